From an optimization exercise on the open Yosys and OpenROAD flow, aimed at small area, a short achievable clock period and few clock cycles; shortcuts taken in it are not production practice. Where RTL was checked, it was by simulation tests only, not by an equivalence proof against the original. Order is by start time. A run may have started before the one above it ended, and the first run may already hold edits. The series may have gaps, and a smaller design here may also do less where the tests do not look. Only the layout flow was run in runs 5 and 6; the RTL was not checked for function there. Power is estimated from default activity; no workload was simulated.

--- flow/config.mk ---
export PLATFORM = sky130hd
export DESIGN_NAME = cpu_v
export DESIGN_NICKNAME = cpu_v
export VERILOG_FILES = /design/flow/design.v
export SDC_FILE = /design/flow/constraint.sdc
export NUM_CORES = 4
export LEC_CHECK = 0
export CAP_MARGIN = 20
export CORE_MARGIN = 2
export CORE_UTILIZATION = 40
export SLEW_MARGIN = 20
--- flow/constraint.sdc ---
create_clock -name core_clock -period 32.0 [get_ports {wire_clock}]
set_input_delay 6.4000 -clock core_clock [delete_from_list [all_inputs] [get_ports {wire_clock}]]
set_output_delay 6.4000 -clock core_clock [all_outputs]
set_load 0.01 [all_outputs]
--- flow/design.v ---
module alu_v(wire_clock, wire_reset, enable_alu, m2, m3, m4, opCode, FR_in, FR_out, useCarry, flagToShifthAndRot, dec);
   input  wire         wire_clock;
   input  wire         wire_reset;
   input  wire         enable_alu;
   output reg  [15:0]  m2;
   input  wire [15:0]  m3;
   input  wire [15:0]  m4;
   input  wire [5:0]   opCode;
   input  wire [15:0]  FR_in;
   output reg  [15:0]  FR_out;
   input  wire         useCarry;
   input  wire [2:0]   flagToShifthAndRot;
   input  wire         dec;
   reg [15:0]  m2_next;
   reg [15:0]  FR_next;
   reg         m2_we;
   reg [31:0]  temp;
   reg [15:0]  m3c;
   wire        cin = useCarry & FR_out[11];
   always @* begin
      m2_next = m2;
      FR_next = FR_out;
      m2_we   = 1'b0;
      temp    = 32'h00000000;
      m3c     = 16'h0000;
      casez(opCode)
        6'b000110: begin
           FR_next = FR_in;
        end
        6'b100000: begin
           temp = {16'h0000, m3} + {16'h0000, m4} + {31'h0, cin};
           FR_next[11] = (temp > 32'h0000ffff);
           m2_next = temp[15:0];
           m2_we = 1'b1;
           FR_next[12] = (temp[15:0] == 16'h0000);
        end
        6'b100001: begin
           temp = {16'h0000, m3} - {16'h0000, m4} + {31'h0, cin};
           m3c = m3 + {15'h0000, cin};
           m2_we = 1'b1;
           if(m4 > m3c) begin
              FR_next[6] = 1'b1;
              m2_next = 16'h0000;
           end
           else begin
              FR_next[6] = 1'b0;
              m2_next = temp[15:0];
           end
           FR_next[12] = (temp[15:0] == 16'h0000);
        end
        6'b100010: begin
           temp = m3 * m4;
           m2_next = temp[15:0];
           m2_we = 1'b1;
           FR_next[10] = (temp > 32'h0000ffff);
           FR_next[12] = (temp[15:0] == 16'h0000);
        end
        6'b100011: begin
           m2_we = 1'b1;
           if(m4 == 16'h0000) begin
              FR_next[9] = 1'b1;
              m2_next = 16'h0000;
           end
           else begin
              FR_next[9] = 1'b0;
              m2_next = m3 / m4;
           end
           FR_next[12] = (m2_next == 16'h0000);
        end
        6'b100101: begin
           m2_we = 1'b1;
           if(m4 == 16'h0000) begin
              FR_next[9] = 1'b1;
              m2_next = 16'h0000;
           end
           else begin
              FR_next[9] = 1'b0;
              m2_next = m3 % m4;
           end
           FR_next[12] = (m2_next == 16'h0000);
        end
        6'b100100: begin
           m2_we = 1'b1;
           if(dec == 1'b0) begin
              m2_next = m3 + 16'h0001;
              FR_next[12] = 1'b0;
           end
           else begin
              m2_next = m3 - 16'h0001;
              FR_next[12] = (m2_next == 16'h0000);
           end
        end
        6'b010110: begin
           if(m3 == m4) FR_next[15:13] = 3'b001;
           if(m3 <  m4) FR_next[15:13] = 3'b010;
           if(m3 >  m4) FR_next[15:13] = 3'b100;
        end
        6'b010010: begin
           m2_next = m3 & m4;
           m2_we = 1'b1;
           if(m2_next == 16'h0000) FR_next[12] = 1'b1;
        end
        6'b010011: begin
           m2_next = m3 | m4;
           m2_we = 1'b1;
           if(m2_next == 16'h0000) FR_next[12] = 1'b1;
        end
        6'b010100: begin
           m2_next = m3 ^ m4;
           m2_we = 1'b1;
           if(m2_next == 16'h0000) FR_next[12] = 1'b1;
        end
        6'b010101: begin
           m2_next = ~m3;
           m2_we = 1'b1;
           if(m2_next == 16'h0000) FR_next[12] = 1'b1;
        end
        6'b010000: begin
           m2_we = 1'b1;
           casez(flagToShifthAndRot)
             3'b10?: m2_next = ((m3 << m4) & 16'hffff) | (m3 >> (16'h000f - m4));
             3'b11?: m2_next = ((m3 >> (16'h0010 - m4)) | (m3 << m4)) & 16'hffff;
             3'b00?: m2_next = m3 << m4;
             default: m2_next = m3 >> m4;
           endcase
        end
        default: begin
        end
      endcase
   end
   always @(posedge wire_clock) begin
      if(wire_reset) begin
         FR_out <= 16'h0000;
      end
      else if(enable_alu) begin
         FR_out <= FR_next;
         if(m2_we) m2 <= m2_next;
      end
   end
endmodule
module control_unit_v(wire_clock, wire_reset, bus_RAM_DATA_IN, bus_RAM_DATA_OUT, bus_RAM_ADDRESS, wire_RW, bus_keyboard, videoflag, bus_vga_pos, bus_vga_char, enable_alu, FR_in_at_control, FR_out_at_control, opcode, useCarry, flagToShifthAndRot, useDec, m2, m3, m4, data_debug, led);
   input  wire        wire_clock;
   input  wire        wire_reset;
   input  wire [15:0] bus_RAM_DATA_IN;
   output reg  [15:0] bus_RAM_DATA_OUT;
   output reg  [15:0] bus_RAM_ADDRESS;
   output reg         wire_RW;
   input  wire [7:0]  bus_keyboard;
   output reg         videoflag;
   output reg  [15:0] bus_vga_pos;
   output reg  [15:0] bus_vga_char;
   output reg         enable_alu;
   input  wire [15:0] FR_in_at_control;
   output reg  [15:0] FR_out_at_control;
   output reg  [5:0]  opcode;
   output reg         useCarry;
   output reg  [2:0]  flagToShifthAndRot;
   output reg         useDec;
   input  wire [15:0] m2;
   output reg  [15:0] m3;
   output reg  [15:0] m4;
   output wire [15:0] data_debug;
   output wire [15:0] led;
   reg [2:0]   stage;
   reg         processing_instruction;
   reg [15:0]  IR;
   reg [15:0]  PC;
   reg [15:0]  Rn [0:7];
   reg [15:0]  END;
   reg [15:0]  SP;
   assign led = 16'h0000;
   assign data_debug = 16'h0000;
   wire [2:0]  ra = IR[9:7];
   wire [2:0]  rb = IR[6:4];
   wire [2:0]  rc = IR[3:1];
   wire [15:0] FR = FR_in_at_control;
   reg cond;
   always @* begin
      case(IR[9:6])
        4'b0000: cond = 1'b1;
        4'b0001: cond = FR[13];
        4'b0010: cond = ~FR[13];
        4'b0011: cond = FR[12];
        4'b0100: cond = ~FR[12];
        4'b0101: cond = FR[11];
        4'b0110: cond = ~FR[11];
        4'b0111: cond = FR[15];
        4'b1000: cond = FR[14];
        4'b1001: cond = FR[15] | FR[13];
        4'b1010: cond = FR[14] | FR[13];
        4'b1011: cond = FR[10];
        4'b1100: cond = ~FR[10];
        4'b1101: cond = FR[6];
        4'b1110: cond = FR[9];
        default: cond = 1'b0;
      endcase
   end
   always @(posedge wire_clock) begin
      if(wire_reset) begin
         wire_RW <= 1'b0;
         PC <= 16'h0000;
         SP <= 16'h7ffc;
         videoflag <= 1'b0;
         enable_alu <= 1'b0;
         Rn[1] <= 16'h0121;
         Rn[3] <= 16'h0241;
         stage <= 3'd1;
         processing_instruction <= 1'b0;
      end
      else begin
         stage <= stage + 3'd1;
         enable_alu <= 1'b0;
         if(processing_instruction == 1'b0) begin
            case(stage)
              3'd1: begin
                 bus_RAM_ADDRESS <= PC;
              end
              3'd2: begin
                 processing_instruction <= 1'b1;
                 IR <= bus_RAM_DATA_IN;
                 PC <= PC + 16'h0001;
                 stage <= 3'd1;
              end
              default: ;
            endcase
         end
         else begin
            casez(IR)
              16'b110000??????????: begin
                 case(stage)
                   3'd1: bus_RAM_ADDRESS <= PC;
                   3'd2: END <= bus_RAM_DATA_IN;
                   3'd3: bus_RAM_ADDRESS <= END;
                   3'd4: begin
                      PC <= PC + 16'h0001;
                      Rn[ra] <= bus_RAM_DATA_IN;
                      processing_instruction <= 1'b0;
                      stage <= 3'd1;
                   end
                   default: ;
                 endcase
              end
              16'b110001??????????: begin
                 case(stage)
                   3'd1: bus_RAM_ADDRESS <= PC;
                   3'd2: END <= bus_RAM_DATA_IN;
                   3'd3: bus_RAM_ADDRESS <= END;
                   3'd4: begin
                      wire_RW <= 1'b1;
                      bus_RAM_DATA_OUT <= Rn[ra];
                   end
                   3'd5: begin
                      PC <= PC + 16'h0001;
                      wire_RW <= 1'b0;
                      processing_instruction <= 1'b0;
                      stage <= 3'd1;
                   end
                   default: ;
                 endcase
              end
              16'b111101??????????: begin
                 case(stage)
                   3'd1: bus_RAM_ADDRESS <= Rn[ra];
                   3'd2: begin
                      wire_RW <= 1'b1;
                      bus_RAM_DATA_OUT <= Rn[rb];
                   end
                   3'd3: begin
                      wire_RW <= 1'b0;
                      processing_instruction <= 1'b0;
                      stage <= 3'd1;
                   end
                   default: ;
                 endcase
              end
              16'b111100??????????: begin
                 case(stage)
                   3'd1: bus_RAM_ADDRESS <= Rn[rb];
                   3'd2: begin
                      Rn[ra] <= bus_RAM_DATA_IN;
                      processing_instruction <= 1'b0;
                      stage <= 3'd1;
                   end
                   default: ;
                 endcase
              end
              16'b111000??????????: begin
                 case(stage)
                   3'd1: bus_RAM_ADDRESS <= PC;
                   3'd2: begin
                      Rn[ra] <= bus_RAM_DATA_IN;
                      PC <= PC + 16'h0001;
                      processing_instruction <= 1'b0;
                      stage <= 3'd1;
                   end
                   default: ;
                 endcase
              end
              16'b110011??????????: begin
                 case(stage)
                   3'd1: begin
                      casez(IR[1:0])
                        2'b?0: Rn[ra] <= Rn[rb];
                        2'b01: Rn[ra] <= SP;
                        2'b11: SP <= Rn[ra];
                      endcase
                   end
                   3'd2: begin
                      processing_instruction <= 1'b0;
                      stage <= 3'd1;
                   end
                   default: ;
                 endcase
              end
              16'b110010??????????: begin
                 case(stage)
                   3'd1: begin
                      bus_vga_pos <= Rn[rb];
                      bus_vga_char <= Rn[ra];
                   end
                   3'd2: begin
                      if(bus_vga_char[11:8] == 4'h0)
                        bus_vga_char <= Rn[ra] + 16'h0f00;
                      else if(bus_vga_char[11:8] == 4'hf)
                        bus_vga_char <= Rn[ra] - 16'h0f00;
                   end
                   3'd3: videoflag <= 1'b1;
                   3'd4: videoflag <= 1'b0;
                   3'd5: begin
                      processing_instruction <= 1'b0;
                      stage <= 3'd1;
                   end
                   default: ;
                 endcase
              end
              16'b110101??????????: begin
                 case(stage)
                   3'd1: Rn[ra] <= {8'h00, bus_keyboard};
                   3'd2: begin
                      processing_instruction <= 1'b0;
                      stage <= 3'd1;
                   end
                   default: ;
                 endcase
              end
              16'b000101??????????: begin
                 case(stage)
                   3'd1: bus_RAM_ADDRESS <= SP;
                   3'd2: begin
                      wire_RW <= 1'b1;
                      if(IR[6] == 1'b0)
                        bus_RAM_DATA_OUT <= Rn[ra];
                      else
                        bus_RAM_DATA_OUT <= FR;
                   end
                   3'd3: begin
                      wire_RW <= 1'b0;
                      processing_instruction <= 1'b0;
                      stage <= 3'd1;
                      SP <= SP - 16'h0001;
                   end
                   default: ;
                 endcase
              end
              16'b000110??????????: begin
                 case(stage)
                   3'd1: SP <= SP + 16'h0001;
                   3'd2: bus_RAM_ADDRESS <= SP;
                   3'd3: begin
                      if(IR[6] == 1'b0) begin
                         Rn[ra] <= bus_RAM_DATA_IN;
                      end
                      else begin
                         FR_out_at_control <= bus_RAM_DATA_IN;
                         opcode <= IR[15:10];
                         enable_alu <= 1'b1;
                      end
                   end
                   3'd6: begin
                      processing_instruction <= 1'b0;
                      stage <= 3'd1;
                   end
                   default: ;
                 endcase
              end
              16'b000100??????????: begin
                 case(stage)
                   3'd1: SP <= SP + 16'h0001;
                   3'd2: bus_RAM_ADDRESS <= SP;
                   3'd3: PC <= bus_RAM_DATA_IN;
                   3'd4: begin
                      PC <= PC + 16'h0001;
                      processing_instruction <= 1'b0;
                      stage <= 3'd1;
                   end
                   default: ;
                 endcase
              end
              16'b100000??????????, 16'b100001??????????, 16'b100010??????????,
              16'b100011??????????, 16'b100101??????????, 16'b010010??????????,
              16'b010011??????????, 16'b010100??????????, 16'b010101??????????,
              16'b100100??????????, 16'b010110??????????, 16'b010000??????????: begin
                 case(stage)
                   3'd1: begin
                      opcode <= IR[15:10];
                      enable_alu <= 1'b1;
                      casez(IR[15:10])
                        6'b100100: begin
                           m3 <= Rn[ra];
                           useDec <= IR[6];
                        end
                        6'b010110: begin
                           m3 <= Rn[ra];
                           m4 <= Rn[rb];
                        end
                        6'b010101: begin
                           m3 <= Rn[rb];
                        end
                        6'b010000: begin
                           m3 <= Rn[ra];
                           m4 <= {12'h000, IR[3:0]};
                           flagToShifthAndRot <= IR[6:4];
                        end
                        6'b10000?: begin
                           m3 <= Rn[rb];
                           m4 <= Rn[rc];
                           useCarry <= IR[0];
                        end
                        default: begin
                           m3 <= Rn[rb];
                           m4 <= Rn[rc];
                        end
                      endcase
                   end
                   3'd6: begin
                      if(IR[15:10] == 6'b010110)
                        bus_vga_char <= FR;
                      else
                        Rn[ra] <= m2;
                      if(IR[15:10] == 6'b010100)
                        bus_vga_char <= m2;
                      processing_instruction <= 1'b0;
                      stage <= 3'd1;
                   end
                   default: ;
                 endcase
              end
              16'b000010??????????: begin
                 case(stage)
                   3'd1: bus_RAM_ADDRESS <= PC;
                   3'd2: if(cond) PC <= bus_RAM_DATA_IN - 16'h0001;
                   3'd3: PC <= PC + 16'h0001;
                   3'd4: begin
                      processing_instruction <= 1'b0;
                      stage <= 3'd1;
                   end
                   default: ;
                 endcase
              end
              16'b000011??????????: begin
                 case(stage)
                   3'd1: bus_RAM_ADDRESS <= SP;
                   3'd2: begin
                      wire_RW <= 1'b1;
                      bus_RAM_DATA_OUT <= PC;
                   end
                   3'd3: wire_RW <= 1'b0;
                   3'd4: bus_RAM_ADDRESS <= PC;
                   3'd5: begin
                      if(cond) begin
                         PC <= bus_RAM_DATA_IN - 16'h0001;
                         SP <= SP - 16'h0001;
                      end
                   end
                   3'd6: PC <= PC + 16'h0001;
                   3'd7: begin
                      processing_instruction <= 1'b0;
                      stage <= 3'd1;
                   end
                   default: ;
                 endcase
              end
              default: begin
                 wire_RW <= 1'b0;
                 processing_instruction <= 1'b0;
                 stage <= 3'd1;
              end
            endcase
         end
      end
   end
endmodule
module  cpu_v(wire_clock, wire_reset, bus_RAM_DATA_IN,bus_RAM_DATA_OUT,bus_RAM_ADDRESS,wire_RW, bus_keyboard, videoflag, bus_vga_pos, bus_vga_char,data_debug, led);
   input wire         wire_clock;
   input wire         wire_reset;
   input wire [15:0]  bus_RAM_DATA_IN;
   output wire [15:0]  bus_RAM_DATA_OUT;
   output wire [15:0]  bus_RAM_ADDRESS;
   output wire         wire_RW;
   input  wire [7:0]  bus_keyboard;
   output wire         videoflag;
   output wire [15:0]  bus_vga_pos;
   output wire [15:0]  bus_vga_char;
   output wire [15:0]  data_debug;
   output wire [15:0]  led;
   wire [15:0]         m2;
   wire [15:0]         m3;
   wire [15:0]         m4;
   wire                enable_alu;
   wire [5:0]          opCode;
   wire                useCarry;
   wire                useDec;
   wire [15:0]         FR_in_at_control;
   wire [15:0]         FR_out_at_control;
   wire [2:0]          flagToShifthAndRot;
   alu_v alu_v_dut(wire_clock,wire_reset,enable_alu,m2,m3,m4,opCode,FR_out_at_control,FR_in_at_control,useCarry,flagToShifthAndRot,useDec);
   control_unit_v control_v_dut(wire_clock, wire_reset, bus_RAM_DATA_IN,bus_RAM_DATA_OUT,bus_RAM_ADDRESS,wire_RW, bus_keyboard, videoflag, bus_vga_pos, bus_vga_char,enable_alu,FR_in_at_control,FR_out_at_control,opCode,useCarry,flagToShifthAndRot,useDec,m2,m3,m4,data_debug, led);
endmodule
--- flow/run.sh ---
#!/bin/bash
# synth_recipe.tcl (not shown) runs the flow's synth.tcl, then flattens the netlist and writes it again
# the make line also repeats each setting of config.mk as NAME=value (left out here)
make -C /OpenROAD-flow-scripts/flow DESIGN_CONFIG=/design/flow/config.mk WORK_HOME=/design/flow/orfs CLKGATE_MAP_FILE= SYNTH_SCRIPT=/design/flow/synth_recipe.tcl finish
==> flow_summary.html, run 1 <==
<table>
<tr><th>Metric</th><th>Value</th></tr>
<tr><th colspan="2">Outcome</th></tr>
<tr><td>Result of the run</td><td>timing/DRC/antenna clean</td></tr>
<tr><th colspan="2">CTS</th></tr>
<tr><td>Clock Tree Buf Depth</td><td>3</td></tr>
<tr><td>Clock insertion delay at the later pin of the skew report</td><td>0.61 ns</td></tr>
<tr><td>H-tree lvl count</td><td>2</td></tr>
<tr><td>Number of buffers inserted during clock tree synthesis</td><td>41</td></tr>
<tr><td>CTS root buffer</td><td>sky130_fd_sc_hd__clkbuf_16</td></tr>
<tr><td>Register clock-pin slew on the reported worst setup and hold paths</td><td>0.07 ns</td></tr>
<tr><td>Clock tree from TritonCTS</td><td>yes</td></tr>
<tr><td>Clock tree sinks</td><td>362</td></tr>
<tr><th colspan="2">Synth</th></tr>
<tr><td>Gate count after technology mapping</td><td>5,132</td></tr>
<tr><td>Biggest area consumer among synthesized cells</td><td>sky130_fd_sc_hd__edfxtp_1</td></tr>
<tr><td>Share of synthesized registers carrying an async set or reset</td><td>0</td></tr>
<tr><td>Post-synth EDFFs</td><td>282</td></tr>
<tr><td>Most used flip-flop cell after synthesis</td><td>sky130_fd_sc_hd__edfxtp_1</td></tr>
<tr><td>Cell variety after synth</td><td>96</td></tr>
<tr><td>Netlist area before placement</td><td>43,970 um2</td></tr>
<tr><td>Top post-synthesis cells by area</td><td>sky130_fd_sc_hd__edfxtp_1 (19%), sky130_fd_sc_hd__ha_1 (10%), sky130_fd_sc_hd__fa_1 (9.4%)</td></tr>
<tr><td>Fraction of the yosys area taken by sequential cells</td><td>0.2290</td></tr>
<tr><td>Yosys warnings</td><td>2</td></tr>
<tr><td>Mean instance size in the synthesized netlist</td><td>8.568 um2</td></tr>
<tr><td>Top-area cell type share of the netlist area</td><td>0.1926</td></tr>
<tr><td>Post-synthesis sequential element count</td><td>362</td></tr>
<tr><th colspan="2">Floorplanning</th></tr>
<tr><td>Std-Cell Rows</td><td>121</td></tr>
<tr><td>IO Count</td><td>124</td></tr>
<tr><td>Die outline height</td><td>335.5 um</td></tr>
<tr><td>Core footprint</td><td>109,000 um2</td></tr>
<tr><td>Width of the chip</td><td>335.5 um</td></tr>
<tr><td>Area of the die</td><td>112,600 um2</td></tr>
<tr><td>Initial cell density of the core</td><td>0.4034</td></tr>
<tr><th colspan="2">Timing</th></tr>
<tr><td>Max-Slew Margin vs Limit</td><td>0.1773</td></tr>
<tr><td>Final period util</td><td>0.9398</td></tr>
<tr><td>Post-Route Hold Slack</td><td>0.4552 ns</td></tr>
<tr><td>Min Tclk post-route</td><td>30.07 ns</td></tr>
<tr><td>Clk_skew</td><td>0.04284 ns</td></tr>
<tr><td>Final-report setup violation count</td><td>0</td></tr>
<tr><td>Fmax achieved</td><td>33.25 MHz</td></tr>
<tr><td>Number of hold-slack violations in the final timing report</td><td>0</td></tr>
<tr><td>Least-Margin Pin Slew</td><td>1.221 ns</td></tr>
<tr><td>Count of final max-slew check failures</td><td>0</td></tr>
<tr><th colspan="2">Detailed routing</th></tr>
<tr><td>Number of iterations in the first detailed-routing pass</td><td>7</td></tr>
<tr><td>Detailed-route vias per instance</td><td>6.473</td></tr>
<tr><td>Total routed wirelength</td><td>186,400 um</td></tr>
<tr><td>Number of violations reported at the end of detailed-routing iteration 0</td><td>5,367</td></tr>
<tr><td>Remaining DRCs</td><td>0</td></tr>
<tr><td>Final routed wire length divided by cell count</td><td>28.39 um</td></tr>
<tr><td>Count of vias placed by the detailed router</td><td>42.49k</td></tr>
<tr><td>Remaining antenna violation count</td><td>0</td></tr>
<tr><th colspan="2">Cells and area</th></tr>
<tr><td>Post-layout instance count excluding filler cells</td><td>6,564</td></tr>
<tr><td>Nets</td><td>5,709</td></tr>
<tr><td>Util after Layout</td><td>0.4424</td></tr>
<tr><td>Area of all placed cells without fillers</td><td>48,230 um2</td></tr>
<tr><td>Signed area change from the synthesized netlist to the final layout</td><td>9.681%</td></tr>
<tr><td>Total of fill cells in the finished design</td><td>10.79k</td></tr>
<tr><td>Share of post-route cells with drive strength above 1</td><td>0.09169</td></tr>
<tr><th colspan="2">Pwr</th></tr>
<tr><td>Switching power share of the total</td><td>0.3662</td></tr>
<tr><td>Combinational Power Share</td><td>0.342</td></tr>
<tr><td>Relative contribution of the clock network to total power</td><td>0.316</td></tr>
<tr><td>Sum of internal, switching and leakage power</td><td>0.001611 W</td></tr>
<tr><td>Leakage power</td><td>19.79 nW</td></tr>
<tr><td>Total net switching power</td><td>0.0005900 W</td></tr>
<tr><td>Total internal power</td><td>0.001021 W</td></tr>
<tr><td>Power density relative to cell area</td><td>33.41 nW/um2</td></tr>
<tr><td>Reg power frac</td><td>0.343</td></tr>
<tr><td>Worst ir drop on vdd</td><td>0.03881 mV</td></tr>
<tr><th colspan="2">GRT</th></tr>
<tr><td>Overall global routing resource usage</td><td>0.3226</td></tr>
<tr><td>Met1 capacity usage during global routing</td><td>0.4167</td></tr>
<tr><td>Top Usage Layer GRT</td><td>met2</td></tr>
<tr><td>Wire length of the first global-routing pass</td><td>270,600 um</td></tr>
<tr><td>Global Route met2 Usage</td><td>0.5033</td></tr>
<tr><td>Initial antenna violation count</td><td>6</td></tr>
<tr><td>Final global-route overflow total</td><td>0</td></tr>
<tr><td>Met3 demand-to-capacity share in global routing</td><td>0.06122</td></tr>
<tr><td>Number of global-route vias before repair</td><td>40.05k</td></tr>
<tr><td>Maximum number of pins on one net before global-route repair</td><td>46</td></tr>
<tr><th colspan="2">Critical path</th></tr>
<tr><td>Critical-path maximum fanout</td><td>30</td></tr>
<tr><td>Critical-path cell with the highest stage delay</td><td>sky130_fd_sc_hd__nor4_2</td></tr>
<tr><td>CP peak stage delay</td><td>0.68 ns</td></tr>
<tr><td>Worst path most repeated cell</td><td>sky130_fd_sc_hd__ha_1</td></tr>
<tr><td>Setup crit start kind</td><td>flip-flop</td></tr>
<tr><td>Path type of the worst setup path</td><td>reg2reg</td></tr>
<tr><td>Critical path data arrival time</td><td>30.41 ns</td></tr>
<tr><td>Crit path capture type</td><td>flip-flop</td></tr>
<tr><td>Worst path required time</td><td>32.34 ns</td></tr>
<tr><th colspan="2">Placement</th></tr>
<tr><td>Routability congestion estimate</td><td>1.066</td></tr>
<tr><td>Placed Instances</td><td>6,480</td></tr>
<tr><td>DPL Wire Length</td><td>138,000 um</td></tr>
<tr><td>Count of input and output buffers</td><td>91</td></tr>
<tr><td>Placement-stage cell area</td><td>46,660 um2</td></tr>
<tr><th colspan="2">Worst hold path</th></tr>
<tr><td>Hold/Removal Path Class</td><td>reg2reg</td></tr>
<tr><th colspan="2">Run</th></tr>
<tr><td>Total of max-cap violations</td><td>0</td></tr>
</table>
synth_stat cells (39+ instances only):
cell,count
sky130_fd_sc_hd__a31oi_1,53
sky130_fd_sc_hd__fa_1,207
sky130_fd_sc_hd__nand2_1,479
sky130_fd_sc_hd__nor2_1,561
sky130_fd_sc_hd__xor2_1,69
sky130_fd_sc_hd__and3_1,44
sky130_fd_sc_hd__mux2i_1,125
sky130_fd_sc_hd__o211ai_1,58
sky130_fd_sc_hd__a211oi_1,74
sky130_fd_sc_hd__a21oi_1,355
sky130_fd_sc_hd__buf_1,50
sky130_fd_sc_hd__mux4_2,104
sky130_fd_sc_hd__nor3_1,115
sky130_fd_sc_hd__nand3_1,111
sky130_fd_sc_hd__clkbuf_1,262
sky130_fd_sc_hd__o221ai_1,46
sky130_fd_sc_hd__nand2b_1,42
sky130_fd_sc_hd__a21o_1,67
sky130_fd_sc_hd__ha_1,361
sky130_fd_sc_hd__xnor2_1,158
sky130_fd_sc_hd__o21a_1,56
sky130_fd_sc_hd__nor2b_1,40
sky130_fd_sc_hd__inv_1,371
sky130_fd_sc_hd__nor4_1,40
sky130_fd_sc_hd__o21ai_0,264
sky130_fd_sc_hd__dfxtp_1,80
sky130_fd_sc_hd__edfxtp_1,282
sky130_fd_sc_hd__nand4_1,39
sky130_fd_sc_hd__o22ai_1,50
path summary, 6_finish.rpt:
check / startpoint / endpoint / slack [ns] / cells past startpoint
worst max-delay path: control_v_dut.m4[12] / alu_v_dut.m2[15] / 1.93 / 117
worst min-delay path: control_v_dut.stage[0] / control_v_dut.stage[0] / 0.46 / 1
worst max register to register: control_v_dut.m4[12] / alu_v_dut.m2[15] / 1.93 / 117
worst min register to register: control_v_dut.stage[0] / control_v_dut.stage[0] / 0.46 / 1
registers in the layout, indices dropped and copies added, names as in the netlist, 6 cells and up, named ones only:
register and count:
control_v_dut.IR 16, control_v_dut.PC 16, control_v_dut.FR_out_at_control 16, control_v_dut.bus_vga_pos 16, control_v_dut.END 16, control_v_dut.bus_RAM_DATA_OUT 16
alu_v_dut.m2 16, control_v_dut.Rn 128, control_v_dut.opcode 6, control_v_dut.bus_RAM_ADDRESS 16, control_v_dut.m4 16, control_v_dut.m3 16
control_v_dut.bus_vga_char 16, alu_v_dut.FR_out 16, control_v_dut.SP 16
through the flow:
stage / setup WS [ns] / TNS [ns]
detailed placement: 0.8269 / 0
global route: -0.01036 / -0.01036
CTS: 0.6844 / 0
finish: 1.926 / 0
floorplan: 3.647 / 0
global placement: 1.132 / 0
critical path: cells and delay by family, from the launching register on:
kind	cells	cell delay (ns)
buffers and inverters	10	1.38
DFF	1	0.59
AOI/OAI and AO/OA	62	15.20
muxes	5	1.93
adders and majority gates	15	4.69
and+or+nand+nor	25	5.95
power by group through the flow:
stage	Sequential (W)	Clock [W]	Combinational [W]
global route	0.000553	0.000528	0.000596
global placement	0.000560	0	0.000536
detailed placement	0.000560	0	0.000537
floorplan	0.000549	0	0.000367
finish	0.000552	0.000509	0.000550
CTS	0.000550	0.000512	0.000541
metal layers:
layer | share of wire | vias up
met4 | 0.072 | 8
li1 | - | 18585
met1 | 0.39 | 20704
met3 | 0.10 | 613
met2 | 0.44 | 2576
met5 | 0.00029 | -
layout make-up:
| type | count | area, um2 | area share |
|---|---|---|---|
| multi-input combinational | 4072 | 31350 | 0.6501 |
| sequential | 362 | 10070 | 0.2089 |
| timing repair buffer | 260 | 2175 | 0.04509 |
| tap | 1414 | 1769 | 0.03669 |
| inverter | 378 | 1419 | 0.02942 |
| clock buffer | 50 | 1070 | 0.02218 |
| clock inverter | 26 | 362.8 | 0.007524 |
| antenna | 2 | 5.005 | 0.0001038 |
layout by cell type, fill, tap and decap left out, types with 34 or more instances in the layout:
| master | netlist | routed |
|---|---|---|
| sky130_fd_sc_hd__or3_1 | 35 | 35 |
| sky130_fd_sc_hd__clkbuf_16 | 0 | 41 |
| sky130_fd_sc_hd__edfxtp_1 | 282 | 282 |
| sky130_fd_sc_hd__a21oi_1 | 355 | 352 |
| sky130_fd_sc_hd__o22ai_1 | 50 | 50 |
| sky130_fd_sc_hd__fa_1 | 207 | 207 |
| sky130_fd_sc_hd__a21o_1 | 67 | 66 |
| sky130_fd_sc_hd__a211oi_1 | 74 | 74 |
| sky130_fd_sc_hd__nand4_1 | 39 | 39 |
| sky130_fd_sc_hd__nand3_1 | 111 | 109 |
| sky130_fd_sc_hd__nor2b_1 | 40 | 39 |
| sky130_fd_sc_hd__a31oi_1 | 53 | 51 |
| sky130_fd_sc_hd__nor2_1 | 561 | 557 |
| sky130_fd_sc_hd__o21a_1 | 56 | 55 |
| sky130_fd_sc_hd__clkdlybuf4s50_1 | 0 | 90 |
| sky130_fd_sc_hd__buf_4 | 32 | 169 |
| sky130_fd_sc_hd__o21ai_0 | 264 | 262 |
| sky130_fd_sc_hd__o211ai_1 | 58 | 58 |
| sky130_fd_sc_hd__mux2i_1 | 125 | 124 |
| sky130_fd_sc_hd__dfxtp_1 | 80 | 77 |
| sky130_fd_sc_hd__inv_1 | 371 | 370 |
| sky130_fd_sc_hd__nand2_1 | 479 | 477 |
| sky130_fd_sc_hd__mux4_2 | 104 | 104 |
| sky130_fd_sc_hd__nor3_1 | 115 | 112 |
| sky130_fd_sc_hd__a22oi_1 | 37 | 37 |
| sky130_fd_sc_hd__ha_1 | 361 | 361 |
| sky130_fd_sc_hd__nor4_1 | 40 | 34 |
| sky130_fd_sc_hd__and3_1 | 44 | 44 |
| sky130_fd_sc_hd__nand2b_1 | 42 | 42 |
| sky130_fd_sc_hd__xor2_1 | 69 | 69 |
| sky130_fd_sc_hd__o221ai_1 | 46 | 46 |
| sky130_fd_sc_hd__xnor2_1 | 158 | 157 |
cells by family after synthesis:
logic type      Yosys count  share of synthesized area
other cells               1                 0.00008529
buf+inv                 729                    0.06531
xor+xnor                227                    0.04522
simple gates           1630                     0.1701
mux                     262                    0.09027
flops                   362                     0.2290
compound gates         1353                     0.2030
fa+ha+maj               568                     0.1970
repair_timing:
item	in CTS	in global routing
resized for setup	0	16
setup endpoints to repair	0	17
hold buffers	0	0
setup buffers	0	4
Testbench counts, summed over its fixed seeds: cycles 417,741.
==> run 2: changes to the inputs <==
==> flow/design.v (replaced) <==
module alu_v(x, n, mode, y);
   input  wire [15:0] x;
   input  wire [4:0]  n;
   input  wire [1:0]  mode;
   output reg  [15:0] y;
   wire       rmode = (mode == 2'b01);
   wire [3:0] amt = rmode ? (4'd0 - n[3:0]) : n[3:0];
   wire [15:0] s0 = amt[0] ? {x[14:0],  x[15]}    : x;
   wire [15:0] s1 = amt[1] ? {s0[13:0], s0[15:14]} : s0;
   wire [15:0] s2 = amt[2] ? {s1[11:0], s1[15:12]} : s1;
   wire [15:0] rot = amt[3] ? {s2[7:0],  s2[15:8]}  : s2;
   reg [15:0] mhi, mle, mr;
   integer j;
   always @* begin
      for (j = 0; j < 16; j = j + 1) begin
         mhi[j] = (j >= n);
         mle[j] = (j <= n);
         mr[j]  = (j + n <= 15);
      end
      case (mode)
        2'b00: y = rot & mhi;
        2'b01: y = rot & mr;
        2'b10: y = (rot & mhi) | ({rot[14:0], rot[15]} & mle);
        default: y = rot;
      endcase
   end
endmodule
module control_unit_v(clk, rst, din, dout, addr, rw, kb, vf, vpos, vchar);
   input  wire        clk;
   input  wire        rst;
   input  wire [15:0] din;
   output reg  [15:0] dout;
   output reg  [15:0] addr;
   output wire        rw;
   input  wire [7:0]  kb;
   output wire        vf;
   output wire [15:0] vpos;
   output wire [15:0] vchar;
   reg [15:0] R0, R1, R2, R3, R4, R5, R6, R7;
   reg [15:0] PC, SP, FR, IR;
   reg [15:0] T;         
   reg [15:0] Q;         
   reg        ex;        
   reg        ph;        
   reg        it;        
   reg        ov;        
   reg [3:0]  cnt;       
   wire [5:0] op = IR[15:10];
   wire [2:0] ra = IR[9:7];
   wire [2:0] rb = IR[6:4];
   wire [2:0] rc = IR[3:1];
   wire isLOADN  = op == 6'b111000;
   wire isLOAD   = op == 6'b110000;
   wire isSTORE  = op == 6'b110001;
   wire isLOADI  = op == 6'b111100;
   wire isSTOREI = op == 6'b111101;
   wire isMOV    = op == 6'b110011;
   wire isOUT    = op == 6'b110010;
   wire isIN     = op == 6'b110101;
   wire isPUSH   = op == 6'b000101;
   wire isPOP    = op == 6'b000110;
   wire isRTS    = op == 6'b000100;
   wire isJMP    = op == 6'b000010;
   wire isCALL   = op == 6'b000011;
   wire isADD    = op == 6'b100000;
   wire isSUB    = op == 6'b100001;
   wire isMUL    = op == 6'b100010;
   wire isDIV    = op == 6'b100011;
   wire isMOD    = op == 6'b100101;
   wire isINC    = op == 6'b100100;
   wire isCMP    = op == 6'b010110;
   wire isAND    = op == 6'b010010;
   wire isOR     = op == 6'b010011;
   wire isXOR    = op == 6'b010100;
   wire isNOT    = op == 6'b010101;
   wire isSH     = op == 6'b010000;
   wire isDM   = isDIV | isMOD;
   wire isMD   = isMUL | isDM;
   wire isLOG  = isAND | isOR | isXOR | isNOT;
   wire isMEM  = isLOADN | isLOAD | isSTORE | isLOADI | isSTOREI | isPUSH | isPOP | isRTS | isJMP | isCALL;
   wire use_bc = isADD | isSUB | isMD | isLOG;
   wire [2:0] xs = use_bc ? rb : ra;
   wire [2:0] ys = use_bc ? rc : rb;
   reg [15:0] X, Y;
   always @* begin
      case (xs)
        3'd0: X = R0; 3'd1: X = R1; 3'd2: X = R2; 3'd3: X = R3;
        3'd4: X = R4; 3'd5: X = R5; 3'd6: X = R6; default: X = R7;
      endcase
      case (ys)
        3'd0: Y = R0; 3'd1: Y = R1; 3'd2: Y = R2; 3'd3: Y = R3;
        3'd4: Y = R4; 3'd5: Y = R5; 3'd6: Y = R6; default: Y = R7;
      endcase
   end
   reg cond;
   always @* begin
      case (IR[9:6])
        4'b0000: cond = 1'b1;
        4'b0001: cond = FR[13];
        4'b0010: cond = ~FR[13];
        4'b0011: cond = FR[12];
        4'b0100: cond = ~FR[12];
        4'b0101: cond = FR[11];
        4'b0110: cond = ~FR[11];
        4'b0111: cond = FR[15];
        4'b1000: cond = FR[14];
        4'b1001: cond = FR[15] | FR[13];
        4'b1010: cond = FR[14] | FR[13];
        4'b1011: cond = FR[10];
        4'b1100: cond = ~FR[10];
        4'b1101: cond = FR[6];
        4'b1110: cond = FR[9];
        default: cond = 1'b0;
      endcase
   end
   wire        subm = isSUB | isDM | isCMP;
   wire        kk   = isSUB & IR[0] & FR[11];
   wire [15:0] A    = X + {15'h0000, kk};
   wire [15:0] B    = subm ? ~Y : (isINC ? {{15{IR[6]}}, 1'b1} : Y);
   wire        ci   = subm | (isADD & IR[0] & FR[11]);
   wire [16:0] S    = {1'b0, A} + {1'b0, B} + {16'h0000, ci};
   wire        zS   = (S[15:0] == 16'h0000);
   wire        lt   = ~S[16];           
   reg  [4:0]  L;                       
   integer     j;
   always @* begin
      L = 5'd0;
      for (j = 0; j < 16; j = j + 1)
        if (Y[j]) L = j + 1;
   end
   wire [15:0] shres;
   alu_v shifter(.x(X), .n(isDM ? (5'd17 - L) : {1'b0, IR[3:0]}),
                 .mode(isDM ? 2'b01 : IR[6:5]), .y(shres));
   wire [16:0] mstep = {1'b0, T[14:0], 1'b0} + (Y[cnt] ? {1'b0, X} : 17'h00000);
   wire        movf  = ov | T[15] | mstep[16];
   wire [16:0] dsub  = {T, X[cnt]} - {1'b0, Y};
   wire        dge   = ~dsub[16];
   wire [15:0] drem  = dge ? dsub[15:0] : {T[14:0], X[cnt]};
   wire [15:0] dquo  = {Q[14:0], dge};
   wire yzero   = (Y == 16'h0000);
   wire md_init_done = isMUL ? (L <= 5'd1) : (yzero | lt);
   wire md_done = it ? (cnt == 4'd0) : md_init_done;
   reg [15:0] mdres;
   always @* begin
      if (!it) begin
         if (isMUL) mdres = Y[0] ? X : 16'h0000;
         else if (isDIV | yzero) mdres = 16'h0000;
         else mdres = X;
      end
      else if (isMUL) mdres = mstep[15:0];
      else if (isDIV) mdres = dquo;
      else mdres = drem;
   end
   reg [15:0] res;
   always @* begin
      if (isADD | isINC) res = S[15:0];
      else if (isSUB) res = lt ? 16'h0000 : S[15:0];
      else if (isAND) res = X & Y;
      else if (isOR)  res = X | Y;
      else if (isXOR) res = X ^ Y;
      else if (isNOT) res = ~X;
      else if (isSH)  res = shres;
      else if (isMD)  res = mdres;
      else if (isIN)  res = {8'h00, kb};
      else if (isMOV & (IR[1:0] == 2'b01)) res = SP;
      else if (isMOV) res = Y;
      else res = din;
   end
   wire zres = (res == 16'h0000);
   wire simple  = ~isMEM & ~isMD;
   wire fetch   = ~ex | simple | (isMD & md_done);
   wire memlast = isLOADN | isLOADI | isSTOREI | isPUSH | isPOP | isRTS | isJMP |
                  ((isLOAD | isSTORE | isCALL) & ph);
   wire we = ex & ((isADD | isSUB | isINC | isLOG | isSH | isIN) |
                   (isMOV & (IR[1:0] != 2'b11)) |
                   isLOADN | (isLOAD & ph) | isLOADI | (isPOP & ~IR[6]) |
                   (isMD & md_done));
   assign rw = ex & ((isSTORE & ph) | isSTOREI | isPUSH | (isCALL & ~ph));
   wire [15:0] SPp = SP + 16'h0001;
   always @* begin
      if (!ex) addr = PC;
      else if ((isLOAD | isSTORE) & ph) addr = T;
      else if (isLOADI) addr = Y;
      else if (isSTOREI) addr = X;
      else if (isPUSH | (isCALL & ~ph)) addr = SP;
      else if (isPOP | isRTS) addr = SPp;
      else addr = PC;
      if (isCALL) dout = PC;
      else if (isSTOREI) dout = Y;
      else if (isPUSH & IR[6]) dout = FR;
      else dout = X;
   end
   assign vf = ex & isOUT;
   assign vpos = Y;
   assign vchar = {X[15:12], (X[11:8] == 4'h0) ? 4'hf : ((X[11:8] == 4'hf) ? 4'h0 : X[11:8]), X[7:0]};
   wire [15:0] PCp = PC + 16'h0001;
   always @(posedge clk) begin
      if (rst) begin
         ex <= 1'b0;
         ph <= 1'b0;
         it <= 1'b0;
         PC <= 16'h0000;
         SP <= 16'h7ffc;
         FR <= 16'h0000;
         R1 <= 16'h0121;
         R3 <= 16'h0241;
      end
      else begin
         if (fetch) begin
            IR <= din;
            ex <= 1'b1;
            PC <= PCp;
         end
         else begin
            if (memlast) ex <= 1'b0;
            if (isLOADN | ((isLOAD | isSTORE) & ~ph)) PC <= PCp;
            if (isJMP | (isCALL & ph)) PC <= cond ? din : PCp;
            if (isRTS) PC <= din + 16'h0001;
         end
         ph <= ex & (isLOAD | isSTORE | isCALL) & ~ph;
         if (ex & (isLOAD | isSTORE) & ~ph) T <= din;
         if (ex) begin
            if (isPUSH) SP <= SP - 16'h0001;
            if (isPOP | isRTS) SP <= SPp;
            if (isCALL & ph & cond) SP <= SP - 16'h0001;
            if (isMOV & (IR[1:0] == 2'b11)) SP <= X;
            if (isPOP & IR[6]) FR <= din;
            if (isADD) begin FR[11] <= S[16]; FR[12] <= zS; end
            if (isSUB) begin FR[6] <= lt; FR[12] <= zS; end
            if (isINC) FR[12] <= IR[6] & zS;
            if (isCMP) FR[15:13] <= zS ? 3'b001 : (lt ? 3'b010 : 3'b100);
            if (isLOG & zres) FR[12] <= 1'b1;
            if (isMD & md_done) begin
               FR[12] <= zres;
               if (isMUL) FR[10] <= it & movf;
               else FR[9] <= yzero;
            end
            if (isMD & ~md_done) begin
               it <= 1'b1;
               if (!it) begin
                  ov <= 1'b0;
                  Q <= 16'h0000;
                  if (isMUL) begin
                     T <= X;
                     cnt <= L[3:0] - 4'd2;
                  end
                  else begin
                     T <= shres;
                     cnt <= 4'd0 - L[3:0];
                  end
               end
               else begin
                  cnt <= cnt - 4'd1;
                  T <= isMUL ? mstep[15:0] : drem;
                  Q <= dquo;
                  ov <= movf;
               end
            end
            else it <= 1'b0;
         end
         if (we) begin
            case (ra)
              3'd0: R0 <= res; 3'd1: R1 <= res; 3'd2: R2 <= res; 3'd3: R3 <= res;
              3'd4: R4 <= res; 3'd5: R5 <= res; 3'd6: R6 <= res; default: R7 <= res;
            endcase
         end
      end
   end
endmodule
module  cpu_v(wire_clock, wire_reset, bus_RAM_DATA_IN,bus_RAM_DATA_OUT,bus_RAM_ADDRESS,wire_RW, bus_keyboard, videoflag, bus_vga_pos, bus_vga_char,data_debug, led);
   input wire         wire_clock;
   input wire         wire_reset;
   input wire [15:0]  bus_RAM_DATA_IN;
   output wire [15:0]  bus_RAM_DATA_OUT;
   output wire [15:0]  bus_RAM_ADDRESS;
   output wire         wire_RW;
   input  wire [7:0]  bus_keyboard;
   output wire         videoflag;
   output wire [15:0]  bus_vga_pos;
   output wire [15:0]  bus_vga_char;
   output wire [15:0]  data_debug;
   output wire [15:0]  led;
   assign data_debug = 16'h0000;
   assign led = 16'h0000;
   control_unit_v cu(.clk(wire_clock), .rst(wire_reset), .din(bus_RAM_DATA_IN),
                     .dout(bus_RAM_DATA_OUT), .addr(bus_RAM_ADDRESS), .rw(wire_RW),
                     .kb(bus_keyboard), .vf(videoflag), .vpos(bus_vga_pos), .vchar(bus_vga_char));
endmodule
==> flow_summary.html, run 2 <==
<table>
<tr><th>Metric</th><th>Value</th></tr>
<tr><th colspan="2">Outcome</th></tr>
<tr><td>Result of the run</td><td>timing/DRC/antenna clean</td></tr>
<tr><th colspan="2">Pwr</th></tr>
<tr><td>Worst ir drop on vdd</td><td>0.05039 mV</td></tr>
<tr><td>Power density relative to cell area</td><td>51.58 nW/um2</td></tr>
<tr><td>Leakage power</td><td>10.01 nW</td></tr>
<tr><td>Sum of internal, switching and leakage power</td><td>0.001372 W</td></tr>
<tr><th colspan="2">Critical path</th></tr>
<tr><td>Series of cell instances along the critical path</td><td>nor2_2 &gt; o21a_2 &gt; buf_4 &gt; o21ai_0 &gt; nand2_1 &gt; mux2i_1 &gt; o22ai_1 &gt; o22a_1 &gt; inv_1 &gt; a211oi_1 &gt; a21oi_1 &gt; nor2_1 &gt; a21oi_1 &gt; a21oi_1 &gt; clkdlybuf4s50_1</td></tr>
<tr><td>Critical-path cell with the highest stage delay</td><td>sky130_fd_sc_hd__nand2_1</td></tr>
<tr><td>Critical path data arrival time</td><td>6.47 ns</td></tr>
<tr><td>Path type of the worst setup path</td><td>reg2out</td></tr>
<tr><td>CP peak stage delay</td><td>0.76 ns</td></tr>
<tr><td>Worst path most repeated cell</td><td>sky130_fd_sc_hd__a21oi_1</td></tr>
<tr><td>Critical-path maximum fanout</td><td>41</td></tr>
<tr><td>Crit path capture type</td><td>output pin</td></tr>
<tr><td>Setup crit start kind</td><td>flip-flop</td></tr>
<tr><td>Worst path required time</td><td>25.60 ns</td></tr>
<tr><th colspan="2">CTS</th></tr>
<tr><td>CTS root buffer</td><td>sky130_fd_sc_hd__clkbuf_16</td></tr>
<tr><td>H-tree lvl count</td><td>1</td></tr>
<tr><td># resized after CTS</td><td>0</td></tr>
<tr><td>Clock Tree Buf Depth</td><td>3</td></tr>
<tr><td>Post-CTS setup repair buffer count</td><td>0</td></tr>
<tr><td>Clock tree sinks</td><td>231</td></tr>
<tr><td>Register clock-pin slew on the reported worst setup and hold paths</td><td>0.07 ns</td></tr>
<tr><td>Clock insertion delay at the later pin of the skew report</td><td>0.64 ns</td></tr>
<tr><td>Number of buffers inserted by hold repair at cts</td><td>0</td></tr>
<tr><td>Clock tree from TritonCTS</td><td>yes</td></tr>
<tr><td>Number of buffers inserted during clock tree synthesis</td><td>31</td></tr>
<tr><th colspan="2">Cells and area</th></tr>
<tr><td>Share of post-route cells with drive strength above 1</td><td>0.09670</td></tr>
<tr><td>Nets</td><td>3,351</td></tr>
<tr><td>Signed area change from the synthesized netlist to the final layout</td><td>11.79%</td></tr>
<tr><td>Most common cell after layout, fill and taps aside</td><td>sky130_fd_sc_hd__nand2_1</td></tr>
<tr><td>Top library cells by usage in the layout, fill and taps aside</td><td>sky130_fd_sc_hd__nand2_1 (385), sky130_fd_sc_hd__nor2_1 (365), sky130_fd_sc_hd__a21oi_1 (315)</td></tr>
<tr><th colspan="2">Synth</th></tr>
<tr><td>Yosys warnings</td><td>2</td></tr>
<tr><td>Post-synth EDFFs</td><td>148</td></tr>
<tr><td>Fraction of the yosys area taken by sequential cells</td><td>0.2565</td></tr>
<tr><td>Share of synthesized registers carrying an async set or reset</td><td>0</td></tr>
<tr><td>Gate count after technology mapping</td><td>3,222</td></tr>
<tr><td>Top cells by instance count after synthesis</td><td>sky130_fd_sc_hd__nand2_1 (385), sky130_fd_sc_hd__nor2_1 (371), sky130_fd_sc_hd__a21oi_1 (315)</td></tr>
<tr><td>Most frequent cell after synthesis</td><td>sky130_fd_sc_hd__nand2_1</td></tr>
<tr><td>Biggest area consumer among synthesized cells</td><td>sky130_fd_sc_hd__edfxtp_1</td></tr>
<tr><td>Post-synthesis sequential element count</td><td>231</td></tr>
<tr><td>Netlist area before placement</td><td>23,800 um2</td></tr>
<tr><td>Top post-synthesis cells by area</td><td>sky130_fd_sc_hd__edfxtp_1 (19%), sky130_fd_sc_hd__dfxtp_1 (7.0%), sky130_fd_sc_hd__a21oi_1 (6.6%)</td></tr>
<tr><td>Top-area cell type share of the netlist area</td><td>0.1867</td></tr>
<tr><td>Mean instance size in the synthesized netlist</td><td>7.387 um2</td></tr>
<tr><td>Most used flip-flop cell after synthesis</td><td>sky130_fd_sc_hd__edfxtp_1</td></tr>
<tr><td>Cell variety after synth</td><td>109</td></tr>
<tr><th colspan="2">GRT</th></tr>
<tr><td>Number of global-route vias before repair</td><td>25.60k</td></tr>
<tr><td>Initial antenna violation count</td><td>12</td></tr>
<tr><td>Final global-route overflow total</td><td>0</td></tr>
<tr><td>Maximum number of pins on one net before global-route repair</td><td>65</td></tr>
<tr><td>Wire length of the first global-routing pass</td><td>199,400 um</td></tr>
<tr><td>Overall global routing resource usage</td><td>0.4593</td></tr>
<tr><th colspan="2">Timing</th></tr>
<tr><td>Count of final max-slew check failures</td><td>0</td></tr>
<tr><td>Final-report setup violation count</td><td>0</td></tr>
<tr><td>Final period util</td><td>0.4023</td></tr>
<tr><td>Least-Margin Pin Slew</td><td>1.272 ns</td></tr>
<tr><td>Fmax achieved</td><td>77.68 MHz</td></tr>
<tr><td>Unrepaired setup endpoints after global routing</td><td>false</td></tr>
<tr><td>Worst-case setup margin in the final layout</td><td>19.13 ns</td></tr>
<tr><td>Min Tclk post-route</td><td>12.87 ns</td></tr>
<tr><td>Clk_skew</td><td>0.01544 ns</td></tr>
<tr><td>Max-Slew Margin vs Limit</td><td>0.1398</td></tr>
<tr><td>Aggregate negative setup slack</td><td>0 ns</td></tr>
<tr><td>Number of hold-slack violations in the final timing report</td><td>0</td></tr>
<tr><th colspan="2">Detailed routing</th></tr>
<tr><td>Total routed wirelength</td><td>144,900 um</td></tr>
<tr><td>Detailed-route vias per instance</td><td>7.088</td></tr>
<tr><td>Count of vias placed by the detailed router</td><td>28.55k</td></tr>
<tr><td>Remaining DRCs</td><td>0</td></tr>
<tr><td>Number of iterations in the first detailed-routing pass</td><td>7</td></tr>
<tr><td>Remaining antenna violation count</td><td>0</td></tr>
<tr><td>Number of violations reported at the end of detailed-routing iteration 0</td><td>4,139</td></tr>
<tr><td>Final routed wire length divided by cell count</td><td>35.97 um</td></tr>
<tr><th colspan="2">Worst hold path</th></tr>
<tr><td>Hold/Removal Path Class</td><td>reg2reg</td></tr>
<tr><th colspan="2">Placement</th></tr>
<tr><td>DP Worst Slack</td><td>20.11 ns</td></tr>
<tr><td>Count of input and output buffers</td><td>91</td></tr>
<tr><td>DPL Wire Length</td><td>108,000 um</td></tr>
<tr><td>Routability congestion estimate</td><td>1.076</td></tr>
<tr><th colspan="2">Run</th></tr>
<tr><td>Total of max-cap violations</td><td>0</td></tr>
<tr><th colspan="2">Floorplanning</th></tr>
<tr><td>Core footprint</td><td>58,910 um2</td></tr>
<tr><td>Initial cell density of the core</td><td>0.4040</td></tr>
<tr><td>Area of the die</td><td>61,470 um2</td></tr>
<tr><td>Width of the chip</td><td>247.9 um</td></tr>
<tr><td>Die outline height</td><td>247.9 um</td></tr>
<tr><td>Std-Cell Rows</td><td>89</td></tr>
<tr><td>IO Count</td><td>124</td></tr>
</table>
run 2: cell types whose count changed after synthesis, moves of 107 or more:
cell and delta:
sky130_fd_sc_hd__edfxtp_1 -134, sky130_fd_sc_hd__fa_1 -203, sky130_fd_sc_hd__ha_1 -262, sky130_fd_sc_hd__inv_1 -289
sky130_fd_sc_hd__nor2_1 -190, sky130_fd_sc_hd__xnor2_1 -107
run 2: final cells by class:
type / instances / area, um2
diodes: 8 / 20.02
clock buffers: 38 / 802.0
clock inverters: 20 / 166.4
fillers: 6009 / 32300
inverters: 95 / 356.6
multi-input cells: 2644 / 16320
flip-flops and latches: 231 / 6108
well taps: 773 / 967.2
repair buffers: 219 / 1867
run 2: per-stage QoR:
| stage | util | instances | hold WS (ns) | instance area [um2] |
|---|---|---|---|---|
| 2_1_floorplan | - | 3253 | 0.4360 | 23920 |
| 3_3_place_gp | 0.4343 | 3960 | 0.4456 | 25580 |
| 3_5_place_dp | 0.4348 | 3962 | 0.4546 | 25610 |
| 4_1_cts | 0.4512 | 4020 | 0.4625 | 26580 |
| 5_1_grt | 0.4514 | 4021 | 0.4854 | 26590 |
| 6_report | 0.4517 | 4028 | 0.4650 | 26610 |
run 2: logic make-up (layout without fill, tap and decap cells):
group | after synthesis | after routing | synth area share
AO/OA/AOI/OAI | 1160 | 1160 | 0.3133
adder cells (fa/ha/maj) | 103 | 103 | 0.05541
buffers and inverters | 378 | 372 | 0.06771
AND/OR/NAND/NOR | 1161 | 1161 | 0.2222
XOR/XNOR | 69 | 69 | 0.02539
multiplexers | 119 | 119 | 0.05935
other | 1 | 40 | 0.0001576
flip-flops | 231 | 231 | 0.2565
run 2: power breakdown:
part / switching, W / internal (W) / total [W]
Clock: 0.000157 / 0.000188 / 0.000345
Combinational: 0.000472 / 0.000213 / 0.000686
Sequential: 0.0000130 / 0.000328 / 0.000341
Total: 0.000643 / 0.000730 / 0.00137
run 2: worst paths after layout:
kind              slack [ns]      start  depth (start not counted)                  to
hold reg to reg         0.46   cu.FR[5]                          2            cu.FR[5]
hold / removal          0.46   cu.FR[5]                          2            cu.FR[5]
setup / recovery       19.13  cu.IR[13]                         15  bus_RAM_ADDRESS[9]
setup reg to reg       20.72  cu.IR[13]                         27           cu.FR[12]
run 2: worst max-delay path, delay by kind of cell (launching register included):
kind | cells | cell delay, ns
flops | 1 | 0.63
simple gates | 3 | 1.37
compound gates | 8 | 1.98
mux | 1 | 0.18
buf+inv | 3 | 1.60
run 2: metal layers:
metal / routed length [um] / vias to the layer above / share of wire / track usage
met4: 12420 / 14 / 0.086 / 0.3110
met3: 19650 / 647 / 0.14 / 0.1600
met2: 58540 / 2294 / 0.40 / 0.6569
li1: - / 11912 / - / -
met5: 99 / - / 0.00068 / 0
met1: 54160 / 13683 / 0.37 / 0.5783
Testbench counts for the RTL of run 2, summed over its fixed seeds: cycles 119,277.
==> run 3: changes to the inputs <==
--- a/flow/config.mk
+++ b/flow/config.mk
@@ -6,4 +6,5 @@
 export NUM_CORES = 4
 export LEC_CHECK = 0
+export ABC_CLOCK_PERIOD_IN_PS = 6000
 export CAP_MARGIN = 20
 export CORE_MARGIN = 2
==> flow_summary.html, run 3 <==
<table>
<tr><th>Metric</th><th>Value</th></tr>
<tr><th colspan="2">Critical path</th></tr>
<tr><td>CP peak stage delay</td><td>0.76 ns</td></tr>
<tr><td>Series of cell instances along the critical path</td><td>nor2_2 &gt; o21a_2 &gt; buf_4 &gt; o21ai_0 &gt; nand2_1 &gt; mux2i_1 &gt; o22ai_1 &gt; o22a_1 &gt; inv_1 &gt; a211oi_1 &gt; a21oi_1 &gt; nor2_1 &gt; a21oi_1 &gt; a21oi_1 &gt; clkdlybuf4s50_1</td></tr>
<tr><td>Setup crit start kind</td><td>flip-flop</td></tr>
<tr><td>Worst path most repeated cell</td><td>sky130_fd_sc_hd__a21oi_1</td></tr>
<tr><td>Crit path capture type</td><td>output pin</td></tr>
<tr><td>Critical-path maximum fanout</td><td>41</td></tr>
<tr><td>Path type of the worst setup path</td><td>reg2out</td></tr>
<tr><td>Critical-path cell with the highest stage delay</td><td>sky130_fd_sc_hd__nand2_1</td></tr>
<tr><td>Worst path required time</td><td>25.60 ns</td></tr>
<tr><td>Critical path data arrival time</td><td>6.47 ns</td></tr>
<tr><th colspan="2">Cells and area</th></tr>
<tr><td>Share of post-route cells with drive strength above 1</td><td>0.09670</td></tr>
<tr><td>Multi-input logic area</td><td>16,320 um2</td></tr>
<tr><td>Register area</td><td>6108 um2</td></tr>
<tr><td>Signed area change from the synthesized netlist to the final layout</td><td>11.79%</td></tr>
<tr><td>Nets</td><td>3,351</td></tr>
<tr><td>Post-layout instance count excluding filler cells</td><td>4,028</td></tr>
<tr><td>Top library cells by usage in the layout, fill and taps aside</td><td>sky130_fd_sc_hd__nand2_1 (385), sky130_fd_sc_hd__nor2_1 (365), sky130_fd_sc_hd__a21oi_1 (315)</td></tr>
<tr><td>Total of fill cells in the finished design</td><td>6,009</td></tr>
<tr><td>Most common cell after layout, fill and taps aside</td><td>sky130_fd_sc_hd__nand2_1</td></tr>
<tr><th colspan="2">Pwr</th></tr>
<tr><td>Power density relative to cell area</td><td>51.58 nW/um2</td></tr>
<tr><td>Worst ir drop on vdd</td><td>0.05039 mV</td></tr>
<tr><td>Sum of internal, switching and leakage power</td><td>0.001372 W</td></tr>
<tr><td>Leakage power</td><td>10.01 nW</td></tr>
<tr><th colspan="2">Synth</th></tr>
<tr><td>Share of synthesized registers carrying an async set or reset</td><td>0</td></tr>
<tr><td>Cell variety after synth</td><td>109</td></tr>
<tr><td>Yosys warnings</td><td>2</td></tr>
<tr><td>Top-area cell type share of the netlist area</td><td>0.1867</td></tr>
<tr><td>Post-synthesis sequential element count</td><td>231</td></tr>
<tr><td>Mean instance size in the synthesized netlist</td><td>7.387 um2</td></tr>
<tr><td>Biggest area consumer among synthesized cells</td><td>sky130_fd_sc_hd__edfxtp_1</td></tr>
<tr><td>Top post-synthesis cells by area</td><td>sky130_fd_sc_hd__edfxtp_1 (19%), sky130_fd_sc_hd__dfxtp_1 (7.0%), sky130_fd_sc_hd__a21oi_1 (6.6%)</td></tr>
<tr><td>Most used flip-flop cell after synthesis</td><td>sky130_fd_sc_hd__edfxtp_1</td></tr>
<tr><td>Most frequent cell after synthesis</td><td>sky130_fd_sc_hd__nand2_1</td></tr>
<tr><td>Fraction of the yosys area taken by sequential cells</td><td>0.2565</td></tr>
<tr><td>Top cells by instance count after synthesis</td><td>sky130_fd_sc_hd__nand2_1 (385), sky130_fd_sc_hd__nor2_1 (371), sky130_fd_sc_hd__a21oi_1 (315)</td></tr>
<tr><td>Gate count after technology mapping</td><td>3,222</td></tr>
<tr><td>Post-synth EDFFs</td><td>148</td></tr>
<tr><td>Netlist area before placement</td><td>23,800 um2</td></tr>
<tr><th colspan="2">Timing</th></tr>
<tr><td>Max-Slew Margin vs Limit</td><td>0.1398</td></tr>
<tr><td>Min Tclk post-route</td><td>12.87 ns</td></tr>
<tr><td>Final period util</td><td>0.4023</td></tr>
<tr><td>Count of final max-slew check failures</td><td>0</td></tr>
<tr><td>Final-report setup violation count</td><td>0</td></tr>
<tr><td>Fmax achieved</td><td>77.68 MHz</td></tr>
<tr><td>Number of hold-slack violations in the final timing report</td><td>0</td></tr>
<tr><td>Aggregate negative setup slack</td><td>0 ns</td></tr>
<tr><td>Post-Route Hold Slack</td><td>0.4650 ns</td></tr>
<tr><td>Least-Margin Pin Slew</td><td>1.272 ns</td></tr>
<tr><td>Worst-case setup margin in the final layout</td><td>19.13 ns</td></tr>
<tr><td>Unrepaired setup endpoints after global routing</td><td>false</td></tr>
<tr><td>Clk_skew</td><td>0.01544 ns</td></tr>
<tr><th colspan="2">Outcome</th></tr>
<tr><td>Result of the run</td><td>timing/DRC/antenna clean</td></tr>
<tr><th colspan="2">Detailed routing</th></tr>
<tr><td>Remaining DRCs</td><td>0</td></tr>
<tr><td>Number of violations reported at the end of detailed-routing iteration 0</td><td>4,139</td></tr>
<tr><td>Remaining antenna violation count</td><td>0</td></tr>
<tr><td>Count of vias placed by the detailed router</td><td>28.55k</td></tr>
<tr><td>Detailed-route vias per instance</td><td>7.088</td></tr>
<tr><td>Final routed wire length divided by cell count</td><td>35.97 um</td></tr>
<tr><td>Number of iterations in the first detailed-routing pass</td><td>7</td></tr>
<tr><td>Total routed wirelength</td><td>144,900 um</td></tr>
<tr><th colspan="2">CTS</th></tr>
<tr><td># resized after CTS</td><td>0</td></tr>
<tr><td>CTS root buffer</td><td>sky130_fd_sc_hd__clkbuf_16</td></tr>
<tr><td>Post-CTS setup repair buffer count</td><td>0</td></tr>
<tr><td>Register clock-pin slew on the reported worst setup and hold paths</td><td>0.07 ns</td></tr>
<tr><td>Clock tree from TritonCTS</td><td>yes</td></tr>
<tr><td>Number of buffers inserted during clock tree synthesis</td><td>31</td></tr>
<tr><td>Clock insertion delay at the later pin of the skew report</td><td>0.64 ns</td></tr>
<tr><td>Clock Tree Buf Depth</td><td>3</td></tr>
<tr><td>Clock tree sinks</td><td>231</td></tr>
<tr><td>H-tree lvl count</td><td>1</td></tr>
<tr><td>Number of buffers inserted by hold repair at cts</td><td>0</td></tr>
<tr><th colspan="2">Floorplanning</th></tr>
<tr><td>Width of the chip</td><td>247.9 um</td></tr>
<tr><td>Initial cell density of the core</td><td>0.4040</td></tr>
<tr><td>Core footprint</td><td>58,910 um2</td></tr>
<tr><td>Area of the die</td><td>61,470 um2</td></tr>
<tr><td>Std-Cell Rows</td><td>89</td></tr>
<tr><td>Die outline height</td><td>247.9 um</td></tr>
<tr><td>IO Count</td><td>124</td></tr>
<tr><th colspan="2">Worst hold path</th></tr>
<tr><td>Hold/Removal Path Class</td><td>reg2reg</td></tr>
<tr><th colspan="2">Run</th></tr>
<tr><td>Total of max-cap violations</td><td>0</td></tr>
<tr><th colspan="2">Placement</th></tr>
<tr><td>Count of input and output buffers</td><td>91</td></tr>
<tr><td>DP Worst Slack</td><td>20.11 ns</td></tr>
<tr><td>DPL Wire Length</td><td>108,000 um</td></tr>
<tr><td>Placed Instances</td><td>3,962</td></tr>
<tr><td>Routability congestion estimate</td><td>1.076</td></tr>
<tr><th colspan="2">GRT</th></tr>
<tr><td>Initial antenna violation count</td><td>12</td></tr>
<tr><td>Number of global-route vias before repair</td><td>25.60k</td></tr>
<tr><td>Maximum number of pins on one net before global-route repair</td><td>65</td></tr>
<tr><td>Final global-route overflow total</td><td>0</td></tr>
<tr><td>Overall global routing resource usage</td><td>0.4593</td></tr>
<tr><td>Wire length of the first global-routing pass</td><td>199,400 um</td></tr>
</table>
[run 3: cell counts in the layout (fill, tap and decap cells not counted)]
No cell type changed its count.
[run 3: worst max-delay path: cells and delay by family, from the launching register on]
kind / cells / cell delay, ns
simple gates: 3 / 1.37
flops: 1 / 0.63
mux: 1 / 0.18
buf+inv: 3 / 1.60
compound gates: 8 / 1.98
[run 3: routing by layer]
layer,part of all wire,vias to the layer above,track usage
li1,-,11912,-
met1,0.37,13683,0.5783
met2,0.40,2294,0.6569
met3,0.14,647,0.1600
met4,0.086,14,0.3110
met5,0.00068,-,0
[run 3: stage by stage]
step                      instance area (um2)    util
after floorplan                         23920       -
after global placement                  25580  0.4343
after detailed placement                25610  0.4348
after CTS                               26580  0.4512
after global routing                    26590  0.4514
final                                   26610  0.4517
[run 3: cell type report]
cell class	instances	area share
Multi-Input combinational cell	2644	0.6134
Sequential cell	231	0.2296
Timing Repair Buffer	219	0.07016
Tap cell	773	0.03635
Clock buffer	38	0.03014
Inverter	95	0.01340
Clock inverter	20	0.006254
Antenna cell	8	0.0007524
[run 3: power breakdown]
group / switching (W) / leakage (nW) / internal [W]
Clock: 0.000157 / 0.469 / 0.000188
Combinational: 0.000472 / 7.50 / 0.000213
Sequential: 0.0000130 / 2.03 / 0.000328
Total: 0.000643 / 10.0 / 0.000730
[run 3: worst paths after layout]
kind | slack [ns] | startpoint | depth (start not counted) | to
hold / removal | 0.46 | cu.FR[5] | 2 | cu.FR[5]
hold reg to reg | 0.46 | cu.FR[5] | 2 | cu.FR[5]
setup reg to reg | 20.72 | cu.IR[13] | 27 | cu.FR[12]
setup / recovery | 19.13 | cu.IR[13] | 15 | bus_RAM_ADDRESS[9]
[run 3: cell families (layout without fill, tap and decap cells)]
kind of cell / count (synthesis) / count (layout) / share of synthesized area
AND/OR/NAND/NOR: 1161 / 1161 / 0.2222
multiplexers: 119 / 119 / 0.05935
other: 1 / 40 / 0.0001576
AO/OA/AOI/OAI: 1160 / 1160 / 0.3133
adder cells (fa/ha/maj): 103 / 103 / 0.05541
flip-flops: 231 / 231 / 0.2565
XOR/XNOR: 69 / 69 / 0.02539
buffers and inverters: 378 / 372 / 0.06771
==> run 4: changes to the inputs <==
==> flow/flow/run.sh (new file) <==
#!/bin/bash
set -e
cat >> config.mk <<EOC
export SETUP_SLACK_MARGIN = 22
EOC
bash standard.sh > standard.log 2>&1
==> flow/standard.sh (new file) <==
#!/bin/bash
# synth_recipe.tcl (not shown) runs the flow's synth.tcl, then flattens the netlist and writes it again
# the make line also repeats each setting of config.mk as NAME=value (left out here)
make -C /OpenROAD-flow-scripts/flow DESIGN_CONFIG=/design/flow/config.mk WORK_HOME=/design/flow/orfs CLKGATE_MAP_FILE= SYNTH_SCRIPT=/design/flow/synth_recipe.tcl "${@:-finish}"
--- a/flow/config.mk
+++ b/flow/config.mk
@@ -6,7 +6,7 @@
 export NUM_CORES = 4
 export LEC_CHECK = 0
-export ABC_CLOCK_PERIOD_IN_PS = 6000
 export CAP_MARGIN = 20
 export CORE_MARGIN = 2
 export CORE_UTILIZATION = 40
 export SLEW_MARGIN = 20
+export SETUP_SLACK_MARGIN = 22
removed: flow/run.sh
==> flow_summary.html, run 4 <==
<table>
<tr><th>Metric</th><th>Value</th></tr>
<tr><th colspan="2">Timing</th></tr>
<tr><td>Min Tclk post-route</td><td>10.65 ns</td></tr>
<tr><td>Fmax achieved</td><td>93.92 MHz</td></tr>
<tr><td>Final-report setup violation count</td><td>0</td></tr>
<tr><td>Aggregate negative setup slack</td><td>0 ns</td></tr>
<tr><td>Final period util</td><td>0.3327</td></tr>
<tr><td>Post-Route Hold Slack</td><td>0.4580 ns</td></tr>
<tr><td>Count of final max-slew check failures</td><td>0</td></tr>
<tr><td>Unrepaired setup endpoints after global routing</td><td>true</td></tr>
<tr><td>Number of hold-slack violations in the final timing report</td><td>0</td></tr>
<tr><td>Least-Margin Pin Slew</td><td>1.387 ns</td></tr>
<tr><td>Max-Slew Margin vs Limit</td><td>0.07530</td></tr>
<tr><td>Clk_skew</td><td>0.03335 ns</td></tr>
<tr><th colspan="2">Cells and area</th></tr>
<tr><td>Multi-input logic area</td><td>17,690 um2</td></tr>
<tr><td>Most common cell after layout, fill and taps aside</td><td>sky130_fd_sc_hd__nand2_1</td></tr>
<tr><td>Top library cells by usage in the layout, fill and taps aside</td><td>sky130_fd_sc_hd__nand2_1 (373), sky130_fd_sc_hd__nor2_1 (351), sky130_fd_sc_hd__buf_4 (283)</td></tr>
<tr><td>Share of post-route cells with drive strength above 1</td><td>0.2481</td></tr>
<tr><td>Signed area change from the synthesized netlist to the final layout</td><td>33.21%</td></tr>
<tr><td>Nets</td><td>3,660</td></tr>
<tr><td>Register area</td><td>6108 um2</td></tr>
<tr><td>Total of fill cells in the finished design</td><td>5,576</td></tr>
<tr><td>Area of all placed cells without fillers</td><td>31,710 um2</td></tr>
<tr><th colspan="2">Synth</th></tr>
<tr><td>Yosys warnings</td><td>2</td></tr>
<tr><td>Biggest area consumer among synthesized cells</td><td>sky130_fd_sc_hd__edfxtp_1</td></tr>
<tr><td>Gate count after technology mapping</td><td>3,222</td></tr>
<tr><td>Cell variety after synth</td><td>109</td></tr>
<tr><td>Mean instance size in the synthesized netlist</td><td>7.387 um2</td></tr>
<tr><td>Fraction of the yosys area taken by sequential cells</td><td>0.2565</td></tr>
<tr><td>Most used flip-flop cell after synthesis</td><td>sky130_fd_sc_hd__edfxtp_1</td></tr>
<tr><td>Post-synthesis sequential element count</td><td>231</td></tr>
<tr><td>Top-area cell type share of the netlist area</td><td>0.1867</td></tr>
<tr><td>Post-synth EDFFs</td><td>148</td></tr>
<tr><td>Share of synthesized registers carrying an async set or reset</td><td>0</td></tr>
<tr><td>Most frequent cell after synthesis</td><td>sky130_fd_sc_hd__nand2_1</td></tr>
<tr><td>Top cells by instance count after synthesis</td><td>sky130_fd_sc_hd__nand2_1 (385), sky130_fd_sc_hd__nor2_1 (371), sky130_fd_sc_hd__a21oi_1 (315)</td></tr>
<tr><td>Top post-synthesis cells by area</td><td>sky130_fd_sc_hd__edfxtp_1 (19%), sky130_fd_sc_hd__dfxtp_1 (7.0%), sky130_fd_sc_hd__a21oi_1 (6.6%)</td></tr>
<tr><td>Netlist area before placement</td><td>23,800 um2</td></tr>
<tr><th colspan="2">Detailed routing</th></tr>
<tr><td>Count of vias placed by the detailed router</td><td>30.75k</td></tr>
<tr><td>Remaining antenna violation count</td><td>0</td></tr>
<tr><td>Number of violations reported at the end of detailed-routing iteration 0</td><td>4,585</td></tr>
<tr><td>Total routed wirelength</td><td>158,200 um</td></tr>
<tr><td>Detailed-route vias per instance</td><td>7.078</td></tr>
<tr><td>Remaining DRCs</td><td>0</td></tr>
<tr><td>Number of iterations in the first detailed-routing pass</td><td>9</td></tr>
<tr><td>Final routed wire length divided by cell count</td><td>36.41 um</td></tr>
<tr><th colspan="2">Pwr</th></tr>
<tr><td>Total internal power</td><td>0.0008479 W</td></tr>
<tr><td>Combinational Power Share</td><td>0.561</td></tr>
<tr><td>Leakage power</td><td>12.32 nW</td></tr>
<tr><td>Worst ir drop on vdd</td><td>0.04610 mV</td></tr>
<tr><td>Reg power frac</td><td>0.216</td></tr>
<tr><td>Switching power share of the total</td><td>0.4598</td></tr>
<tr><td>Power density relative to cell area</td><td>49.51 nW/um2</td></tr>
<tr><td>Total net switching power</td><td>0.0007218 W</td></tr>
<tr><td>Relative contribution of the clock network to total power</td><td>0.223</td></tr>
<tr><th colspan="2">Floorplanning</th></tr>
<tr><td>Die outline height</td><td>247.9 um</td></tr>
<tr><td>IO Count</td><td>124</td></tr>
<tr><td>Initial cell density of the core</td><td>0.4040</td></tr>
<tr><td>Core footprint</td><td>58,910 um2</td></tr>
<tr><td>Area of the die</td><td>61,470 um2</td></tr>
<tr><td>Width of the chip</td><td>247.9 um</td></tr>
<tr><td>Std-Cell Rows</td><td>89</td></tr>
<tr><th colspan="2">CTS</th></tr>
<tr><td>H-tree lvl count</td><td>1</td></tr>
<tr><td>Clock tree sinks</td><td>231</td></tr>
<tr><td>Clock Tree Buf Depth</td><td>3</td></tr>
<tr><td>Clock insertion delay at the later pin of the skew report</td><td>0.63 ns</td></tr>
<tr><td>Register clock-pin slew on the reported worst setup and hold paths</td><td>0.06 ns</td></tr>
<tr><td>Number of buffers inserted by hold repair at cts</td><td>0</td></tr>
<tr><td>Number of buffers inserted during clock tree synthesis</td><td>30</td></tr>
<tr><td>CTS root buffer</td><td>sky130_fd_sc_hd__clkbuf_16</td></tr>
<tr><td>Clock tree from TritonCTS</td><td>yes</td></tr>
<tr><th colspan="2">Placement</th></tr>
<tr><td>Count of input and output buffers</td><td>91</td></tr>
<tr><td>DPL Wire Length</td><td>105,600 um</td></tr>
<tr><td>Placement-stage cell area</td><td>25,560 um2</td></tr>
<tr><td>Routability congestion estimate</td><td>1.106</td></tr>
<tr><th colspan="2">GRT</th></tr>
<tr><td>Overall global routing resource usage</td><td>0.4983</td></tr>
<tr><td>Initial antenna violation count</td><td>15</td></tr>
<tr><td>Wire length of the first global-routing pass</td><td>215,100 um</td></tr>
<tr><td>Number of global-route vias before repair</td><td>27.95k</td></tr>
<tr><td>Final global-route overflow total</td><td>0</td></tr>
<tr><td>Maximum number of pins on one net before global-route repair</td><td>65</td></tr>
<tr><th colspan="2">Worst hold path</th></tr>
<tr><td>Hold/Removal Path Class</td><td>reg2reg</td></tr>
<tr><td>Hold Crit Start</td><td>cu.FR[1]</td></tr>
<tr><th colspan="2">Critical path</th></tr>
<tr><td>Crit. Startpoint</td><td>cu.IR[14]</td></tr>
<tr><td>RR Startpoint</td><td>cu.IR[14]</td></tr>
<tr><td>Setup crit start kind</td><td>flip-flop</td></tr>
<tr><td>Critical-path maximum fanout</td><td>6</td></tr>
<tr><td>Path type of the worst setup path</td><td>reg2out</td></tr>
<tr><td>Critical path data arrival time</td><td>4.25 ns</td></tr>
<tr><td>Crit path capture type</td><td>output pin</td></tr>
<tr><td>Worst path required time</td><td>25.60 ns</td></tr>
<tr><th colspan="2">Outcome</th></tr>
<tr><td>Result of the run</td><td>timing/DRC/antenna clean</td></tr>
<tr><th colspan="2">Run</th></tr>
<tr><td>Total of max-cap violations</td><td>0</td></tr>
</table>
==> run 4: cells by family (layout without fill, tap and decap cells) <==
family                     after synthesis  in the layout  share of synthesized area
buffers and inverters                  378            679                    0.06771
adders and majority gates              103            103                    0.05541
and+or+nand+nor                       1161           1162                     0.2222
AOI/OAI and AO/OA                     1160           1160                     0.3133
xor gates and xnor gates                69             69                    0.02539
other                                    1             48                  0.0001576
DFF                                    231            231                     0.2565
muxes                                  119            119                    0.05935
==> run 4: repair_timing <==
action | in CTS | in global routing
pin swaps | 102 | 89
setup buffers | 236 | 63
resized for setup | 640 | 169
endpoints found under the setup margin | 207 | 89
gates cloned | 17 | 2
==> run 4: final timing paths <==
kind / endpoint / slack, ns / depth (start not counted)
worst max-delay path: bus_RAM_ADDRESS[1] / 21.35 / 16
worst min-delay path: cu.FR[1] / 0.46 / 2
worst max register to register: cu.FR[12] / 22.20 / 35
worst min register to register: cu.FR[1] / 0.46 / 2
==> run 4: layout make-up <==
cell class	instances	share of cell area
diodes	16	0.001263
clock buffers	38	0.02463
clock inverters	18	0.006117
inverters	95	0.01555
multi-input cells	2645	0.5578
flip-flops and latches	231	0.1927
well taps	773	0.03051
repair buffers	528	0.1715
==> run 4: power by group through the flow <==
| stage | clock [W] | sequential (W) | combinational (W) |
|---|---|---|---|
| after floorplan | 0 | 0.000338 | 0.000368 |
| after global placement | 0 | 0.000346 | 0.000637 |
| after detailed placement | 0 | 0.000346 | 0.000642 |
| after CTS | 0.000350 | 0.000339 | 0.000787 |
| after global routing | 0.000360 | 0.000339 | 0.000889 |
| final | 0.000350 | 0.000340 | 0.000880 |
==> run 4: metrics by stage <==
stage                 util  setup slack (ns)  total power, W  std cells
global route        0.5375             21.30        0.001587       4328
floorplan                -             21.93       0.0007062       3253
finish              0.5382             21.35        0.001570       4344
CTS                 0.5190             21.44        0.001476       4262
global placement    0.4334             20.01       0.0009829       3951
detailed placement  0.4339             19.79       0.0009888       3953
==> run 4: critical path, cell delays in order, from the launching register on <==
cell and delay [ns]:
sky130_fd_sc_hd__edfxtp_1 0.52, sky130_fd_sc_hd__nand3b_4 0.24, sky130_fd_sc_hd__a211o_4 0.40, sky130_fd_sc_hd__buf_12 0.18, sky130_fd_sc_hd__and3_4 0.19, sky130_fd_sc_hd__nor2_4 0.18
sky130_fd_sc_hd__buf_6 0.14, sky130_fd_sc_hd__buf_8 0.13, sky130_fd_sc_hd__nor3_4 0.05, sky130_fd_sc_hd__a32o_1 0.21, sky130_fd_sc_hd__o32a_1 0.36, sky130_fd_sc_hd__buf_12 0.16
sky130_fd_sc_hd__a211oi_2 0.26, sky130_fd_sc_hd__a211oi_2 0.09, sky130_fd_sc_hd__a21oi_2 0.16, sky130_fd_sc_hd__a21oi_2 0.11, sky130_fd_sc_hd__buf_2 0.20
==> run 4: routing by layer <==
| layer | up-vias | routed length [um] | GRT usage |
|---|---|---|---|
| met3 | 885 | 22370 | 0.1803 |
| met5 | - | 173 | 0.01431 |
| met4 | 10 | 17170 | 0.4079 |
| li1 | 12537 | - | - |
| met1 | 14586 | 55450 | 0.5982 |
| met2 | 2731 | 63010 | 0.7090 |
==> run 5: changes to the inputs <==
--- a/flow/design.v
+++ b/flow/design.v
@@ -30,9 +30,9 @@
    input  wire        rst;
    input  wire [15:0] din;
-   output reg  [15:0] dout;
-   output reg  [15:0] addr;
-   output wire        rw;
+   output wire [15:0] dout;
+   output wire [15:0] addr;
+   output reg         rw;
    input  wire [7:0]  kb;
-   output wire        vf;
+   output reg         vf;
    output wire [15:0] vpos;
    output wire [15:0] vchar;
@@ -46,8 +46,9 @@
    reg        ov;        
    reg [3:0]  cnt;       
+   reg [7:0]  xoh, yoh;  
+   reg [5:0]  asel;      
+   reg [3:0]  dsel;      
    wire [5:0] op = IR[15:10];
    wire [2:0] ra = IR[9:7];
-   wire [2:0] rb = IR[6:4];
-   wire [2:0] rc = IR[3:1];
    wire isLOADN  = op == 6'b111000;
    wire isLOAD   = op == 6'b110000;
@@ -79,17 +80,15 @@
    wire isLOG  = isAND | isOR | isXOR | isNOT;
    wire isMEM  = isLOADN | isLOAD | isSTORE | isLOADI | isSTOREI | isPUSH | isPOP | isRTS | isJMP | isCALL;
-   wire use_bc = isADD | isSUB | isMD | isLOG;
-   wire [2:0] xs = use_bc ? rb : ra;
-   wire [2:0] ys = use_bc ? rc : rb;
    reg [15:0] X, Y;
+   integer    k;
    always @* begin
-      case (xs)
-        3'd0: X = R0; 3'd1: X = R1; 3'd2: X = R2; 3'd3: X = R3;
-        3'd4: X = R4; 3'd5: X = R5; 3'd6: X = R6; default: X = R7;
-      endcase
-      case (ys)
-        3'd0: Y = R0; 3'd1: Y = R1; 3'd2: Y = R2; 3'd3: Y = R3;
-        3'd4: Y = R4; 3'd5: Y = R5; 3'd6: Y = R6; default: Y = R7;
-      endcase
+      X = 16'h0000;
+      Y = 16'h0000;
+      for (k = 0; k < 16; k = k + 1) begin
+         X[k] = (xoh[0] & R0[k]) | (xoh[1] & R1[k]) | (xoh[2] & R2[k]) | (xoh[3] & R3[k]) |
+                (xoh[4] & R4[k]) | (xoh[5] & R5[k]) | (xoh[6] & R6[k]) | (xoh[7] & R7[k]);
+         Y[k] = (yoh[0] & R0[k]) | (yoh[1] & R1[k]) | (yoh[2] & R2[k]) | (yoh[3] & R3[k]) |
+                (yoh[4] & R4[k]) | (yoh[5] & R5[k]) | (yoh[6] & R6[k]) | (yoh[7] & R7[k]);
+      end
    end
    reg cond;
@@ -114,13 +113,7 @@
       endcase
    end
-   wire        subm = isSUB | isDM | isCMP;
-   wire        kk   = isSUB & IR[0] & FR[11];
-   wire [15:0] A    = X + {15'h0000, kk};
-   wire [15:0] B    = subm ? ~Y : (isINC ? {{15{IR[6]}}, 1'b1} : Y);
-   wire        ci   = subm | (isADD & IR[0] & FR[11]);
-   wire [16:0] S    = {1'b0, A} + {1'b0, B} + {16'h0000, ci};
-   wire        zS   = (S[15:0] == 16'h0000);
-   wire        lt   = ~S[16];           
-   reg  [4:0]  L;                       
+   wire        subm  = isSUB | isDM | isCMP;
+   wire        kk    = isSUB & IR[0] & FR[11];
+   reg  [4:0]  L;                                 
    integer     j;
    always @* begin
@@ -129,26 +122,52 @@
         if (Y[j]) L = j + 1;
    end
+   wire [3:0]  mcnt  = it ? cnt : ((L == 5'd0) ? 4'd0 : (L[3:0] - 4'd1));
+   wire        mbit  = Y[mcnt];
+   wire        xb    = X[cnt];
+   wire        diter = isDM & it;
+   reg  [15:0] A, B;
+   reg         ci;
+   always @* begin
+      A  = X;
+      B  = Y;
+      ci = 1'b0;
+      if (isMUL) begin
+         A  = mbit ? X : 16'h0000;
+         B  = it ? {T[14:0], 1'b0} : 16'h0000;
+      end
+      else if (diter) begin
+         A  = T;
+         B  = {1'b1, ~Y[15:1]};
+         ci = xb | ~Y[0];
+      end
+      else if (subm) begin
+         A  = X + {15'h0000, kk};
+         B  = ~Y;
+         ci = 1'b1;
+      end
+      else if (isINC) begin
+         B  = {16{IR[6]}};
+         ci = ~IR[6];
+      end
+      else ci = IR[0] & FR[11];
+   end
+   wire [16:0] S    = {1'b0, A} + {1'b0, B} + {16'h0000, ci};
+   wire        zS   = (S[15:0] == 16'h0000);
+   wire        lt   = ~S[16];
    wire [15:0] shres;
    alu_v shifter(.x(X), .n(isDM ? (5'd17 - L) : {1'b0, IR[3:0]}),
                  .mode(isDM ? 2'b01 : IR[6:5]), .y(shres));
-   wire [16:0] mstep = {1'b0, T[14:0], 1'b0} + (Y[cnt] ? {1'b0, X} : 17'h00000);
-   wire        movf  = ov | T[15] | mstep[16];
-   wire [16:0] dsub  = {T, X[cnt]} - {1'b0, Y};
-   wire        dge   = ~dsub[16];
-   wire [15:0] drem  = dge ? dsub[15:0] : {T[14:0], X[cnt]};
+   wire        movf  = (it & (ov | T[15])) | S[16];
+   wire        dge   = S[16];
+   wire [15:0] drem  = dge ? {S[14:0], xb ^ Y[0]} : {T[14:0], xb};
    wire [15:0] dquo  = {Q[14:0], dge};
    wire yzero   = (Y == 16'h0000);
-   wire md_init_done = isMUL ? (L <= 5'd1) : (yzero | lt);
-   wire md_done = it ? (cnt == 4'd0) : md_init_done;
+   wire md_done = isMUL ? (mcnt == 4'd0) : (it ? (cnt == 4'd0) : (yzero | lt));
    reg [15:0] mdres;
    always @* begin
-      if (!it) begin
-         if (isMUL) mdres = Y[0] ? X : 16'h0000;
-         else if (isDIV | yzero) mdres = 16'h0000;
-         else mdres = X;
-      end
-      else if (isMUL) mdres = mstep[15:0];
-      else if (isDIV) mdres = dquo;
-      else mdres = drem;
+      if (isMUL) mdres = S[15:0];
+      else if (it) mdres = isDIV ? dquo : drem;
+      else if (isDIV | yzero) mdres = 16'h0000;
+      else mdres = X;
    end
    reg [15:0] res;
@@ -164,8 +183,9 @@
       else if (isIN)  res = {8'h00, kb};
       else if (isMOV & (IR[1:0] == 2'b01)) res = SP;
-      else if (isMOV) res = Y;
-      else res = din;
+      else res = Y;
    end
    wire zres = (res == 16'h0000);
+   wire ldw  = isLOADN | isLOAD | isLOADI | isPOP;    
+   wire [15:0] wd = ldw ? din : res;
    wire simple  = ~isMEM & ~isMD;
    wire fetch   = ~ex | simple | (isMD & md_done);
@@ -176,20 +196,40 @@
                    isLOADN | (isLOAD & ph) | isLOADI | (isPOP & ~IR[6]) |
                    (isMD & md_done));
-   assign rw = ex & ((isSTORE & ph) | isSTOREI | isPUSH | (isCALL & ~ph));
-   wire [15:0] SPp = SP + 16'h0001;
+   wire        ex_n = fetch | ~memlast;
+   wire        ph_n = ex & (isLOAD | isSTORE | isCALL) & ~ph;
+   wire [15:0] IR_n = fetch ? din : IR;
+   wire [5:0]  op_n = IR_n[15:10];
+   wire        bc_n = (op_n == 6'b100000) | (op_n == 6'b100001) | (op_n == 6'b100010) |
+                      (op_n == 6'b100011) | (op_n == 6'b100101) | (op_n == 6'b010010) |
+                      (op_n == 6'b010011) | (op_n == 6'b010100) | (op_n == 6'b010101);
+   wire [2:0]  xs_n = bc_n ? IR_n[6:4] : IR_n[9:7];
+   wire [2:0]  ys_n = bc_n ? IR_n[3:1] : IR_n[6:4];
+   reg  [5:0]  asel_n;
+   reg  [3:0]  dsel_n;
+   reg         rw_n;
    always @* begin
-      if (!ex) addr = PC;
-      else if ((isLOAD | isSTORE) & ph) addr = T;
-      else if (isLOADI) addr = Y;
-      else if (isSTOREI) addr = X;
-      else if (isPUSH | (isCALL & ~ph)) addr = SP;
-      else if (isPOP | isRTS) addr = SPp;
-      else addr = PC;
-      if (isCALL) dout = PC;
-      else if (isSTOREI) dout = Y;
-      else if (isPUSH & IR[6]) dout = FR;
-      else dout = X;
+      asel_n = 6'b000001;
+      dsel_n = 4'b1000;
+      rw_n   = 1'b0;
+      if (ex_n) begin
+         case (op_n)
+           6'b110000: if (ph_n) asel_n = 6'b000010;                       
+           6'b110001: if (ph_n) begin asel_n = 6'b000010; rw_n = 1'b1; end  
+           6'b111100: asel_n = 6'b000100;                                 
+           6'b111101: begin asel_n = 6'b001000; rw_n = 1'b1; dsel_n = 4'b0010; end  
+           6'b000101: begin asel_n = 6'b010000; rw_n = 1'b1;              
+                            if (IR_n[6]) dsel_n = 4'b0100; end
+           6'b000110, 6'b000100: asel_n = 6'b100000;                      
+           6'b000011: begin dsel_n = 4'b0001;                             
+                            if (!ph_n) begin asel_n = 6'b010000; rw_n = 1'b1; end end
+           default: ;
+         endcase
+      end
    end
-   assign vf = ex & isOUT;
+   wire [15:0] SPp = SP + 16'h0001;
+   assign addr = ({16{asel[0]}} & PC) | ({16{asel[1]}} & T) | ({16{asel[2]}} & Y) |
+                 ({16{asel[3]}} & X)  | ({16{asel[4]}} & SP) | ({16{asel[5]}} & SPp);
+   assign dout = ({16{dsel[0]}} & PC) | ({16{dsel[1]}} & Y) | ({16{dsel[2]}} & FR) |
+                 ({16{dsel[3]}} & X);
    assign vpos = Y;
    assign vchar = {X[15:12], (X[11:8] == 4'h0) ? 4'hf : ((X[11:8] == 4'hf) ? 4'h0 : X[11:8]), X[7:0]};
@@ -200,4 +240,7 @@
          ph <= 1'b0;
          it <= 1'b0;
+         rw <= 1'b0;
+         vf <= 1'b0;
+         asel <= 6'b000001;
          PC <= 16'h0000;
          SP <= 16'h7ffc;
@@ -207,16 +250,21 @@
       end
       else begin
+         ex <= ex_n;
+         ph <= ph_n;
+         rw <= rw_n;
+         vf <= ex_n & (op_n == 6'b110010);
+         asel <= asel_n;
+         dsel <= dsel_n;
+         xoh <= 8'h01 << xs_n;
+         yoh <= 8'h01 << ys_n;
          if (fetch) begin
             IR <= din;
-            ex <= 1'b1;
             PC <= PCp;
          end
          else begin
-            if (memlast) ex <= 1'b0;
             if (isLOADN | ((isLOAD | isSTORE) & ~ph)) PC <= PCp;
             if (isJMP | (isCALL & ph)) PC <= cond ? din : PCp;
             if (isRTS) PC <= din + 16'h0001;
          end
-         ph <= ex & (isLOAD | isSTORE | isCALL) & ~ph;
          if (ex & (isLOAD | isSTORE) & ~ph) T <= din;
          if (ex) begin
@@ -233,26 +281,23 @@
             if (isMD & md_done) begin
                FR[12] <= zres;
-               if (isMUL) FR[10] <= it & movf;
+               if (isMUL) FR[10] <= movf;
                else FR[9] <= yzero;
             end
             if (isMD & ~md_done) begin
                it <= 1'b1;
-               if (!it) begin
-                  ov <= 1'b0;
+               if (isMUL) begin
+                  T <= S[15:0];
+                  ov <= movf;
+                  cnt <= mcnt - 4'd1;
+               end
+               else if (!it) begin
                   Q <= 16'h0000;
-                  if (isMUL) begin
-                     T <= X;
-                     cnt <= L[3:0] - 4'd2;
-                  end
-                  else begin
-                     T <= shres;
-                     cnt <= 4'd0 - L[3:0];
-                  end
+                  T <= shres;
+                  cnt <= 4'd0 - L[3:0];
                end
                else begin
                   cnt <= cnt - 4'd1;
-                  T <= isMUL ? mstep[15:0] : drem;
+                  T <= drem;
                   Q <= dquo;
-                  ov <= movf;
                end
             end
@@ -261,6 +306,6 @@
          if (we) begin
             case (ra)
-              3'd0: R0 <= res; 3'd1: R1 <= res; 3'd2: R2 <= res; 3'd3: R3 <= res;
-              3'd4: R4 <= res; 3'd5: R5 <= res; 3'd6: R6 <= res; default: R7 <= res;
+              3'd0: R0 <= wd; 3'd1: R1 <= wd; 3'd2: R2 <= wd; 3'd3: R3 <= wd;
+              3'd4: R4 <= wd; 3'd5: R5 <= wd; 3'd6: R6 <= wd; default: R7 <= wd;
             endcase
          end
==> flow/flow/run.sh (replaced) <==
#!/bin/bash
set -e
cat >> config.mk <<EOC
export SETUP_SLACK_MARGIN = 21
EOC
bash standard.sh > standard.log 2>&1
--- a/flow/config.mk
+++ b/flow/config.mk
@@ -10,3 +10,3 @@
 export CORE_UTILIZATION = 40
 export SLEW_MARGIN = 20
-export SETUP_SLACK_MARGIN = 22
+export SETUP_SLACK_MARGIN = 21
==> flow_summary.html, run 5 <==
<table>
<tr><th>Metric</th><th>Value</th></tr>
<tr><th colspan="2">Cells and area</th></tr>
<tr><td>Nets</td><td>2,763</td></tr>
<tr><td>Area of all placed cells without fillers</td><td>24,890 um2</td></tr>
<tr><td>Most common cell after layout, fill and taps aside</td><td>sky130_fd_sc_hd__nand2_1</td></tr>
<tr><td>Signed area change from the synthesized netlist to the final layout</td><td>10.68%</td></tr>
<tr><td>Share of post-route cells with drive strength above 1</td><td>0.09219</td></tr>
<tr><td>Multi-input logic area</td><td>14,250 um2</td></tr>
<tr><td>Top library cells by usage in the layout, fill and taps aside</td><td>sky130_fd_sc_hd__nand2_1 (238), sky130_fd_sc_hd__nor2_1 (217), sky130_fd_sc_hd__a21oi_1 (183)</td></tr>
<tr><td>Total of fill cells in the finished design</td><td>5,484</td></tr>
<tr><td>Register area</td><td>6868 um2</td></tr>
<tr><th colspan="2">Timing</th></tr>
<tr><td>Min Tclk post-route</td><td>10.70 ns</td></tr>
<tr><td>Final period util</td><td>0.3344</td></tr>
<tr><td>Aggregate negative setup slack</td><td>0 ns</td></tr>
<tr><td>Number of hold-slack violations in the final timing report</td><td>0</td></tr>
<tr><td>Final-report setup violation count</td><td>0</td></tr>
<tr><td>Max-Slew Margin vs Limit</td><td>0.2273</td></tr>
<tr><td>Fmax achieved</td><td>93.46 MHz</td></tr>
<tr><td>Least-Margin Pin Slew</td><td>1.159 ns</td></tr>
<tr><td>Clk_skew</td><td>0.02175 ns</td></tr>
<tr><td>Count of final max-slew check failures</td><td>0</td></tr>
<tr><td>Unrepaired setup endpoints after global routing</td><td>false</td></tr>
<tr><th colspan="2">Worst hold path</th></tr>
<tr><td>Hold Crit Start</td><td>cu.FR[0]</td></tr>
<tr><td>Worst hold path depth</td><td>2</td></tr>
<tr><td>Endpoint, Worst Hold</td><td>cu.FR[0]</td></tr>
<tr><td>Hold/Removal Path Class</td><td>reg2reg</td></tr>
<tr><th colspan="2">Synth</th></tr>
<tr><td>Most frequent cell after synthesis</td><td>sky130_fd_sc_hd__nand2_1</td></tr>
<tr><td>Netlist area before placement</td><td>22,480 um2</td></tr>
<tr><td>Top-area cell type share of the netlist area</td><td>0.2244</td></tr>
<tr><td>Most used flip-flop cell after synthesis</td><td>sky130_fd_sc_hd__edfxtp_1</td></tr>
<tr><td>Share of synthesized registers carrying an async set or reset</td><td>0</td></tr>
<tr><td>Yosys warnings</td><td>2</td></tr>
<tr><td>Mean instance size in the synthesized netlist</td><td>8.358 um2</td></tr>
<tr><td>Fraction of the yosys area taken by sequential cells</td><td>0.3054</td></tr>
<tr><td>Cell variety after synth</td><td>110</td></tr>
<tr><td>Top cells by instance count after synthesis</td><td>sky130_fd_sc_hd__nand2_1 (238), sky130_fd_sc_hd__nor2_1 (219), sky130_fd_sc_hd__a21oi_1 (184)</td></tr>
<tr><td>Post-synth EDFFs</td><td>168</td></tr>
<tr><td>Gate count after technology mapping</td><td>2,690</td></tr>
<tr><td>Top post-synthesis cells by area</td><td>sky130_fd_sc_hd__edfxtp_1 (22%), sky130_fd_sc_hd__dfxtp_1 (8.1%), sky130_fd_sc_hd__mux2i_1 (5.9%)</td></tr>
<tr><td>Post-synthesis sequential element count</td><td>259</td></tr>
<tr><td>Biggest area consumer among synthesized cells</td><td>sky130_fd_sc_hd__edfxtp_1</td></tr>
<tr><th colspan="2">Critical path</th></tr>
<tr><td>Critical path data arrival time</td><td>11.04 ns</td></tr>
<tr><td>Endpoint of the worst register-to-register path</td><td>cu.xoh[7]</td></tr>
<tr><td>Worst path required time</td><td>32.35 ns</td></tr>
<tr><td>Setup crit start kind</td><td>flip-flop</td></tr>
<tr><td>Critical path buffers and inverters</td><td>4</td></tr>
<tr><td>Critical-path cell with the highest stage delay</td><td>sky130_fd_sc_hd__edfxtp_1</td></tr>
<tr><td>Number of cells traversed by the worst register-to-register path</td><td>27</td></tr>
<tr><td>Path type of the worst setup path</td><td>reg2reg</td></tr>
<tr><td>Crit path capture type</td><td>flip-flop</td></tr>
<tr><td>RR Startpoint</td><td>cu.yoh[1]</td></tr>
<tr><td>Critical-path maximum fanout</td><td>34</td></tr>
<tr><td>Worst path most repeated cell</td><td>sky130_fd_sc_hd__o21a_1</td></tr>
<tr><td>Worst reg-to-reg setup slack</td><td>21.30 ns</td></tr>
<tr><td>CP delay by family, top</td><td>compound AO/OA/AOI/OAI gates</td></tr>
<tr><td>CP peak stage delay</td><td>0.73 ns</td></tr>
<tr><th colspan="2">Pwr</th></tr>
<tr><td>Power density relative to cell area</td><td>47.09 nW/um2</td></tr>
<tr><td>Combinational Power Share</td><td>0.364</td></tr>
<tr><td>Total net switching power</td><td>0.0004736 W</td></tr>
<tr><td>Leakage power</td><td>9.045 nW</td></tr>
<tr><td>Switching power share of the total</td><td>0.4042</td></tr>
<tr><td>Relative contribution of the clock network to total power</td><td>0.295</td></tr>
<tr><td>Reg power frac</td><td>0.342</td></tr>
<tr><td>Total internal power</td><td>0.0006982 W</td></tr>
<tr><td>Worst ir drop on vdd</td><td>0.03329 mV</td></tr>
<tr><th colspan="2">Outcome</th></tr>
<tr><td>Result of the run</td><td>timing/DRC/antenna clean</td></tr>
<tr><th colspan="2">Detailed routing</th></tr>
<tr><td>Remaining DRCs</td><td>0</td></tr>
<tr><td>Total routed wirelength</td><td>121,300 um</td></tr>
<tr><td>Number of iterations in the first detailed-routing pass</td><td>14</td></tr>
<tr><td>Final routed wire length divided by cell count</td><td>35.23 um</td></tr>
<tr><td>Remaining antenna violation count</td><td>0</td></tr>
<tr><td>Count of vias placed by the detailed router</td><td>24.93k</td></tr>
<tr><td>Number of violations reported at the end of detailed-routing iteration 0</td><td>4,273</td></tr>
<tr><td>Detailed-route vias per instance</td><td>7.240</td></tr>
<tr><th colspan="2">CTS</th></tr>
<tr><td>Clock insertion delay at the later pin of the skew report</td><td>0.61 ns</td></tr>
<tr><td>H-tree lvl count</td><td>1</td></tr>
<tr><td>Clock tree from TritonCTS</td><td>yes</td></tr>
<tr><td>Register clock-pin slew on the reported worst setup and hold paths</td><td>0.07 ns</td></tr>
<tr><td>Clock tree sinks</td><td>259</td></tr>
<tr><td>Clock Tree Buf Depth</td><td>3</td></tr>
<tr><td>CTS root buffer</td><td>sky130_fd_sc_hd__clkbuf_16</td></tr>
<tr><td>Number of buffers inserted by hold repair at cts</td><td>0</td></tr>
<tr><td>Number of buffers inserted during clock tree synthesis</td><td>29</td></tr>
<tr><td>Post-CTS setup repair buffer count</td><td>0</td></tr>
<tr><th colspan="2">GRT</th></tr>
<tr><td>Initial antenna violation count</td><td>12</td></tr>
<tr><td>Wire length of the first global-routing pass</td><td>168,900 um</td></tr>
<tr><td>Overall global routing resource usage</td><td>0.4058</td></tr>
<tr><td>Number of global-route vias before repair</td><td>22.71k</td></tr>
<tr><td>Final global-route overflow total</td><td>0</td></tr>
<tr><td>Maximum number of pins on one net before global-route repair</td><td>57</td></tr>
<tr><th colspan="2">Floorplanning</th></tr>
<tr><td>Area of the die</td><td>58,120 um2</td></tr>
<tr><td>Width of the chip</td><td>241.1 um</td></tr>
<tr><td>IO Count</td><td>124</td></tr>
<tr><td>Die outline height</td><td>241.1 um</td></tr>
<tr><td>Core footprint</td><td>55,310 um2</td></tr>
<tr><td>Initial cell density of the core</td><td>0.4065</td></tr>
<tr><td>Std-Cell Rows</td><td>86</td></tr>
<tr><th colspan="2">Placement</th></tr>
<tr><td>DPL Wire Length</td><td>85,300 um</td></tr>
<tr><td>Placement-stage cell area</td><td>23,850 um2</td></tr>
<tr><td>Routability congestion estimate</td><td>1.082</td></tr>
<tr><td>Count of input and output buffers</td><td>91</td></tr>
<tr><th colspan="2">Run</th></tr>
<tr><td>Total of max-cap violations</td><td>0</td></tr>
</table>
[run 5: routing by layer]
| layer | global-route usage | wire length, um | up-vias |
|---|---|---|---|
| met3 | 0.1230 | 17180 | 533 |
| met1 | 0.5268 | 44960 | 11927 |
| met5 | 0 | 78 | - |
| met4 | 0.2681 | 9769 | 12 |
| met2 | 0.5799 | 49350 | 2182 |
| li1 | - | - | 10279 |
[run 5: power by group through the flow]
stage | clock network (W) | registers, W | logic, W
3_3_place_gp | 0 | 0.000405 | 0.000399
4_1_cts | 0.000345 | 0.000398 | 0.000402
2_1_floorplan | 0 | 0.000384 | 0.000255
3_5_place_dp | 0 | 0.000405 | 0.000400
6_report | 0.000346 | 0.000400 | 0.000426
5_1_grt | 0.000357 | 0.000400 | 0.000436
[run 5: worst min-delay path, delay by kind of cell (launching register included)]
family           cells  cell delay (ns)
AND/OR/NAND/NOR      1             0.05
flip-flops           1             0.31
AO/OA/AOI/OAI        1             0.05
[run 5: cell type report]
cell class,instances,share of cell area
Inverter,79,0.01212
Clock inverter,18,0.007542
Sequential cell,259,0.2760
Tap cell,748,0.03761
Antenna cell,6,0.0006033
Clock buffer,36,0.03062
Multi-Input combinational cell,2121,0.5726
Timing Repair Buffer,177,0.06295
[run 5: worst max-delay path by stage]
| stage | endpoint | slack, ns | cells past startpoint | startpoint |
|---|---|---|---|---|
| 2_1_floorplan | cu.IR[10] | 23.03 | 4 | wire_reset |
| 3_3_place_gp | cu.xoh[7] | 21.74 | 28 | cu.yoh[1] |
| 3_5_place_dp | cu.xoh[7] | 21.46 | 28 | cu.yoh[1] |
| 4_1_cts | cu.xoh[7] | 21.41 | 28 | cu.yoh[1] |
| 5_1_grt | cu.xoh[7] | 21.16 | 28 | cu.yoh[3] |
| 6_report | cu.xoh[7] | 21.30 | 27 | cu.yoh[1] |
[run 5: what timing repair did]
action | CTS | global route
endpoints found under the hold margin | 0 | 0
resized for setup | 0 | 4
setup endpoints to repair | 0 | 16
[run 5: cells by family after synthesis]
family                     share of synthesized area
AOI/OAI and AO/OA                             0.3031
and+or+nand+nor                               0.1762
buffers and inverters                        0.07234
DFF                                           0.3054
muxes                                        0.08203
adders and majority gates                    0.03962
xor gates and xnor gates                     0.02109
other                                      0.0001668
[run 5: through the flow]
| stage | power (W) | hold WS, ns | worst slack (ns) | std cells | util |
|---|---|---|---|---|---|
| 2_1_floorplan | 0.0006390 | 0.4357 | 23.03 | 2721 | - |
| 3_3_place_gp | 0.0008036 | 0.4440 | 21.74 | 3381 | 0.4310 |
| 3_5_place_dp | 0.0008046 | 0.4464 | 21.46 | 3382 | 0.4313 |
| 4_1_cts | 0.001145 | 0.4549 | 21.41 | 3436 | 0.4485 |
| 5_1_grt | 0.001192 | 0.4768 | 21.16 | 3438 | 0.4497 |
| 6_report | 0.001172 | 0.4576 | 21.30 | 3444 | 0.4499 |
==> run 6: changes to the inputs <==
==> flow/run.sh (new file) <==
#!/bin/bash
# synth_recipe.tcl (not shown) runs the flow's synth.tcl, then flattens the netlist and writes it again
# the make line also repeats each setting of config.mk as NAME=value (left out here)
make -C /OpenROAD-flow-scripts/flow DESIGN_CONFIG=/design/flow/config.mk WORK_HOME=/design/flow/orfs CLKGATE_MAP_FILE= SYNTH_SCRIPT=/design/flow/synth_recipe.tcl finish
--- a/flow/config.mk
+++ b/flow/config.mk
@@ -10,3 +10,2 @@
 export CORE_UTILIZATION = 40
 export SLEW_MARGIN = 20
-export SETUP_SLACK_MARGIN = 21
removed: flow/flow/run.sh
removed: flow/standard.sh
==> flow_summary.html, run 6 <==
<table>
<tr><th>Metric</th><th>Value</th></tr>
<tr><th colspan="2">Timing</th></tr>
<tr><td>Count of final max-slew check failures</td><td>0</td></tr>
<tr><td>Min Tclk post-route</td><td>11.12 ns</td></tr>
<tr><td>Max-Slew Margin vs Limit</td><td>0.2402</td></tr>
<tr><td>Fmax achieved</td><td>89.94 MHz</td></tr>
<tr><td>Least-Margin Pin Slew</td><td>1.111 ns</td></tr>
<tr><td>Final period util</td><td>0.3475</td></tr>
<tr><td>Unrepaired setup endpoints after global routing</td><td>false</td></tr>
<tr><td>Final-report setup violation count</td><td>0</td></tr>
<tr><td>Number of hold-slack violations in the final timing report</td><td>0</td></tr>
<tr><td>Clk_skew</td><td>0.02606 ns</td></tr>
<tr><td>Post-Route Hold Slack</td><td>0.4553 ns</td></tr>
<tr><td>Aggregate negative setup slack</td><td>0 ns</td></tr>
<tr><th colspan="2">Detailed routing</th></tr>
<tr><td>Final routed wire length divided by cell count</td><td>35.17 um</td></tr>
<tr><td>Total routed wirelength</td><td>121,100 um</td></tr>
<tr><td>Detailed-route vias per instance</td><td>7.292</td></tr>
<tr><td>Remaining antenna violation count</td><td>0</td></tr>
<tr><td>Count of vias placed by the detailed router</td><td>25.11k</td></tr>
<tr><td>Remaining DRCs</td><td>0</td></tr>
<tr><td>Number of iterations in the first detailed-routing pass</td><td>10</td></tr>
<tr><td>Number of violations reported at the end of detailed-routing iteration 0</td><td>4,115</td></tr>
<tr><th colspan="2">Placement</th></tr>
<tr><td>DPL Wire Length</td><td>85,300 um</td></tr>
<tr><td>Count of input and output buffers</td><td>91</td></tr>
<tr><td>Routability congestion estimate</td><td>1.082</td></tr>
<tr><th colspan="2">Synth</th></tr>
<tr><td>Top post-synthesis cells by area</td><td>sky130_fd_sc_hd__edfxtp_1 (22%), sky130_fd_sc_hd__dfxtp_1 (8.1%), sky130_fd_sc_hd__mux2i_1 (5.9%)</td></tr>
<tr><td>Mean instance size in the synthesized netlist</td><td>8.358 um2</td></tr>
<tr><td>Fraction of the yosys area taken by sequential cells</td><td>0.3054</td></tr>
<tr><td>Post-synth EDFFs</td><td>168</td></tr>
<tr><td>Share of synthesized registers carrying an async set or reset</td><td>0</td></tr>
<tr><td>Biggest area consumer among synthesized cells</td><td>sky130_fd_sc_hd__edfxtp_1</td></tr>
<tr><td>Gate count after technology mapping</td><td>2,690</td></tr>
<tr><td>Yosys warnings</td><td>2</td></tr>
<tr><td>Post-synthesis sequential element count</td><td>259</td></tr>
<tr><td>Top cells by instance count after synthesis</td><td>sky130_fd_sc_hd__nand2_1 (238), sky130_fd_sc_hd__nor2_1 (219), sky130_fd_sc_hd__a21oi_1 (184)</td></tr>
<tr><td>Netlist area before placement</td><td>22,480 um2</td></tr>
<tr><td>Most used flip-flop cell after synthesis</td><td>sky130_fd_sc_hd__edfxtp_1</td></tr>
<tr><td>Top-area cell type share of the netlist area</td><td>0.2244</td></tr>
<tr><td>Cell variety after synth</td><td>110</td></tr>
<tr><td>Most frequent cell after synthesis</td><td>sky130_fd_sc_hd__nand2_1</td></tr>
<tr><th colspan="2">Floorplanning</th></tr>
<tr><td>Core footprint</td><td>55,310 um2</td></tr>
<tr><td>Width of the chip</td><td>241.1 um</td></tr>
<tr><td>IO Count</td><td>124</td></tr>
<tr><td>Initial cell density of the core</td><td>0.4065</td></tr>
<tr><td>Die outline height</td><td>241.1 um</td></tr>
<tr><td>Area of the die</td><td>58,120 um2</td></tr>
<tr><td>Std-Cell Rows</td><td>86</td></tr>
<tr><th colspan="2">Cells and area</th></tr>
<tr><td>Total of fill cells in the finished design</td><td>5,482</td></tr>
<tr><td>Signed area change from the synthesized netlist to the final layout</td><td>10.57%</td></tr>
<tr><td>Most common cell after layout, fill and taps aside</td><td>sky130_fd_sc_hd__nand2_1</td></tr>
<tr><td>Util after Layout</td><td>0.4495</td></tr>
<tr><td>Share of post-route cells with drive strength above 1</td><td>0.09037</td></tr>
<tr><td>Top library cells by usage in the layout, fill and taps aside</td><td>sky130_fd_sc_hd__nand2_1 (238), sky130_fd_sc_hd__nor2_1 (217), sky130_fd_sc_hd__a21oi_1 (184)</td></tr>
<tr><td>Nets</td><td>2,762</td></tr>
<tr><td>Multi-input logic area</td><td>14,220 um2</td></tr>
<tr><td>Register area</td><td>6868 um2</td></tr>
<tr><th colspan="2">CTS</th></tr>
<tr><td>Register clock-pin slew on the reported worst setup and hold paths</td><td>0.06 ns</td></tr>
<tr><td>Clock tree sinks</td><td>259</td></tr>
<tr><td>Number of buffers inserted during clock tree synthesis</td><td>29</td></tr>
<tr><td>Clock tree from TritonCTS</td><td>yes</td></tr>
<tr><td>H-tree lvl count</td><td>1</td></tr>
<tr><td># resized after CTS</td><td>0</td></tr>
<tr><td>Clock Tree Buf Depth</td><td>3</td></tr>
<tr><td>Number of buffers inserted by hold repair at cts</td><td>0</td></tr>
<tr><td>Post-CTS setup repair buffer count</td><td>0</td></tr>
<tr><td>CTS root buffer</td><td>sky130_fd_sc_hd__clkbuf_16</td></tr>
<tr><td>Clock insertion delay at the later pin of the skew report</td><td>0.62 ns</td></tr>
<tr><th colspan="2">Worst hold path</th></tr>
<tr><td>Hold/Removal Path Class</td><td>reg2reg</td></tr>
<tr><td>Endpoint, Worst Hold</td><td>cu.FR[0]</td></tr>
<tr><td>Hold Crit Start</td><td>cu.FR[0]</td></tr>
<tr><td>Worst hold path depth</td><td>2</td></tr>
<tr><th colspan="2">GRT</th></tr>
<tr><td>Met1 capacity usage during global routing</td><td>0.5268</td></tr>
<tr><td>Overall global routing resource usage</td><td>0.4058</td></tr>
<tr><td>Met3 demand-to-capacity share in global routing</td><td>0.1230</td></tr>
<tr><td>Number of global-route vias before repair</td><td>22.71k</td></tr>
<tr><td>Global Route met2 Usage</td><td>0.5799</td></tr>
<tr><td>Top Usage Layer GRT</td><td>met2</td></tr>
<tr><td>Final global-route overflow total</td><td>0</td></tr>
<tr><td>Wire length of the first global-routing pass</td><td>168,900 um</td></tr>
<tr><td>Initial antenna violation count</td><td>12</td></tr>
<tr><td>Maximum number of pins on one net before global-route repair</td><td>57</td></tr>
<tr><th colspan="2">Pwr</th></tr>
<tr><td>Leakage power</td><td>9.046 nW</td></tr>
<tr><td>Worst ir drop on vdd</td><td>0.03379 mV</td></tr>
<tr><td>Power density relative to cell area</td><td>47.10 nW/um2</td></tr>
<tr><th colspan="2">Critical path</th></tr>
<tr><td>Endpoint of the worst register-to-register path</td><td>cu.xoh[7]</td></tr>
<tr><td>Crit path capture type</td><td>flip-flop</td></tr>
<tr><td>Worst path most repeated cell</td><td>sky130_fd_sc_hd__o21a_1</td></tr>
<tr><td>Critical-path cell with the highest stage delay</td><td>sky130_fd_sc_hd__edfxtp_1</td></tr>
<tr><td>CP peak stage delay</td><td>0.73 ns</td></tr>
<tr><td>Setup crit start kind</td><td>flip-flop</td></tr>
<tr><td>Worst reg-to-reg setup slack</td><td>20.88 ns</td></tr>
<tr><td>RR Startpoint</td><td>cu.yoh[2]</td></tr>
<tr><td>Crit. Startpoint</td><td>cu.yoh[2]</td></tr>
<tr><td>Path type of the worst setup path</td><td>reg2reg</td></tr>
<tr><td>Number of cells traversed by the worst register-to-register path</td><td>28</td></tr>
<tr><td>Critical-path maximum fanout</td><td>34</td></tr>
<tr><td>Critical path data arrival time</td><td>11.47 ns</td></tr>
<tr><td>Worst path required time</td><td>32.35 ns</td></tr>
<tr><th colspan="2">Outcome</th></tr>
<tr><td>Result of the run</td><td>timing/DRC/antenna clean</td></tr>
<tr><th colspan="2">Run</th></tr>
<tr><td>Total of max-cap violations</td><td>0</td></tr>
</table>
-- run 6: cell counts after synthesis --
Identical to the previous run, type by type.
-- run 6: worst max-delay path, delay by kind of cell, from the launching register on --
kind / cells / cell delay, ns
DFF: 1 / 0.73
muxes: 3 / 1.43
buffers and inverters: 4 / 1.64
AOI/OAI and AO/OA: 17 / 5.21
and+or+nand+nor: 2 / 0.93
adders and majority gates: 2 / 0.84
-- run 6: worst max-delay path by stage --
| stage | endpoint | slack (ns) |
|---|---|---|
| 3_5_place_dp | cu.xoh[7] | 21.46 |
| 2_1_floorplan | cu.IR[10] | 23.03 |
| 3_3_place_gp | cu.xoh[7] | 21.74 |
| 4_1_cts | cu.xoh[7] | 21.41 |
| 6_report | cu.xoh[7] | 20.88 |
| 5_1_grt | cu.xoh[7] | 20.70 |
-- run 6: routing by layer --
| metal | vias up | share of wire |
|---|---|---|
| met2 | 2196 | 0.41 |
| met4 | 8 | 0.077 |
| met3 | 526 | 0.14 |
| met5 | - | 0.00064 |
| li1 | 10290 | - |
| met1 | 12092 | 0.37 |
-- run 6: logic make-up after synthesis --
group           synth area share
simple gates              0.1762
mux                      0.08203
compound gates            0.3031
other cells            0.0001668
buf+inv                  0.07234
xor+xnor                 0.02109
fa+ha+maj                0.03962
flops                     0.3054
-- run 6: cell type report --
class / count / share of cell area
Multi-Input combinational cell: 2120 / 0.5722
Clock buffer: 36 / 0.03065
Inverter: 79 / 0.01198
Antenna cell: 7 / 0.0007046
Tap cell: 748 / 0.03765
Timing Repair Buffer: 177 / 0.06301
Clock inverter: 18 / 0.007549
Sequential cell: 259 / 0.2763
-- run 6: through the flow --
step | std cells | instance area, um2 | setup slack, ns | power, W
2_1_floorplan | 2721 | 22600 | 23.03 | 0.0006390
3_3_place_gp | 3381 | 23840 | 21.74 | 0.0008036
3_5_place_dp | 3382 | 23850 | 21.46 | 0.0008046
4_1_cts | 3436 | 24800 | 21.41 | 0.001145
5_1_grt | 3437 | 24840 | 20.70 | 0.001191
6_report | 3444 | 24860 | 20.88 | 0.001171
-- run 6: power breakdown --
part           internal [W]  switching, W
Sequential         0.000372     0.0000279
Clock              0.000194      0.000153
Combinational      0.000131      0.000293
Total              0.000698      0.000473
==> run 7: changes to the inputs <==
--- a/flow/design.v
+++ b/flow/design.v
@@ -80,4 +80,39 @@
    wire isLOG  = isAND | isOR | isXOR | isNOT;
    wire isMEM  = isLOADN | isLOAD | isSTORE | isLOADI | isSTOREI | isPUSH | isPOP | isRTS | isJMP | isCALL;
+   function [16:0] addpp;
+      input [15:0] a, b;
+      input        c;
+      reg   [16:0] g, p, g2, p2;
+      integer      i, d;
+      begin
+         g = {a & b, c};
+         p = {a ^ b, 1'b0};
+         for (d = 1; d < 17; d = d * 2) begin
+            g2 = g; p2 = p;
+            for (i = d; i < 17; i = i + 1) begin
+               g2[i] = g[i] | (p[i] & g[i-d]);
+               p2[i] = p[i] & p[i-d];
+            end
+            g = g2; p = p2;
+         end
+         addpp = {g[16], (a ^ b) ^ g[15:0]};
+      end
+   endfunction
+   function [15:0] incpp;
+      input [15:0] a;
+      integer i;
+      begin
+         for (i = 0; i < 16; i = i + 1)
+           incpp[i] = a[i] ^ ((i == 0) ? 1'b1 : &(a | ~((16'h0001 << i) - 16'h0001)));
+      end
+   endfunction
+   function [15:0] decpp;
+      input [15:0] a;
+      integer i;
+      begin
+         for (i = 0; i < 16; i = i + 1)
+           decpp[i] = a[i] ^ ((i == 0) ? 1'b1 : ~|(a & ((16'h0001 << i) - 16'h0001)));
+      end
+   endfunction
    reg [15:0] X, Y;
    integer    k;
@@ -114,5 +149,6 @@
    end
    wire        subm  = isSUB | isDM | isCMP;
-   wire        kk    = isSUB & IR[0] & FR[11];
+   wire        kk    = isSUB & IR[0] & FR[11];    
+   wire        sub1  = kk & ~it;
    reg  [4:0]  L;                                 
    integer     j;
@@ -122,6 +158,7 @@
         if (Y[j]) L = j + 1;
    end
+   wire        yzero = (Y == 16'h0000);
    wire [3:0]  mcnt  = it ? cnt : ((L == 5'd0) ? 4'd0 : (L[3:0] - 4'd1));
-   wire        mbit  = Y[mcnt];
+   wire        mbit  = it ? Y[cnt] : ~yzero;    
    wire        xb    = X[cnt];
    wire        diter = isDM & it;
@@ -141,6 +178,10 @@
          ci = xb | ~Y[0];
       end
+      else if (sub1) begin
+         B  = 16'h0000;
+         ci = 1'b1;
+      end
       else if (subm) begin
-         A  = X + {15'h0000, kk};
+         if (kk) A = T;
          B  = ~Y;
          ci = 1'b1;
@@ -152,5 +193,5 @@
       else ci = IR[0] & FR[11];
    end
-   wire [16:0] S    = {1'b0, A} + {1'b0, B} + {16'h0000, ci};
+   wire [16:0] S    = addpp(A, B, ci);
    wire        zS   = (S[15:0] == 16'h0000);
    wire        lt   = ~S[16];
@@ -162,6 +203,27 @@
    wire [15:0] drem  = dge ? {S[14:0], xb ^ Y[0]} : {T[14:0], xb};
    wire [15:0] dquo  = {Q[14:0], dge};
-   wire yzero   = (Y == 16'h0000);
-   wire md_done = isMUL ? (mcnt == 4'd0) : (it ? (cnt == 4'd0) : (yzero | lt));
+   reg [15:0] cg, ce;
+   reg [7:0]  cg1, ce1;
+   reg [3:0]  cg2, ce2;
+   reg [1:0]  cg3, ce3;
+   integer    m;
+   always @* begin
+      cg = X & ~Y;
+      ce = ~(X ^ Y);
+      for (m = 0; m < 8; m = m + 1) begin
+         cg1[m] = cg[2*m+1] | (ce[2*m+1] & cg[2*m]);
+         ce1[m] = ce[2*m+1] & ce[2*m];
+      end
+      for (m = 0; m < 4; m = m + 1) begin
+         cg2[m] = cg1[2*m+1] | (ce1[2*m+1] & cg1[2*m]);
+         ce2[m] = ce1[2*m+1] & ce1[2*m];
+      end
+      for (m = 0; m < 2; m = m + 1) begin
+         cg3[m] = cg2[2*m+1] | (ce2[2*m+1] & cg2[2*m]);
+         ce3[m] = ce2[2*m+1] & ce2[2*m];
+      end
+   end
+   wire xlty = ~(cg3[1] | (ce3[1] & cg3[0])) & ~(ce3[1] & ce3[0]);
+   wire md_done = isMUL ? (it ? (cnt == 4'd0) : ~|Y[15:1]) : (it ? (cnt == 4'd0) : (yzero | xlty));
    reg [15:0] mdres;
    always @* begin
@@ -188,44 +250,42 @@
    wire ldw  = isLOADN | isLOAD | isLOADI | isPOP;    
    wire [15:0] wd = ldw ? din : res;
-   wire simple  = ~isMEM & ~isMD;
+   wire simple  = ~isMEM & ~isMD & ~sub1;
    wire fetch   = ~ex | simple | (isMD & md_done);
    wire memlast = isLOADN | isLOADI | isSTOREI | isPUSH | isPOP | isRTS | isJMP |
                   ((isLOAD | isSTORE | isCALL) & ph);
-   wire we = ex & ((isADD | isSUB | isINC | isLOG | isSH | isIN) |
+   wire we = ex & ((isADD | (isSUB & ~sub1) | isINC | isLOG | isSH | isIN) |
                    (isMOV & (IR[1:0] != 2'b11)) |
                    isLOADN | (isLOAD & ph) | isLOADI | (isPOP & ~IR[6]) |
                    (isMD & md_done));
-   wire        ex_n = fetch | ~memlast;
-   wire        ph_n = ex & (isLOAD | isSTORE | isCALL) & ~ph;
-   wire [15:0] IR_n = fetch ? din : IR;
-   wire [5:0]  op_n = IR_n[15:10];
-   wire        bc_n = (op_n == 6'b100000) | (op_n == 6'b100001) | (op_n == 6'b100010) |
-                      (op_n == 6'b100011) | (op_n == 6'b100101) | (op_n == 6'b010010) |
-                      (op_n == 6'b010011) | (op_n == 6'b010100) | (op_n == 6'b010101);
-   wire [2:0]  xs_n = bc_n ? IR_n[6:4] : IR_n[9:7];
-   wire [2:0]  ys_n = bc_n ? IR_n[3:1] : IR_n[6:4];
-   reg  [5:0]  asel_n;
-   reg  [3:0]  dsel_n;
-   reg         rw_n;
-   always @* begin
-      asel_n = 6'b000001;
-      dsel_n = 4'b1000;
-      rw_n   = 1'b0;
-      if (ex_n) begin
-         case (op_n)
-           6'b110000: if (ph_n) asel_n = 6'b000010;                       
-           6'b110001: if (ph_n) begin asel_n = 6'b000010; rw_n = 1'b1; end  
-           6'b111100: asel_n = 6'b000100;                                 
-           6'b111101: begin asel_n = 6'b001000; rw_n = 1'b1; dsel_n = 4'b0010; end  
-           6'b000101: begin asel_n = 6'b010000; rw_n = 1'b1;              
-                            if (IR_n[6]) dsel_n = 4'b0100; end
-           6'b000110, 6'b000100: asel_n = 6'b100000;                      
-           6'b000011: begin dsel_n = 4'b0001;                             
-                            if (!ph_n) begin asel_n = 6'b010000; rw_n = 1'b1; end end
-           default: ;
-         endcase
-      end
+   wire [5:0]  fop  = din[15:10];
+   wire        fbc  = (fop == 6'b100000) | (fop == 6'b100001) | (fop == 6'b100010) |
+                      (fop == 6'b100011) | (fop == 6'b100101) | (fop == 6'b010010) |
+                      (fop == 6'b010011) | (fop == 6'b010100) | (fop == 6'b010101);
+   wire [2:0]  fxs  = fbc ? din[6:4] : din[9:7];
+   wire [2:0]  fys  = fbc ? din[3:1] : din[6:4];
+   reg  [5:0]  fasel;
+   reg  [3:0]  fdsel;
+   reg         frw;
+   always @* begin
+      fasel = 6'b000001;
+      fdsel = 4'b1000;
+      frw   = 1'b0;
+      case (fop)
+        6'b111100: fasel = 6'b000100;                                       
+        6'b111101: begin fasel = 6'b001000; frw = 1'b1; fdsel = 4'b0010; end  
+        6'b000101: begin fasel = 6'b010000; frw = 1'b1;                     
+                         if (din[6]) fdsel = 4'b0100; end
+        6'b000110, 6'b000100: fasel = 6'b100000;                            
+        6'b000011: begin fdsel = 4'b0001; fasel = 6'b010000; frw = 1'b1; end  
+        default: ;
+      endcase
    end
-   wire [15:0] SPp = SP + 16'h0001;
+   wire        p2   = ex & (isLOAD | isSTORE) & ~ph;
+   wire [5:0]  iasel = p2 ? 6'b000010 : 6'b000001;
+   wire [3:0]  idsel = isCALL ? 4'b0001 : 4'b1000;
+   wire        irw   = p2 & isSTORE;
+   wire        ph_n  = ex & (isLOAD | isSTORE | isCALL) & ~ph;
+   wire        ex_n  = fetch | ~memlast;
+   wire [15:0] SPp = incpp(SP);
    assign addr = ({16{asel[0]}} & PC) | ({16{asel[1]}} & T) | ({16{asel[2]}} & Y) |
                  ({16{asel[3]}} & X)  | ({16{asel[4]}} & SP) | ({16{asel[5]}} & SPp);
@@ -234,5 +294,5 @@
    assign vpos = Y;
    assign vchar = {X[15:12], (X[11:8] == 4'h0) ? 4'hf : ((X[11:8] == 4'hf) ? 4'h0 : X[11:8]), X[7:0]};
-   wire [15:0] PCp = PC + 16'h0001;
+   wire [15:0] PCp = incpp(PC);
    always @(posedge clk) begin
       if (rst) begin
@@ -252,10 +312,18 @@
          ex <= ex_n;
          ph <= ph_n;
-         rw <= rw_n;
-         vf <= ex_n & (op_n == 6'b110010);
-         asel <= asel_n;
-         dsel <= dsel_n;
-         xoh <= 8'h01 << xs_n;
-         yoh <= 8'h01 << ys_n;
+         if (fetch) begin
+            rw <= frw;
+            vf <= (fop == 6'b110010);
+            asel <= fasel;
+            dsel <= fdsel;
+            xoh <= 8'h01 << fxs;
+            yoh <= 8'h01 << fys;
+         end
+         else begin
+            rw <= irw;
+            vf <= 1'b0;
+            asel <= iasel;
+            dsel <= idsel;
+         end
          if (fetch) begin
             IR <= din;
@@ -265,15 +333,15 @@
             if (isLOADN | ((isLOAD | isSTORE) & ~ph)) PC <= PCp;
             if (isJMP | (isCALL & ph)) PC <= cond ? din : PCp;
-            if (isRTS) PC <= din + 16'h0001;
+            if (isRTS) PC <= incpp(din);
          end
          if (ex & (isLOAD | isSTORE) & ~ph) T <= din;
          if (ex) begin
-            if (isPUSH) SP <= SP - 16'h0001;
+            if (isPUSH) SP <= decpp(SP);
             if (isPOP | isRTS) SP <= SPp;
-            if (isCALL & ph & cond) SP <= SP - 16'h0001;
+            if (isCALL & ph & cond) SP <= decpp(SP);
             if (isMOV & (IR[1:0] == 2'b11)) SP <= X;
             if (isPOP & IR[6]) FR <= din;
             if (isADD) begin FR[11] <= S[16]; FR[12] <= zS; end
-            if (isSUB) begin FR[6] <= lt; FR[12] <= zS; end
+            if (isSUB & ~sub1) begin FR[6] <= lt; FR[12] <= zS; end
             if (isINC) FR[12] <= IR[6] & zS;
             if (isCMP) FR[15:13] <= zS ? 3'b001 : (lt ? 3'b010 : 3'b100);
@@ -284,7 +352,8 @@
                else FR[9] <= yzero;
             end
-            if (isMD & ~md_done) begin
+            if ((isMD & ~md_done) | sub1) begin
                it <= 1'b1;
-               if (isMUL) begin
+               if (sub1) T <= S[15:0];
+               else if (isMUL) begin
                   T <= S[15:0];
                   ov <= movf;
==> flow/flow/run.sh (new file) <==
#!/bin/bash
# The standard layout, with two changes to how it is made:
#  - the port buffers are sky130_fd_sc_hd__buf_4 (buffer_ports picks a slow
#    delay cell by default);
#  - repair_timing aims for extra setup slack, to get a shorter achieved period.
# The constraints (constraint.sdc, the clock period) are the standard flow's, unchanged.
set -e
cat >> config.mk <<EOC
export BUFFER_PORTS_ARGS = -buffer_cell sky130_fd_sc_hd__buf_4
export SETUP_SLACK_MARGIN = 22.5
EOC
bash standard.sh > standard.log 2>&1
==> flow/standard.sh (new file) <==
#!/bin/bash
# synth_recipe.tcl (not shown) runs the flow's synth.tcl, then flattens the netlist and writes it again
# the make line also repeats each setting of config.mk as NAME=value (left out here)
make -C /OpenROAD-flow-scripts/flow DESIGN_CONFIG=/design/flow/config.mk WORK_HOME=/design/flow/orfs CLKGATE_MAP_FILE= SYNTH_SCRIPT=/design/flow/synth_recipe.tcl "${@:-finish}"
--- a/flow/config.mk
+++ b/flow/config.mk
@@ -10,2 +10,4 @@
 export CORE_UTILIZATION = 40
 export SLEW_MARGIN = 20
+export BUFFER_PORTS_ARGS = -buffer_cell sky130_fd_sc_hd__buf_4
+export SETUP_SLACK_MARGIN = 22.5
removed: flow/run.sh
==> flow_summary.html, run 7 <==
<table>
<tr><th>Metric</th><th>Value</th></tr>
<tr><th colspan="2">Synth</th></tr>
<tr><td>Top cells by instance count after synthesis</td><td>sky130_fd_sc_hd__nand2_1 (264), sky130_fd_sc_hd__nor2_1 (264), sky130_fd_sc_hd__a21oi_1 (242)</td></tr>
<tr><td>Cell variety after synth</td><td>109</td></tr>
<tr><td>Share of the synthesized netlist area taken by xor and xnor gates</td><td>0.01481</td></tr>
<tr><td>Top-area cell type share of the netlist area</td><td>0.2174</td></tr>
<tr><td>Share of synthesized registers carrying an async set or reset</td><td>0</td></tr>
<tr><td>Mean instance size in the synthesized netlist</td><td>8.191 um2</td></tr>
<tr><td>Top post-synthesis cells by area</td><td>sky130_fd_sc_hd__edfxtp_1 (22%), sky130_fd_sc_hd__dfxtp_1 (7.9%), sky130_fd_sc_hd__a22oi_1 (5.5%)</td></tr>
<tr><td>Post-synthesis sequential element count</td><td>258</td></tr>
<tr><td>Post-synth EDFFs</td><td>167</td></tr>
<tr><td>Most used flip-flop cell after synthesis</td><td>sky130_fd_sc_hd__edfxtp_1</td></tr>
<tr><td>Netlist area before placement</td><td>23,070 um2</td></tr>
<tr><td>Gate count after technology mapping</td><td>2,816</td></tr>
<tr><td>Yosys warnings</td><td>2</td></tr>
<tr><td>Main combinational cell family by area after synthesis</td><td>compound AO/OA/AOI/OAI gates</td></tr>
<tr><td>Adder-Cell Fraction of Synth Area</td><td>0.05348</td></tr>
<tr><td>Simple-gate portion of the synthesized area</td><td>0.1820</td></tr>
<tr><td>Synth Area in Compound Gates</td><td>0.3027</td></tr>
<tr><td>Biggest area consumer among synthesized cells</td><td>sky130_fd_sc_hd__edfxtp_1</td></tr>
<tr><td>Portion of netlist area occupied by mux cells</td><td>0.07833</td></tr>
<tr><td>Fraction of the yosys area taken by sequential cells</td><td>0.2964</td></tr>
<tr><th colspan="2">Floorplanning</th></tr>
<tr><td>IO Count</td><td>124</td></tr>
<tr><td>Std-Cell Rows</td><td>88</td></tr>
<tr><td>Core footprint</td><td>57,370 um2</td></tr>
<tr><td>Area of the die</td><td>59,600 um2</td></tr>
<tr><td>Width of the chip</td><td>244.1 um</td></tr>
<tr><td>Die outline height</td><td>244.1 um</td></tr>
<tr><td>Initial cell density of the core</td><td>0.4021</td></tr>
<tr><th colspan="2">Timing</th></tr>
<tr><td>Clk_skew</td><td>0.07323 ns</td></tr>
<tr><td>Number of hold-slack violations in the final timing report</td><td>0</td></tr>
<tr><td>Worst-case setup margin in the final layout</td><td>22.58 ns</td></tr>
<tr><td>Final-report setup violation count</td><td>0</td></tr>
<tr><td>Fmax achieved</td><td>106.2 MHz</td></tr>
<tr><td>Max-Slew Margin vs Limit</td><td>0.2356</td></tr>
<tr><td>Unrepaired setup endpoints after global routing</td><td>true</td></tr>
<tr><td>Final period util</td><td>0.2943</td></tr>
<tr><td>Aggregate negative setup slack</td><td>0 ns</td></tr>
<tr><td>Least-Margin Pin Slew</td><td>1.136 ns</td></tr>
<tr><td>Min Tclk post-route</td><td>9.418 ns</td></tr>
<tr><td>Count of final max-slew check failures</td><td>0</td></tr>
<tr><th colspan="2">Critical path</th></tr>
<tr><td>Number of cells traversed by the worst register-to-register path</td><td>20</td></tr>
<tr><td>Setup crit start kind</td><td>flip-flop</td></tr>
<tr><td>Critical path data arrival time</td><td>3.02 ns</td></tr>
<tr><td>Worst reg-to-reg setup slack</td><td>23.17 ns</td></tr>
<tr><td>Endpoint of the worst register-to-register path</td><td>cu.FR[12]</td></tr>
<tr><td>Worst path required time</td><td>25.60 ns</td></tr>
<tr><td>Critical path destination</td><td>bus_RAM_DATA_OUT[11]</td></tr>
<tr><td>Crit path capture type</td><td>output pin</td></tr>
<tr><td>Crit. Startpoint</td><td>cu.yoh[1]</td></tr>
<tr><td>Critical-path maximum fanout</td><td>16</td></tr>
<tr><td>Path type of the worst setup path</td><td>reg2out</td></tr>
<tr><td>RR Startpoint</td><td>cu.IR[10]</td></tr>
<tr><th colspan="2">Cells and area</th></tr>
<tr><td>Share of post-route cells with drive strength above 1</td><td>0.1319</td></tr>
<tr><td>Nets</td><td>2,923</td></tr>
<tr><td>Total of fill cells in the finished design</td><td>5,695</td></tr>
<tr><td>Most common cell after layout, fill and taps aside</td><td>sky130_fd_sc_hd__nand2_1</td></tr>
<tr><td>Top library cells by usage in the layout, fill and taps aside</td><td>sky130_fd_sc_hd__nand2_1 (264), sky130_fd_sc_hd__nor2_1 (259), sky130_fd_sc_hd__a21oi_1 (242)</td></tr>
<tr><td>Signed area change from the synthesized netlist to the final layout</td><td>10.63%</td></tr>
<tr><td>Area of all placed cells without fillers</td><td>25,520 um2</td></tr>
<tr><th colspan="2">Run</th></tr>
<tr><td>Total of max-cap violations</td><td>0</td></tr>
<tr><th colspan="2">CTS</th></tr>
<tr><td>CTS root buffer</td><td>sky130_fd_sc_hd__clkbuf_16</td></tr>
<tr><td>Number of buffers inserted during clock tree synthesis</td><td>28</td></tr>
<tr><td>Clock tree sinks</td><td>258</td></tr>
<tr><td>H-tree lvl count</td><td>1</td></tr>
<tr><td>Clock Tree Buf Depth</td><td>3</td></tr>
<tr><td>Clock tree from TritonCTS</td><td>yes</td></tr>
<tr><td>Register clock-pin slew on the reported worst setup and hold paths</td><td>0.06 ns</td></tr>
<tr><td>Clock insertion delay at the later pin of the skew report</td><td>0.65 ns</td></tr>
<tr><th colspan="2">GRT</th></tr>
<tr><td>Final global-route overflow total</td><td>0</td></tr>
<tr><td>Maximum number of pins on one net before global-route repair</td><td>66</td></tr>
<tr><td>Initial antenna violation count</td><td>2</td></tr>
<tr><td>Overall global routing resource usage</td><td>0.3773</td></tr>
<tr><td>Wire length of the first global-routing pass</td><td>165,700 um</td></tr>
<tr><td>Number of global-route vias before repair</td><td>23.36k</td></tr>
<tr><th colspan="2">Pwr</th></tr>
<tr><td>Power density relative to cell area</td><td>45.74 nW/um2</td></tr>
<tr><td>Leakage power</td><td>9.507 nW</td></tr>
<tr><td>Sum of internal, switching and leakage power</td><td>0.001167 W</td></tr>
<tr><td>Worst ir drop on vdd</td><td>0.04728 mV</td></tr>
<tr><th colspan="2">Detailed routing</th></tr>
<tr><td>Remaining DRCs</td><td>0</td></tr>
<tr><td>Remaining antenna violation count</td><td>0</td></tr>
<tr><td>Total routed wirelength</td><td>117,500 um</td></tr>
<tr><td>Final routed wire length divided by cell count</td><td>32.75 um</td></tr>
<tr><td>Count of vias placed by the detailed router</td><td>25.36k</td></tr>
<tr><td>Number of iterations in the first detailed-routing pass</td><td>9</td></tr>
<tr><td>Detailed-route vias per instance</td><td>7.071</td></tr>
<tr><td>Number of violations reported at the end of detailed-routing iteration 0</td><td>4,364</td></tr>
<tr><th colspan="2">Placement</th></tr>
<tr><td>DPL Wire Length</td><td>82,900 um</td></tr>
<tr><td>DP Worst Slack</td><td>23.01 ns</td></tr>
<tr><td>Placement-stage cell area</td><td>24,140 um2</td></tr>
<tr><td>Count of input and output buffers</td><td>91</td></tr>
<tr><td>Routability congestion estimate</td><td>1.094</td></tr>
<tr><th colspan="2">Outcome</th></tr>
<tr><td>Result of the run</td><td>timing/DRC/antenna clean</td></tr>
<tr><th colspan="2">Worst hold path</th></tr>
<tr><td>Hold/Removal Path Class</td><td>reg2reg</td></tr>
</table>
## run 7: changes by cell type after synthesis, sizes merged, moves of 20 or more
cell | previous run | this run
mux2i | 136 | 107
nand2 | 238 | 264
o221ai | 35 | 15
a21oi | 188 | 245
nor2 | 219 | 266
ha | 68 | 97
clkbuf | 167 | 193
## run 7: power breakdown
group / internal, W / switching (W)
logic: 0.000132 / 0.000296
registers: 0.000370 / 0.0000179
clock network: 0.000203 / 0.000149
## run 7: final cells by class
type	instances	area, um2	area share
diodes	1	2.502	0.00009806
clock buffers	34	726.9	0.02849
clock inverters	18	245.2	0.009610
inverters	82	309.0	0.01211
multi-input cells	2225	14820	0.5807
flip-flops and latches	258	6839	0.2680
well taps	765	957.2	0.03751
repair buffers	204	1622	0.06354
## run 7: worst min-delay path by stage
stage	depth (start not counted)	endpoint	startpoint
final	2	cu.FR[0]	cu.FR[0]
after global routing	2	cu.FR[2]	cu.FR[2]
after CTS	2	cu.FR[1]	cu.FR[1]
after detailed placement	2	cu.FR[1]	cu.FR[1]
after global placement	2	cu.FR[2]	cu.FR[2]
after floorplan	2	cu.FR[0]	cu.FR[0]
## run 7: stage by stage
stage                     instances  utilization  hold WS, ns
after detailed placement       3498       0.4209       0.4484
after global placement         3497       0.4206       0.4453
final                          3587       0.4449       0.4583
after CTS                      3572       0.4411       0.4563
after floorplan                2847            -       0.4357
after global routing           3586       0.4448       0.4792
## run 7: logic make-up (layout without fill, tap and decap cells)
kind of cell               count (synthesis)  in the layout
DFF                                      258            258
other                                      1             33
xor gates and xnor gates                  39             39
adders and majority gates                 98             98
buffers and inverters                    364            338
AOI/OAI and AO/OA                       1029           1029
and+or+nand+nor                          876            876
muxes                                    151            151
## run 7: metal layers
metal / part of all wire / vias to the layer above / global-route usage / wire length (um)
met4: 0.082 / 2 / 0.2376 / 9643
met1: 0.38 / 12171 / 0.4978 / 44530
met3: 0.13 / 458 / 0.1001 / 15510
met2: 0.41 / 2093 / 0.5455 / 47760
li1: - / 10638 / - / -
met5: 0.00011 / - / 0 / 13
## run 7: repair_timing
item | in CTS | in global routing
cloned | 0 | 0
pin swaps | 1 | 1
setup buffers | 22 | 13
setup endpoints to repair | 8 | 15
hold buffers | 0 | 0
gates resized for setup | 5 | 4
## run 7: worst max-delay path, stage by stage (launching register included)
cell and delay, ns:
sky130_fd_sc_hd__edfxtp_1 0.45, sky130_fd_sc_hd__buf_12 0.20, sky130_fd_sc_hd__a22oi_1 0.26, sky130_fd_sc_hd__nand4_2 0.65, sky130_fd_sc_hd__a222oi_1 0.55, sky130_fd_sc_hd__nand2_1 0.10, sky130_fd_sc_hd__buf_4 0.15
Testbench counts for the RTL of run 7, summed over its fixed seeds: cycles 119,612.
==> run 8: changes to the inputs <==
==> flow/run.sh (new file) <==
#!/bin/bash
# synth_recipe.tcl (not shown) runs the flow's synth.tcl, then flattens the netlist and writes it again
# the make line also repeats each setting of config.mk as NAME=value (left out here)
make -C /OpenROAD-flow-scripts/flow DESIGN_CONFIG=/design/flow/config.mk WORK_HOME=/design/flow/orfs CLKGATE_MAP_FILE= SYNTH_SCRIPT=/design/flow/synth_recipe.tcl finish
--- a/flow/config.mk
+++ b/flow/config.mk
@@ -10,4 +10,2 @@
 export CORE_UTILIZATION = 40
 export SLEW_MARGIN = 20
-export BUFFER_PORTS_ARGS = -buffer_cell sky130_fd_sc_hd__buf_4
-export SETUP_SLACK_MARGIN = 22.5
removed: flow/flow/run.sh
removed: flow/standard.sh
==> flow_summary.html, run 8 <==
<table>
<tr><th>Metric</th><th>Value</th></tr>
<tr><th colspan="2">Outcome</th></tr>
<tr><td>Result of the run</td><td>timing/DRC/antenna clean</td></tr>
<tr><th colspan="2">Timing</th></tr>
<tr><td>Count of final max-slew check failures</td><td>0</td></tr>
<tr><td>Least-Margin Pin Slew</td><td>1.242 ns</td></tr>
<tr><td>Final-report setup violation count</td><td>0</td></tr>
<tr><td>Final period util</td><td>0.3223</td></tr>
<tr><td>Worst-case setup margin in the final layout</td><td>21.68 ns</td></tr>
<tr><td>Fmax achieved</td><td>96.95 MHz</td></tr>
<tr><td>Aggregate negative setup slack</td><td>0 ns</td></tr>
<tr><td>Min Tclk post-route</td><td>10.32 ns</td></tr>
<tr><td>Unrepaired setup endpoints after global routing</td><td>false</td></tr>
<tr><td>Number of hold-slack violations in the final timing report</td><td>0</td></tr>
<tr><td>Max-Slew Margin vs Limit</td><td>0.1654</td></tr>
<tr><td>Clk_skew</td><td>0.06249 ns</td></tr>
<tr><th colspan="2">CTS</th></tr>
<tr><td>Number of buffers inserted by hold repair at cts</td><td>0</td></tr>
<tr><td>Clock Tree Buf Depth</td><td>3</td></tr>
<tr><td>Post-CTS setup repair buffer count</td><td>0</td></tr>
<tr><td># resized after CTS</td><td>0</td></tr>
<tr><td>H-tree lvl count</td><td>1</td></tr>
<tr><td>Register clock-pin slew on the reported worst setup and hold paths</td><td>0.06 ns</td></tr>
<tr><td>Clock insertion delay at the later pin of the skew report</td><td>0.63 ns</td></tr>
<tr><td>Clock tree sinks</td><td>258</td></tr>
<tr><td>Clock tree from TritonCTS</td><td>yes</td></tr>
<tr><td>Number of buffers inserted during clock tree synthesis</td><td>28</td></tr>
<tr><td>CTS root buffer</td><td>sky130_fd_sc_hd__clkbuf_16</td></tr>
<tr><th colspan="2">Floorplanning</th></tr>
<tr><td>Core footprint</td><td>57,370 um2</td></tr>
<tr><td>Area of the die</td><td>59,600 um2</td></tr>
<tr><td>Width of the chip</td><td>244.1 um</td></tr>
<tr><td>Die outline height</td><td>244.1 um</td></tr>
<tr><td>Initial cell density of the core</td><td>0.4021</td></tr>
<tr><td>Std-Cell Rows</td><td>88</td></tr>
<tr><td>IO Count</td><td>124</td></tr>
<tr><th colspan="2">Worst hold path</th></tr>
<tr><td>Hold/Removal Path Class</td><td>reg2reg</td></tr>
<tr><th colspan="2">Cells and area</th></tr>
<tr><td>Register area</td><td>6838 um2</td></tr>
<tr><td>Multi-input logic area</td><td>14,770 um2</td></tr>
<tr><td>Nets</td><td>2,889</td></tr>
<tr><td>Share of post-route cells with drive strength above 1</td><td>0.08683</td></tr>
<tr><td>Top library cells by usage in the layout, fill and taps aside</td><td>sky130_fd_sc_hd__nand2_1 (264), sky130_fd_sc_hd__nor2_1 (259), sky130_fd_sc_hd__a21oi_1 (242)</td></tr>
<tr><td>Most common cell after layout, fill and taps aside</td><td>sky130_fd_sc_hd__nand2_1</td></tr>
<tr><td>Signed area change from the synthesized netlist to the final layout</td><td>9.937%</td></tr>
<tr><td>Total of fill cells in the finished design</td><td>5,702</td></tr>
<tr><th colspan="2">GRT</th></tr>
<tr><td>Overall global routing resource usage</td><td>0.3781</td></tr>
<tr><td>Number of global-route vias before repair</td><td>22.96k</td></tr>
<tr><td>Initial antenna violation count</td><td>0</td></tr>
<tr><td>Final global-route overflow total</td><td>0</td></tr>
<tr><td>Maximum number of pins on one net before global-route repair</td><td>63</td></tr>
<tr><td>Wire length of the first global-routing pass</td><td>165,600 um</td></tr>
<tr><th colspan="2">Synth</th></tr>
<tr><td>Share of synthesized registers carrying an async set or reset</td><td>0</td></tr>
<tr><td>Top cells by instance count after synthesis</td><td>sky130_fd_sc_hd__nand2_1 (264), sky130_fd_sc_hd__nor2_1 (264), sky130_fd_sc_hd__a21oi_1 (242)</td></tr>
<tr><td>Synth Area in Compound Gates</td><td>0.3027</td></tr>
<tr><td>Portion of netlist area occupied by mux cells</td><td>0.07833</td></tr>
<tr><td>Adder-Cell Fraction of Synth Area</td><td>0.05348</td></tr>
<tr><td>Most used flip-flop cell after synthesis</td><td>sky130_fd_sc_hd__edfxtp_1</td></tr>
<tr><td>Yosys warnings</td><td>2</td></tr>
<tr><td>Mean instance size in the synthesized netlist</td><td>8.191 um2</td></tr>
<tr><td>Gate count after technology mapping</td><td>2,816</td></tr>
<tr><td>Post-synthesis sequential element count</td><td>258</td></tr>
<tr><td>Top-area cell type share of the netlist area</td><td>0.2174</td></tr>
<tr><td>Netlist area before placement</td><td>23,070 um2</td></tr>
<tr><td>Post-synth EDFFs</td><td>167</td></tr>
<tr><td>Main combinational cell family by area after synthesis</td><td>compound AO/OA/AOI/OAI gates</td></tr>
<tr><td>Share of the synthesized netlist area taken by xor and xnor gates</td><td>0.01481</td></tr>
<tr><td>Top post-synthesis cells by area</td><td>sky130_fd_sc_hd__edfxtp_1 (22%), sky130_fd_sc_hd__dfxtp_1 (7.9%), sky130_fd_sc_hd__a22oi_1 (5.5%)</td></tr>
<tr><td>Fraction of the yosys area taken by sequential cells</td><td>0.2964</td></tr>
<tr><td>Biggest area consumer among synthesized cells</td><td>sky130_fd_sc_hd__edfxtp_1</td></tr>
<tr><td>Cell variety after synth</td><td>109</td></tr>
<tr><td>Simple-gate portion of the synthesized area</td><td>0.1820</td></tr>
<tr><th colspan="2">Detailed routing</th></tr>
<tr><td>Remaining antenna violation count</td><td>0</td></tr>
<tr><td>Number of violations reported at the end of detailed-routing iteration 0</td><td>4,171</td></tr>
<tr><td>Count of vias placed by the detailed router</td><td>25.00k</td></tr>
<tr><td>Number of iterations in the first detailed-routing pass</td><td>11</td></tr>
<tr><td>Remaining DRCs</td><td>0</td></tr>
<tr><td>Final routed wire length divided by cell count</td><td>33.09 um</td></tr>
<tr><td>Total routed wirelength</td><td>117,600 um</td></tr>
<tr><td>Detailed-route vias per instance</td><td>7.036</td></tr>
<tr><th colspan="2">Critical path</th></tr>
<tr><td>Worst path required time</td><td>25.60 ns</td></tr>
<tr><td>Critical path data arrival time</td><td>3.92 ns</td></tr>
<tr><td>Critical-path maximum fanout</td><td>18</td></tr>
<tr><td>Crit path capture type</td><td>output pin</td></tr>
<tr><td>Path type of the worst setup path</td><td>reg2out</td></tr>
<tr><td>Setup crit start kind</td><td>flip-flop</td></tr>
<tr><td>Worst reg-to-reg setup slack</td><td>22.55 ns</td></tr>
<tr><th colspan="2">Pwr</th></tr>
<tr><td>Power density relative to cell area</td><td>45.74 nW/um2</td></tr>
<tr><td>Leakage power</td><td>9.239 nW</td></tr>
<tr><td>Sum of internal, switching and leakage power</td><td>0.001160 W</td></tr>
<tr><td>Reg power frac</td><td>0.342</td></tr>
<tr><td>Total internal power</td><td>0.0006974 W</td></tr>
<tr><td>Relative contribution of the clock network to total power</td><td>0.297</td></tr>
<tr><td>Worst ir drop on vdd</td><td>0.04709 mV</td></tr>
<tr><td>Combinational Power Share</td><td>0.361</td></tr>
<tr><td>Total net switching power</td><td>0.0004625 W</td></tr>
<tr><td>Switching power share of the total</td><td>0.3987</td></tr>
<tr><th colspan="2">Run</th></tr>
<tr><td>Total of max-cap violations</td><td>0</td></tr>
<tr><th colspan="2">Placement</th></tr>
<tr><td>Routability congestion estimate</td><td>1.074</td></tr>
<tr><td>Count of input and output buffers</td><td>91</td></tr>
<tr><td>DP Worst Slack</td><td>22.43 ns</td></tr>
<tr><td>DPL Wire Length</td><td>83,250 um</td></tr>
</table>
run 8: cell types whose count changed in the layout (fill, tap and decap cells not counted), sizes merged:
cell | previous run | this run
buf | 204 | 80
clkdlybuf4s50 | 0 | 90
bufinv | 5 | 3
clkinv | 18 | 20
clkinvlp | 2 | 3
inv | 75 | 74
run 8: logic make-up after synthesis:
| group | count (synthesis) |
|---|---|
| adder cells (fa/ha/maj) | 98 |
| AO/OA/AOI/OAI | 1029 |
| multiplexers | 151 |
| AND/OR/NAND/NOR | 876 |
| buffers and inverters | 364 |
| other | 1 |
| XOR/XNOR | 39 |
| flip-flops | 258 |
run 8: layout make-up:
cell class	count	share of cell area
Antenna cell	1	0.00009868
Inverter	82	0.01214
Sequential cell	258	0.2696
Tap cell	765	0.03774
Clock inverter	18	0.007894
Multi-Input combinational cell	2225	0.5823
Timing Repair Buffer	170	0.05985
Clock buffer	34	0.03034
run 8: per-layer routing:
layer | global-route usage | vias to the layer above | part of all wire
met1 | 0.5043 | 12105 | 0.38
met2 | 0.5544 | 1942 | 0.42
met4 | 0.2197 | 0 | 0.071
met5 | 0.001634 | - | 0
met3 | 0.09230 | 374 | 0.13
li1 | - | 10578 | -
run 8: path summary, 6_finish.rpt:
check | cells after the start | end | start
max | 7 | bus_vga_char[11] | cu.xoh[1]
min | 2 | cu.FR[2] | cu.FR[2]
max reg2reg | 21 | cu.R3[14] | cu.yoh[7]
min reg2reg | 2 | cu.FR[2] | cu.FR[2]
run 8: through the flow:
step	cell area, um2	utilization	hold slack, ns	instances
after floorplan	23180	-	0.4357	2847
after global placement	24340	0.4243	0.4465	3497
after detailed placement	24360	0.4246	0.4487	3498
after CTS	25330	0.4415	0.4571	3550
after global routing	25360	0.4420	0.4708	3552
final	25360	0.4421	0.4551	3553
run 8: worst max-delay path: stages (launching register included):
cell and delay (ns):
sky130_fd_sc_hd__edfxtp_1 0.70, sky130_fd_sc_hd__a22oi_1 0.31, sky130_fd_sc_hd__nand4_1 0.58, sky130_fd_sc_hd__buf_4 0.46, sky130_fd_sc_hd__inv_1 0.15, sky130_fd_sc_hd__nor2_1 0.06
sky130_fd_sc_hd__o21ai_0 0.39, sky130_fd_sc_hd__clkdlybuf4s50_1 0.63
run 8: power groups by stage:
| stage | Clock, W | Combinational [W] | Sequential (W) |
|---|---|---|---|
| after floorplan | 0 | 0.000255 | 0.000381 |
| after global placement | 0 | 0.000396 | 0.000401 |
| after detailed placement | 0 | 0.000399 | 0.000402 |
| after CTS | 0.000346 | 0.000400 | 0.000395 |
| after global routing | 0.000359 | 0.000432 | 0.000397 |
| final | 0.000344 | 0.000419 | 0.000397 |
==> run 9: changes to the inputs <==
--- a/flow/config.mk
+++ b/flow/config.mk
@@ -8,4 +8,4 @@
 export CAP_MARGIN = 20
 export CORE_MARGIN = 2
-export CORE_UTILIZATION = 40
+export CORE_UTILIZATION = 60
 export SLEW_MARGIN = 20
==> flow_summary.html, run 9 <==
<table>
<tr><th>Metric</th><th>Value</th></tr>
<tr><th colspan="2">Detailed routing</th></tr>
<tr><td>Final routed wire length divided by cell count</td><td>33.75 um</td></tr>
<tr><td>Number of violations reported at the end of detailed-routing iteration 0</td><td>5,339</td></tr>
<tr><td>Remaining antenna violation count</td><td>0</td></tr>
<tr><td>Count of vias placed by the detailed router</td><td>26.34k</td></tr>
<tr><td>Total routed wirelength</td><td>111,500 um</td></tr>
<tr><td>Number of iterations in the first detailed-routing pass</td><td>12</td></tr>
<tr><td>Detailed-route vias per instance</td><td>7.969</td></tr>
<tr><td>Remaining DRCs</td><td>0</td></tr>
<tr><th colspan="2">Floorplanning</th></tr>
<tr><td>Initial cell density of the core</td><td>0.6110</td></tr>
<tr><td>Area of the die</td><td>40,030 um2</td></tr>
<tr><td>Core footprint</td><td>37,760 um2</td></tr>
<tr><td>IO Count</td><td>124</td></tr>
<tr><td>Std-Cell Rows</td><td>71</td></tr>
<tr><td>Width of the chip</td><td>200.1 um</td></tr>
<tr><td>Die outline height</td><td>200.1 um</td></tr>
<tr><th colspan="2">Timing</th></tr>
<tr><td>Final period util</td><td>0.3229</td></tr>
<tr><td>Max-Slew Margin vs Limit</td><td>0.1620</td></tr>
<tr><td>Count of final max-slew check failures</td><td>0</td></tr>
<tr><td>Fmax achieved</td><td>96.77 MHz</td></tr>
<tr><td>Number of hold-slack violations in the final timing report</td><td>0</td></tr>
<tr><td>Clk_skew</td><td>0.06519 ns</td></tr>
<tr><td>Final-report setup violation count</td><td>0</td></tr>
<tr><td>Least-Margin Pin Slew</td><td>1.245 ns</td></tr>
<tr><td>Unrepaired setup endpoints after global routing</td><td>false</td></tr>
<tr><td>Min Tclk post-route</td><td>10.33 ns</td></tr>
<tr><td>Aggregate negative setup slack</td><td>0 ns</td></tr>
<tr><td>Post-Route Hold Slack</td><td>0.4756 ns</td></tr>
<tr><th colspan="2">Critical path</th></tr>
<tr><td>Critical path data arrival time</td><td>3.93 ns</td></tr>
<tr><td>Worst path required time</td><td>25.60 ns</td></tr>
<tr><td>Critical-path maximum fanout</td><td>16</td></tr>
<tr><td>Number of cells traversed by the worst register-to-register path</td><td>22</td></tr>
<tr><td>Path type of the worst setup path</td><td>reg2out</td></tr>
<tr><td>Setup crit start kind</td><td>flip-flop</td></tr>
<tr><td>Crit path capture type</td><td>output pin</td></tr>
<tr><td>Stages on the worst setup path</td><td>6</td></tr>
<tr><td>Critical path buffers and inverters</td><td>2</td></tr>
<tr><td>CP delay by family, top</td><td>buffers and inverters</td></tr>
<tr><td>CP peak stage delay</td><td>0.75 ns</td></tr>
<tr><td>Worst reg-to-reg setup slack</td><td>22.42 ns</td></tr>
<tr><td>Critical-path cell with the highest stage delay</td><td>sky130_fd_sc_hd__edfxtp_1</td></tr>
<tr><td>Series of cell instances along the critical path</td><td>a22oi_1 &gt; and4_1 &gt; clkinv_1 &gt; a22oi_1 &gt; nand3_1 &gt; clkdlybuf4s50_1</td></tr>
<tr><td>Worst path most repeated cell</td><td>sky130_fd_sc_hd__a22oi_1</td></tr>
<tr><th colspan="2">Cells and area</th></tr>
<tr><td>Top library cells by usage in the layout, fill and taps aside</td><td>sky130_fd_sc_hd__nand2_1 (264), sky130_fd_sc_hd__nor2_1 (261), sky130_fd_sc_hd__a21oi_1 (242)</td></tr>
<tr><td>Area of all placed cells without fillers</td><td>25,050 um2</td></tr>
<tr><td>Signed area change from the synthesized netlist to the final layout</td><td>8.581%</td></tr>
<tr><td>Nets</td><td>2,893</td></tr>
<tr><td>Post-layout instance count excluding filler cells</td><td>3,305</td></tr>
<tr><td>Most common cell after layout, fill and taps aside</td><td>sky130_fd_sc_hd__nand2_1</td></tr>
<tr><td>Share of post-route cells with drive strength above 1</td><td>0.08742</td></tr>
<tr><th colspan="2">Placement</th></tr>
<tr><td>Placement-stage cell area</td><td>24,070 um2</td></tr>
<tr><td>DPL Wire Length</td><td>76,660 um</td></tr>
<tr><td>Routability congestion estimate</td><td>1.087</td></tr>
<tr><td>Count of input and output buffers</td><td>91</td></tr>
<tr><td>Placed Instances</td><td>3,249</td></tr>
<tr><th colspan="2">Synth</th></tr>
<tr><td>Gate count after technology mapping</td><td>2,816</td></tr>
<tr><td>Post-synth EDFFs</td><td>167</td></tr>
<tr><td>Share of synthesized registers carrying an async set or reset</td><td>0</td></tr>
<tr><td>Fraction of the yosys area taken by sequential cells</td><td>0.2964</td></tr>
<tr><td>Mean instance size in the synthesized netlist</td><td>8.191 um2</td></tr>
<tr><td>Netlist area before placement</td><td>23,070 um2</td></tr>
<tr><td>Biggest area consumer among synthesized cells</td><td>sky130_fd_sc_hd__edfxtp_1</td></tr>
<tr><td>Top post-synthesis cells by area</td><td>sky130_fd_sc_hd__edfxtp_1 (22%), sky130_fd_sc_hd__dfxtp_1 (7.9%), sky130_fd_sc_hd__a22oi_1 (5.5%)</td></tr>
<tr><td>Most used flip-flop cell after synthesis</td><td>sky130_fd_sc_hd__edfxtp_1</td></tr>
<tr><td>Top cells by instance count after synthesis</td><td>sky130_fd_sc_hd__nand2_1 (264), sky130_fd_sc_hd__nor2_1 (264), sky130_fd_sc_hd__a21oi_1 (242)</td></tr>
<tr><td>Post-synthesis sequential element count</td><td>258</td></tr>
<tr><td>Top-area cell type share of the netlist area</td><td>0.2174</td></tr>
<tr><td>Cell variety after synth</td><td>109</td></tr>
<tr><td>Yosys warnings</td><td>2</td></tr>
<tr><th colspan="2">GRT</th></tr>
<tr><td>Wire length of the first global-routing pass</td><td>161,300 um</td></tr>
<tr><td>Initial antenna violation count</td><td>3</td></tr>
<tr><td>Maximum number of pins on one net before global-route repair</td><td>66</td></tr>
<tr><td>Overall global routing resource usage</td><td>0.5511</td></tr>
<tr><td>Final global-route overflow total</td><td>0</td></tr>
<tr><td>Number of global-route vias before repair</td><td>24.55k</td></tr>
<tr><th colspan="2">CTS</th></tr>
<tr><td>Clock insertion delay at the later pin of the skew report</td><td>0.63 ns</td></tr>
<tr><td>Clock tree sinks</td><td>258</td></tr>
<tr><td>Clock tree from TritonCTS</td><td>yes</td></tr>
<tr><td>Number of buffers inserted during clock tree synthesis</td><td>28</td></tr>
<tr><td>Clock Tree Buf Depth</td><td>3</td></tr>
<tr><td>CTS root buffer</td><td>sky130_fd_sc_hd__clkbuf_16</td></tr>
<tr><td>H-tree lvl count</td><td>1</td></tr>
<tr><td>Register clock-pin slew on the reported worst setup and hold paths</td><td>0.06 ns</td></tr>
<tr><td>Number of buffers inserted by hold repair at cts</td><td>0</td></tr>
<tr><td># resized after CTS</td><td>0</td></tr>
<tr><td>Post-CTS setup repair buffer count</td><td>0</td></tr>
<tr><th colspan="2">Pwr</th></tr>
<tr><td>Power density relative to cell area</td><td>45.92 nW/um2</td></tr>
<tr><td>Worst ir drop on vdd</td><td>0.05023 mV</td></tr>
<tr><td>Sum of internal, switching and leakage power</td><td>0.001150 W</td></tr>
<tr><td>Leakage power</td><td>9.239 nW</td></tr>
<tr><th colspan="2">Worst hold path</th></tr>
<tr><td>Hold/Removal Path Class</td><td>reg2reg</td></tr>
<tr><td>Worst hold path depth</td><td>2</td></tr>
<tr><th colspan="2">Run</th></tr>
<tr><td>Total of max-cap violations</td><td>0</td></tr>
<tr><th colspan="2">Outcome</th></tr>
<tr><td>Result of the run</td><td>timing/DRC/antenna clean</td></tr>
</table>
==> run 9: cell counts after synthesis <==
Identical to the previous run, type by type.
==> run 9: report_power, final <==
group	switching [W]	internal (W)
clock network	0.000150	0.000186
logic	0.000287	0.000131
registers	0.0000262	0.000370
total	0.000463	0.000687
==> run 9: worst paths after layout <==
path | from | endpoint
worst max-delay path | cu.yoh[0] | bus_RAM_ADDRESS[1]
worst min-delay path | cu.FR[5] | cu.FR[5]
worst max register to register | cu.yoh[0] | cu.FR[12]
worst min register to register | cu.FR[5] | cu.FR[5]
==> run 9: cell type report <==
type / instances / area (um2)
Timing Repair Buffer: 174 / 1540
Multi-Input combinational cell: 2225 / 14790
Sequential cell: 258 / 6838
Fill cell: 3037 / 12710
Clock inverter: 13 / 155.1
Antenna cell: 3 / 7.507
Clock buffer: 39 / 772.0
Inverter: 82 / 307.8
Tap cell: 511 / 639.4
==> run 9: cell families (layout without fill, tap and decap cells) <==
family / Yosys count / count (layout) / share of synthesized area
AO/OA/AOI/OAI: 1029 / 1029 / 0.3027
flip-flops: 258 / 258 / 0.2964
other: 1 / 35 / 0.0001626
multiplexers: 151 / 151 / 0.07832
buffers and inverters: 364 / 308 / 0.07209
adder cells (fa/ha/maj): 98 / 98 / 0.05348
AND/OR/NAND/NOR: 876 / 876 / 0.1820
XOR/XNOR: 39 / 39 / 0.01481
==> run 9: per-layer routing <==
metal,part of all wire,routed length (um),vias to the layer above,track usage
met5,0.00031,35,-,0.01728
met4,0.11,12220,2,0.4392
met3,0.18,19800,871,0.2194
met2,0.39,43500,2762,0.7645
met1,0.32,35980,12117,0.6753
li1,-,-,10584,-
==> run 9: tightest hold or removal path: stages (launching register included) <==
cell and delay [ns]:
sky130_fd_sc_hd__dfxtp_1 0.31, sky130_fd_sc_hd__nand2_1 0.06, sky130_fd_sc_hd__a21oi_1 0.06
==> run 9: metrics by stage <==
stage | util | setup slack, ns
after detailed placement | 0.6374 | 22.34
after global routing | 0.6633 | 21.71
after global placement | 0.6371 | 22.40
final | 0.6634 | 21.67
after CTS | 0.6620 | 21.82
after floorplan | - | 23.33
==> run 10: changes to the inputs <==
--- a/flow/design.v
+++ b/flow/design.v
@@ -197,6 +197,6 @@
    wire        lt   = ~S[16];
    wire [15:0] shres;
-   alu_v shifter(.x(X), .n(isDM ? (5'd17 - L) : {1'b0, IR[3:0]}),
-                 .mode(isDM ? 2'b01 : IR[6:5]), .y(shres));
+   alu_v shifter(.x(X), .n({1'b0, IR[3:0]}),
+                 .mode(IR[6:5]), .y(shres));
    wire        movf  = (it & (ov | T[15])) | S[16];
    wire        dge   = S[16];
@@ -243,5 +243,4 @@
       else if (isSH)  res = shres;
       else if (isMD)  res = mdres;
-      else if (isIN)  res = {8'h00, kb};
       else if (isMOV & (IR[1:0] == 2'b01)) res = SP;
       else res = Y;
@@ -249,5 +248,5 @@
    wire zres = (res == 16'h0000);
    wire ldw  = isLOADN | isLOAD | isLOADI | isPOP;    
-   wire [15:0] wd = ldw ? din : res;
+   wire [15:0] wd = ldw ? din : (isIN ? {8'h00, kb} : res);
    wire simple  = ~isMEM & ~isMD & ~sub1;
    wire fetch   = ~ex | simple | (isMD & md_done);
@@ -362,6 +361,20 @@
                else if (!it) begin
                   Q <= 16'h0000;
-                  T <= shres;
-                  cnt <= 4'd0 - L[3:0];
+                  if (Y[15]) begin
+                     T <= {1'b0, X[15:1]};
+                     cnt <= 4'd0;
+                  end
+                  else if (|Y[14:12]) begin
+                     T <= {4'h0, X[15:4]};
+                     cnt <= 4'd3;
+                  end
+                  else if (|Y[11:8]) begin
+                     T <= {8'h00, X[15:8]};
+                     cnt <= 4'd7;
+                  end
+                  else begin
+                     T <= 16'h0000;
+                     cnt <= 4'd15;
+                  end
                end
                else begin
==> flow/flow/run.sh (new file) <==
#!/bin/bash
# The standard layout, with two changes to how it is made:
#  - the port buffers are sky130_fd_sc_hd__buf_4 (buffer_ports picks a slow
#    delay cell by default);
#  - repair_timing aims for extra setup slack, to get a shorter achieved period.
# The constraints (constraint.sdc, the clock period) are the standard flow's, unchanged.
set -e
cat >> config.mk <<EOC
export BUFFER_PORTS_ARGS = -buffer_cell sky130_fd_sc_hd__buf_4
export SETUP_SLACK_MARGIN = 23
EOC
bash standard.sh > standard.log 2>&1
==> flow/standard.sh (new file) <==
#!/bin/bash
# synth_recipe.tcl (not shown) runs the flow's synth.tcl, then flattens the netlist and writes it again
# the make line also repeats each setting of config.mk as NAME=value (left out here)
make -C /OpenROAD-flow-scripts/flow DESIGN_CONFIG=/design/flow/config.mk WORK_HOME=/design/flow/orfs CLKGATE_MAP_FILE= SYNTH_SCRIPT=/design/flow/synth_recipe.tcl "${@:-finish}"
--- a/flow/config.mk
+++ b/flow/config.mk
@@ -8,4 +8,6 @@
 export CAP_MARGIN = 20
 export CORE_MARGIN = 2
-export CORE_UTILIZATION = 60
+export CORE_UTILIZATION = 40
 export SLEW_MARGIN = 20
+export BUFFER_PORTS_ARGS = -buffer_cell sky130_fd_sc_hd__buf_4
+export SETUP_SLACK_MARGIN = 23
removed: flow/run.sh
==> flow_summary.html, run 10 <==
<table>
<tr><th>Metric</th><th>Value</th></tr>
<tr><th colspan="2">Outcome</th></tr>
<tr><td>Result of the run</td><td>timing/DRC/antenna clean</td></tr>
<tr><th colspan="2">Placement</th></tr>
<tr><td>DP Worst Slack</td><td>22.58 ns</td></tr>
<tr><td>DPL Wire Length</td><td>81,630 um</td></tr>
<tr><td>Routability congestion estimate</td><td>1.031</td></tr>
<tr><td>Placement-stage cell area</td><td>23,200 um2</td></tr>
<tr><td>Placed Instances</td><td>3,345</td></tr>
<tr><td>Count of input and output buffers</td><td>91</td></tr>
<tr><th colspan="2">Synth</th></tr>
<tr><td>Yosys warnings</td><td>2</td></tr>
<tr><td>Gate count after technology mapping</td><td>2,694</td></tr>
<tr><td>Share of synthesized registers carrying an async set or reset</td><td>0</td></tr>
<tr><td>Top-area cell type share of the netlist area</td><td>0.2276</td></tr>
<tr><td>Biggest area consumer among synthesized cells</td><td>sky130_fd_sc_hd__edfxtp_1</td></tr>
<tr><td>Netlist area before placement</td><td>22,040 um2</td></tr>
<tr><td>Top post-synthesis cells by area</td><td>sky130_fd_sc_hd__edfxtp_1 (23%), sky130_fd_sc_hd__dfxtp_1 (8.3%), sky130_fd_sc_hd__a22oi_1 (5.9%)</td></tr>
<tr><td>Cell variety after synth</td><td>104</td></tr>
<tr><td>Mean instance size in the synthesized netlist</td><td>8.180 um2</td></tr>
<tr><td>Post-synth EDFFs</td><td>167</td></tr>
<tr><td>Most used flip-flop cell after synthesis</td><td>sky130_fd_sc_hd__edfxtp_1</td></tr>
<tr><td>Post-synthesis sequential element count</td><td>258</td></tr>
<tr><td>Top cells by instance count after synthesis</td><td>sky130_fd_sc_hd__nand2_1 (274), sky130_fd_sc_hd__nor2_1 (253), sky130_fd_sc_hd__a21oi_1 (204)</td></tr>
<tr><td>Fraction of the yosys area taken by sequential cells</td><td>0.3102</td></tr>
<tr><td>Most frequent cell after synthesis</td><td>sky130_fd_sc_hd__nand2_1</td></tr>
<tr><th colspan="2">Critical path</th></tr>
<tr><td>Critical-path maximum fanout</td><td>10</td></tr>
<tr><td>CP peak stage delay</td><td>0.43 ns</td></tr>
<tr><td>Path type of the worst setup path</td><td>reg2out</td></tr>
<tr><td>Crit path capture type</td><td>output pin</td></tr>
<tr><td>Critical-path cell with the highest stage delay</td><td>sky130_fd_sc_hd__edfxtp_1</td></tr>
<tr><td>Setup crit start kind</td><td>flip-flop</td></tr>
<tr><td>Critical path data arrival time</td><td>2.74 ns</td></tr>
<tr><td>Series of cell instances along the critical path</td><td>buf_6 &gt; buf_4 &gt; a22oi_1 &gt; and4_1 &gt; buf_6 &gt; inv_4 &gt; a22oi_1 &gt; nand3_2 &gt; buf_6</td></tr>
<tr><td>Worst path most repeated cell</td><td>sky130_fd_sc_hd__buf_6</td></tr>
<tr><td>Worst path required time</td><td>25.60 ns</td></tr>
<tr><th colspan="2">Cells and area</th></tr>
<tr><td>Most common cell after layout, fill and taps aside</td><td>sky130_fd_sc_hd__buf_4</td></tr>
<tr><td>Signed area change from the synthesized netlist to the final layout</td><td>19.58%</td></tr>
<tr><td>Multi-input logic area</td><td>14,150 um2</td></tr>
<tr><td>Total of fill cells in the finished design</td><td>5,266</td></tr>
<tr><td>Register area</td><td>6845 um2</td></tr>
<tr><td>Nets</td><td>2,964</td></tr>
<tr><td>Post-layout instance count excluding filler cells</td><td>3,570</td></tr>
<tr><td>Share of post-route cells with drive strength above 1</td><td>0.2022</td></tr>
<tr><td>Area of all placed cells without fillers</td><td>26,350 um2</td></tr>
<tr><td>Top library cells by usage in the layout, fill and taps aside</td><td>sky130_fd_sc_hd__buf_4 (282), sky130_fd_sc_hd__nand2_1 (273), sky130_fd_sc_hd__nor2_1 (249)</td></tr>
<tr><th colspan="2">CTS</th></tr>
<tr><td>Register clock-pin slew on the reported worst setup and hold paths</td><td>0.07 ns</td></tr>
<tr><td>H-tree lvl count</td><td>1</td></tr>
<tr><td>Number of buffers inserted by hold repair at cts</td><td>0</td></tr>
<tr><td>Clock tree from TritonCTS</td><td>yes</td></tr>
<tr><td>Clock tree sinks</td><td>258</td></tr>
<tr><td>Number of buffers inserted during clock tree synthesis</td><td>31</td></tr>
<tr><td>CTS root buffer</td><td>sky130_fd_sc_hd__clkbuf_16</td></tr>
<tr><td>Clock insertion delay at the later pin of the skew report</td><td>0.62 ns</td></tr>
<tr><td>Clock Tree Buf Depth</td><td>3</td></tr>
<tr><th colspan="2">Timing</th></tr>
<tr><td>Fmax achieved</td><td>109.4 MHz</td></tr>
<tr><td>Count of final max-slew check failures</td><td>0</td></tr>
<tr><td>Final-report setup violation count</td><td>0</td></tr>
<tr><td>Final period util</td><td>0.2855</td></tr>
<tr><td>Worst-case setup margin in the final layout</td><td>22.86 ns</td></tr>
<tr><td>Clk_skew</td><td>0.02001 ns</td></tr>
<tr><td>Unrepaired setup endpoints after global routing</td><td>true</td></tr>
<tr><td>Aggregate negative setup slack</td><td>0 ns</td></tr>
<tr><td>Number of hold-slack violations in the final timing report</td><td>0</td></tr>
<tr><td>Max-Slew Margin vs Limit</td><td>0.1600</td></tr>
<tr><td>Min Tclk post-route</td><td>9.137 ns</td></tr>
<tr><td>Least-Margin Pin Slew</td><td>1.251 ns</td></tr>
<tr><th colspan="2">Floorplanning</th></tr>
<tr><td>IO Count</td><td>124</td></tr>
<tr><td>Width of the chip</td><td>238.7 um</td></tr>
<tr><td>Core footprint</td><td>54,770 um2</td></tr>
<tr><td>Std-Cell Rows</td><td>86</td></tr>
<tr><td>Die outline height</td><td>238.7 um</td></tr>
<tr><td>Area of the die</td><td>56,980 um2</td></tr>
<tr><td>Initial cell density of the core</td><td>0.4023</td></tr>
<tr><th colspan="2">Detailed routing</th></tr>
<tr><td>Remaining DRCs</td><td>0</td></tr>
<tr><td>Final routed wire length divided by cell count</td><td>33.93 um</td></tr>
<tr><td>Count of vias placed by the detailed router</td><td>25.43k</td></tr>
<tr><td>Number of iterations in the first detailed-routing pass</td><td>13</td></tr>
<tr><td>Detailed-route vias per instance</td><td>7.122</td></tr>
<tr><td>Number of violations reported at the end of detailed-routing iteration 0</td><td>4,146</td></tr>
<tr><td>Remaining antenna violation count</td><td>0</td></tr>
<tr><td>Total routed wirelength</td><td>121,100 um</td></tr>
<tr><th colspan="2">Pwr</th></tr>
<tr><td>Power density relative to cell area</td><td>44.57 nW/um2</td></tr>
<tr><td>Leakage power</td><td>9.923 nW</td></tr>
<tr><td>Sum of internal, switching and leakage power</td><td>0.001174 W</td></tr>
<tr><td>Worst ir drop on vdd</td><td>0.04712 mV</td></tr>
<tr><th colspan="2">GRT</th></tr>
<tr><td>Wire length of the first global-routing pass</td><td>167,900 um</td></tr>
<tr><td>Final global-route overflow total</td><td>0</td></tr>
<tr><td>Overall global routing resource usage</td><td>0.4059</td></tr>
<tr><td>Initial antenna violation count</td><td>10</td></tr>
<tr><td>Maximum number of pins on one net before global-route repair</td><td>60</td></tr>
<tr><td>Number of global-route vias before repair</td><td>23.04k</td></tr>
<tr><th colspan="2">Run</th></tr>
<tr><td>Total of max-cap violations</td><td>0</td></tr>
<tr><th colspan="2">Worst hold path</th></tr>
<tr><td>Hold/Removal Path Class</td><td>reg2reg</td></tr>
</table>
## run 10: changes by cell type in the layout (fill, tap and decap cells not counted), moves of 14 or more
cell	previous run	this run
sky130_fd_sc_hd__a22oi_2	1	36
sky130_fd_sc_hd__a21oi_1	242	203
sky130_fd_sc_hd__buf_12	0	20
sky130_fd_sc_hd__mux2i_1	105	57
sky130_fd_sc_hd__o21ai_1	8	23
sky130_fd_sc_hd__a22oi_1	169	136
sky130_fd_sc_hd__clkdlybuf4s50_1	90	0
sky130_fd_sc_hd__buf_6	1	35
sky130_fd_sc_hd__buf_4	81	282
sky130_fd_sc_hd__nand3_1	76	62
## run 10: worst max-delay path, delay by kind of cell (launching register included)
| family | cells | cell delay [ns] |
|---|---|---|
| and+or+nand+nor | 2 | 0.36 |
| AOI/OAI and AO/OA | 2 | 0.43 |
| DFF | 1 | 0.43 |
| buffers and inverters | 5 | 0.89 |
## run 10: path summary, 6_finish.rpt
check	startpoint	to	slack (ns)	cells after the start
min reg2reg	cu.FR[5]	cu.FR[5]	0.46	2
min	cu.FR[5]	cu.FR[5]	0.46	2
max	cu.xoh[3]	bus_RAM_ADDRESS[15]	22.86	9
max reg2reg	cu.IR[12]	cu.FR[12]	23.56	23
## run 10: metrics by stage
| stage | hold WS, ns | utilization |
|---|---|---|
| CTS | 0.4560 | 0.4640 |
| global placement | 0.4415 | 0.4237 |
| floorplan | 0.4357 | - |
| finish | 0.4571 | 0.4811 |
| global route | 0.4769 | 0.4810 |
| detailed placement | 0.4477 | 0.4237 |
## run 10: layout make-up
type | count | share of cell area
multi-input cells | 2109 | 0.5370
well taps | 704 | 0.03343
repair buffers | 345 | 0.1144
flip-flops and latches | 258 | 0.2598
clock buffers | 41 | 0.03362
inverters | 94 | 0.01633
clock inverters | 16 | 0.005128
diodes | 3 | 0.0002849
## run 10: cells by family after synthesis
family,after synthesis,synth area share
compound gates,996,0.3046
xor+xnor,43,0.01743
fa+ha+maj,99,0.05655
buf+inv,358,0.07217
flops,258,0.3102
mux,94,0.05604
other cells,1,0.0001702
simple gates,845,0.1828
## run 10: what timing repair did
item	4_1_cts	5_1_grt
setup buffers	99	62
setup endpoints to repair	52	33
pin swaps	29	49
gates resized for setup	121	99
cloned	0	4
## run 10: per-layer routing
layer / part of all wire / vias to the layer above / global-route usage
met5: 0.0011 / - / 0
met4: 0.080 / 18 / 0.2617
met3: 0.14 / 541 / 0.1283
met2: 0.41 / 2197 / 0.5833
met1: 0.37 / 12126 / 0.5235
li1: - / 10544 / -
## run 10: power by group
part	switching (W)	total, W	internal (W)
Clock	0.000156	0.000359	0.000203
Combinational	0.000290	0.000431	0.000142
Sequential	0.0000153	0.000384	0.000369
Total	0.000461	0.00117	0.000714
Testbench counts for the RTL of run 10, summed over its fixed seeds: cycles 120,680.
==> run 11: changes to the inputs <==
--- a/flow/flow/run.sh
+++ b/flow/flow/run.sh
@@ -8,5 +8,5 @@
 cat >> config.mk <<EOC
 export BUFFER_PORTS_ARGS = -buffer_cell sky130_fd_sc_hd__buf_4
-export SETUP_SLACK_MARGIN = 23
+export SETUP_SLACK_MARGIN = 22.5
 EOC
 bash standard.sh > standard.log 2>&1
--- a/flow/config.mk
+++ b/flow/config.mk
@@ -11,3 +11,3 @@
 export SLEW_MARGIN = 20
 export BUFFER_PORTS_ARGS = -buffer_cell sky130_fd_sc_hd__buf_4
-export SETUP_SLACK_MARGIN = 23
+export SETUP_SLACK_MARGIN = 22.5
==> flow_summary.html, run 11 <==
<table>
<tr><th>Metric</th><th>Value</th></tr>
<tr><th colspan="2">Cells and area</th></tr>
<tr><td>Total of fill cells in the finished design</td><td>5,403</td></tr>
<tr><td>Share of post-route cells with drive strength above 1</td><td>0.1467</td></tr>
<tr><td>Top library cells by usage in the layout, fill and taps aside</td><td>sky130_fd_sc_hd__nand2_1 (274), sky130_fd_sc_hd__nor2_1 (250), sky130_fd_sc_hd__buf_4 (230)</td></tr>
<tr><td>Most common cell after layout, fill and taps aside</td><td>sky130_fd_sc_hd__nand2_1</td></tr>
<tr><td>Post-layout instance count excluding filler cells</td><td>3,464</td></tr>
<tr><td>Signed area change from the synthesized netlist to the final layout</td><td>12.37%</td></tr>
<tr><td>Util after Layout</td><td>0.4521</td></tr>
<tr><td>Nets</td><td>2,854</td></tr>
<tr><th colspan="2">Floorplanning</th></tr>
<tr><td>IO Count</td><td>124</td></tr>
<tr><td>Die outline height</td><td>238.7 um</td></tr>
<tr><td>Width of the chip</td><td>238.7 um</td></tr>
<tr><td>Std-Cell Rows</td><td>86</td></tr>
<tr><td>Area of the die</td><td>56,980 um2</td></tr>
<tr><td>Initial cell density of the core</td><td>0.4023</td></tr>
<tr><td>Core footprint</td><td>54,770 um2</td></tr>
<tr><th colspan="2">Synth</th></tr>
<tr><td>Top post-synthesis cells by area</td><td>sky130_fd_sc_hd__edfxtp_1 (23%), sky130_fd_sc_hd__dfxtp_1 (8.3%), sky130_fd_sc_hd__a22oi_1 (5.9%)</td></tr>
<tr><td>Most frequent cell after synthesis</td><td>sky130_fd_sc_hd__nand2_1</td></tr>
<tr><td>Top cells by instance count after synthesis</td><td>sky130_fd_sc_hd__nand2_1 (274), sky130_fd_sc_hd__nor2_1 (253), sky130_fd_sc_hd__a21oi_1 (204)</td></tr>
<tr><td>Cell variety after synth</td><td>104</td></tr>
<tr><td>Mean instance size in the synthesized netlist</td><td>8.180 um2</td></tr>
<tr><td>Netlist area before placement</td><td>22,040 um2</td></tr>
<tr><td>Biggest area consumer among synthesized cells</td><td>sky130_fd_sc_hd__edfxtp_1</td></tr>
<tr><td>Gate count after technology mapping</td><td>2,694</td></tr>
<tr><td>Post-synthesis sequential element count</td><td>258</td></tr>
<tr><td>Yosys warnings</td><td>2</td></tr>
<tr><td>Top-area cell type share of the netlist area</td><td>0.2276</td></tr>
<tr><td>Share of synthesized registers carrying an async set or reset</td><td>0</td></tr>
<tr><td>Post-synth EDFFs</td><td>167</td></tr>
<tr><td>Most used flip-flop cell after synthesis</td><td>sky130_fd_sc_hd__edfxtp_1</td></tr>
<tr><td>Fraction of the yosys area taken by sequential cells</td><td>0.3102</td></tr>
<tr><th colspan="2">Pwr</th></tr>
<tr><td>Switching power share of the total</td><td>0.3923</td></tr>
<tr><td>Total internal power</td><td>0.0006915 W</td></tr>
<tr><td>Reg power frac</td><td>0.338</td></tr>
<tr><td>Worst ir drop on vdd</td><td>0.04604 mV</td></tr>
<tr><td>Sum of internal, switching and leakage power</td><td>0.001138 W</td></tr>
<tr><td>Leakage power</td><td>9.202 nW</td></tr>
<tr><td>Combinational Power Share</td><td>0.347</td></tr>
<tr><td>Total net switching power</td><td>0.0004464 W</td></tr>
<tr><td>Relative contribution of the clock network to total power</td><td>0.315</td></tr>
<tr><td>Power density relative to cell area</td><td>45.96 nW/um2</td></tr>
<tr><th colspan="2">Timing</th></tr>
<tr><td>Unrepaired setup endpoints after global routing</td><td>true</td></tr>
<tr><td>Min Tclk post-route</td><td>9.515 ns</td></tr>
<tr><td>Clk_skew</td><td>0.01685 ns</td></tr>
<tr><td>Max-Slew Margin vs Limit</td><td>0.1889</td></tr>
<tr><td>Post-Route Hold Slack</td><td>0.4567 ns</td></tr>
<tr><td>Fmax achieved</td><td>105.1 MHz</td></tr>
<tr><td>Final-report setup violation count</td><td>0</td></tr>
<tr><td>Count of final max-slew check failures</td><td>0</td></tr>
<tr><td>Final period util</td><td>0.2974</td></tr>
<tr><td>Aggregate negative setup slack</td><td>0 ns</td></tr>
<tr><td>Least-Margin Pin Slew</td><td>1.207 ns</td></tr>
<tr><td>Number of hold-slack violations in the final timing report</td><td>0</td></tr>
<tr><th colspan="2">CTS</th></tr>
<tr><td>Clock tree from TritonCTS</td><td>yes</td></tr>
<tr><td>CTS root buffer</td><td>sky130_fd_sc_hd__clkbuf_16</td></tr>
<tr><td>Clock insertion delay at the later pin of the skew report</td><td>0.62 ns</td></tr>
<tr><td>Clock Tree Buf Depth</td><td>3</td></tr>
<tr><td>H-tree lvl count</td><td>1</td></tr>
<tr><td>Register clock-pin slew on the reported worst setup and hold paths</td><td>0.07 ns</td></tr>
<tr><td>Number of buffers inserted by hold repair at cts</td><td>0</td></tr>
<tr><td>Clock tree sinks</td><td>258</td></tr>
<tr><td>Number of buffers inserted during clock tree synthesis</td><td>31</td></tr>
<tr><th colspan="2">Run</th></tr>
<tr><td>Total of max-cap violations</td><td>0</td></tr>
<tr><th colspan="2">Critical path</th></tr>
<tr><td>Worst path required time</td><td>25.60 ns</td></tr>
<tr><td>Setup crit start kind</td><td>flip-flop</td></tr>
<tr><td>Critical-path maximum fanout</td><td>12</td></tr>
<tr><td>Critical path data arrival time</td><td>3.12 ns</td></tr>
<tr><td>Path type of the worst setup path</td><td>reg2out</td></tr>
<tr><td>Crit path capture type</td><td>output pin</td></tr>
<tr><th colspan="2">Placement</th></tr>
<tr><td>DPL Wire Length</td><td>81,630 um</td></tr>
<tr><td>Placed Instances</td><td>3,345</td></tr>
<tr><td>Count of input and output buffers</td><td>91</td></tr>
<tr><td>Routability congestion estimate</td><td>1.031</td></tr>
<tr><th colspan="2">Detailed routing</th></tr>
<tr><td>Remaining antenna violation count</td><td>0</td></tr>
<tr><td>Detailed-route vias per instance</td><td>7.159</td></tr>
<tr><td>Number of violations reported at the end of detailed-routing iteration 0</td><td>4,387</td></tr>
<tr><td>Total routed wirelength</td><td>116,900 um</td></tr>
<tr><td>Number of iterations in the first detailed-routing pass</td><td>11</td></tr>
<tr><td>Remaining DRCs</td><td>0</td></tr>
<tr><td>Count of vias placed by the detailed router</td><td>24.80k</td></tr>
<tr><td>Final routed wire length divided by cell count</td><td>33.73 um</td></tr>
<tr><th colspan="2">GRT</th></tr>
<tr><td>Maximum number of pins on one net before global-route repair</td><td>60</td></tr>
<tr><td>Number of global-route vias before repair</td><td>22.75k</td></tr>
<tr><td>Wire length of the first global-routing pass</td><td>165,100 um</td></tr>
<tr><td>Initial antenna violation count</td><td>10</td></tr>
<tr><td>Overall global routing resource usage</td><td>0.3983</td></tr>
<tr><td>Final global-route overflow total</td><td>0</td></tr>
<tr><th colspan="2">Outcome</th></tr>
<tr><td>Result of the run</td><td>timing/DRC/antenna clean</td></tr>
<tr><th colspan="2">Worst hold path</th></tr>
<tr><td>Hold/Removal Path Class</td><td>reg2reg</td></tr>
</table>
run 11: cell type report:
| class | instances | area, um2 | share of cell area |
|---|---|---|---|
| Antenna cell | 7 | 17.52 | 0.0007074 |
| Clock inverter | 16 | 135.1 | 0.005457 |
| Clock buffer | 41 | 885.9 | 0.03578 |
| Timing Repair Buffer | 235 | 1812 | 0.07317 |
| Tap cell | 704 | 880.8 | 0.03557 |
| Multi-Input combinational cell | 2109 | 13820 | 0.5583 |
| Sequential cell | 258 | 6840 | 0.2763 |
| Inverter | 94 | 365.4 | 0.01475 |
run 11: timing repair:
action	CTS	global route
endpoints found under the setup margin	17	10
resized for setup	9	6
buffers inserted	47	7
pin swaps	2	1
run 11: critical path, cell delays in order, from the launching register on:
cell and delay (ns):
sky130_fd_sc_hd__edfxtp_1 0.50, sky130_fd_sc_hd__buf_4 0.26, sky130_fd_sc_hd__a22oi_1 0.20, sky130_fd_sc_hd__and4_1 0.97, sky130_fd_sc_hd__o21ai_0 0.31, sky130_fd_sc_hd__buf_4 0.24
run 11: path summary, 6_finish.rpt:
path	from	cells past startpoint	to	slack, ns
worst max-delay path	cu.xoh[5]	5	bus_RAM_DATA_OUT[5]	22.48
worst max register to register	cu.IR[12]	23	cu.FR[12]	23.52
worst min register to register	cu.FR[5]	2	cu.FR[5]	0.46
worst min-delay path	cu.FR[5]	2	cu.FR[5]	0.46
run 11: power by group through the flow:
stage	clock (W)	combinational (W)	sequential [W]
CTS	0.000360	0.000369	0.000383
finish	0.000359	0.000395	0.000385
detailed placement	0	0.000349	0.000399
global placement	0	0.000349	0.000399
global route	0.000373	0.000403	0.000384
floorplan	0	0.000215	0.000380
run 11: cells by family (layout without fill, tap and decap cells):
logic type	after synthesis	in the layout	synth area share
AO/OA/AOI/OAI	996	996	0.3046
AND/OR/NAND/NOR	845	845	0.1828
buffers and inverters	358	386	0.07217
flip-flops	258	258	0.3102
adder cells (fa/ha/maj)	99	99	0.05655
multiplexers	94	94	0.05604
XOR/XNOR	43	43	0.01743
other	1	39	0.0001702
run 11: metrics by stage:
stage          area, um2  setup slack (ns)
2_1_floorplan      22150             23.10
3_3_place_gp       23200             22.66
3_5_place_dp       23200             22.58
4_1_cts            24650             22.52
5_1_grt            24740             22.44
6_report           24760             22.48
run 11: routing by layer:
metal | GRT usage | up-vias | share of wire
met4 | 0.2438 | 6 | 0.076
met5 | 0 | - | 0.00031
met2 | 0.5746 | 2087 | 0.41
met3 | 0.1174 | 522 | 0.13
met1 | 0.5225 | 11852 | 0.38
li1 | - | 10332 | -
==> run 12: changes to the inputs <==
--- a/flow/flow/run.sh
+++ b/flow/flow/run.sh
@@ -8,5 +8,5 @@
 cat >> config.mk <<EOC
 export BUFFER_PORTS_ARGS = -buffer_cell sky130_fd_sc_hd__buf_4
-export SETUP_SLACK_MARGIN = 22.5
+export SETUP_SLACK_MARGIN = 22
 EOC
 bash standard.sh > standard.log 2>&1
--- a/flow/config.mk
+++ b/flow/config.mk
@@ -11,3 +11,3 @@
 export SLEW_MARGIN = 20
 export BUFFER_PORTS_ARGS = -buffer_cell sky130_fd_sc_hd__buf_4
-export SETUP_SLACK_MARGIN = 22.5
+export SETUP_SLACK_MARGIN = 22
==> flow_summary.html, run 12 <==
<table>
<tr><th>Metric</th><th>Value</th></tr>
<tr><th colspan="2">Timing</th></tr>
<tr><td>Clk_skew</td><td>0.01420 ns</td></tr>
<tr><td>Final period util</td><td>0.3110</td></tr>
<tr><td>Final-report setup violation count</td><td>0</td></tr>
<tr><td>Aggregate negative setup slack</td><td>0 ns</td></tr>
<tr><td>Fmax achieved</td><td>100.5 MHz</td></tr>
<tr><td>Unrepaired setup endpoints after global routing</td><td>false</td></tr>
<tr><td>Min Tclk post-route</td><td>9.952 ns</td></tr>
<tr><td>Number of hold-slack violations in the final timing report</td><td>0</td></tr>
<tr><td>Max-Slew Margin vs Limit</td><td>0.1766</td></tr>
<tr><td>Count of final max-slew check failures</td><td>0</td></tr>
<tr><td>Least-Margin Pin Slew</td><td>1.235 ns</td></tr>
<tr><td>Post-Route Hold Slack</td><td>0.4573 ns</td></tr>
<tr><th colspan="2">Pwr</th></tr>
<tr><td>Sum of internal, switching and leakage power</td><td>0.001127 W</td></tr>
<tr><td>Switching power share of the total</td><td>0.3922</td></tr>
<tr><td>Power density relative to cell area</td><td>46.31 nW/um2</td></tr>
<tr><td>Total internal power</td><td>0.0006850 W</td></tr>
<tr><td>Total net switching power</td><td>0.0004421 W</td></tr>
<tr><td>Leakage power</td><td>8.961 nW</td></tr>
<tr><td>Reg power frac</td><td>0.348</td></tr>
<tr><td>Combinational Power Share</td><td>0.333</td></tr>
<tr><td>Worst ir drop on vdd</td><td>0.04542 mV</td></tr>
<tr><td>Relative contribution of the clock network to total power</td><td>0.318</td></tr>
<tr><th colspan="2">GRT</th></tr>
<tr><td>Maximum number of pins on one net before global-route repair</td><td>60</td></tr>
<tr><td>Initial antenna violation count</td><td>8</td></tr>
<tr><td>Overall global routing resource usage</td><td>0.3929</td></tr>
<tr><td>Wire length of the first global-routing pass</td><td>162,900 um</td></tr>
<tr><td>Final global-route overflow total</td><td>0</td></tr>
<tr><td>Number of global-route vias before repair</td><td>22.44k</td></tr>
<tr><th colspan="2">Critical path</th></tr>
<tr><td>Critical path data arrival time</td><td>3.55 ns</td></tr>
<tr><td>Setup crit start kind</td><td>flip-flop</td></tr>
<tr><td>Crit path capture type</td><td>output pin</td></tr>
<tr><td>Worst path required time</td><td>25.60 ns</td></tr>
<tr><td>CP delay by family, top</td><td>flip-flops</td></tr>
<tr><td>Critical path buffers and inverters</td><td>2</td></tr>
<tr><td>Worst path most repeated cell</td><td>sky130_fd_sc_hd__o21ai_0</td></tr>
<tr><td>Series of cell instances along the critical path</td><td>a22oi_1 &gt; nand4_1 &gt; clkinvlp_4 &gt; o21ai_0 &gt; o21ai_0 &gt; buf_4</td></tr>
<tr><td>Critical-path maximum fanout</td><td>16</td></tr>
<tr><td>CP peak stage delay</td><td>0.91 ns</td></tr>
<tr><td>Path type of the worst setup path</td><td>reg2out</td></tr>
<tr><td>Critical-path cell with the highest stage delay</td><td>sky130_fd_sc_hd__edfxtp_1</td></tr>
<tr><th colspan="2">CTS</th></tr>
<tr><td>CTS root buffer</td><td>sky130_fd_sc_hd__clkbuf_16</td></tr>
<tr><td>Register clock-pin slew on the reported worst setup and hold paths</td><td>0.07 ns</td></tr>
<tr><td>Clock insertion delay at the later pin of the skew report</td><td>0.62 ns</td></tr>
<tr><td>Clock Tree Buf Depth</td><td>3</td></tr>
<tr><td>Number of buffers inserted by hold repair at cts</td><td>0</td></tr>
<tr><td>Clock tree from TritonCTS</td><td>yes</td></tr>
<tr><td>H-tree lvl count</td><td>1</td></tr>
<tr><td>Number of buffers inserted during clock tree synthesis</td><td>31</td></tr>
<tr><td>Clock tree sinks</td><td>258</td></tr>
<tr><th colspan="2">Detailed routing</th></tr>
<tr><td>Number of iterations in the first detailed-routing pass</td><td>12</td></tr>
<tr><td>Remaining DRCs</td><td>0</td></tr>
<tr><td>Final routed wire length divided by cell count</td><td>33.79 um</td></tr>
<tr><td>Total routed wirelength</td><td>115,500 um</td></tr>
<tr><td>Count of vias placed by the detailed router</td><td>24.38k</td></tr>
<tr><td>Number of violations reported at the end of detailed-routing iteration 0</td><td>4,110</td></tr>
<tr><td>Remaining antenna violation count</td><td>0</td></tr>
<tr><td>Detailed-route vias per instance</td><td>7.135</td></tr>
<tr><th colspan="2">Outcome</th></tr>
<tr><td>Result of the run</td><td>timing/DRC/antenna clean</td></tr>
<tr><th colspan="2">Placement</th></tr>
<tr><td>Placed Instances</td><td>3,345</td></tr>
<tr><td>Count of input and output buffers</td><td>91</td></tr>
<tr><td>DPL Wire Length</td><td>81,630 um</td></tr>
<tr><td>Routability congestion estimate</td><td>1.031</td></tr>
<tr><th colspan="2">Synth</th></tr>
<tr><td>Mean instance size in the synthesized netlist</td><td>8.180 um2</td></tr>
<tr><td>Most frequent cell after synthesis</td><td>sky130_fd_sc_hd__nand2_1</td></tr>
<tr><td>Most used flip-flop cell after synthesis</td><td>sky130_fd_sc_hd__edfxtp_1</td></tr>
<tr><td>Share of synthesized registers carrying an async set or reset</td><td>0</td></tr>
<tr><td>Fraction of the yosys area taken by sequential cells</td><td>0.3102</td></tr>
<tr><td>Biggest area consumer among synthesized cells</td><td>sky130_fd_sc_hd__edfxtp_1</td></tr>
<tr><td>Top cells by instance count after synthesis</td><td>sky130_fd_sc_hd__nand2_1 (274), sky130_fd_sc_hd__nor2_1 (253), sky130_fd_sc_hd__a21oi_1 (204)</td></tr>
<tr><td>Gate count after technology mapping</td><td>2,694</td></tr>
<tr><td>Top post-synthesis cells by area</td><td>sky130_fd_sc_hd__edfxtp_1 (23%), sky130_fd_sc_hd__dfxtp_1 (8.3%), sky130_fd_sc_hd__a22oi_1 (5.9%)</td></tr>
<tr><td>Yosys warnings</td><td>2</td></tr>
<tr><td>Post-synth EDFFs</td><td>167</td></tr>
<tr><td>Post-synthesis sequential element count</td><td>258</td></tr>
<tr><td>Netlist area before placement</td><td>22,040 um2</td></tr>
<tr><td>Cell variety after synth</td><td>104</td></tr>
<tr><td>Top-area cell type share of the netlist area</td><td>0.2276</td></tr>
<tr><th colspan="2">Run</th></tr>
<tr><td>Total of max-cap violations</td><td>0</td></tr>
<tr><th colspan="2">Floorplanning</th></tr>
<tr><td>Width of the chip</td><td>238.7 um</td></tr>
<tr><td>Core footprint</td><td>54,770 um2</td></tr>
<tr><td>Die outline height</td><td>238.7 um</td></tr>
<tr><td>Initial cell density of the core</td><td>0.4023</td></tr>
<tr><td>Area of the die</td><td>56,980 um2</td></tr>
<tr><td>IO Count</td><td>124</td></tr>
<tr><td>Std-Cell Rows</td><td>86</td></tr>
<tr><th colspan="2">Worst hold path</th></tr>
<tr><td>Hold/Removal Path Class</td><td>reg2reg</td></tr>
<tr><th colspan="2">Cells and area</th></tr>
<tr><td>Signed area change from the synthesized netlist to the final layout</td><td>10.44%</td></tr>
<tr><td>Most common cell after layout, fill and taps aside</td><td>sky130_fd_sc_hd__nand2_1</td></tr>
<tr><td>Top library cells by usage in the layout, fill and taps aside</td><td>sky130_fd_sc_hd__nand2_1 (274), sky130_fd_sc_hd__nor2_1 (251), sky130_fd_sc_hd__a21oi_1 (203)</td></tr>
<tr><td>Post-layout instance count excluding filler cells</td><td>3,417</td></tr>
<tr><td>Nets</td><td>2,807</td></tr>
<tr><td>Share of post-route cells with drive strength above 1</td><td>0.1275</td></tr>
<tr><td>Util after Layout</td><td>0.4443</td></tr>
</table>
[run 12: timing repair]
| action | 4_1_cts | 5_1_grt |
|---|---|---|
| hold endpoints to repair | 0 | 0 |
| resized for setup | 0 | 1 |
| buffers inserted | 0 | 7 |
| setup endpoints to repair | 0 | 4 |
[run 12: metrics by stage]
step | area [um2] | worst slack, ns
floorplan | 22150 | 23.10
global placement | 23200 | 22.66
detailed placement | 23200 | 22.58
CTS | 24230 | 22.08
global route | 24320 | 22.01
finish | 24340 | 22.05
[run 12: power by group through the flow]
stage               clock network, W  logic [W]  registers, W
floorplan                          0   0.000215      0.000380
global placement                   0   0.000349      0.000399
detailed placement                 0   0.000349      0.000399
CTS                         0.000360   0.000351      0.000392
global route                0.000373   0.000385      0.000392
finish                      0.000358   0.000376      0.000393
[run 12: metal layers]
layer	part of all wire	wire, um	up-vias	global-route usage
li1	-	-	10218	-
met1	0.38	43770	11615	0.5156
met2	0.41	47390	2086	0.5661
met3	0.14	15760	457	0.1161
met4	0.074	8518	6	0.2409
met5	0.00030	35	-	0
[run 12: cells by family (layout without fill, tap and decap cells)]
kind of cell	Yosys count	in the layout	synth area share
other cells	1	39	0.0001702
flops	258	258	0.3102
mux	94	94	0.05604
buf+inv	358	339	0.07217
compound gates	996	996	0.3046
fa+ha+maj	99	99	0.05655
simple gates	845	845	0.1828
xor+xnor	43	43	0.01743
[run 12: final cells by class]
type | instances | area (um2)
diodes | 7 | 17.52
clock buffers | 41 | 885.9
clock inverters | 16 | 135.1
fillers | 5420 | 30430
inverters | 94 | 356.6
multi-input cells | 2109 | 13800
flip-flops and latches | 258 | 6838
well taps | 704 | 880.8
repair buffers | 188 | 1421
[run 12: worst paths after layout]
kind,start,endpoint,slack [ns],cells after the start
hold reg to reg,cu.FR[5],cu.FR[5],0.46,2
hold / removal,cu.FR[5],cu.FR[5],0.46,2
setup / recovery,cu.xoh[2],bus_vga_char[9],22.05,6
setup reg to reg,cu.yoh[2],cu.FR[12],23.26,23
[run 12: worst min-delay path: stages (launching register included)]
cell and delay, ns:
sky130_fd_sc_hd__dfxtp_1 0.31, sky130_fd_sc_hd__nand2_1 0.05, sky130_fd_sc_hd__a21oi_1 0.05
==> run 13: changes to the inputs <==
--- a/flow/flow/run.sh
+++ b/flow/flow/run.sh
@@ -8,5 +8,5 @@
 cat >> config.mk <<EOC
 export BUFFER_PORTS_ARGS = -buffer_cell sky130_fd_sc_hd__buf_4
-export SETUP_SLACK_MARGIN = 22
+export SETUP_SLACK_MARGIN = 22.75
 EOC
 bash standard.sh > standard.log 2>&1
--- a/flow/config.mk
+++ b/flow/config.mk
@@ -11,3 +11,3 @@
 export SLEW_MARGIN = 20
 export BUFFER_PORTS_ARGS = -buffer_cell sky130_fd_sc_hd__buf_4
-export SETUP_SLACK_MARGIN = 22
+export SETUP_SLACK_MARGIN = 22.75
==> flow_summary.html, run 13 <==
<table>
<tr><th>Metric</th><th>Value</th></tr>
<tr><th colspan="2">Synth</th></tr>
<tr><td>Gate count after technology mapping</td><td>2,694</td></tr>
<tr><td>Simple-gate portion of the synthesized area</td><td>0.1828</td></tr>
<tr><td>Most frequent cell after synthesis</td><td>sky130_fd_sc_hd__nand2_1</td></tr>
<tr><td>Mean instance size in the synthesized netlist</td><td>8.180 um2</td></tr>
<tr><td>Netlist area before placement</td><td>22,040 um2</td></tr>
<tr><td>Fraction of the yosys area taken by sequential cells</td><td>0.3102</td></tr>
<tr><td>Share of the synthesized netlist area taken by xor and xnor gates</td><td>0.01743</td></tr>
<tr><td>Yosys warnings</td><td>2</td></tr>
<tr><td>Main combinational cell family by area after synthesis</td><td>compound AO/OA/AOI/OAI gates</td></tr>
<tr><td>Share of synthesized registers carrying an async set or reset</td><td>0</td></tr>
<tr><td>Top-area cell type share of the netlist area</td><td>0.2276</td></tr>
<tr><td>Top post-synthesis cells by area</td><td>sky130_fd_sc_hd__edfxtp_1 (23%), sky130_fd_sc_hd__dfxtp_1 (8.3%), sky130_fd_sc_hd__a22oi_1 (5.9%)</td></tr>
<tr><td>Top cells by instance count after synthesis</td><td>sky130_fd_sc_hd__nand2_1 (274), sky130_fd_sc_hd__nor2_1 (253), sky130_fd_sc_hd__a21oi_1 (204)</td></tr>
<tr><td>Post-synthesis sequential element count</td><td>258</td></tr>
<tr><td>Most used flip-flop cell after synthesis</td><td>sky130_fd_sc_hd__edfxtp_1</td></tr>
<tr><td>Biggest area consumer among synthesized cells</td><td>sky130_fd_sc_hd__edfxtp_1</td></tr>
<tr><td>Post-synth EDFFs</td><td>167</td></tr>
<tr><td>Portion of netlist area occupied by mux cells</td><td>0.05604</td></tr>
<tr><td>Adder-Cell Fraction of Synth Area</td><td>0.05655</td></tr>
<tr><td>Cell variety after synth</td><td>104</td></tr>
<tr><td>Synth Area in Compound Gates</td><td>0.3046</td></tr>
<tr><th colspan="2">Detailed routing</th></tr>
<tr><td>Count of vias placed by the detailed router</td><td>24.86k</td></tr>
<tr><td>Final routed wire length divided by cell count</td><td>33.66 um</td></tr>
<tr><td>Detailed-route vias per instance</td><td>7.145</td></tr>
<tr><td>Total routed wirelength</td><td>117,100 um</td></tr>
<tr><td>Number of violations reported at the end of detailed-routing iteration 0</td><td>4,225</td></tr>
<tr><td>Number of iterations in the first detailed-routing pass</td><td>14</td></tr>
<tr><td>Remaining DRCs</td><td>0</td></tr>
<tr><td>Remaining antenna violation count</td><td>0</td></tr>
<tr><th colspan="2">CTS</th></tr>
<tr><td>Number of buffers inserted during clock tree synthesis</td><td>31</td></tr>
<tr><td>H-tree lvl count</td><td>1</td></tr>
<tr><td>Clock Tree Buf Depth</td><td>3</td></tr>
<tr><td>Clock tree sinks</td><td>258</td></tr>
<tr><td>Clock tree from TritonCTS</td><td>yes</td></tr>
<tr><td>Number of buffers inserted by hold repair at cts</td><td>0</td></tr>
<tr><td>CTS root buffer</td><td>sky130_fd_sc_hd__clkbuf_16</td></tr>
<tr><td>Register clock-pin slew on the reported worst setup and hold paths</td><td>0.07 ns</td></tr>
<tr><td>Clock insertion delay at the later pin of the skew report</td><td>0.62 ns</td></tr>
<tr><th colspan="2">Floorplanning</th></tr>
<tr><td>Area of the die</td><td>56,980 um2</td></tr>
<tr><td>Core footprint</td><td>54,770 um2</td></tr>
<tr><td>IO Count</td><td>124</td></tr>
<tr><td>Initial cell density of the core</td><td>0.4023</td></tr>
<tr><td>Std-Cell Rows</td><td>86</td></tr>
<tr><td>Width of the chip</td><td>238.7 um</td></tr>
<tr><td>Die outline height</td><td>238.7 um</td></tr>
<tr><th colspan="2">Placement</th></tr>
<tr><td>Routability congestion estimate</td><td>1.031</td></tr>
<tr><td>Count of input and output buffers</td><td>91</td></tr>
<tr><td>DPL Wire Length</td><td>81,630 um</td></tr>
<tr><th colspan="2">Timing</th></tr>
<tr><td>Final period util</td><td>0.2932</td></tr>
<tr><td>Aggregate negative setup slack</td><td>0 ns</td></tr>
<tr><td>Unrepaired setup endpoints after global routing</td><td>true</td></tr>
<tr><td>Final-report setup violation count</td><td>0</td></tr>
<tr><td>Number of hold-slack violations in the final timing report</td><td>0</td></tr>
<tr><td>Count of final max-slew check failures</td><td>0</td></tr>
<tr><td>Least-Margin Pin Slew</td><td>1.325 ns</td></tr>
<tr><td>Max-Slew Margin vs Limit</td><td>0.1139</td></tr>
<tr><td>Clk_skew</td><td>0.01523 ns</td></tr>
<tr><td>Fmax achieved</td><td>106.6 MHz</td></tr>
<tr><td>Min Tclk post-route</td><td>9.381 ns</td></tr>
<tr><th colspan="2">GRT</th></tr>
<tr><td>Overall global routing resource usage</td><td>0.3989</td></tr>
<tr><td>Number of global-route vias before repair</td><td>22.82k</td></tr>
<tr><td>Final global-route overflow total</td><td>0</td></tr>
<tr><td>Initial antenna violation count</td><td>10</td></tr>
<tr><td>Maximum number of pins on one net before global-route repair</td><td>60</td></tr>
<tr><td>Wire length of the first global-routing pass</td><td>165,400 um</td></tr>
<tr><th colspan="2">Worst hold path</th></tr>
<tr><td>Hold Crit Start</td><td>cu.FR[5]</td></tr>
<tr><td>Worst hold path depth</td><td>2</td></tr>
<tr><td>Hold/Removal Path Class</td><td>reg2reg</td></tr>
<tr><td>Endpoint, Worst Hold</td><td>cu.FR[5]</td></tr>
<tr><th colspan="2">Cells and area</th></tr>
<tr><td>Util after Layout</td><td>0.4574</td></tr>
<tr><td>Share of post-route cells with drive strength above 1</td><td>0.1563</td></tr>
<tr><td>Most common cell after layout, fill and taps aside</td><td>sky130_fd_sc_hd__nand2_1</td></tr>
<tr><td>Top library cells by usage in the layout, fill and taps aside</td><td>sky130_fd_sc_hd__nand2_1 (274), sky130_fd_sc_hd__nor2_1 (250), sky130_fd_sc_hd__buf_4 (234)</td></tr>
<tr><td>Nets</td><td>2,871</td></tr>
<tr><td>Signed area change from the synthesized netlist to the final layout</td><td>13.69%</td></tr>
<tr><th colspan="2">Critical path</th></tr>
<tr><td>Endpoint of the worst register-to-register path</td><td>cu.R3[6]</td></tr>
<tr><td>Worst reg-to-reg setup slack</td><td>23.46 ns</td></tr>
<tr><td>CP peak stage delay</td><td>0.57 ns</td></tr>
<tr><td>Critical path data arrival time</td><td>2.98 ns</td></tr>
<tr><td>Worst path required time</td><td>25.60 ns</td></tr>
<tr><td>RR Startpoint</td><td>cu.IR[12]</td></tr>
<tr><td>Worst path most repeated cell</td><td>sky130_fd_sc_hd__buf_4</td></tr>
<tr><td>CP delay by family, top</td><td>buffers and inverters</td></tr>
<tr><td>Critical-path cell with the highest stage delay</td><td>sky130_fd_sc_hd__inv_1</td></tr>
<tr><td>Number of cells traversed by the worst register-to-register path</td><td>22</td></tr>
<tr><td>Critical-path maximum fanout</td><td>10</td></tr>
<tr><td>Crit path capture type</td><td>output pin</td></tr>
<tr><td>Series of cell instances along the critical path</td><td>buf_4 &gt; a22oi_1 &gt; nand4_1 &gt; buf_4 &gt; inv_1 &gt; o21ai_0 &gt; buf_4</td></tr>
<tr><td>Critical path buffers and inverters</td><td>4</td></tr>
<tr><td>Path type of the worst setup path</td><td>reg2out</td></tr>
<tr><td>Setup crit start kind</td><td>flip-flop</td></tr>
<tr><th colspan="2">Pwr</th></tr>
<tr><td>Leakage power</td><td>9.306 nW</td></tr>
<tr><td>Worst ir drop on vdd</td><td>0.04521 mV</td></tr>
<tr><td>Power density relative to cell area</td><td>45.64 nW/um2</td></tr>
<tr><th colspan="2">Run</th></tr>
<tr><td>Total of max-cap violations</td><td>0</td></tr>
<tr><th colspan="2">Outcome</th></tr>
<tr><td>Result of the run</td><td>timing/DRC/antenna clean</td></tr>
</table>
-- run 13: cell count changes in the layout (fill, tap and decap cells not counted), moves of 5 or more --
cell	change
sky130_fd_sc_hd__buf_12	+5
sky130_fd_sc_hd__buf_6	+9
sky130_fd_sc_hd__buf_4	+48
sky130_fd_sc_hd__o21ai_0	-7
sky130_fd_sc_hd__and4_1	-6
sky130_fd_sc_hd__inv_4	+5
sky130_fd_sc_hd__o21ai_1	+7
sky130_fd_sc_hd__inv_2	-5
-- run 13: how the worst max path moves through the flow --
| stage | start | to | slack [ns] | cells past startpoint |
|---|---|---|---|---|
| after floorplan | wire_reset | cu.R0[0] | 23.10 | 4 |
| after CTS | cu.yoh[7] | bus_RAM_DATA_OUT[4] | 22.75 | 9 |
| after global routing | cu.SP[0] | bus_RAM_ADDRESS[15] | 22.72 | 12 |
| after detailed placement | wire_reset | cu.R6[6] | 22.58 | 8 |
| after global placement | wire_reset | cu.R6[10] | 22.66 | 8 |
| final | cu.xoh[2] | bus_RAM_DATA_OUT[1] | 22.62 | 7 |
-- run 13: report_power, final --
part	total, W	internal [W]	switching [W]
Sequential	0.000383	0.000369	0.0000144
Combinational	0.000402	0.000124	0.000278
Clock	0.000359	0.000203	0.000156
Total	0.00114	0.000695	0.000448
-- run 13: layout make-up --
cell class              instances  area, um2
flip-flops and latches        258       6844
fillers                      5353      29720
diodes                          5      12.51
inverters                      94      381.6
clock inverters                16      135.1
clock buffers                  41      885.9
well taps                     704      880.8
repair buffers                252       2013
multi-input cells            2109      13900
-- run 13: kinds of logic after synthesis --
logic type / after synthesis
compound gates: 996
xor+xnor: 43
fa+ha+maj: 99
buf+inv: 358
flops: 258
mux: 94
other cells: 1
simple gates: 845
-- run 13: repair_timing --
item / CTS / global route
endpoints found under the setup margin: 37 / 20
resized for setup: 33 / 34
pin swaps: 3 / 9
setup buffers: 61 / 10
-- run 13: per-stage QoR --
stage               instance area [um2]  hold WS [ns]  instances  setup slack, ns  power (W)
global route                      25040        0.4766       3474            22.72   0.001166
finish                            25050        0.4581       3479            22.62   0.001143
CTS                               24830        0.4560       3463            22.75   0.001115
detailed placement                23200        0.4477       3345            22.58  0.0007485
global placement                  23200        0.4415       3345            22.66  0.0007480
floorplan                         22150        0.4357       2725            23.10  0.0005955
-- run 13: routing by layer --
metal | vias up | part of all wire | global-route usage
li1 | 10358 | - | -
met5 | - | 0.00035 | 0
met1 | 11860 | 0.38 | 0.5228
met2 | 2107 | 0.41 | 0.5757
met3 | 530 | 0.14 | 0.1172
met4 | 4 | 0.077 | 0.2451
-- run 13: worst reg2reg max path: stages, from the launching register on --
cell and delay, ns:
sky130_fd_sc_hd__edfxtp_1 0.35, sky130_fd_sc_hd__buf_4 0.22, sky130_fd_sc_hd__nor4b_1 0.74, sky130_fd_sc_hd__nand2_1 0.48
sky130_fd_sc_hd__or3_1 0.60, sky130_fd_sc_hd__nand2_1 0.12, sky130_fd_sc_hd__buf_4 0.29, sky130_fd_sc_hd__nor2_1 0.31
sky130_fd_sc_hd__nand2_1 0.17, sky130_fd_sc_hd__o21ai_0 0.13, sky130_fd_sc_hd__ha_1 0.42, sky130_fd_sc_hd__a21oi_1 0.37
sky130_fd_sc_hd__o21a_1 0.28, sky130_fd_sc_hd__o221ai_1 0.23, sky130_fd_sc_hd__a221oi_2 0.86, sky130_fd_sc_hd__nand3_1 0.52
sky130_fd_sc_hd__o211ai_1 0.24, sky130_fd_sc_hd__a21oi_1 0.10, sky130_fd_sc_hd__o31ai_1 0.91, sky130_fd_sc_hd__mux2i_1 0.18
sky130_fd_sc_hd__o21ai_1 0.68, sky130_fd_sc_hd__nor2_1 0.10, sky130_fd_sc_hd__o21ai_0 0.17
==> run 14: changes to the inputs <==
--- a/flow/config.mk
+++ b/flow/config.mk
@@ -9,4 +9,5 @@
 export CORE_MARGIN = 2
 export CORE_UTILIZATION = 40
+export GPL_TIMING_DRIVEN = 1
 export SLEW_MARGIN = 20
 export BUFFER_PORTS_ARGS = -buffer_cell sky130_fd_sc_hd__buf_4
==> flow_summary.html, run 14 <==
<table>
<tr><th>Metric</th><th>Value</th></tr>
<tr><th colspan="2">Outcome</th></tr>
<tr><td>Result of the run</td><td>timing/DRC/antenna clean</td></tr>
<tr><th colspan="2">Cells and area</th></tr>
<tr><td>Nets</td><td>2,871</td></tr>
<tr><td>Top library cells by usage in the layout, fill and taps aside</td><td>sky130_fd_sc_hd__nand2_1 (274), sky130_fd_sc_hd__nor2_1 (250), sky130_fd_sc_hd__buf_4 (234)</td></tr>
<tr><td>Share of post-route cells with drive strength above 1</td><td>0.1563</td></tr>
<tr><td>Signed area change from the synthesized netlist to the final layout</td><td>13.69%</td></tr>
<tr><td>Post-layout instance count excluding filler cells</td><td>3,479</td></tr>
<tr><td>Total of fill cells in the finished design</td><td>5,353</td></tr>
<tr><td>Most common cell after layout, fill and taps aside</td><td>sky130_fd_sc_hd__nand2_1</td></tr>
<tr><th colspan="2">Critical path</th></tr>
<tr><td>Setup crit start kind</td><td>flip-flop</td></tr>
<tr><td>RR Startpoint</td><td>cu.IR[12]</td></tr>
<tr><td>Worst reg-to-reg setup slack</td><td>23.46 ns</td></tr>
<tr><td>Worst path required time</td><td>25.60 ns</td></tr>
<tr><td>Number of cells traversed by the worst register-to-register path</td><td>22</td></tr>
<tr><td>Crit path capture type</td><td>output pin</td></tr>
<tr><td>Critical path data arrival time</td><td>2.98 ns</td></tr>
<tr><td>Endpoint of the worst register-to-register path</td><td>cu.R3[6]</td></tr>
<tr><td>Path type of the worst setup path</td><td>reg2out</td></tr>
<tr><td>Critical-path maximum fanout</td><td>10</td></tr>
<tr><th colspan="2">Detailed routing</th></tr>
<tr><td>Final routed wire length divided by cell count</td><td>33.66 um</td></tr>
<tr><td>Remaining DRCs</td><td>0</td></tr>
<tr><td>Count of vias placed by the detailed router</td><td>24.86k</td></tr>
<tr><td>Remaining antenna violation count</td><td>0</td></tr>
<tr><td>Total routed wirelength</td><td>117,100 um</td></tr>
<tr><td>Number of violations reported at the end of detailed-routing iteration 0</td><td>4,225</td></tr>
<tr><td>Detailed-route vias per instance</td><td>7.145</td></tr>
<tr><td>Number of iterations in the first detailed-routing pass</td><td>14</td></tr>
<tr><th colspan="2">Floorplanning</th></tr>
<tr><td>Width of the chip</td><td>238.7 um</td></tr>
<tr><td>Core footprint</td><td>54,770 um2</td></tr>
<tr><td>IO Count</td><td>124</td></tr>
<tr><td>Area of the die</td><td>56,980 um2</td></tr>
<tr><td>Initial cell density of the core</td><td>0.4023</td></tr>
<tr><td>Std-Cell Rows</td><td>86</td></tr>
<tr><td>Die outline height</td><td>238.7 um</td></tr>
<tr><th colspan="2">Timing</th></tr>
<tr><td>Unrepaired setup endpoints after global routing</td><td>true</td></tr>
<tr><td>Number of hold-slack violations in the final timing report</td><td>0</td></tr>
<tr><td>Aggregate negative setup slack</td><td>0 ns</td></tr>
<tr><td>Final period util</td><td>0.2932</td></tr>
<tr><td>Clk_skew</td><td>0.01523 ns</td></tr>
<tr><td>Final-report setup violation count</td><td>0</td></tr>
<tr><td>Fmax achieved</td><td>106.6 MHz</td></tr>
<tr><td>Max-Slew Margin vs Limit</td><td>0.1139</td></tr>
<tr><td>Min Tclk post-route</td><td>9.381 ns</td></tr>
<tr><td>Least-Margin Pin Slew</td><td>1.325 ns</td></tr>
<tr><td>Count of final max-slew check failures</td><td>0</td></tr>
<tr><th colspan="2">Placement</th></tr>
<tr><td>Count of input and output buffers</td><td>91</td></tr>
<tr><td>Placed Instances</td><td>3,345</td></tr>
<tr><td>Routability congestion estimate</td><td>1.031</td></tr>
<tr><td>DPL Wire Length</td><td>81,630 um</td></tr>
<tr><th colspan="2">Worst hold path</th></tr>
<tr><td>Endpoint, Worst Hold</td><td>cu.FR[5]</td></tr>
<tr><td>Hold Crit Start</td><td>cu.FR[5]</td></tr>
<tr><td>Worst hold path depth</td><td>2</td></tr>
<tr><td>Hold/Removal Path Class</td><td>reg2reg</td></tr>
<tr><th colspan="2">Synth</th></tr>
<tr><td>Yosys warnings</td><td>2</td></tr>
<tr><td>Most used flip-flop cell after synthesis</td><td>sky130_fd_sc_hd__edfxtp_1</td></tr>
<tr><td>Gate count after technology mapping</td><td>2,694</td></tr>
<tr><td>Biggest area consumer among synthesized cells</td><td>sky130_fd_sc_hd__edfxtp_1</td></tr>
<tr><td>Most frequent cell after synthesis</td><td>sky130_fd_sc_hd__nand2_1</td></tr>
<tr><td>Share of synthesized registers carrying an async set or reset</td><td>0</td></tr>
<tr><td>Top cells by instance count after synthesis</td><td>sky130_fd_sc_hd__nand2_1 (274), sky130_fd_sc_hd__nor2_1 (253), sky130_fd_sc_hd__a21oi_1 (204)</td></tr>
<tr><td>Top-area cell type share of the netlist area</td><td>0.2276</td></tr>
<tr><td>Fraction of the yosys area taken by sequential cells</td><td>0.3102</td></tr>
<tr><td>Post-synthesis sequential element count</td><td>258</td></tr>
<tr><td>Mean instance size in the synthesized netlist</td><td>8.180 um2</td></tr>
<tr><td>Cell variety after synth</td><td>104</td></tr>
<tr><td>Netlist area before placement</td><td>22,040 um2</td></tr>
<tr><td>Top post-synthesis cells by area</td><td>sky130_fd_sc_hd__edfxtp_1 (23%), sky130_fd_sc_hd__dfxtp_1 (8.3%), sky130_fd_sc_hd__a22oi_1 (5.9%)</td></tr>
<tr><td>Post-synth EDFFs</td><td>167</td></tr>
<tr><th colspan="2">CTS</th></tr>
<tr><td>H-tree lvl count</td><td>1</td></tr>
<tr><td>Number of buffers inserted during clock tree synthesis</td><td>31</td></tr>
<tr><td>Clock tree from TritonCTS</td><td>yes</td></tr>
<tr><td>Clock insertion delay at the later pin of the skew report</td><td>0.62 ns</td></tr>
<tr><td>Clock Tree Buf Depth</td><td>3</td></tr>
<tr><td>Clock tree sinks</td><td>258</td></tr>
<tr><td>Register clock-pin slew on the reported worst setup and hold paths</td><td>0.07 ns</td></tr>
<tr><td>CTS root buffer</td><td>sky130_fd_sc_hd__clkbuf_16</td></tr>
<tr><th colspan="2">GRT</th></tr>
<tr><td>Wire length of the first global-routing pass</td><td>165,400 um</td></tr>
<tr><td>Number of global-route vias before repair</td><td>22.82k</td></tr>
<tr><td>Maximum number of pins on one net before global-route repair</td><td>60</td></tr>
<tr><td>Final global-route overflow total</td><td>0</td></tr>
<tr><td>Overall global routing resource usage</td><td>0.3989</td></tr>
<tr><td>Initial antenna violation count</td><td>10</td></tr>
<tr><th colspan="2">Pwr</th></tr>
<tr><td>Power density relative to cell area</td><td>45.64 nW/um2</td></tr>
<tr><td>Worst ir drop on vdd</td><td>0.04521 mV</td></tr>
<tr><td>Leakage power</td><td>9.306 nW</td></tr>
<tr><th colspan="2">Run</th></tr>
<tr><td>Total of max-cap violations</td><td>0</td></tr>
</table>
-- run 14: cell counts in the layout (fill, tap and decap cells not counted) --
No cell type changed its count.
-- run 14: power breakdown --
| part | leakage [nW] | internal (W) | switching [W] | total [W] |
|---|---|---|---|---|
| registers | 2.28 | 0.000369 | 0.0000144 | 0.000383 |
| clock network | 0.491 | 0.000203 | 0.000156 | 0.000359 |
| logic | 6.54 | 0.000124 | 0.000278 | 0.000402 |
-- run 14: worst max-delay path, stage by stage, from the launching register on --
cell                       delay, ns
sky130_fd_sc_hd__edfxtp_1       0.50
sky130_fd_sc_hd__buf_4          0.23
sky130_fd_sc_hd__a22oi_1        0.16
sky130_fd_sc_hd__nand4_1        0.12
sky130_fd_sc_hd__buf_4          0.25
sky130_fd_sc_hd__inv_1          0.57
sky130_fd_sc_hd__o21ai_0        0.31
sky130_fd_sc_hd__buf_4          0.22
-- run 14: how the worst max path moves through the flow --
stage,startpoint,to,slack (ns),cells past startpoint
6_report,cu.xoh[2],bus_RAM_DATA_OUT[1],22.62,7
4_1_cts,cu.yoh[7],bus_RAM_DATA_OUT[4],22.75,9
3_5_place_dp,wire_reset,cu.R6[6],22.58,8
5_1_grt,cu.SP[0],bus_RAM_ADDRESS[15],22.72,12
2_1_floorplan,wire_reset,cu.R0[0],23.10,4
3_3_place_gp,wire_reset,cu.R6[10],22.66,8
-- run 14: cell type report --
type / instances / area [um2] / share of cell area
Antenna cell: 5 / 12.51 / 0.0004994
Clock buffer: 41 / 885.9 / 0.03536
Clock inverter: 16 / 135.1 / 0.005394
Inverter: 94 / 381.6 / 0.01523
Multi-Input combinational cell: 2109 / 13900 / 0.5548
Sequential cell: 258 / 6844 / 0.2732
Tap cell: 704 / 880.8 / 0.03516
Timing Repair Buffer: 252 / 2013 / 0.08036
-- run 14: cell families (layout without fill, tap and decap cells) --
family,count (synthesis),after routing,share of synthesized area
AO/OA/AOI/OAI,996,996,0.3046
XOR/XNOR,43,43,0.01743
adder cells (fa/ha/maj),99,99,0.05655
buffers and inverters,358,403,0.07217
flip-flops,258,258,0.3102
multiplexers,94,94,0.05604
other,1,37,0.0001702
AND/OR/NAND/NOR,845,845,0.1828
-- run 14: layer usage --
| metal | GRT usage | routed length, um | vias up |
|---|---|---|---|
| met2 | 0.5757 | 47810 | 2107 |
| li1 | - | - | 10358 |
| met5 | 0 | 41 | - |
| met4 | 0.2451 | 9056 | 4 |
| met3 | 0.1172 | 16040 | 530 |
| met1 | 0.5228 | 44160 | 11860 |
-- run 14: what timing repair did --
| action | 4_1_cts | 5_1_grt |
|---|---|---|
| resized for setup | 33 | 34 |
| setup buffers | 61 | 10 |
| hold buffers | 0 | 0 |
| cloned | 0 | 0 |
| pin swaps | 3 | 9 |
| endpoints found under the setup margin | 37 | 20 |
-- run 14: per-stage QoR --
step	utilization	total power (W)	hold slack, ns	worst slack, ns	area [um2]
3_3_place_gp	0.4237	0.0007480	0.4415	22.66	23200
3_5_place_dp	0.4237	0.0007485	0.4477	22.58	23200
5_1_grt	0.4572	0.001166	0.4766	22.72	25040
4_1_cts	0.4533	0.001115	0.4560	22.75	24830
6_report	0.4574	0.001143	0.4581	22.62	25050
2_1_floorplan	-	0.0005955	0.4357	23.10	22150
==> run 15: changes to the inputs <==
--- a/flow/config.mk
+++ b/flow/config.mk
@@ -8,6 +8,5 @@
 export CAP_MARGIN = 20
 export CORE_MARGIN = 2
-export CORE_UTILIZATION = 40
-export GPL_TIMING_DRIVEN = 1
+export CORE_UTILIZATION = 50
 export SLEW_MARGIN = 20
 export BUFFER_PORTS_ARGS = -buffer_cell sky130_fd_sc_hd__buf_4
==> flow_summary.html, run 15 <==
<table>
<tr><th>Metric</th><th>Value</th></tr>
<tr><th colspan="2">Outcome</th></tr>
<tr><td>Result of the run</td><td>timing/DRC/antenna clean</td></tr>
<tr><th colspan="2">Synth</th></tr>
<tr><td>Post-synthesis sequential element count</td><td>258</td></tr>
<tr><td>Top-area cell type share of the netlist area</td><td>0.2276</td></tr>
<tr><td>Top cells by instance count after synthesis</td><td>sky130_fd_sc_hd__nand2_1 (274), sky130_fd_sc_hd__nor2_1 (253), sky130_fd_sc_hd__a21oi_1 (204)</td></tr>
<tr><td>Cell variety after synth</td><td>104</td></tr>
<tr><td>Portion of netlist area occupied by mux cells</td><td>0.05604</td></tr>
<tr><td>Yosys warnings</td><td>2</td></tr>
<tr><td>Biggest area consumer among synthesized cells</td><td>sky130_fd_sc_hd__edfxtp_1</td></tr>
<tr><td>Mean instance size in the synthesized netlist</td><td>8.180 um2</td></tr>
<tr><td>Most used flip-flop cell after synthesis</td><td>sky130_fd_sc_hd__edfxtp_1</td></tr>
<tr><td>Main combinational cell family by area after synthesis</td><td>compound AO/OA/AOI/OAI gates</td></tr>
<tr><td>Share of the synthesized netlist area taken by xor and xnor gates</td><td>0.01743</td></tr>
<tr><td>Top post-synthesis cells by area</td><td>sky130_fd_sc_hd__edfxtp_1 (23%), sky130_fd_sc_hd__dfxtp_1 (8.3%), sky130_fd_sc_hd__a22oi_1 (5.9%)</td></tr>
<tr><td>Gate count after technology mapping</td><td>2,694</td></tr>
<tr><td>Fraction of the yosys area taken by sequential cells</td><td>0.3102</td></tr>
<tr><td>Most frequent cell after synthesis</td><td>sky130_fd_sc_hd__nand2_1</td></tr>
<tr><td>Adder-Cell Fraction of Synth Area</td><td>0.05655</td></tr>
<tr><td>Share of synthesized registers carrying an async set or reset</td><td>0</td></tr>
<tr><td>Post-synth EDFFs</td><td>167</td></tr>
<tr><td>Simple-gate portion of the synthesized area</td><td>0.1828</td></tr>
<tr><td>Netlist area before placement</td><td>22,040 um2</td></tr>
<tr><td>Synth Area in Compound Gates</td><td>0.3046</td></tr>
<tr><th colspan="2">Floorplanning</th></tr>
<tr><td>Initial cell density of the core</td><td>0.5093</td></tr>
<tr><td>Core footprint</td><td>43,270 um2</td></tr>
<tr><td>Std-Cell Rows</td><td>76</td></tr>
<tr><td>Width of the chip</td><td>213.9 um</td></tr>
<tr><td>IO Count</td><td>124</td></tr>
<tr><td>Area of the die</td><td>45,770 um2</td></tr>
<tr><td>Die outline height</td><td>213.9 um</td></tr>
<tr><th colspan="2">Placement</th></tr>
<tr><td>Count of input and output buffers</td><td>91</td></tr>
<tr><td>Routability congestion estimate</td><td>1.073</td></tr>
<tr><td>DPL Wire Length</td><td>80,260 um</td></tr>
<tr><td>DP Worst Slack</td><td>22.83 ns</td></tr>
<tr><th colspan="2">CTS</th></tr>
<tr><td>H-tree lvl count</td><td>1</td></tr>
<tr><td>CTS root buffer</td><td>sky130_fd_sc_hd__clkbuf_16</td></tr>
<tr><td>Number of buffers inserted during clock tree synthesis</td><td>29</td></tr>
<tr><td>Clock tree sinks</td><td>258</td></tr>
<tr><td>Clock Tree Buf Depth</td><td>3</td></tr>
<tr><td>Register clock-pin slew on the reported worst setup and hold paths</td><td>0.07 ns</td></tr>
<tr><td>Number of buffers inserted by hold repair at cts</td><td>0</td></tr>
<tr><td>Clock insertion delay at the later pin of the skew report</td><td>0.62 ns</td></tr>
<tr><td>Clock tree from TritonCTS</td><td>yes</td></tr>
<tr><th colspan="2">Timing</th></tr>
<tr><td>Final-report setup violation count</td><td>0</td></tr>
<tr><td>Max-Slew Margin vs Limit</td><td>0.2139</td></tr>
<tr><td>Count of final max-slew check failures</td><td>0</td></tr>
<tr><td>Unrepaired setup endpoints after global routing</td><td>true</td></tr>
<tr><td>Least-Margin Pin Slew</td><td>1.175 ns</td></tr>
<tr><td>Fmax achieved</td><td>107.5 MHz</td></tr>
<tr><td>Final period util</td><td>0.2907</td></tr>
<tr><td>Aggregate negative setup slack</td><td>0 ns</td></tr>
<tr><td>Post-Route Hold Slack</td><td>0.4640 ns</td></tr>
<tr><td>Min Tclk post-route</td><td>9.302 ns</td></tr>
<tr><td>Clk_skew</td><td>0.03431 ns</td></tr>
<tr><td>Number of hold-slack violations in the final timing report</td><td>0</td></tr>
<tr><td>Worst-case setup margin in the final layout</td><td>22.70 ns</td></tr>
<tr><th colspan="2">GRT</th></tr>
<tr><td>Maximum number of pins on one net before global-route repair</td><td>61</td></tr>
<tr><td>Number of global-route vias before repair</td><td>23.33k</td></tr>
<tr><td>Overall global routing resource usage</td><td>0.4828</td></tr>
<tr><td>Initial antenna violation count</td><td>6</td></tr>
<tr><td>Final global-route overflow total</td><td>0</td></tr>
<tr><td>Wire length of the first global-routing pass</td><td>164,100 um</td></tr>
<tr><th colspan="2">Critical path</th></tr>
<tr><td>Endpoint of the worst register-to-register path</td><td>cu.FR[12]</td></tr>
<tr><td>RR Startpoint</td><td>cu.yoh[2]</td></tr>
<tr><td>Number of cells traversed by the worst register-to-register path</td><td>24</td></tr>
<tr><td>Worst reg-to-reg setup slack</td><td>23.74 ns</td></tr>
<tr><td>Critical-path maximum fanout</td><td>11</td></tr>
<tr><td>Path type of the worst setup path</td><td>reg2out</td></tr>
<tr><td>Crit path capture type</td><td>output pin</td></tr>
<tr><td>Setup crit start kind</td><td>flip-flop</td></tr>
<tr><td>Critical path data arrival time</td><td>2.90 ns</td></tr>
<tr><td>Worst path required time</td><td>25.60 ns</td></tr>
<tr><th colspan="2">Detailed routing</th></tr>
<tr><td>Total routed wirelength</td><td>115,900 um</td></tr>
<tr><td>Final routed wire length divided by cell count</td><td>34.48 um</td></tr>
<tr><td>Count of vias placed by the detailed router</td><td>25.72k</td></tr>
<tr><td>Detailed-route vias per instance</td><td>7.655</td></tr>
<tr><td>Remaining antenna violation count</td><td>0</td></tr>
<tr><td>Number of iterations in the first detailed-routing pass</td><td>12</td></tr>
<tr><td>Number of violations reported at the end of detailed-routing iteration 0</td><td>4,767</td></tr>
<tr><td>Remaining DRCs</td><td>0</td></tr>
<tr><th colspan="2">Cells and area</th></tr>
<tr><td>Signed area change from the synthesized netlist to the final layout</td><td>12.80%</td></tr>
<tr><td>Top library cells by usage in the layout, fill and taps aside</td><td>sky130_fd_sc_hd__nand2_1 (274), sky130_fd_sc_hd__nor2_1 (249), sky130_fd_sc_hd__buf_4 (233)</td></tr>
<tr><td>Share of post-route cells with drive strength above 1</td><td>0.1521</td></tr>
<tr><td>Most common cell after layout, fill and taps aside</td><td>sky130_fd_sc_hd__nand2_1</td></tr>
<tr><td>Nets</td><td>2,864</td></tr>
<tr><th colspan="2">Worst hold path</th></tr>
<tr><td>Worst hold path depth</td><td>2</td></tr>
<tr><td>Endpoint, Worst Hold</td><td>cu.FR[2]</td></tr>
<tr><td>Hold Crit Start</td><td>cu.FR[2]</td></tr>
<tr><td>Hold/Removal Path Class</td><td>reg2reg</td></tr>
<tr><th colspan="2">Pwr</th></tr>
<tr><td>Sum of internal, switching and leakage power</td><td>0.001134 W</td></tr>
<tr><td>Leakage power</td><td>9.262 nW</td></tr>
<tr><td>Power density relative to cell area</td><td>45.62 nW/um2</td></tr>
<tr><td>Worst ir drop on vdd</td><td>0.06183 mV</td></tr>
<tr><th colspan="2">Run</th></tr>
<tr><td>Total of max-cap violations</td><td>0</td></tr>
</table>
==> run 15: cell counts after synthesis <==
Identical to the previous run, type by type.
==> run 15: cells by family (layout without fill, tap and decap cells) <==
group,Yosys count,after routing
XOR/XNOR,43,43
multiplexers,94,94
AO/OA/AOI/OAI,996,996
flip-flops,258,258
buffers and inverters,358,394
AND/OR/NAND/NOR,845,845
adder cells (fa/ha/maj),99,99
other,1,46
==> run 15: how the worst max path moves through the flow <==
stage / slack (ns) / startpoint / cells after the start / to
floorplan: 23.10 / wire_reset / 4 / cu.R0[0]
global placement: 22.82 / wire_reset / 7 / cu.R7[12]
detailed placement: 22.83 / wire_reset / 7 / cu.R7[12]
CTS: 22.76 / cu.SP[1] / 12 / bus_RAM_ADDRESS[14]
global route: 22.63 / cu.yoh[2] / 8 / bus_RAM_DATA_OUT[8]
finish: 22.70 / cu.xoh[2] / 8 / bus_RAM_DATA_OUT[0]
==> run 15: layout make-up <==
class                   instances  area [um2]
clock buffers                  34       765.7
clock inverters                19       206.4
inverters                      94       381.6
diodes                         14       35.03
well taps                     585       732.0
multi-input cells            2109       13900
repair buffers                247        1993
fillers                      3872       18410
flip-flops and latches        258        6845
==> run 15: worst max-delay path: stages (launching register included) <==
cell and delay [ns]:
sky130_fd_sc_hd__edfxtp_1 0.41, sky130_fd_sc_hd__buf_12 0.18, sky130_fd_sc_hd__buf_4 0.15, sky130_fd_sc_hd__a22oi_1 0.19
sky130_fd_sc_hd__nand4_1 0.13, sky130_fd_sc_hd__buf_4 0.26, sky130_fd_sc_hd__inv_1 0.52, sky130_fd_sc_hd__o21ai_0 0.24
sky130_fd_sc_hd__buf_4 0.20
==> run 15: repair_timing <==
action                                  CTS  global route
endpoints found under the setup margin   27            24
hold endpoints to repair                  0             0
gates resized for setup                  17            30
setup buffers                            57            17
pin swaps                                 3             9
==> run 15: metrics by stage <==
stage / utilization / cells / instance area [um2]
4_1_cts: 0.5678 / 3329 / 24570
2_1_floorplan: - / 2725 / 22150
5_1_grt: 0.5738 / 3347 / 24830
3_3_place_gp: 0.5315 / 3218 / 22990
3_5_place_dp: 0.5321 / 3219 / 23020
6_report: 0.5745 / 3360 / 24860
==> run 15: report_power, final <==
| part | total, W | internal (W) | switching (W) |
|---|---|---|---|
| Sequential | 0.000386 | 0.000368 | 0.0000175 |
| Clock | 0.000351 | 0.000197 | 0.000154 |
| Combinational | 0.000397 | 0.000124 | 0.000273 |
| Total | 0.00113 | 0.000689 | 0.000445 |
==> run 15: layer usage <==
layer / part of all wire / wire, um / vias up / global-route usage
li1: - / - / 10353 / -
met1: 0.36 / 41380 / 12098 / 0.6297
met2: 0.39 / 45400 / 2585 / 0.6719
met3: 0.16 / 18570 / 677 / 0.1661
met4: 0.089 / 10340 / 8 / 0.3231
met5: 0.0014 / 165 / - / 0.007292

[static timing again, ports no longer ideal]
How much do the figures lean on ideal ports? The routed layouts below were timed once more, with nothing changed but the port constraints. Step 1 assumes that a clkbuf_16 drives the clock port and a buf_2 every other input. Step 2 moves the port delays by t, midway between the first and last clock arrival at a register: inputs arrive t later, outputs are due t later. That takes back most of the time a late clock gives input paths. Slacks: no drivers / after step 1 / after step 2; pairs: no drivers / after step 1.
| run | t (ns) | setup slack, ns | hold slack, ns | slew at the worst register clock pin (ns) | cell pins on the clock port's net |
|---|---|---|---|---|---|
| run 1 | 0.653 | 1.926 / 1.926 / 1.926 | 0.455 / 0.455 / 0.455 | 0.08 / 0.08 | 1 |
| run 2 | 0.693 | 19.126 / 19.061 / 19.754 | 0.465 / 0.465 / 0.465 | 0.07 / 0.07 | 1 |
| run 3 | 0.693 | 19.126 / 19.061 / 19.754 | 0.465 / 0.465 / 0.465 | 0.07 / 0.07 | 1 |
| run 4 | 0.682 | 21.352 / 21.288 / 21.518 | 0.458 / 0.458 / 0.458 | 0.07 / 0.07 | 1 |
| run 5 | 0.654 | 21.301 / 21.287 / 21.301 | 0.458 / 0.458 / 0.458 | 0.07 / 0.07 | 1 |
| run 6 | 0.660 | 20.881 / 20.881 / 20.881 | 0.455 / 0.455 / 0.455 | 0.07 / 0.07 | 1 |
| run 7 | 0.674 | 22.582 / 22.518 / 22.987 | 0.458 / 0.458 / 0.458 | 0.07 / 0.07 | 1 |
| run 8 | 0.668 | 21.685 / 21.619 / 22.287 | 0.455 / 0.455 / 0.455 | 0.07 / 0.07 | 1 |
| run 9 | 0.655 | 21.666 / 21.607 / 22.180 | 0.476 / 0.476 / 0.476 | 0.07 / 0.07 | 1 |
| run 10 | 0.670 | 22.863 / 22.803 / 22.427 | 0.457 / 0.457 / 0.457 | 0.07 / 0.07 | 1 |
| run 11 | 0.675 | 22.485 / 22.418 / 22.487 | 0.457 / 0.457 / 0.457 | 0.07 / 0.07 | 1 |
| run 12 | 0.679 | 22.048 / 21.980 / 22.479 | 0.457 / 0.457 / 0.457 | 0.07 / 0.07 | 1 |
| run 13 | 0.667 | 22.619 / 22.560 / 22.431 | 0.458 / 0.458 / 0.458 | 0.07 / 0.07 | 1 |
| run 14 | 0.667 | 22.619 / 22.560 / 22.431 | 0.458 / 0.458 / 0.458 | 0.07 / 0.07 | 1 |
| run 15 | 0.667 | 22.698 / 22.635 / 22.724 | 0.464 / 0.464 / 0.464 | 0.07 / 0.07 | 1 |
After both steps setup and hold are still met in every run listed. For run 10, which loses most, drivers alone change the setup slack by -0.060 ns; drivers and shift together by -0.436 ns.
